From an optimization exercise on the open Yosys and OpenROAD flow, aimed at small area; shortcuts taken in it are not production practice.
At most, simulation tests tie the RTL to the original design; equivalence was not proved.
The runs stand in the order in which they began. Some may have run side by side, so a run need not build on the results above it, and the first need not be the original design.
The series may have gaps, and a smaller design here may also do less where the tests do not look.
No functional check of the RTL was part of runs 1, 6 and 7.
Power and IR drop assume default switching activity.

==> flow/design.v <==
module DisplayNum (num, hex); 
input [3:0] num;
output [7:0] hex;
reg [7:0] hex;
	always @(num) begin
		case (num)
		0 : hex = 8'b11000000;
		1 : hex = 8'b11111001;
		2 : hex = 8'b10100100;
		3 : hex = 8'b10110000;
		4 : hex = 8'b10011001;
		5 : hex = 8'b10010010;
		6 : hex = 8'b10000010;
		7 : hex = 8'b11111000;
		8 : hex = 8'b10000000;
		9 : hex = 8'b10010000;
		default : hex = 8'b1111111;
		endcase
	end
endmodule
module lfsr(
    input clk,             
    input reset,           
    output reg [2:0] rnd   
);
    reg [15:0] lfsr;
    wire feedback;
    assign feedback = lfsr[15] ^ lfsr[13] ^ lfsr[12] ^ lfsr[10];
    always @(posedge clk or posedge reset) begin
        if (reset) begin
            lfsr <= 16'hACE1;  
        end else begin
            lfsr <= {lfsr[14:0], feedback};
            rnd <= lfsr[15:13] % 7;
        end
    end
endmodule
module pattern_generator (
    input clk,
    input ce,                      
    input rst,
    input [9:0]   counter_x,       
    input [9:0]   counter_y,       
    input [239:0] data,            
    output [3:0]  r_red,           
    output [3:0]  r_green,         
    output [3:0]  r_blue           
);
    parameter COL_START = 340;
    parameter COL_END = COL_START + 12*BLOCK_SIZE + 11*GAP;
    parameter ROW_START = 67;
    parameter ROW_END = ROW_START + 20*BLOCK_SIZE + 19*GAP;
    parameter BLOCK_SIZE = 17;
    parameter GAP = 4;
    reg [4:0] game_area_row;
    reg valid_line;
    integer i;
     always @ (posedge clk) begin
	 if (rst) begin
		  valid_line <= 0;
		  game_area_row <= 0;
	 end else if (ce) begin
		  valid_line <= 0;  
		  for (i = 0; i < 20; i = i + 1) begin
				if ((counter_y >= ROW_START + i * (BLOCK_SIZE + GAP)) &&
					 (counter_y <= ROW_START + i * (BLOCK_SIZE + GAP) + BLOCK_SIZE)) begin
					 game_area_row <= i;  
					 valid_line <= 1;  
				end
		  end
	 end
     end
    reg [11:0] game_area_mx;
	 always @(*) begin
        case (game_area_row)
            0: game_area_mx = valid_line ? data[11:0]    : 12'h000;
            1: game_area_mx = valid_line ? data[23:12]   : 12'h000;
            2: game_area_mx = valid_line ? data[35:24]   : 12'h000;
            3: game_area_mx = valid_line ? data[47:36]   : 12'h000;
            4: game_area_mx = valid_line ? data[59:48]   : 12'h000;
            5: game_area_mx = valid_line ? data[71:60]   : 12'h000;
            6: game_area_mx = valid_line ? data[83:72]   : 12'h000;
            7: game_area_mx = valid_line ? data[95:84]   : 12'h000;
            8: game_area_mx = valid_line ? data[107:96]  : 12'h000;
            9: game_area_mx = valid_line ? data[119:108] : 12'h000;
            10: game_area_mx = valid_line  ? data[131:120] : 12'h000;
            11: game_area_mx = valid_line  ? data[143:132] : 12'h000;
            12: game_area_mx = valid_line  ? data[155:144] : 12'h000;
            13: game_area_mx = valid_line  ? data[167:156] : 12'h000;
            14: game_area_mx = valid_line  ? data[179:168] : 12'h000;
            15: game_area_mx = valid_line  ? data[191:180] : 12'h000;
            16: game_area_mx = valid_line  ? data[203:192] : 12'h000;
            17: game_area_mx = valid_line  ? data[215:204] : 12'h000;
            18: game_area_mx = valid_line  ? data[227:216] : 12'h000;
            19: game_area_mx = valid_line  ? data[239:228] : 12'h000;
            default: game_area_mx = 12'b0;
        endcase
    end
	reg block;  
	reg frame;  
	always @ (posedge clk) if (ce) begin
	  block = 0;   
	  frame = 0;   
	  for (i = 0; i < 12; i = i + 1) begin
			if ((game_area_mx[i] == 1) &&
				 (counter_x >= COL_START + i * (BLOCK_SIZE + GAP)) &&
				 (counter_x <= COL_START + i * (BLOCK_SIZE + GAP) + BLOCK_SIZE)) begin
				 block = 1;  
			end
	  end
	  if ((counter_y == ROW_START - GAP || counter_y == ROW_END + GAP) &&
			(counter_x >= COL_START - GAP && counter_x <= COL_END + GAP)) begin
			frame = 1;  
	  end else if ((counter_x == COL_START - GAP || counter_x == COL_END + GAP) &&
				   (counter_y >= ROW_START - GAP && counter_y <= ROW_END + GAP)) begin
			frame = 1;  
	  end
	end
	assign r_red   = (block || frame) && ~rst ? 4'hF : 4'h0;
	assign r_blue  = (block || frame) && ~rst ? 4'hF : 4'h0;
	assign r_green = (block || frame) && ~rst ? 4'hF : 4'h0;
endmodule
module vga(
   input clock50MHz,
   input rst,
   input [239:0] data, 
   output [3:0] red,
   output [3:0] blue,
   output [3:0] green,
   output hsync,
   output vsync
);
	reg [9:0] counter_x;   
	reg [9:0] counter_y;   
	wire [3:0] r_red;
	wire [3:0] r_blue;
	wire [3:0] r_green;
	wire reset = 1'b0;   
	reg pix_en;
	always @(posedge clock50MHz)
		begin
			if (rst)
				pix_en <= 1'b0;
			else
				pix_en <= ~pix_en;
		end
	always @(posedge clock50MHz)   
		begin 
			if (rst)
				counter_x <= 0;
			else if (!pix_en)
				counter_x <= counter_x;
			else if (counter_x < 799)
				counter_x <= counter_x + 1;   
			else
				counter_x <= 0;              
		end   
	always @ (posedge clock50MHz)   
		begin 
			if (rst)
				counter_y <= 0;
			else if (pix_en && counter_x == 799)   
				begin
					if (counter_y < 525)   
						counter_y <= counter_y + 1;
					else
						counter_y <= 0;              
				end 
		end
	assign hsync = (counter_x >= 0 && counter_x < 96) ? 1:0;   
	assign vsync = (counter_y >= 0 && counter_y < 2) ? 1:0;    
	pattern_generator pattern_gen(
		.clk(clock50MHz),
		.ce(pix_en),
		.rst(reset),
		.counter_x(counter_x),
		.counter_y(counter_y),
		.data(data),
		.r_red(r_red),
		.r_green(r_green),
		.r_blue(r_blue)
	);			
	assign red = (counter_x > 144 && counter_x <= 787 && counter_y > 35 && counter_y <= 514) ? r_red : 4'h0;
	assign blue = (counter_x > 144 && counter_x <= 787 && counter_y > 35 && counter_y <= 514) ? r_blue : 4'h0;
	assign green = (counter_x > 144 && counter_x <= 787 && counter_y > 35 && counter_y <= 514) ? r_green : 4'h0;
endmodule
module game_state_machine (
    input clk,
    input rst,
    input start_game,  
    input drop,  
    input rotate,  
    input left,  
    input right,  
    input [2:0] chooseBlock,
    output reg [239:0] game_space_vga,
    output reg [7:0] gamepoints
);
	parameter INIT         = 4'b0000;
	parameter SPAWN_BLOCK  = 4'b0001;
	parameter MOVE_BLOCK   = 4'b0010;
	parameter MOVE_LEFT    = 4'b0011;
	parameter MOVE_RIGHT   = 4'b0100;
	parameter MOVE_DOWN    = 4'b0101;
	parameter EVALUATE     = 4'b0110;
	parameter PREROTATE    = 4'b0111;
	parameter ROTATE_BLOCK = 4'b1000;
	parameter END_GAME     = 4'b1001;
	parameter FALL_SLOW    = 1999;
	parameter FALL_FAST    = 199;
	reg [11:0] game_space[19:0];           
	reg [11:0] game_space_newblock[3:0];   
	reg [11:0] game_space_previous[3:0];   
	reg [3:0] gamestate;          
	reg [4:0] current_top;    
	reg [3:0] current_left;   
	reg [2:0] block_row;
	reg [4:0] game_row;
	wire gameborder_left;
	wire gameborder_right;
	assign gameborder_left  = |(game_space_newblock[0][11] | game_space_newblock[1][11] | game_space_newblock[2][11] | game_space_newblock[3][11]);
	assign gameborder_right = |(game_space_newblock[0][0]  | game_space_newblock[1][0]  | game_space_newblock[2][0]  | game_space_newblock[3][0]);
	reg collision;
	reg collision_begin_check;
	reg collision_complete;
	wire fall;
	reg quick_fall;
	reg [10:0] cntr;
	reg [7:0] rotate_cntr;
	integer i;
	integer row;
	reg left_d;
	reg right_d;
	reg drop_d;
	reg start_game_d;
	reg rotate_d;
	always @ (posedge clk) begin
		left_d <= left;
		right_d <= right;
		drop_d <= drop;
		start_game_d <= start_game;
		rotate_d <= rotate;
	end
	always @ (posedge clk) begin
		if(rst) begin
			cntr <= 0;   
		end else begin
			if(~quick_fall && (cntr >= FALL_SLOW))
				cntr <= 0;   
			else if(quick_fall && (cntr >= FALL_FAST))
				cntr <= 0;   
			else
				cntr <= cntr + 1;   
		end
	end
	assign fall = quick_fall?(cntr == FALL_FAST):(cntr == FALL_SLOW);
	always @ (posedge clk) begin
		if (rst) begin
			gamestate <= INIT;
			collision_begin_check <= 0;
			gamepoints <= 0;
			quick_fall <= 0;
		end else if(collision_begin_check) begin
			block_row <= block_row +1;
			game_row <= game_row +1;
			if(~collision && (block_row <4) && (game_row <20)) begin
				 if(game_space[game_row] & game_space_newblock[block_row]) begin
					  collision <= 1;
				 end
			end else if((game_row == 20) && (block_row <4) && (game_space_newblock[block_row]!=0))
				 collision <= 1;
			else begin
				 collision_complete <= 1;
				 collision_begin_check <= 0;
			end
		end else begin
			case (gamestate)
				 INIT: begin
					  if (start_game_d && ~start_game || ~start_game_d && start_game) begin
							gamestate <= SPAWN_BLOCK;   
							collision_complete <= 0;
							gamepoints <= 0;
							for (i = 0; i < 20; i = i + 1) begin
								 game_space[i] <= 0;   
							end
					  end
				 end
				 SPAWN_BLOCK: begin
					  if(~collision_complete) begin
							case (chooseBlock)
								3'b000: begin  
									 game_space_newblock[0] <= 12'b000011000000;
									 game_space_newblock[1] <= 12'b000011000000;
									 game_space_newblock[2] <= 12'b000000000000;
									 game_space_newblock[3] <= 12'b000000000000;
								end
								3'b001: begin  
									 game_space_newblock[0] <= 12'b000011110000;
									 game_space_newblock[1] <= 12'b000000000000;
									 game_space_newblock[2] <= 12'b000000000000;
									 game_space_newblock[3] <= 12'b000000000000;
								end
								3'b010: begin  
									 game_space_newblock[0] <= 12'b000001000000;
									 game_space_newblock[1] <= 12'b000011100000;
									 game_space_newblock[2] <= 12'b000000000000;
									 game_space_newblock[3] <= 12'b000000000000;
								end
								3'b011: begin  
									 game_space_newblock[0] <= 12'b000011100000;
									 game_space_newblock[1] <= 12'b000000100000;
									 game_space_newblock[2] <= 12'b000000000000;
									 game_space_newblock[3] <= 12'b000000000000;
								end
								3'b100: begin  
									 game_space_newblock[0] <= 12'b000011100000;
									 game_space_newblock[1] <= 12'b000010000000;
									 game_space_newblock[2] <= 12'b000000000000;
									 game_space_newblock[3] <= 12'b000000000000;
								end
								3'b101: begin  
									 game_space_newblock[0] <= 12'b000011000000;
									 game_space_newblock[1] <= 12'b000001100000;
									 game_space_newblock[2] <= 12'b000000000000;
									 game_space_newblock[3] <= 12'b000000000000;
								end
								3'b110: begin  
									 game_space_newblock[0] <= 12'b000001100000;
									 game_space_newblock[1] <= 12'b000011000000;
									 game_space_newblock[2] <= 12'b000000000000;
									 game_space_newblock[3] <= 12'b000000000000;
								end
							endcase
							current_top <= 0;   
							current_left <= 4;  
							collision_begin_check <= 1;
							collision <= 0;
							quick_fall <= 0;
							block_row <= 0;
							game_row <= 0;
					  end else if (collision) begin
							gamestate <= END_GAME;
					  end else if (collision_complete) begin
							gamestate <= MOVE_BLOCK;
					  end
				 end
				 MOVE_BLOCK: begin
					  collision_complete <= 0;
					  if(fall) begin
							gamestate <= MOVE_DOWN;
					  end else if ((left_d && ~left) && ~gameborder_left) begin
							gamestate <= MOVE_LEFT;
					  end else if ((right_d && ~right) && ~gameborder_right) begin
							gamestate <= MOVE_RIGHT;
					  end else if(drop_d && ~drop || ~drop_d && drop) begin
							quick_fall <= 1;
					  end else if (rotate_d && ~rotate || ~rotate_d && rotate) begin
							gamestate <= PREROTATE;
							rotate_cntr <= 0;
							for(i=0;i<4;i=i+1) begin
								 game_space_previous[i] <= game_space_newblock[i];
							end
					  end
				 end
				 MOVE_LEFT: begin
					  if (~collision_complete) begin
							collision <= 0;
							collision_begin_check <= 1;
							block_row <= 0;
							game_row <= current_top;
							for(i=0;i<4;i=i+1) begin
								 game_space_newblock[i] <= {game_space_newblock[i][10:0],1'b0};
							end
					  end else begin
							if(collision) begin
								 for(i=0;i<4;i=i+1) begin
									  game_space_newblock[i] <= {1'b0,game_space_newblock[i][11:1]};
								 end
							end else begin
								 current_left <= current_left - 1;
							end
							gamestate <= MOVE_BLOCK;   
					  end
				 end
				 MOVE_RIGHT: begin
					  if(~collision_complete) begin
							collision <= 0;
							collision_begin_check <= 1;
							block_row <= 0;
							game_row <= current_top;
							for(i=0;i<4;i=i+1) begin
								 game_space_newblock[i] <= {1'b0,game_space_newblock[i][11:1]};
							end
					  end else begin
							 if(collision) begin
								 for (i=0;i<4;i=i+1) begin
									  game_space_newblock[i] <= {game_space_newblock[i][10:0],1'b0};
								 end
							 end else begin
								 current_left <= current_left+1;
							 end
							gamestate <= MOVE_BLOCK;
					  end
				 end
				 MOVE_DOWN: begin
					  if(~collision_complete) begin
							if(current_top < 19) begin
								 collision <= 0;
								 collision_begin_check <= 1;
							end else if(current_top == 19 && game_space_newblock[0]!=0) begin
								 collision <= 1;
								 collision_complete <= 1;
							end
							block_row <= 0;
							game_row <= current_top+1;
					  end else if(collision) begin   
							for(i=0;i<20;i=i+1) begin
								 if(i>=current_top && (i-current_top) < 4) begin
									game_space[i] <= game_space[i] | game_space_newblock[i-current_top];
								 end
							end
							gamestate <= EVALUATE;
							rotate_cntr <= 0;
							game_row <= 0;
					  end else begin
							current_top <= current_top + 1;
							gamestate <= MOVE_BLOCK;
					  end
				 end
				 EVALUATE: begin
					if(game_row == 20) begin
						gamestate <= SPAWN_BLOCK;  
						collision_complete <= 0;  
					end else begin
						game_row <= game_row +1;  
						if(game_space[game_row]==12'hFFF) begin
								gamepoints <= gamepoints + 1;  
								for(i=19;i>0;i=i-1) begin
									if(i<=game_row) begin
										game_space[i] <= game_space[i-1];  
									end
								end
								game_space[0]<=12'h000;  
						end
					end
				end
				PREROTATE: begin
				  if (rotate_cntr < current_left) begin
						for (i = 0; i < 4; i = i + 1) begin
							game_space_newblock[i] <= {game_space_newblock[i][10:0], 1'b0};
							rotate_cntr <= rotate_cntr + 1;
						end
					end else begin
						game_space_newblock[0] <= {game_space_newblock[3][11], game_space_newblock[2][11], game_space_newblock[1][11], game_space_newblock[0][11], 8'h00};
						game_space_newblock[1] <= {game_space_newblock[3][10], game_space_newblock[2][10], game_space_newblock[1][10], game_space_newblock[0][10], 8'h00};
						game_space_newblock[2] <= {game_space_newblock[3][9],  game_space_newblock[2][9], game_space_newblock[1][9],  game_space_newblock[0][9],  8'h00};
						game_space_newblock[3] <= {game_space_newblock[3][8],  game_space_newblock[2][8], game_space_newblock[1][8],  game_space_newblock[0][8],  8'h00};
						rotate_cntr <= 0;
						collision_complete <= 0;
						gamestate <= ROTATE_BLOCK;
					 end
				 end
				 ROTATE_BLOCK: begin
					 if (game_space_newblock[0] == 12'h000) begin
						 for (i = 0; i < 3; i = i + 1) begin
							 game_space_newblock[i] <= game_space_newblock[i + 1];
						 end
						 game_space_newblock[3] <= 12'h000;
					 end else if (~gameborder_left && rotate_cntr == 0) begin
						 for (i = 0; i < 4; i = i + 1) begin
							game_space_newblock[i] <= {game_space_newblock[i][10:0], 1'b0};
						 end
					 end else if (rotate_cntr < current_left) begin
						 rotate_cntr <= rotate_cntr + 1;
						 if (~gameborder_right) begin
							for (i = 0; i < 4; i = i + 1) begin
							  game_space_newblock[i] <= {1'b0, game_space_newblock[i][11:1]};
							end
						 end else begin
							gamestate <= MOVE_BLOCK;
							for (i = 0; i < 4; i = i + 1) begin
							  game_space_newblock[i] <= game_space_previous[i];
							end
						  end
					  end else begin
						 if (~collision_complete) begin
							collision_begin_check <= 1;
							collision <= 0;
							block_row <= 0;
							game_row <= current_top;
						 end else if (collision) begin
							gamestate <= MOVE_BLOCK;
							for (i = 0; i < 4; i = i + 1) begin
							  game_space_newblock[i] <= game_space_previous[i];
							end
						 end else begin
							gamestate <= MOVE_BLOCK;
						 end
					  end
				 end
				END_GAME: begin
				  if(start_game_d && ~start_game || ~start_game_d && start_game) begin
					 gamestate <= INIT;
				  end
				end
			endcase  
		end  
	end  
	always @ (posedge clk) begin
		for (row = 0; row < 20; row = row + 1) begin
			if (row >= current_top && row < current_top + 4) begin
				game_space_vga[(row * 12) +: 12] <= game_space[row] | game_space_newblock[row - current_top];
			end else begin
				game_space_vga[(row * 12) +: 12] <= game_space[row];
			end
		end
	end
endmodule
module top(
    input clk,                  
    input rst,                  
    input start_game,           
    input drop,                 
    input rotate,               
    input left,                 
    input right,                
    output [3:0] red,           
    output [3:0] blue,
    output [3:0] green,
    output hsync,               
    output vsync,               
    output [7:0] disp0,         
    output [7:0] disp1          
);
	reg [3:0] ones;
	reg [3:0] tens;
	wire [2:0] chooseBlock;
	wire [239:0] game_space_vga;
	wire [7:0] gamepoints;
	game_state_machine game_state_machine_inst (
		.clk(clk),
		.rst(rst),
		.start_game(start_game),
		.drop(drop),
		.rotate(rotate),
		.left(left),
		.right(right),
		.chooseBlock(chooseBlock),
		.game_space_vga(game_space_vga),
		.gamepoints(gamepoints)
	);
	vga vga_inst (
		.clock50MHz(clk),
		.rst(rst),
		.data(game_space_vga),
		.red(red),
		.blue(blue),
		.green(green),
		.hsync(hsync),
		.vsync(vsync)
	);
	always @ (posedge clk) begin
		ones <= gamepoints % 10;
		tens <= gamepoints / 10;
	end
	DisplayNum disp_ones (ones, disp0);
	DisplayNum disp_tens (tens, disp1);
	lfsr random_block_generator (
		.clk(clk),
		.reset(rst),
		.rnd(chooseBlock)
	);
endmodule
==> flow/run.sh <==
#!/bin/bash
# synth_recipe.tcl (not shown) runs the flow's synth.tcl, then flattens the netlist and writes it again
# the make line also repeats each setting of config.mk as NAME=value (left out here)
make -C /OpenROAD-flow-scripts/flow DESIGN_CONFIG=/design/flow/config.mk WORK_HOME=/design/flow/orfs CLKGATE_MAP_FILE= SYNTH_SCRIPT=/design/flow/synth_recipe.tcl finish
==> flow/config.mk <==
export PLATFORM = sky130hd
export DESIGN_NAME = top
export DESIGN_NICKNAME = top
export VERILOG_FILES = /design/flow/design.v
export SDC_FILE = /design/flow/constraint.sdc
export NUM_CORES = 4
export LEC_CHECK = 0
export CAP_MARGIN = 20
export CORE_MARGIN = 2
export CORE_UTILIZATION = 30
export PLACE_DENSITY = 0.5
export SLEW_MARGIN = 20
==> flow/constraint.sdc <==
create_clock -name core_clock -period 20.0 [get_ports {clk}]
set_input_delay 4.0000 -clock core_clock [delete_from_list [all_inputs] [get_ports {clk}]]
set_output_delay 4.0000 -clock core_clock [all_outputs]
set_load 0.01 [all_outputs]
==> results.yml, run 1 <==
status:
  outcome: "complete, no violations"
placed_design:
  gp_congestion: 0.9946
  dp_slack_ns: 12.56
  numPortBuffers: 36
  dp_hpwl_mm: 116.6
floorplan:
  core_area_mm2: 0.1235
  dieHeight_um: 356.3
  dieArea_mm2: 0.1270
  die_x_um: 356.3
  io_pins: 37
  start_util_pct: 30.16
  rows: 129
pwr:
  vdd_ir_drop_max_mv: 0.06079
  power_uw: 5280
  power_density_mw_per_mm2: 124.4
  leakagePower_uw: 0.01627
sta:
  whs_ns: 0.3502
  worstMarginPinSlew_ns: 1.327
  finalSetupViolCount: 0
  final-hold-violation-count: 0
  max_freq_ghz: 0.1325
  fin_crit_ns: 7.545
  skew_ns: 0.03747
  final.period_utilization_pct: 37.72
  rsz0062_at_grt: "no"
  slew_headroom_pct: 11.34
  worst_slack_ns: 12.46
  tns_ns: 0
  finalMaxSlewViolations: 0
flow_run:
  cap_violations: 0
clocking:
  insertion_delay_ns: 0.69
  root_buffer: "clkbuf_16"
  clk_pin_slew_ns: 0.06
  holdBufCountCts: 0
  cts_resized: 0
  cts_sinks: 697
  cts_buffer_depth: 3
  cts_tree: "yes"
  cts_setup_buffers: 0
  cts_buffers: 83
  htree_levels: 3
critical_path:
  worstPathArrival_ns: 3.54
  cp_max_fo: 22
  startpoint_type: "flip-flop"
  cpPeakStageDelay_ns: 0.68
  path_class: "flip-flop to output port"
  worstSetupEndpointType: "output port"
  timing.critical_path.from: "vga_inst.counter_y[2]"
  cp_slowest_cell: "clkdlybuf4s50_1"
  regToRegStartpoint: "game_state_machine_inst.game_row[2]"
  worstPathRequired_ns: 16.00
  crit_chain: "nor2_1, o2111ai_1, a211oi_1, o21ai_0, a21oi_1, clkdlybuf4s50_1"
detailed_routing:
  wl_mm: 170.6
  drtPass1Iterations: 17
  via_count: 34250
  viasPerCell: 6.079
  wl_per_cell_um: 30.28
  antenna_left: 0
  drtIter0Drc: 5321
  drc: 0
global_route:
  grt_pass1_vias: 31200
  antenna_found_initial: 8
  track_usage_pct: 26.00
  grt_max_degree: 89
  grt_overflow: 0
  grt_pass1_wl_mm: 239.2
synthesis:
  synthArstFlopShare_pct: 2.296
  ys_types: 93
  yosys.area.top_type_share_pct: 30.16
  synth_area_leaders: "edfxtp_1 (30%), dfxtp_1 (17%), nand2_1 (5.1%)"
  ys_warn_count: 9
  synth_seq_cells: 697
  synth_top_area_cell: "edfxtp_1"
  avgSynthCellArea_um2: 9.277
  synth_cells: 4014
  ys.flop_type: "edfxtp_1"
  synth_edf_count: 374
  syn-cell-area_mm2: 0.03724
  ys_seq_area_share_pct: 47.77
min_path:
  holdCritPathClass: "flip-flop to flip-flop"
  hp-start: "random_block_generator.lfsr[3]"
finish:
  nNetsFinal: 3994
  final_util_pct: 34.36
  drive_above_1_share_pct: 8.818
  area_delta_synth_final_pct: 13.93
  fillers: 12620
[metal layers]
metal | vias to the layer above | global-route usage (%) | share of wire [%]
met1 | 16860 | 35.13 | 41
met4 | 2 | 12.56 | 5.2
met5 | - | 0 | 0.0076
met2 | 2173 | 39.04 | 43
met3 | 400 | 6.046 | 11
li1 | 14820 | - | -
[registers in the layout, indices dropped and copies added, names as in the netlist, 4 cells and up]
name                                         flops
disp0                                            8
disp1                                            8
game_state_machine_inst.cntr                    11
game_state_machine_inst.current_left             4
game_state_machine_inst.current_top              5
game_state_machine_inst.game_row                 5
game_state_machine_inst.game_space             240
game_state_machine_inst.game_space_newblock     48
game_state_machine_inst.game_space_previous     48
game_state_machine_inst.game_space_vga         240
game_state_machine_inst.gamepoints               8
game_state_machine_inst.gamestate                4
game_state_machine_inst.rotate_cntr              8
random_block_generator.lfsr                     16
vga_inst.counter_x                              10
vga_inst.counter_y                              10
vga_inst.pattern_gen.game_area_row               5
[placed cells by master, fill, tap and decap left out, types with 19 or more instances in the layout]
cell type        netlist  final
clkbuf_16              0     88
a211oi_1              31     24
mux2i_1               95     80
buf_4                 12    110
dfxtp_1              307    307
xnor2_1               36     36
a221oi_1              69     60
nand2_1              508    507
and3_1                22     21
o21ai_0              360    359
a21oi_1              180    175
nand4_1               42     42
xor2_1                24     24
nor3_1                52     41
edfxtp_1             374    374
inv_1                 77     77
a21o_1               198    198
a22o_1                64     64
ha_1                  62     61
nand2b_1              36     36
clkdlybuf4s50_1        0     36
nor2_1               380    372
nor2b_1               54     54
o211ai_1              37     37
o21bai_1              89     89
nand3_1               72     71
a222oi_1              87     87
a22oi_1              112    112
a31oi_1               22     22
and2_1                19     19
[path summary, 6_finish.rpt]
check	to	slack [ns]	cells past startpoint
worst min-delay path	random_block_generator.lfsr[4]	0.35	0
worst min register to register	random_block_generator.lfsr[4]	0.35	0
min in group asynchronous	random_block_generator.lfsr[3]	3.92	4
worst max-delay path	red[0]	12.46	6
worst max register to register	game_state_machine_inst.game_space[7][9]	13.80	12
max in group asynchronous	random_block_generator.lfsr[13]	15.78	4
[through the flow]
| step | cell area [um^2] | instances |
|---|---|---|
| finish | 42420 | 5634 |
| global route | 42410 | 5629 |
| CTS | 42350 | 5626 |
| detailed placement | 39570 | 5473 |
| global placement | 39540 | 5472 |
| floorplan | 37240 | 4014 |
[power by group]
group / internal, uW / total [uW] / leakage, uW / switching [uW]
registers: 1930 / 2330 / 0.00629 / 404
clock network: 887 / 1550 / 0.00138 / 662
logic: 420 / 1400 / 0.00860 / 981
total: 3230 / 5280 / 0.0163 / 2050
[worst max-delay path, delay by kind of cell (launching register included)]
kind | cells | cell delay (ns)
AOI/OAI and AO/OA | 4 | 1.18
buffers and inverters | 1 | 0.68
DFF | 1 | 0.55
and+or+nand+nor | 1 | 0.45
[logic make-up after synthesis]
logic type	synth area share, %
muxes	2.705
buffers and inverters	4.361
DFF	47.77
and+or+nand+nor	15.23
adders and majority gates	2.137
AOI/OAI and AO/OA	26.38
xor gates and xnor gates	1.411
[cells in the mapped netlist (all sizes together) (64+ instances only)]
master,n
o21bai,89
a222oi,87
a21o,198
buf,74
inv,79
a221oi,69
nand3,72
clkbuf,250
mux2i,95
a21oi,181
edfxtp,374
a22o,64
a22oi,112
o21ai,367
nor2,380
nand2,508
dfxtp,307
[final cells by class]
cell class	instances	area [um^2]	area share (%)
clock buffers	118	2486	5.860
repair buffers	149	1236	2.914
clock inverters	35	292.8	0.6901
well taps	1637	2048	4.828
multi-input cells	2908	18240	43.00
flip-flops and latches	697	17790	41.93
diodes	5	12.51	0.02949
inverters	85	319.1	0.7521
==> run 2, diff against run 1 <==
==> flow/design.v (replaced) <==
module DisplayNum (num, hex); 
input [3:0] num;
output [7:0] hex;
reg [7:0] hex;
	always @(num) begin
		case (num)
		0 : hex = 8'b11000000;
		1 : hex = 8'b11111001;
		2 : hex = 8'b10100100;
		3 : hex = 8'b10110000;
		4 : hex = 8'b10011001;
		5 : hex = 8'b10010010;
		6 : hex = 8'b10000010;
		7 : hex = 8'b11111000;
		8 : hex = 8'b10000000;
		9 : hex = 8'b10010000;
		default : hex = 8'b1111111;
		endcase
	end
endmodule
module lfsr(
    input clk,             
    input reset,           
    output reg [2:0] rnd   
);
    reg [15:0] lfsr;
    wire feedback;
    assign feedback = lfsr[15] ^ lfsr[13] ^ lfsr[12] ^ lfsr[10];
    always @(posedge clk or posedge reset) begin
        if (reset) begin
            lfsr <= 16'hACE1;  
        end else begin
            lfsr <= {lfsr[14:0], feedback};
            rnd <= lfsr[15:13] % 7;
        end
    end
endmodule
module pattern_generator (
    input clk,
    input ce,                      
    input [9:0]   counter_x,       
    input [9:0]   counter_y,       
    output reg [4:0] disp_row,     
    output reg    disp_valid,      
    input [11:0]  disp_data,       
    output reg    pix              
);
    parameter COL_START = 340;
    parameter COL_END = COL_START + 12*BLOCK_SIZE + 11*GAP;
    parameter ROW_START = 67;
    parameter ROW_END = ROW_START + 20*BLOCK_SIZE + 19*GAP;
    parameter BLOCK_SIZE = 17;
    parameter GAP = 4;
    integer i;
    always @(*) begin
        disp_valid = 0;
        disp_row = 0;
        for (i = 0; i < 20; i = i + 1) begin
            if ((counter_y >= ROW_START + i * (BLOCK_SIZE + GAP)) &&
                (counter_y <= ROW_START + i * (BLOCK_SIZE + GAP) + BLOCK_SIZE)) begin
                disp_row = i;
                disp_valid = 1;
            end
        end
    end
    reg block, frame;
    always @(*) begin
        block = 0;
        frame = 0;
        for (i = 0; i < 12; i = i + 1) begin
            if (disp_valid && disp_data[i] &&
                (counter_x >= COL_START + i * (BLOCK_SIZE + GAP)) &&
                (counter_x <= COL_START + i * (BLOCK_SIZE + GAP) + BLOCK_SIZE))
                block = 1;
        end
        if ((counter_y == ROW_START - GAP || counter_y == ROW_END + GAP) &&
            (counter_x >= COL_START - GAP && counter_x <= COL_END + GAP))
            frame = 1;
        else if ((counter_x == COL_START - GAP || counter_x == COL_END + GAP) &&
                 (counter_y >= ROW_START - GAP && counter_y <= ROW_END + GAP))
            frame = 1;
    end
    reg pix_pre;
    always @(posedge clk) begin
        pix_pre <= block | frame;
        if (ce)
            pix <= pix_pre;
    end
endmodule
module vga(
   input clock50MHz,
   input rst,
   output [4:0] disp_row,
   output disp_valid,
   input [11:0] disp_data,
   output [3:0] red,
   output [3:0] blue,
   output [3:0] green,
   output hsync,
   output vsync
);
	reg [9:0] counter_x;   
	reg [9:0] counter_y;   
	wire pix;
	reg pix_en;
	always @(posedge clock50MHz)
		begin
			if (rst)
				pix_en <= 1'b0;
			else
				pix_en <= ~pix_en;
		end
	always @(posedge clock50MHz)   
		begin
			if (rst)
				counter_x <= 0;
			else if (!pix_en)
				counter_x <= counter_x;
			else if (counter_x < 799)
				counter_x <= counter_x + 1;
			else
				counter_x <= 0;
		end
	always @ (posedge clock50MHz)   
		begin
			if (rst)
				counter_y <= 0;
			else if (pix_en && counter_x == 799)
				begin
					if (counter_y < 525)
						counter_y <= counter_y + 1;
					else
						counter_y <= 0;
				end
		end
	assign hsync = (counter_x < 96);
	assign vsync = (counter_y < 2);
	pattern_generator pattern_gen(
		.clk(clock50MHz),
		.ce(pix_en),
		.counter_x(counter_x),
		.counter_y(counter_y),
		.disp_row(disp_row),
		.disp_valid(disp_valid),
		.disp_data(disp_data),
		.pix(pix)
	);
	wire on = (counter_x > 144 && counter_x <= 787 && counter_y > 35 && counter_y <= 514) && pix;
	assign red = {4{on}};
	assign blue = {4{on}};
	assign green = {4{on}};
endmodule
module game_state_machine (
    input clk,
    input rst,
    input start_game,  
    input drop,  
    input rotate,  
    input left,  
    input right,  
    input [2:0] chooseBlock,
    input [4:0] disp_row,           
    input disp_valid,
    output [11:0] disp_data,        
    output pts_clr,                 
    output pts_inc                  
);
	parameter INIT         = 4'b0000;
	parameter SPAWN_BLOCK  = 4'b0001;
	parameter MOVE_BLOCK   = 4'b0010;
	parameter MOVE_LEFT    = 4'b0011;
	parameter MOVE_RIGHT   = 4'b0100;
	parameter MOVE_DOWN    = 4'b0101;
	parameter EVALUATE     = 4'b0110;
	parameter PREROTATE    = 4'b0111;
	parameter ROTATE_BLOCK = 4'b1000;
	parameter END_GAME     = 4'b1001;
	parameter FALL_SLOW    = 1999;
	parameter FALL_FAST    = 199;
	reg [11:0] game_space[19:0];
	reg [11:0] game_space_newblock[3:0];   
	reg [11:0] game_space_previous[3:0];   
	reg [3:0] gamestate;
	reg [4:0] current_top;    
	reg [3:0] current_left;   
	reg [2:0] block_row;
	reg [4:0] game_row;
	wire gameborder_left  = game_space_newblock[0][11] | game_space_newblock[1][11] | game_space_newblock[2][11] | game_space_newblock[3][11];
	wire gameborder_right = game_space_newblock[0][0]  | game_space_newblock[1][0]  | game_space_newblock[2][0]  | game_space_newblock[3][0];
	reg collision;
	reg collision_begin_check;
	reg collision_complete;
	wire fall;
	reg quick_fall;
	reg [10:0] cntr;
	reg [3:0] rotate_cntr;    
	integer i;
	reg left_d;
	reg right_d;
	reg drop_d;
	reg start_game_d;
	reg rotate_d;
	always @ (posedge clk) begin
		left_d <= left;
		right_d <= right;
		drop_d <= drop;
		start_game_d <= start_game;
		rotate_d <= rotate;
	end
	always @ (posedge clk) begin
		if(rst)
			cntr <= 0;
		else if(~quick_fall && (cntr >= FALL_SLOW))
			cntr <= 0;
		else if(quick_fall && (cntr >= FALL_FAST))
			cntr <= 0;
		else
			cntr <= cntr + 1;
	end
	assign fall = quick_fall?(cntr == FALL_FAST):(cntr == FALL_SLOW);
	wire start_edge  = start_game_d ^ start_game;
	wire left_rel    = left_d & ~left;
	wire right_rel   = right_d & ~right;
	wire drop_edge   = drop_d ^ drop;
	wire rotate_edge = rotate_d ^ rotate;
	wire [11:0] gs_rd = (game_row < 20) ? game_space[game_row] : 12'h000;
	wire [4:0] ev_off = game_row - current_top;
	wire [11:0] ev_blk = (game_row >= current_top && ev_off < 4) ? game_space_newblock[ev_off[1:0]] : 12'h000;
	wire [11:0] ev_row = gs_rd | ev_blk;
	wire ev_full = (ev_row == 12'hFFF);
	reg fs_clear;         
	reg fs_write;         
	reg fs_shift;         
	always @(*) begin
		fs_clear = 0;
		fs_write = 0;
		fs_shift = 0;
		if (~rst && ~collision_begin_check) begin
			if (gamestate == INIT && start_edge)
				fs_clear = 1;
			if (gamestate == EVALUATE && game_row != 20) begin
				if (ev_full)
					fs_shift = 1;
				else
					fs_write = 1;
			end
		end
	end
	wire [11:0] wr_data = fs_clear ? 12'h000 : ev_row;
	always @(posedge clk) begin
		for (i = 0; i < 20; i = i + 1) begin
			if (fs_shift && i <= game_row)
				game_space[i] <= (i == 0) ? 12'h000 : game_space[(i == 0) ? 0 : i - 1];
			else if (fs_clear || (fs_write && i == game_row))
				game_space[i] <= wr_data;
		end
	end
	assign pts_clr = rst | (~collision_begin_check && gamestate == INIT && start_edge);
	assign pts_inc = fs_shift;
	always @ (posedge clk) begin
		if (rst) begin
			gamestate <= INIT;
			collision_begin_check <= 0;
			quick_fall <= 0;
		end else if(collision_begin_check) begin
			block_row <= block_row +1;
			game_row <= game_row +1;
			if(~collision && (block_row <4) && (game_row <20)) begin
				 if(game_space[game_row] & game_space_newblock[block_row[1:0]]) begin
					  collision <= 1;
				 end
			end else if((game_row == 20) && (block_row <4) && (game_space_newblock[block_row[1:0]]!=0))
				 collision <= 1;
			else begin
				 collision_complete <= 1;
				 collision_begin_check <= 0;
			end
		end else begin
			case (gamestate)
				 INIT: begin
					  if (start_edge) begin
							gamestate <= SPAWN_BLOCK;
							collision_complete <= 0;
					  end
				 end
				 SPAWN_BLOCK: begin
					  if(~collision_complete) begin
							case (chooseBlock)
								3'b000: begin  
									 game_space_newblock[0] <= 12'b000011000000;
									 game_space_newblock[1] <= 12'b000011000000;
									 game_space_newblock[2] <= 12'b000000000000;
									 game_space_newblock[3] <= 12'b000000000000;
								end
								3'b001: begin  
									 game_space_newblock[0] <= 12'b000011110000;
									 game_space_newblock[1] <= 12'b000000000000;
									 game_space_newblock[2] <= 12'b000000000000;
									 game_space_newblock[3] <= 12'b000000000000;
								end
								3'b010: begin  
									 game_space_newblock[0] <= 12'b000001000000;
									 game_space_newblock[1] <= 12'b000011100000;
									 game_space_newblock[2] <= 12'b000000000000;
									 game_space_newblock[3] <= 12'b000000000000;
								end
								3'b011: begin  
									 game_space_newblock[0] <= 12'b000011100000;
									 game_space_newblock[1] <= 12'b000000100000;
									 game_space_newblock[2] <= 12'b000000000000;
									 game_space_newblock[3] <= 12'b000000000000;
								end
								3'b100: begin  
									 game_space_newblock[0] <= 12'b000011100000;
									 game_space_newblock[1] <= 12'b000010000000;
									 game_space_newblock[2] <= 12'b000000000000;
									 game_space_newblock[3] <= 12'b000000000000;
								end
								3'b101: begin  
									 game_space_newblock[0] <= 12'b000011000000;
									 game_space_newblock[1] <= 12'b000001100000;
									 game_space_newblock[2] <= 12'b000000000000;
									 game_space_newblock[3] <= 12'b000000000000;
								end
								3'b110: begin  
									 game_space_newblock[0] <= 12'b000001100000;
									 game_space_newblock[1] <= 12'b000011000000;
									 game_space_newblock[2] <= 12'b000000000000;
									 game_space_newblock[3] <= 12'b000000000000;
								end
							endcase
							current_top <= 0;
							current_left <= 4;
							collision_begin_check <= 1;
							collision <= 0;
							quick_fall <= 0;
							block_row <= 0;
							game_row <= 0;
					  end else if (collision) begin
							gamestate <= END_GAME;
					  end else if (collision_complete) begin
							gamestate <= MOVE_BLOCK;
					  end
				 end
				 MOVE_BLOCK: begin
					  collision_complete <= 0;
					  if(fall) begin
							gamestate <= MOVE_DOWN;
					  end else if (left_rel && ~gameborder_left) begin
							gamestate <= MOVE_LEFT;
					  end else if (right_rel && ~gameborder_right) begin
							gamestate <= MOVE_RIGHT;
					  end else if(drop_edge) begin
							quick_fall <= 1;
					  end else if (rotate_edge) begin
							gamestate <= PREROTATE;
							rotate_cntr <= 0;
							for(i=0;i<4;i=i+1)
								 game_space_previous[i] <= game_space_newblock[i];
					  end
				 end
				 MOVE_LEFT: begin
					  if (~collision_complete) begin
							collision <= 0;
							collision_begin_check <= 1;
							block_row <= 0;
							game_row <= current_top;
							for(i=0;i<4;i=i+1)
								 game_space_newblock[i] <= {game_space_newblock[i][10:0],1'b0};
					  end else begin
							if(collision) begin
								 for(i=0;i<4;i=i+1)
									  game_space_newblock[i] <= {1'b0,game_space_newblock[i][11:1]};
							end else begin
								 current_left <= current_left - 1;
							end
							gamestate <= MOVE_BLOCK;
					  end
				 end
				 MOVE_RIGHT: begin
					  if(~collision_complete) begin
							collision <= 0;
							collision_begin_check <= 1;
							block_row <= 0;
							game_row <= current_top;
							for(i=0;i<4;i=i+1)
								 game_space_newblock[i] <= {1'b0,game_space_newblock[i][11:1]};
					  end else begin
							 if(collision) begin
								 for (i=0;i<4;i=i+1)
									  game_space_newblock[i] <= {game_space_newblock[i][10:0],1'b0};
							 end else begin
								 current_left <= current_left+1;
							 end
							gamestate <= MOVE_BLOCK;
					  end
				 end
				 MOVE_DOWN: begin
					  if(~collision_complete) begin
							if(current_top < 19) begin
								 collision <= 0;
								 collision_begin_check <= 1;
							end else if(current_top == 19 && game_space_newblock[0]!=0) begin
								 collision <= 1;
								 collision_complete <= 1;
							end
							block_row <= 0;
							game_row <= current_top+1;
					  end else if(collision) begin
							gamestate <= EVALUATE;
							rotate_cntr <= 0;
							game_row <= 0;
					  end else begin
							current_top <= current_top + 1;
							gamestate <= MOVE_BLOCK;
					  end
				 end
				 EVALUATE: begin
					if(game_row == 20) begin
						gamestate <= SPAWN_BLOCK;
						collision_complete <= 0;
					end else begin
						game_row <= game_row +1;
					end
				end
				PREROTATE: begin
				  if (rotate_cntr < current_left) begin
						for (i = 0; i < 4; i = i + 1)
							game_space_newblock[i] <= {game_space_newblock[i][10:0], 1'b0};
						rotate_cntr <= rotate_cntr + 1;
					end else begin
						game_space_newblock[0] <= {game_space_newblock[3][11], game_space_newblock[2][11], game_space_newblock[1][11], game_space_newblock[0][11], 8'h00};
						game_space_newblock[1] <= {game_space_newblock[3][10], game_space_newblock[2][10], game_space_newblock[1][10], game_space_newblock[0][10], 8'h00};
						game_space_newblock[2] <= {game_space_newblock[3][9],  game_space_newblock[2][9], game_space_newblock[1][9],  game_space_newblock[0][9],  8'h00};
						game_space_newblock[3] <= {game_space_newblock[3][8],  game_space_newblock[2][8], game_space_newblock[1][8],  game_space_newblock[0][8],  8'h00};
						rotate_cntr <= 0;
						collision_complete <= 0;
						gamestate <= ROTATE_BLOCK;
					 end
				 end
				 ROTATE_BLOCK: begin
					 if (game_space_newblock[0] == 12'h000) begin
						 for (i = 0; i < 3; i = i + 1)
							 game_space_newblock[i] <= game_space_newblock[i + 1];
						 game_space_newblock[3] <= 12'h000;
					 end else if (~gameborder_left && rotate_cntr == 0) begin
						 for (i = 0; i < 4; i = i + 1)
							game_space_newblock[i] <= {game_space_newblock[i][10:0], 1'b0};
					 end else if (rotate_cntr < current_left) begin
						 rotate_cntr <= rotate_cntr + 1;
						 if (~gameborder_right) begin
							for (i = 0; i < 4; i = i + 1)
							  game_space_newblock[i] <= {1'b0, game_space_newblock[i][11:1]};
						 end else begin
							gamestate <= MOVE_BLOCK;
							for (i = 0; i < 4; i = i + 1)
							  game_space_newblock[i] <= game_space_previous[i];
						  end
					  end else begin
						 if (~collision_complete) begin
							collision_begin_check <= 1;
							collision <= 0;
							block_row <= 0;
							game_row <= current_top;
						 end else if (collision) begin
							gamestate <= MOVE_BLOCK;
							for (i = 0; i < 4; i = i + 1)
							  game_space_newblock[i] <= game_space_previous[i];
						 end else begin
							gamestate <= MOVE_BLOCK;
						 end
					  end
				 end
				END_GAME: begin
				  if(start_edge)
					 gamestate <= INIT;
				end
			endcase
		end
	end
	wire [11:0] dp_gs = (disp_row < 20) ? game_space[disp_row] : 12'h000;
	wire [4:0] dp_off = disp_row - current_top;
	wire [11:0] dp_blk = (disp_row >= current_top && dp_off < 4) ? game_space_newblock[dp_off[1:0]] : 12'h000;
	assign disp_data = dp_gs | dp_blk;
endmodule
module top(
    input clk,                  
    input rst,                  
    input start_game,           
    input drop,                 
    input rotate,               
    input left,                 
    input right,                
    output [3:0] red,           
    output [3:0] blue,
    output [3:0] green,
    output hsync,               
    output vsync,               
    output [7:0] disp0,         
    output [7:0] disp1          
);
	wire [2:0] chooseBlock;
	wire [4:0] disp_row;
	wire disp_valid;
	wire [11:0] disp_data;
	wire pts_clr, pts_inc;
	game_state_machine game_state_machine_inst (
		.clk(clk),
		.rst(rst),
		.start_game(start_game),
		.drop(drop),
		.rotate(rotate),
		.left(left),
		.right(right),
		.chooseBlock(chooseBlock),
		.disp_row(disp_row),
		.disp_valid(disp_valid),
		.disp_data(disp_data),
		.pts_clr(pts_clr),
		.pts_inc(pts_inc)
	);
	vga vga_inst (
		.clock50MHz(clk),
		.rst(rst),
		.disp_row(disp_row),
		.disp_valid(disp_valid),
		.disp_data(disp_data),
		.red(red),
		.blue(blue),
		.green(green),
		.hsync(hsync),
		.vsync(vsync)
	);
	reg pts_clr_d, pts_inc_d;
	reg [3:0] ones;
	reg [4:0] tens;
	always @(posedge clk) begin
		pts_clr_d <= pts_clr;
		pts_inc_d <= pts_inc;
		if (pts_clr_d) begin
			ones <= 0;
			tens <= 0;
		end else if (pts_inc_d) begin
			if (ones == 9) begin
				ones <= 0;
				tens <= tens + 1;
			end else if (tens == 25 && ones == 5) begin
				ones <= 0;
				tens <= 0;
			end else
				ones <= ones + 1;
		end
	end
	DisplayNum disp_ones (ones, disp0);
	DisplayNum disp_tens (tens[3:0], disp1);
	lfsr random_block_generator (
		.clk(clk),
		.reset(rst),
		.rnd(chooseBlock)
	);
endmodule
==> results.yml, run 2 <==
status:
  outcome: "complete, no violations"
global_route:
  grt_max_degree: 49
  antenna_found_initial: 2
  use_met2_pct: 37.41
  grt_util_met1_pct: 32.71
  grt_overflow: 0
  track_usage_pct: 24.61
  grt_pass1_vias: 22760
  top_usage_layer: "met2"
  grt_util_met3_pct: 6.386
  grt_pass1_wl_mm: 170.4
clocking:
  cts_buffer_depth: 3
  cts_sinks: 450
  cts_buffers: 54
  holdBufCountCts: 0
  root_buffer: "clkbuf_16"
  cts_setup_buffers: 0
  cts_tree: "yes"
  htree_levels: 2
  insertion_delay_ns: 0.66
  clk_pin_slew_ns: 0.06
  cts_resized: 0
synthesis:
  ys.flop_type: "edfxtp_1"
  ys_types: 99
  synthArstFlopShare_pct: 3.556
  synth_top_area_cell: "edfxtp_1"
  avgSynthCellArea_um2: 10.65
  yosys.area.top_type_share_pct: 38.08
  ys_seq_area_share_pct: 45.57
  syn-cell-area_mm2: 0.02768
  synth_seq_cells: 450
  post-synth-top-count-cell: "edfxtp_1"
  synth_edf_count: 351
  ys_warn_count: 9
  synth_cells: 2599
  synthTopCellsByCount: "edfxtp_1 (351), mux2_2 (215), nor2_1 (190), nand2_1 (169), clkbuf_1 (131)"
  synth_area_leaders: "edfxtp_1 (38%), mux2_2 (8.7%), dfxtp_1 (6.0%)"
sta:
  rsz0062_at_grt: "no"
  slew_headroom_pct: 19.94
  worstMarginPinSlew_ns: 1.199
  finalMaxSlewViolations: 0
  tns_ns: 0
  max_freq_ghz: 0.1332
  final-hold-violation-count: 0
  final.period_utilization_pct: 37.55
  skew_ns: 0.04005
  worst_slack_ns: 12.49
  fin_crit_ns: 7.510
  finalSetupViolCount: 0
floorplan:
  core_area_mm2: 0.09152
  io_pins: 37
  start_util_pct: 30.24
  dieHeight_um: 307.7
  die_x_um: 307.7
  rows: 111
  dieArea_mm2: 0.09470
flow_run:
  cap_violations: 0
critical_path:
  worstSetupEndpointType: "output port"
  cp_max_fo: 18
  regToRegStartpoint: "game_state_machine_inst.game_row[1]"
  ff2ff_path_depth: 13
  cp-endpoint: "blue[2]"
  timing.rr.end: "game_state_machine_inst.game_space[4][10]"
  worstPathRequired_ns: 16.00
  timing.critical_path.from: "vga_inst.counter_x[2]"
  worstPathArrival_ns: 3.51
  path_class: "flip-flop to output port"
  startpoint_type: "flip-flop"
  reg2reg_slack_ns: 13.37
detailed_routing:
  viasPerCell: 6.449
  drtPass1Iterations: 7
  wl_mm: 119.8
  drtIter0Drc: 3548
  via_count: 24260
  wl_per_cell_um: 31.84
  drc: 0
  antenna_left: 0
placed_design:
  dp_slack_ns: 12.81
  gp_congestion: 0.9900
  numPortBuffers: 36
  dp_hpwl_mm: 83.80
  dpl_cell_area_mm2: 0.02916
finish:
  final_util_pct: 33.85
  final_area_mm2: 0.03098
  fillers: 9131
  reg_top3: "game_state_machine_inst.game_space: 240 flops, game_state_machine_inst.game_space_newblock: 48 flops, game_state_machine_inst.game_space_previous: 48 flops"
  drive_above_1_share_pct: 18.23
  nNetsFinal: 2588
  final_common_cell: "edfxtp_1"
  area_delta_synth_final_pct: 11.92
  layout_common_cells: "edfxtp_1 (351), mux2_2 (215), nor2_1 (176)"
  regMostFlops: "game_state_machine_inst.game_space"
  largest_register_ffs: 240
min_path:
  holdCritPathClass: "flip-flop to flip-flop"
pwr:
  power_uw: 4061
  power_density_mw_per_mm2: 131.1
  leakagePower_uw: 0.01070
  vdd_ir_drop_max_mv: 0.09812
## run 2: cell count changes after synthesis, moves of 30 or more
cell      before  now
o21bai_1      89    4
mux2_2         5  215
clkbuf_1     250  131
a21o_1       198    7
nor2b_1       54   22
dfxtp_1      307   83
nor2_1       380  190
a221oi_1      69   39
nand2_1      508  169
a21oi_1      180  122
o21ai_0      360   83
## run 2: worst max-delay path, cell delays in order, from the launching register on
cell,delay (ns)
dfxtp_1,0.70
nor2_1,0.19
nand2_1,0.16
nand2_1,0.09
nand2_1,0.10
a211oi_1,0.08
nor4_2,0.86
clkdlybuf4s50_1,0.70
## run 2: routing by layer
| layer | routed length [um] | vias up |
|---|---|---|
| met5 | 41 | - |
| met4 | 6491 | 4 |
| met3 | 12920 | 371 |
| met2 | 51750 | 1717 |
| met1 | 48570 | 12120 |
| li1 | - | 10050 |
## run 2: worst min path at each step
| stage | start | endpoint | cells past startpoint |
|---|---|---|---|
| 2_1_floorplan | random_block_generator.lfsr[1] | random_block_generator.lfsr[2] | 0 |
| 3_3_place_gp | random_block_generator.lfsr[8] | random_block_generator.lfsr[9] | 0 |
| 3_5_place_dp | random_block_generator.lfsr[3] | random_block_generator.lfsr[4] | 0 |
| 4_1_cts | random_block_generator.lfsr[3] | random_block_generator.lfsr[4] | 0 |
| 5_1_grt | random_block_generator.lfsr[4] | random_block_generator.lfsr[5] | 0 |
| 6_report | random_block_generator.lfsr[3] | random_block_generator.lfsr[4] | 0 |
## run 2: cell families after synthesis
kind of cell	Yosys count	synth area share, %
fa+ha+maj	52	2.432
xor+xnor	51	1.614
buf+inv	303	4.900
flops	450	45.57
compound gates	706	18.89
mux	318	13.22
simple gates	719	13.38
## run 2: through the flow
stage | std cells | hold WS [ns]
final | 3762 | 0.3478
after global placement | 3658 | 0.3361
after floorplan | 2599 | 0.3312
after global routing | 3759 | 0.3595
after CTS | 3759 | 0.3505
after detailed placement | 3659 | 0.3371
## run 2: cell type report
| class | instances | area (um^2) | share of cell area, % |
|---|---|---|---|
| clock inverter | 29 | 287.8 | 0.9290 |
| tap | 1186 | 1484 | 4.790 |
| clock buffer | 71 | 1516 | 4.895 |
| antenna | 3 | 7.507 | 0.02423 |
| inverter | 76 | 285.3 | 0.9209 |
| sequential | 450 | 12610 | 40.71 |
| multi-input combinational | 1846 | 13940 | 44.99 |
| timing repair buffer | 101 | 848.3 | 2.739 |
## run 2: report_power, final
part	leakage (uW)	total, uW	internal (uW)	switching [uW]
logic	0.00567	1410	531	874
registers	0.00414	1630	1320	308
clock network	0.000884	1020	587	436
total	0.0107	4060	2440	1620
==> run 3, diff against run 2 <==
==> flow/design.v (replaced) <==
module DisplayNum (num, hex); 
input [3:0] num;
output [7:0] hex;
reg [7:0] hex;
	always @(num) begin
		case (num)
		0 : hex = 8'b11000000;
		1 : hex = 8'b11111001;
		2 : hex = 8'b10100100;
		3 : hex = 8'b10110000;
		4 : hex = 8'b10011001;
		5 : hex = 8'b10010010;
		6 : hex = 8'b10000010;
		7 : hex = 8'b11111000;
		8 : hex = 8'b10000000;
		9 : hex = 8'b10010000;
		default : hex = 8'b1111111;
		endcase
	end
endmodule
module lfsr(
    input clk,             
    input reset,           
    output reg [2:0] rnd   
);
    reg [15:0] lfsr;
    wire feedback;
    assign feedback = lfsr[15] ^ lfsr[13] ^ lfsr[12] ^ lfsr[10];
    always @(posedge clk or posedge reset) begin
        if (reset) begin
            lfsr <= 16'hACE1;  
        end else begin
            lfsr <= {lfsr[14:0], feedback};
            rnd <= lfsr[15:13] % 7;
        end
    end
endmodule
module pattern_generator (
    input clk,
    input ce,                      
    input [5:0] qx,
    input [4:0] sx,
    input [4:0] qy,
    input [4:0] sy,
    input row_on,                  
    input [11:0] disp_data,        
    output reg pix
);
	reg block;
	integer i;
	always @(*) begin
		block = 0;
		for (i = 0; i < 12; i = i + 1)
			if (qx == 17 + i && disp_data[i])
				block = 1;
		block = block && row_on && (sx <= 17);
	end
	wire x_in = (qx > 16 || (qx == 16 && sx >= 17)) && (qx < 29 || (qx == 29 && sx == 0));
	wire y_in = (qy > 3 || (qy == 3 && sy >= 17)) && (qy < 24 || (qy == 24 && sy == 0));
	wire x_edge = (qx == 16 && sx == 17) || (qx == 29 && sx == 0);
	wire y_edge = (qy == 3 && sy == 17) || (qy == 24 && sy == 0);
	wire frame = (y_edge && x_in) || (x_edge && y_in);
	reg pix_pre;
	always @(posedge clk) begin
		pix_pre <= block | frame;
		if (ce)
			pix <= pix_pre;
	end
endmodule
module vga(
   input clock50MHz,
   input rst,
   output [4:0] qy_o,
   output row_on,
   input [11:0] disp_data,
   output [3:0] red,
   output [3:0] blue,
   output [3:0] green,
   output hsync,
   output vsync
);
	reg [5:0] qx;
	reg [4:0] sx;
	reg [4:0] qy;
	reg [4:0] sy;
	reg pix_en;
	always @(posedge clock50MHz)
		if (rst)
			pix_en <= 1'b0;
		else
			pix_en <= ~pix_en;
	wire x_last = (qx == 38) && (sx == 18);    
	wire y_last = (qy == 25) && (sy == 17);    
	always @(posedge clock50MHz) begin
		if (rst) begin
			qx <= 0;
			sx <= 17;
		end else if (pix_en) begin
			if (x_last) begin
				qx <= 0;
				sx <= 17;
			end else if (sx == 20) begin
				qx <= qx + 1;
				sx <= 0;
			end else
				sx <= sx + 1;
		end
	end
	always @(posedge clock50MHz) begin
		if (rst) begin
			qy <= 0;
			sy <= 17;
		end else if (pix_en && x_last) begin
			if (y_last) begin
				qy <= 0;
				sy <= 17;
			end else if (sy == 20) begin
				qy <= qy + 1;
				sy <= 0;
			end else
				sy <= sy + 1;
		end
	end
	assign hsync = (qx < 5) || (qx == 5 && sx < 8);        
	assign vsync = (qy == 0) && (sy < 19);                 
	assign qy_o = qy;
	assign row_on = (qy >= 4) && (qy <= 23) && (sy <= 17);
	wire pix;
	pattern_generator pattern_gen (
		.clk(clock50MHz),
		.ce(pix_en),
		.qx(qx), .sx(sx), .qy(qy), .sy(sy),
		.row_on(row_on),
		.disp_data(disp_data),
		.pix(pix)
	);
	wire vis_x = (qx > 7 || (qx == 7 && sx > 14)) && (qx < 38 || (qx == 38 && sx <= 6));
	wire vis_y = (qy > 2 || (qy == 2 && sy > 10)) && (qy < 25 || (qy == 25 && sy <= 6));
	wire on = vis_x && vis_y && pix;
	assign red = {4{on}};
	assign blue = {4{on}};
	assign green = {4{on}};
endmodule
module game_state_machine (
    input clk,
    input rst,
    input start_game,  
    input drop,  
    input rotate,  
    input left,  
    input right,  
    input [2:0] chooseBlock,
    input [4:0] disp_qy,            
    output [11:0] disp_data,        
    output pts_clr,                 
    output pts_inc                  
);
	parameter INIT         = 4'b0000;
	parameter SPAWN_BLOCK  = 4'b0001;
	parameter MOVE_BLOCK   = 4'b0010;
	parameter MOVE_LEFT    = 4'b0011;
	parameter MOVE_RIGHT   = 4'b0100;
	parameter MOVE_DOWN    = 4'b0101;
	parameter EVALUATE     = 4'b0110;
	parameter PREROTATE    = 4'b0111;
	parameter ROTATE_BLOCK = 4'b1000;
	parameter END_GAME     = 4'b1001;
	parameter FALL_SLOW    = 1999;
	parameter FALL_FAST    = 199;
	reg [11:0] game_space[19:0];
	reg [3:0] blk[3:0];
	reg [3:0] blk_col;
	reg [3:0] prev[3:0];      
	reg [3:0] gamestate;
	reg [4:0] current_top;    
	reg [3:0] current_left;   
	reg [2:0] block_row;
	reg [4:0] game_row;
	wire blk_any3 = blk[0][3] | blk[1][3] | blk[2][3] | blk[3][3];    
	wire gameborder_left  = (blk_col == 0) && blk_any3;
	reg gameborder_right;
	always @(*) begin
		case (blk_col)
			4'd8:  gameborder_right = blk[0][0] | blk[1][0] | blk[2][0] | blk[3][0];
			4'd9:  gameborder_right = blk[0][1] | blk[1][1] | blk[2][1] | blk[3][1];
			4'd10: gameborder_right = blk[0][2] | blk[1][2] | blk[2][2] | blk[3][2];
			4'd11: gameborder_right = blk[0][3] | blk[1][3] | blk[2][3] | blk[3][3];
			default: gameborder_right = 1'b0;
		endcase
	end
	reg collision;
	reg collision_begin_check;
	reg collision_complete;
	wire fall;
	reg quick_fall;
	reg [10:0] cntr;
	integer i;
	reg left_d;
	reg right_d;
	reg drop_d;
	reg start_game_d;
	reg rotate_d;
	always @ (posedge clk) begin
		left_d <= left;
		right_d <= right;
		drop_d <= drop;
		start_game_d <= start_game;
		rotate_d <= rotate;
	end
	always @ (posedge clk) begin
		if(rst)
			cntr <= 0;
		else if(~quick_fall && (cntr >= FALL_SLOW))
			cntr <= 0;
		else if(quick_fall && (cntr >= FALL_FAST))
			cntr <= 0;
		else
			cntr <= cntr + 1;
	end
	assign fall = quick_fall?(cntr == FALL_FAST):(cntr == FALL_SLOW);
	wire start_edge  = start_game_d ^ start_game;
	wire left_rel    = left_d & ~left;
	wire right_rel   = right_d & ~right;
	wire drop_edge   = drop_d ^ drop;
	wire rotate_edge = rotate_d ^ rotate;
	wire [11:0] gs_rd = (game_row < 20) ? game_space[game_row] : 12'h000;
	wire [4:0] ev_off = game_row - current_top;
	wire ev_in = (game_row >= current_top) && (ev_off < 4);
	wire [1:0] br_sel = collision_begin_check ? block_row[1:0] : ev_off[1:0];
	wire [3:0] br_box = blk[br_sel];
	wire [11:0] br_row = {br_box, 8'h00} >> blk_col;
	wire [11:0] ev_row = gs_rd | (ev_in ? br_row : 12'h000);
	wire ev_full = (ev_row == 12'hFFF);
	reg fs_clear;         
	reg fs_write;         
	reg fs_shift;         
	always @(*) begin
		fs_clear = 0;
		fs_write = 0;
		fs_shift = 0;
		if (~rst && ~collision_begin_check) begin
			if (gamestate == INIT && start_edge)
				fs_clear = 1;
			if (gamestate == EVALUATE && game_row != 20) begin
				if (ev_full)
					fs_shift = 1;
				else
					fs_write = 1;
			end
		end
	end
	wire [11:0] wr_data = fs_clear ? 12'h000 : ev_row;
	always @(posedge clk) begin
		for (i = 0; i < 20; i = i + 1) begin
			if (fs_shift && i <= game_row)
				game_space[i] <= (i == 0) ? 12'h000 : game_space[(i == 0) ? 0 : i - 1];
			else if (fs_clear || (fs_write && i == game_row))
				game_space[i] <= wr_data;
		end
	end
	assign pts_clr = rst | (~collision_begin_check && gamestate == INIT && start_edge);
	assign pts_inc = fs_shift;
	task shift_left;    
		begin
			if (blk_col != 0)
				blk_col <= blk_col - 1;
			else
				for (i = 0; i < 4; i = i + 1)
					blk[i] <= {blk[i][2:0], 1'b0};
		end
	endtask
	task shift_right;   
		blk_col <= blk_col + 1;
	endtask
	task restore;
		begin
			for (i = 0; i < 4; i = i + 1)
				blk[i] <= prev[i];
			blk_col <= current_left;
		end
	endtask
	always @ (posedge clk) begin
		if (rst) begin
			gamestate <= INIT;
			collision_begin_check <= 0;
			quick_fall <= 0;
		end else if(collision_begin_check) begin
			block_row <= block_row +1;
			game_row <= game_row +1;
			if(~collision && (block_row <4) && (game_row <20)) begin
				 if(gs_rd & br_row)
					  collision <= 1;
			end else if((game_row == 20) && (block_row <4) && (br_box != 0))
				 collision <= 1;
			else begin
				 collision_complete <= 1;
				 collision_begin_check <= 0;
			end
		end else begin
			case (gamestate)
				 INIT: begin
					  if (start_edge) begin
							gamestate <= SPAWN_BLOCK;
							collision_complete <= 0;
					  end
				 end
				 SPAWN_BLOCK: begin
					  if(~collision_complete) begin
							case (chooseBlock)
								3'b001: begin blk[0] <= 4'b1111; blk[1] <= 4'b0000; end  
								3'b010: begin blk[0] <= 4'b0100; blk[1] <= 4'b1110; end  
								3'b011: begin blk[0] <= 4'b1110; blk[1] <= 4'b0010; end  
								3'b100: begin blk[0] <= 4'b1110; blk[1] <= 4'b1000; end  
								3'b101: begin blk[0] <= 4'b1100; blk[1] <= 4'b0110; end  
								3'b110: begin blk[0] <= 4'b0110; blk[1] <= 4'b1100; end  
								default: begin blk[0] <= 4'b1100; blk[1] <= 4'b1100; end  
							endcase
							blk[2] <= 4'b0000;
							blk[3] <= 4'b0000;
							blk_col <= 4;
							current_top <= 0;
							current_left <= 4;
							collision_begin_check <= 1;
							collision <= 0;
							quick_fall <= 0;
							block_row <= 0;
							game_row <= 0;
					  end else if (collision) begin
							gamestate <= END_GAME;
					  end else if (collision_complete) begin
							gamestate <= MOVE_BLOCK;
					  end
				 end
				 MOVE_BLOCK: begin
					  collision_complete <= 0;
					  if(fall) begin
							gamestate <= MOVE_DOWN;
					  end else if (left_rel && ~gameborder_left) begin
							gamestate <= MOVE_LEFT;
					  end else if (right_rel && ~gameborder_right) begin
							gamestate <= MOVE_RIGHT;
					  end else if(drop_edge) begin
							quick_fall <= 1;
					  end else if (rotate_edge) begin
							gamestate <= PREROTATE;
							for(i=0;i<4;i=i+1)
								 prev[i] <= blk[i];
					  end
				 end
				 MOVE_LEFT: begin
					  if (~collision_complete) begin
							collision <= 0;
							collision_begin_check <= 1;
							block_row <= 0;
							game_row <= current_top;
							shift_left;
					  end else begin
							if(collision)
								 shift_right;
							else
								 current_left <= current_left - 1;
							gamestate <= MOVE_BLOCK;
					  end
				 end
				 MOVE_RIGHT: begin
					  if(~collision_complete) begin
							collision <= 0;
							collision_begin_check <= 1;
							block_row <= 0;
							game_row <= current_top;
							shift_right;
					  end else begin
							 if(collision)
								 shift_left;
							 else
								 current_left <= current_left+1;
							gamestate <= MOVE_BLOCK;
					  end
				 end
				 MOVE_DOWN: begin
					  if(~collision_complete) begin
							if(current_top < 19) begin
								 collision <= 0;
								 collision_begin_check <= 1;
							end else if(current_top == 19 && blk[0] != 0) begin
								 collision <= 1;
								 collision_complete <= 1;
							end
							block_row <= 0;
							game_row <= current_top+1;
					  end else if(collision) begin
							gamestate <= EVALUATE;
							game_row <= 0;
					  end else begin
							current_top <= current_top + 1;
							gamestate <= MOVE_BLOCK;
					  end
				 end
				 EVALUATE: begin
					if(game_row == 20) begin
						gamestate <= SPAWN_BLOCK;
						collision_complete <= 0;
					end else begin
						game_row <= game_row +1;
					end
				end
				PREROTATE: begin
				  if (blk_col != 0) begin
						blk_col <= blk_col - 1;
					end else begin
						for (i = 0; i < 4; i = i + 1)
							blk[i] <= {blk[3][3-i], blk[2][3-i], blk[1][3-i], blk[0][3-i]};
						collision_complete <= 0;
						gamestate <= ROTATE_BLOCK;
					 end
				 end
				 ROTATE_BLOCK: begin
					 if (blk[0] == 4'h0) begin
						 for (i = 0; i < 3; i = i + 1)
							 blk[i] <= blk[i + 1];
						 blk[3] <= 4'h0;
					 end else if (blk_col == 0 && ~blk_any3) begin
						 for (i = 0; i < 4; i = i + 1)
							blk[i] <= {blk[i][2:0], 1'b0};
					 end else if (blk_col < current_left) begin
						 if (~gameborder_right) begin
							shift_right;
						 end else begin
							gamestate <= MOVE_BLOCK;
							restore;
						  end
					  end else begin
						 if (~collision_complete) begin
							collision_begin_check <= 1;
							collision <= 0;
							block_row <= 0;
							game_row <= current_top;
						 end else if (collision) begin
							gamestate <= MOVE_BLOCK;
							restore;
						 end else begin
							gamestate <= MOVE_BLOCK;
						 end
					  end
				 end
				END_GAME: begin
				  if(start_edge)
					 gamestate <= INIT;
				end
			endcase
		end
	end
	wire [4:0] dp_row = disp_qy - 5'd4;
	reg [11:0] dp_gs;
	always @(*) begin
		dp_gs = 12'h000;
		for (i = 0; i < 20; i = i + 1)
			if (disp_qy == i + 4)
				dp_gs = game_space[i];
	end
	wire [4:0] dp_off = dp_row - current_top;
	wire dp_in = (dp_row >= current_top) && (dp_off < 4);
	wire [11:0] dp_blk = {blk[dp_off[1:0]], 8'h00} >> blk_col;
	assign disp_data = dp_gs | (dp_in ? dp_blk : 12'h000);
endmodule
module top(
    input clk,                  
    input rst,                  
    input start_game,           
    input drop,                 
    input rotate,               
    input left,                 
    input right,                
    output [3:0] red,           
    output [3:0] blue,
    output [3:0] green,
    output hsync,               
    output vsync,               
    output [7:0] disp0,         
    output [7:0] disp1          
);
	wire [2:0] chooseBlock;
	wire [4:0] disp_qy;
	wire disp_on;
	wire [11:0] disp_data;
	wire pts_clr, pts_inc;
	game_state_machine game_state_machine_inst (
		.clk(clk),
		.rst(rst),
		.start_game(start_game),
		.drop(drop),
		.rotate(rotate),
		.left(left),
		.right(right),
		.chooseBlock(chooseBlock),
		.disp_qy(disp_qy),
		.disp_data(disp_data),
		.pts_clr(pts_clr),
		.pts_inc(pts_inc)
	);
	vga vga_inst (
		.clock50MHz(clk),
		.rst(rst),
		.qy_o(disp_qy),
		.row_on(disp_on),
		.disp_data(disp_data),
		.red(red),
		.blue(blue),
		.green(green),
		.hsync(hsync),
		.vsync(vsync)
	);
	reg pts_clr_d, pts_inc_d;
	reg [3:0] ones;
	reg [4:0] tens;
	always @(posedge clk) begin
		pts_clr_d <= pts_clr;
		pts_inc_d <= pts_inc;
		if (pts_clr_d) begin
			ones <= 0;
			tens <= 0;
		end else if (pts_inc_d) begin
			if (ones == 9) begin
				ones <= 0;
				tens <= tens + 1;
			end else if (tens == 25 && ones == 5) begin
				ones <= 0;
				tens <= 0;
			end else
				ones <= ones + 1;
		end
	end
	DisplayNum disp_ones (ones, disp0);
	DisplayNum disp_tens (tens[3:0], disp1);
	lfsr random_block_generator (
		.clk(clk),
		.reset(rst),
		.rnd(chooseBlock)
	);
endmodule
==> results.yml, run 3 <==
status:
  outcome: "complete, no violations"
synthesis:
  ys_seq_area_share_pct: 42.14
  ys.flop_type: "edfxtp_1"
  post-synth-top-count-cell: "edfxtp_1"
  synth_edf_count: 287
  syn-cell-area_mm2: 0.02541
  synthArstFlopShare_pct: 4.134
  synth_area_leaders: "edfxtp_1 (34%), mux2_2 (11%), dfxtp_1 (6.6%)"
  ys_types: 92
  synth_seq_cells: 387
  avgSynthCellArea_um2: 9.862
  synthTopCellsByCount: "edfxtp_1 (287), mux2_2 (243), nor2_1 (195), nand2_1 (171), a21oi_1 (133)"
  synth_top_area_cell: "edfxtp_1"
  yosys.area.top_type_share_pct: 33.91
  synth_cells: 2577
  ys_warn_count: 9
critical_path:
  worstSetupEndpointType: "output port"
  crit_family: "compound AO/OA/AOI/OAI gates"
  worstPathArrival_ns: 4.06
  crit_chain: "inv_1, ha_2, nand2_1, nor4b_1, o311ai_0, a2111oi_4, clkdlybuf4s50_1"
  cp_slowest_cell: "clkdlybuf4s50_1"
  cp_num_buf_inv: 2
  cp_max_fo: 22
  path_class: "flip-flop to output port"
  timing.critical_path.from: "vga_inst.qy[1]"
  worstPathRequired_ns: 16.00
  regToRegStartpoint: "game_state_machine_inst.game_row[0]"
  cpPeakStageDelay_ns: 0.66
  startpoint_type: "flip-flop"
global_route:
  grt_pass1_wl_mm: 174.6
  grt_pass1_vias: 22040
  antenna_found_initial: 10
  track_usage_pct: 28.12
  grt_max_degree: 58
  grt_overflow: 0
pwr:
  vdd_ir_drop_max_mv: 0.05963
  p_sw_uw: 1205
  power_density_mw_per_mm2: 109.7
  intPower_uw: 1950
  seqPwrFrac_pct: 41.0
  clkPwrFrac_pct: 28.8
  swShare_pct: 38.19
  leakagePower_uw: 0.01011
  combPwrFrac_pct: 30.2
placed_design:
  dp_hpwl_mm: 92.70
  gp_congestion: 1.028
  dp_slack_ns: 12.27
  dpl_cell_area_mm2: 0.02709
  numPortBuffers: 36
flow_run:
  cap_violations: 0
clocking:
  cts_buffer_depth: 3
  cts_tree: "yes"
  cts_resized: 0
  insertion_delay_ns: 0.61
  holdBufCountCts: 0
  cts_buffers: 48
  clk_pin_slew_ns: 0.06
  cts_setup_buffers: 0
  cts_sinks: 387
  htree_levels: 2
  root_buffer: "clkbuf_16"
detailed_routing:
  wl_per_cell_um: 33.52
  wl_mm: 124.8
  drtIter0Drc: 3272
  via_count: 23510
  antenna_left: 0
  drtPass1Iterations: 6
  viasPerCell: 6.316
  drc: 0
min_path:
  holdCritPathClass: "flip-flop to flip-flop"
  hp-start: "random_block_generator.lfsr[2]"
floorplan:
  die_x_um: 295.1
  start_util_pct: 30.32
  core_area_mm2: 0.08382
  io_pins: 37
  dieHeight_um: 295.1
  dieArea_mm2: 0.08706
  rows: 106
finish:
  nNetsFinal: 2622
  regMostFlops: "game_state_machine_inst.game_space"
  area_delta_synth_final_pct: 13.19
  largest_register_ffs: 240
  final_area_mm2: 0.02877
  fillers: 8516
  layout_common_cells: "edfxtp_1 (287), mux2_2 (243), nor2_1 (195)"
  final_common_cell: "edfxtp_1"
  drive_above_1_share_pct: 18.13
sta:
  fin_crit_ns: 8.056
  slew_headroom_pct: 11.45
  max_freq_ghz: 0.1241
  final-hold-violation-count: 0
  worstMarginPinSlew_ns: 1.295
  skew_ns: 0.02772
  tns_ns: 0
  final.period_utilization_pct: 40.28
  finalSetupViolCount: 0
  rsz0062_at_grt: "no"
  finalMaxSlewViolations: 0
  worst_slack_ns: 11.94
## run 3: changes by cell type after synthesis, moves of 16 or more
cell      delta
mux2_2      +28
nand3_1     +46
nand3b_1    +16
a22o_1      -25
a222oi_1    -42
a22oi_1     -57
mux2i_1     -30
buf_4       -28
edfxtp_1    -64
mux2_1      -16
o22ai_1     +22
and3_1      +19
o21ai_0     +25
## run 3: path summary, 6_finish.rpt
| kind | endpoint | slack, ns | cells after the start |
|---|---|---|---|
| setup / recovery | blue[3] | 11.94 | 7 |
| hold / removal | random_block_generator.lfsr[3] | 0.35 | 0 |
| setup reg to reg | game_state_machine_inst.game_space[6][6] | 13.48 | 15 |
| hold reg to reg | random_block_generator.lfsr[3] | 0.35 | 0 |
| max in group asynchronous | random_block_generator.lfsr[13] | 15.59 | 4 |
| min in group asynchronous | random_block_generator.lfsr[9] | 4.10 | 4 |
## run 3: power groups by stage
stage | clock network (uW) | registers [uW] | logic (uW)
after floorplan | 0 | 1140 | 609
after detailed placement | 0 | 1290 | 923
after global placement | 0 | 1290 | 910
final | 909 | 1290 | 953
after global routing | 954 | 1290 | 1000
after CTS | 925 | 1280 | 928
## run 3: cell type report
class | count | area, um^2 | area share (%)
well taps | 1134 | 1419 | 4.932
repair buffers | 116 | 960.9 | 3.340
multi-input cells | 1919 | 13770 | 47.87
clock buffers | 67 | 1398 | 4.858
flip-flops and latches | 387 | 10710 | 37.23
inverters | 76 | 285.3 | 0.9917
clock inverters | 22 | 217.7 | 0.7568
diodes | 2 | 5.005 | 0.01740
## run 3: logic make-up after synthesis
logic type / after synthesis / synth area share (%)
and+or+nand+nor: 862 / 17.78
AOI/OAI and AO/OA: 659 / 17.88
DFF: 387 / 42.14
muxes: 292 / 13.04
buffers and inverters: 271 / 4.426
adders and majority gates: 67 / 3.387
xor gates and xnor gates: 39 / 1.344
## run 3: routing by layer
layer / global-route usage [%] / part of all wire [%] / wire length (um)
met4: 10.99 / 4.6 / 5703
met2: 42.53 / 43 / 53480
met1: 39.44 / 43 / 53820
met3: 5.450 / 9.4 / 11770
met5: 0 / 0.032 / 40
## run 3: stage by stage
stage / hold slack [ns] / instances / total power (uW) / utilization [%]
6_report: 0.3493 / 3723 / 3154 / 34.32
5_1_grt: 0.3564 / 3721 / 3246 / 34.31
4_1_cts: 0.3550 / 3719 / 3131 / 34.24
3_5_place_dp: 0.3394 / 3630 / 2215 / 32.31
3_3_place_gp: 0.3380 / 3630 / 2205 / 32.29
2_1_floorplan: 0.3312 / 2577 / 1749 / -
==> run 4, diff against run 3 <==
--- a/flow/config.mk
+++ b/flow/config.mk
@@ -8,5 +8,6 @@
 export CAP_MARGIN = 20
 export CORE_MARGIN = 2
-export CORE_UTILIZATION = 30
-export PLACE_DENSITY = 0.5
+export CORE_UTILIZATION = 50
+export CTS_BUF_LIST = sky130_fd_sc_hd__clkbuf_4
+export PLACE_DENSITY = 0.65
 export SLEW_MARGIN = 20
==> results.yml, run 4 <==
global_route:
  use_met2_pct: 65.66
  grt_util_met3_pct: 14.17
  grt_max_degree: 59
  grt_util_met1_pct: 52.46
  track_usage_pct: 43.63
  grt_overflow: 0
  antenna_found_initial: 17
  grt_pass1_wl_mm: 166.0
  grt_pass1_vias: 23170
  top_usage_layer: "met2"
floorplan:
  dieArea_mm2: 0.05265
  die_x_um: 229.5
  dieHeight_um: 229.5
  start_util_pct: 50.66
  core_area_mm2: 0.05017
  io_pins: 37
  rows: 82
detailed_routing:
  wl_mm: 116.7
  drtIter0Drc: 4028
  viasPerCell: 7.257
  drtPass1Iterations: 9
  wl_per_cell_um: 34.72
  antenna_left: 0
  drc: 0
  via_count: 24400
clocking:
  clk_pin_slew_ns: 0.06
  cts_setup_buffers: 0
  cts_tree: "yes"
  cts_buffer_depth: 3
  htree_levels: 3
  cts_buffers: 105
  cts_sinks: 387
  insertion_delay_ns: 0.94
  holdBufCountCts: 0
  root_buffer: "clkbuf_4"
  cts_resized: 0
pwr:
  intPower_uw: 1813
  leakagePower_uw: 0.01010
  swShare_pct: 39.19
  power_density_mw_per_mm2: 106.7
  seqPwrFrac_pct: 42.8
  combPwrFrac_pct: 31.2
  clkPwrFrac_pct: 26.0
  vdd_ir_drop_max_mv: 0.06339
  p_sw_uw: 1168
synthesis:
  ys.flop_type: "edfxtp_1"
  post-synth-top-count-cell: "edfxtp_1"
  yosys.area.top_type_share_pct: 33.91
  ys_types: 92
  ys_seq_area_share_pct: 42.14
  synth_top_area_cell: "edfxtp_1"
  synthTopCellsByCount: "edfxtp_1 (287), mux2_2 (243), nor2_1 (195), nand2_1 (171), a21oi_1 (133)"
  avgSynthCellArea_um2: 9.862
  synth_area_leaders: "edfxtp_1 (34%), mux2_2 (11%), dfxtp_1 (6.6%)"
  synth_edf_count: 287
  ys_warn_count: 9
  synth_seq_cells: 387
  synth_cells: 2577
  synthArstFlopShare_pct: 4.134
  syn-cell-area_mm2: 0.02541
critical_path:
  cp_max_fo: 52
  worstPathArrival_ns: 4.68
  path_class: "flip-flop to output port"
  worstPathRequired_ns: 16.00
  worstSetupEndpointType: "output port"
  startpoint_type: "flip-flop"
  ff2ff_path_depth: 12
sta:
  whs_ns: 0.3584
  slew_headroom_pct: 10.01
  worstMarginPinSlew_ns: 1.316
  skew_ns: 0.06875
  worst_slack_ns: 11.32
  finalMaxSlewViolations: 0
  final-hold-violation-count: 0
  max_freq_ghz: 0.1152
  rsz0062_at_grt: "no"
  fin_crit_ns: 8.679
  final.period_utilization_pct: 43.39
  finalSetupViolCount: 0
  tns_ns: 0
finish:
  largest_register_ffs: 240
  layout_common_cells: "edfxtp_1 (287), mux2_2 (243), nor2_1 (192)"
  area_delta_synth_final_pct: 9.925
  regMostFlops: "game_state_machine_inst.game_space"
  drive_above_1_share_pct: 20.86
  nNetsFinal: 2665
  fillers: 4486
  final_common_cell: "edfxtp_1"
  layout.area.seq_mm2: 0.01071
  multiInputGateArea_mm2: 0.01377
flow_run:
  cap_violations: 0
min_path:
  min_path_cells: 0
  holdCritPathClass: "flip-flop to flip-flop"
status:
  outcome: "complete, no violations"
placed_design:
  numPortBuffers: 36
  dp_hpwl_mm: 86.43
  gp_congestion: 1.053
  dp_slack_ns: 12.26
run 4: layout make-up:
cell class / count / share of cell area, %
Antenna cell: 15 / 0.1344
Clock buffer: 153 / 4.111
Clock inverter: 38 / 0.9987
Inverter: 76 / 1.021
Multi-Input combinational cell: 1919 / 49.31
Sequential cell: 387 / 38.34
Tap cell: 672 / 3.010
Timing Repair Buffer: 102 / 3.081
run 4: worst paths after layout:
path,to,slack [ns],from
min in group asynchronous,random_block_generator.lfsr[12],3.78,rst
min reg2reg,random_block_generator.lfsr[5],0.36,random_block_generator.lfsr[4]
max reg2reg,game_state_machine_inst.game_space[3][9],13.07,game_state_machine_inst.game_row[0]
min,random_block_generator.lfsr[5],0.36,random_block_generator.lfsr[4]
max in group asynchronous,random_block_generator.lfsr[11],15.92,rst
max,red[3],11.32,vga_inst.qy[1]
run 4: worst max-delay path: stages (launching register included):
cell and delay (ns):
dfxtp_1 0.47, inv_1 0.19, ha_2 0.18, buf_4 0.61, nand2_1 0.21, nor4b_1 0.27, o311ai_0 0.21, a2111oi_2 0.91
clkdlybuf4s50_1 0.70
run 4: power groups by stage:
| stage | logic (uW) | clock network, uW | registers (uW) |
|---|---|---|---|
| after CTS | 890 | 774 | 1260 |
| after detailed placement | 883 | 0 | 1280 |
| after global placement | 858 | 0 | 1270 |
| after floorplan | 609 | 0 | 1140 |
| final | 931 | 774 | 1280 |
| after global routing | 972 | 818 | 1270 |
run 4: kinds of logic after synthesis:
| kind of cell | after synthesis | synth area share, % |
|---|---|---|
| adders and majority gates | 67 | 3.387 |
| and+or+nand+nor | 862 | 17.78 |
| muxes | 292 | 13.04 |
| AOI/OAI and AO/OA | 659 | 17.88 |
| xor gates and xnor gates | 39 | 1.344 |
| buffers and inverters | 271 | 4.426 |
| DFF | 387 | 42.14 |
run 4: per-stage QoR:
| stage | utilization (%) | power (uW) | instance area, um^2 | std cells |
|---|---|---|---|---|
| floorplan | - | 1749 | 25410 | 2577 |
| global placement | 52.52 | 2133 | 26350 | 3152 |
| detailed placement | 52.61 | 2159 | 26390 | 3154 |
| CTS | 55.45 | 2923 | 27820 | 3345 |
| global route | 55.61 | 3062 | 27900 | 3348 |
| finish | 55.68 | 2981 | 27940 | 3362 |
run 4: routing by layer:
layer / wire [um] / up-vias
met1: 41250 / 11840
li1: - / 10050
met5: 92 / -
met4: 10590 / 14
met3: 14470 / 551
met2: 50330 / 1938
==> run 5, diff against run 4 <==
==> flow/flow/run.sh (new file) <==
#!/bin/bash
# The standard layout (standard.sh), with one change in synthesis: the ABC
# technology-mapping step uses flow/area.abc, an area-oriented script, in
# place of ORFS's delay-oriented abc_speed.script (the 20 ns clock leaves
# plenty of slack). Everything else, including register mapping, is the
# standard synthesis and layout.
set -euo pipefail
W=$PWD
cat > "$W/abc_override.tcl" <<EOT
proc abc {args} {
  foreach opt {-script -D -constr} {
    set i [lsearch -exact \$args \$opt]
    if {\$i >= 0} { set args [lreplace \$args \$i [expr {\$i + 1}]] }
  }
  yosys abc -script $W/flow/area.abc {*}\$args
}
EOT
cat "$W/abc_override.tcl" "$W/synth_recipe.tcl" > "$W/synth_area.tcl"
sed "s|SYNTH_SCRIPT=[^ ]*|SYNTH_SCRIPT=$W/synth_area.tcl|" "$W/standard.sh" > "$W/standard_area.sh"
bash "$W/standard_area.sh" > "$W/flow.log" 2>&1
==> flow/flow/area.abc (new file) <==
strash
&get -n
&fraig -x
&put
scorr
dc2
strash
&get -n
&synch2
&dch -f
&nf -R 1000
&put
strash
&get -n
&dch -f
&nf -R 1000
&put
==> flow/standard.sh (new file) <==
#!/bin/bash
# synth_recipe.tcl (not shown) runs the flow's synth.tcl, then flattens the netlist and writes it again
# the make line also repeats each setting of config.mk as NAME=value (left out here)
make -C /OpenROAD-flow-scripts/flow DESIGN_CONFIG=/design/flow/config.mk WORK_HOME=/design/flow/orfs CLKGATE_MAP_FILE= SYNTH_SCRIPT=/design/flow/synth_recipe.tcl "${@:-finish}"
removed: flow/run.sh
==> results.yml, run 5 <==
pwr:
  p_sw_uw: 1275
  seqPwrFrac_pct: 44.1
  power_density_mw_per_mm2: 131.6
  swShare_pct: 40.13
  combPwrFrac_pct: 33.3
  intPower_uw: 1902
  leakagePower_uw: 0.008392
  clkPwrFrac_pct: 22.6
  vdd_ir_drop_max_mv: 0.08321
detailed_routing:
  drtPass1Iterations: 9
  via_count: 20170
  antenna_left: 0
  wl_mm: 86.21
  drc: 0
  drtIter0Drc: 3264
  wl_per_cell_um: 29.56
  viasPerCell: 6.918
synthesis:
  synth_top_area_cell: "edfxtp_1"
  ys_warn_count: 9
  ys_seq_area_share_pct: 50.05
  synth_area_leaders: "edfxtp_1 (40%), dfxtp_1 (7.9%), o21a_1 (7.5%)"
  synthArstFlopShare_pct: 4.134
  ys.flop_type: "edfxtp_1"
  syn-cell-area_mm2: 0.02140
  synth_cells: 2102
  ys_types: 63
  synth_edf_count: 287
  synth_seq_cells: 387
  avgSynthCellArea_um2: 10.18
  post-synth-top-count-cell: "edfxtp_1"
  yosys.area.top_type_share_pct: 40.28
  synthTopCellsByCount: "edfxtp_1 (287), o21a_1 (214), nand2_1 (197), nor2_1 (174), a21oi_1 (169)"
global_route:
  track_usage_pct: 38.55
  antenna_found_initial: 7
  grt_overflow: 0
  grt_max_degree: 30
  grt_pass1_wl_mm: 124.9
  grt_pass1_vias: 18750
critical_path:
  cp_max_fo: 12
  crit_family: "buffers and inverters"
  worstPathArrival_ns: 3.92
  worstPathRequired_ns: 16.00
  cpPeakStageDelay_ns: 0.65
  startpoint_type: "flip-flop"
  cp_num_buf_inv: 2
  cp_slowest_cell: "clkdlybuf4s50_1"
  worstSetupEndpointType: "output port"
  path_class: "flip-flop to output port"
  crit_chain: "clkinv_1, ha_1, nand2_1, a2111oi_0, o21ai_0, nand3_1, a211o_1, nor2_1, clkdlybuf4s50_1"
placed_design:
  dp.cells: 2718
  dp_hpwl_mm: 62.86
  gp_congestion: 1.080
  numPortBuffers: 36
  dp_slack_ns: 12.43
sta:
  skew_ns: 0.06243
  rsz0062_at_grt: "no"
  tns_ns: 0
  worst_slack_ns: 12.08
  finalMaxSlewViolations: 0
  final-hold-violation-count: 0
  finalSetupViolCount: 0
  worstMarginPinSlew_ns: 1.195
  max_freq_ghz: 0.1262
  slew_headroom_pct: 20.10
  fin_crit_ns: 7.922
  final.period_utilization_pct: 39.61
floorplan:
  rows: 75
  io_pins: 37
  dieHeight_um: 210.9
  dieArea_mm2: 0.04447
  die_x_um: 210.9
  core_area_mm2: 0.04213
  start_util_pct: 50.79
status:
  outcome: "complete, no violations"
clocking:
  cts_buffers: 103
  root_buffer: "clkbuf_4"
  cts_buffer_depth: 3
  cts_resized: 0
  htree_levels: 3
  insertion_delay_ns: 0.90
  holdBufCountCts: 0
  cts_tree: "yes"
  cts_sinks: 387
  cts_setup_buffers: 0
  clk_pin_slew_ns: 0.07
finish:
  regMostFlops: "game_state_machine_inst.game_space"
  final_common_cell: "edfxtp_1"
  nNetsFinal: 2359
  layout_common_cells: "edfxtp_1 (287), o21a_1 (214), nand2_1 (197)"
  area_delta_synth_final_pct: 12.83
  drive_above_1_share_pct: 10.35
  largest_register_ffs: 240
  final_cells: 2916
flow_run:
  cap_violations: 0
min_path:
  holdCritPathClass: "flip-flop to flip-flop"
## run 5: worst paths after layout
check / startpoint / endpoint / slack (ns) / cells after the start
max: vga_inst.qy[2] / blue[0] / 12.08 / 9
min: random_block_generator.lfsr[1] / random_block_generator.lfsr[2] / 0.35 / 0
max reg2reg: game_state_machine_inst.game_row[0] / game_state_machine_inst.game_space[16][4] / 13.71 / 19
min reg2reg: random_block_generator.lfsr[1] / random_block_generator.lfsr[2] / 0.35 / 0
max in group asynchronous: rst / random_block_generator.lfsr[15] / 15.90 / 4
min in group asynchronous: rst / random_block_generator.lfsr[9] / 3.80 / 4
## run 5: layout make-up
class                           instances  area (um^2)
Inverter                               52        195.2
Sequential cell                       387        10710
Clock inverter                         26        130.1
Clock buffer                          162         1216
Timing Repair Buffer                   90        763.2
Antenna cell                            9        22.52
Tap cell                              539        674.4
Multi-Input combinational cell       1651        10430
Fill cell                            3739        17990
## run 5: logic make-up after synthesis
logic type,count (synthesis),share of synthesized area (%)
and+or+nand+nor,658,14.31
xor gates and xnor gates,35,1.433
buffers and inverters,64,1.333
AOI/OAI and AO/OA,871,27.60
adders and majority gates,67,4.023
muxes,20,1.245
DFF,387,50.05
## run 5: stage by stage
step	power (uW)	utilization (%)	area (um^2)	hold slack (ns)
2_1_floorplan	1917	-	21400	0.3312
3_3_place_gp	2396	54.00	22750	0.3375
3_5_place_dp	2417	54.03	22770	0.3418
4_1_cts	3139	57.23	24110	0.3501
5_1_grt	3296	57.28	24140	0.3593
6_report	3177	57.30	24140	0.3490
## run 5: worst register-to-register path, delay by kind of cell, from the launching register on
family	cells	cell delay, ns
AND/OR/NAND/NOR	8	1.77
flip-flops	1	0.60
multiplexers	3	1.08
AO/OA/AOI/OAI	3	1.13
adder cells (fa/ha/maj)	2	0.68
buffers and inverters	3	0.56
## run 5: per-layer routing
metal | share of wire (%) | track usage [%] | up-vias
met5 | 0 | 0 | -
met2 | 44 | 58.89 | 1412
met1 | 38 | 49.31 | 9617
met4 | 7.3 | 25.04 | 0
met3 | 10 | 8.950 | 346
li1 | - | - | 8799
## run 5: power groups by stage
stage                     registers (uW)  logic (uW)  clock network (uW)
after floorplan                     1250         665                   0
after detailed placement            1400        1020                   0
final                               1400        1060                 719
after global placement              1400         999                   0
after CTS                           1380        1030                 733
after global routing                1400        1130                 775
==> run 6, diff against run 5 <==
--- a/flow/design.v
+++ b/flow/design.v
@@ -44,16 +44,8 @@
     input [4:0] sy,
     input row_on,                  
-    input [11:0] disp_data,        
+    input disp_bit,                
     output reg pix
 );
-	reg block;
-	integer i;
-	always @(*) begin
-		block = 0;
-		for (i = 0; i < 12; i = i + 1)
-			if (qx == 17 + i && disp_data[i])
-				block = 1;
-		block = block && row_on && (sx <= 17);
-	end
+	wire block = disp_bit && row_on && (qx >= 17) && (qx <= 28) && (sx <= 17);
 	wire x_in = (qx > 16 || (qx == 16 && sx >= 17)) && (qx < 29 || (qx == 29 && sx == 0));
 	wire y_in = (qy > 3 || (qy == 3 && sy >= 17)) && (qy < 24 || (qy == 24 && sy == 0));
@@ -72,6 +64,6 @@
    input rst,
    output [4:0] qy_o,
-   output row_on,
-   input [11:0] disp_data,
+   output [5:0] qx_o,
+   input disp_bit,
    output [3:0] red,
    output [3:0] blue,
@@ -125,5 +117,6 @@
 	assign vsync = (qy == 0) && (sy < 19);                 
 	assign qy_o = qy;
-	assign row_on = (qy >= 4) && (qy <= 23) && (sy <= 17);
+	assign qx_o = qx;
+	wire row_on = (qy >= 4) && (qy <= 23) && (sy <= 17);
 	wire pix;
 	pattern_generator pattern_gen (
@@ -132,5 +125,5 @@
 		.qx(qx), .sx(sx), .qy(qy), .sy(sy),
 		.row_on(row_on),
-		.disp_data(disp_data),
+		.disp_bit(disp_bit),
 		.pix(pix)
 	);
@@ -152,5 +145,6 @@
     input [2:0] chooseBlock,
     input [4:0] disp_qy,            
-    output [11:0] disp_data,        
+    input [5:0] disp_qx,            
+    output disp_bit,                
     output pts_clr,                 
     output pts_inc                  
@@ -224,5 +218,10 @@
 	wire drop_edge   = drop_d ^ drop;
 	wire rotate_edge = rotate_d ^ rotate;
-	wire [11:0] gs_rd = (game_row < 20) ? game_space[game_row] : 12'h000;
+	reg [11:0] gs_rd;
+	always @(*) begin
+		gs_rd = 12'h000;
+		for (i = 0; i < 20; i = i + 1)
+			gs_rd = gs_rd | (game_space[i] & {12{game_row == i}});
+	end
 	wire [4:0] ev_off = game_row - current_top;
 	wire ev_in = (game_row >= current_top) && (ev_off < 4);
@@ -416,9 +415,5 @@
 				 end
 				 ROTATE_BLOCK: begin
-					 if (blk[0] == 4'h0) begin
-						 for (i = 0; i < 3; i = i + 1)
-							 blk[i] <= blk[i + 1];
-						 blk[3] <= 4'h0;
-					 end else if (blk_col == 0 && ~blk_any3) begin
+					 if (blk_col == 0 && ~blk_any3) begin
 						 for (i = 0; i < 4; i = i + 1)
 							blk[i] <= {blk[i][2:0], 1'b0};
@@ -451,16 +446,24 @@
 		end
 	end
-	wire [4:0] dp_row = disp_qy - 5'd4;
 	reg [11:0] dp_gs;
+	reg dp_gs_bit;
+	reg [19:0] dp_sel;
 	always @(*) begin
+		for (i = 0; i < 20; i = i + 1)
+			dp_sel[i] = (disp_qy == i + 4);
 		dp_gs = 12'h000;
 		for (i = 0; i < 20; i = i + 1)
-			if (disp_qy == i + 4)
-				dp_gs = game_space[i];
+			dp_gs = dp_gs | (game_space[i] & {12{dp_sel[i]}});
+		dp_gs_bit = 1'b0;
+		for (i = 0; i < 12; i = i + 1)
+			dp_gs_bit = dp_gs_bit | (dp_gs[i] & (disp_qx == i + 17));
 	end
+	wire [4:0] dp_row = disp_qy - 5'd4;
 	wire [4:0] dp_off = dp_row - current_top;
 	wire dp_in = (dp_row >= current_top) && (dp_off < 4);
-	wire [11:0] dp_blk = {blk[dp_off[1:0]], 8'h00} >> blk_col;
-	assign disp_data = dp_gs | (dp_in ? dp_blk : 12'h000);
+	wire [5:0] dp_j = disp_qx + {2'b00, blk_col} - 6'd25;
+	wire [3:0] dp_box = blk[dp_off[1:0]];
+	wire dp_blk_bit = dp_in && (dp_j < 4) && dp_box[dp_j[1:0]];
+	assign disp_bit = dp_gs_bit | dp_blk_bit;
 endmodule
 module top(
@@ -482,6 +485,6 @@
 	wire [2:0] chooseBlock;
 	wire [4:0] disp_qy;
-	wire disp_on;
-	wire [11:0] disp_data;
+	wire [5:0] disp_qx;
+	wire disp_bit;
 	wire pts_clr, pts_inc;
 	game_state_machine game_state_machine_inst (
@@ -495,5 +498,6 @@
 		.chooseBlock(chooseBlock),
 		.disp_qy(disp_qy),
-		.disp_data(disp_data),
+		.disp_qx(disp_qx),
+		.disp_bit(disp_bit),
 		.pts_clr(pts_clr),
 		.pts_inc(pts_inc)
@@ -503,6 +507,6 @@
 		.rst(rst),
 		.qy_o(disp_qy),
-		.row_on(disp_on),
-		.disp_data(disp_data),
+		.qx_o(disp_qx),
+		.disp_bit(disp_bit),
 		.red(red),
 		.blue(blue),
==> flow/flow/run.sh (replaced) <==
#!/bin/bash
# The standard layout (standard.sh) with two changes:
# - synthesis: the ABC technology-mapping step uses flow/area.abc, an
#   area-oriented script, in place of ORFS's delay-oriented abc_speed.script
#   (the 20 ns clock leaves plenty of slack). Register mapping and everything
#   else in synthesis is the standard synthesis.
# - clock tree: clkbuf_4 buffers and no dummy loads.
set -euo pipefail
W=$PWD
cat > "$W/abc_override.tcl" <<EOT
proc abc {args} {
  foreach opt {-script -D -constr} {
    set i [lsearch -exact \$args \$opt]
    if {\$i >= 0} { set args [lreplace \$args \$i [expr {\$i + 1}]] }
  }
  yosys abc -script $W/flow/area.abc {*}\$args
}
EOT
cat "$W/abc_override.tcl" "$W/synth_recipe.tcl" > "$W/synth_area.tcl"
sed "s|SYNTH_SCRIPT=[^ ]*|SYNTH_SCRIPT=$W/synth_area.tcl|" "$W/standard.sh" > "$W/standard_area.sh"
export CTS_ARGS="-sink_clustering_enable -repair_clock_nets -dont_use_dummy_load -buf_list sky130_fd_sc_hd__clkbuf_4"
bash "$W/standard_area.sh" finish > "$W/flow.log" 2>&1
==> flow/flow/area.abc (replaced) <==
strash
&get -n
&fraig -x
&put
scorr
dc2
strash
&get -n
&synch2
&dch -f
&nf -R 1000 -p -F 8
&put
strash
&get -n
&dch -f
&nf -R 1000 -p -F 8
&put
--- a/flow/config.mk
+++ b/flow/config.mk
@@ -9,5 +9,4 @@
 export CORE_MARGIN = 2
 export CORE_UTILIZATION = 50
-export CTS_BUF_LIST = sky130_fd_sc_hd__clkbuf_4
 export PLACE_DENSITY = 0.65
 export SLEW_MARGIN = 20
==> results.yml, run 6 <==
synthesis:
  ys_seq_area_share_pct: 51.85
  yosys.area.top_type_share_pct: 41.72
  synthXorXnorAreaFrac_pct: 1.526
  ys.flop_type: "edfxtp_1"
  synth_compound_gate_area_share_pct: 26.15
  synth_cells: 1886
  synth_top_family_by_area: "compound AO/OA/AOI/OAI gates"
  synth_mux_area_share_pct: 1.333
  syn-cell-area_mm2: 0.02066
  avgSynthCellArea_um2: 10.95
  ys_warn_count: 9
  synth_area_leaders: "edfxtp_1 (42%), o21a_1 (8.4%), dfxtp_1 (8.1%)"
  synth_top_area_cell: "edfxtp_1"
  post-synth-top-count-cell: "edfxtp_1"
  ys_types: 60
  synthTopCellsByCount: "edfxtp_1 (287), o21a_1 (231), nand2_1 (163), nor2_1 (128), a21oi_1 (103)"
  synth_seq_cells: 387
  synth_edf_count: 287
  synthArstFlopShare_pct: 4.134
  synth_fa_ha_area_share_pct: 4.749
  synthSimpleGateAreaFrac_pct: 12.85
placed_design:
  gp_congestion: 1.152
  numPortBuffers: 36
  dp_hpwl_mm: 67.54
critical_path:
  path_class: "flip-flop to output port"
  worstSetupEndpointType: "output port"
  cp_max_fo: 12
  startpoint_type: "flip-flop"
  worstPathArrival_ns: 3.55
  worstPathRequired_ns: 16.00
status:
  outcome: "complete, no violations"
detailed_routing:
  drtPass1Iterations: 22
  antenna_left: 0
  wl_mm: 93.38
  viasPerCell: 7.470
  drc: 0
  via_count: 19460
  wl_per_cell_um: 35.85
  drtIter0Drc: 3939
sta:
  worstMarginPinSlew_ns: 1.186
  final-hold-violation-count: 0
  finalSetupViolCount: 0
  finalMaxSlewViolations: 0
  slew_headroom_pct: 20.93
  fin_crit_ns: 7.554
  tns_ns: 0
  rsz0062_at_grt: "no"
  whs_ns: 0.3429
  max_freq_ghz: 0.1324
  final.period_utilization_pct: 37.77
  skew_ns: 0.07113
pwr:
  clkPwrFrac_pct: 15.9
  swShare_pct: 43.34
  power_density_mw_per_mm2: 145.3
  combPwrFrac_pct: 39.5
  vdd_ir_drop_max_mv: 0.1125
  power_uw: 3328
  p_sw_uw: 1442
  seqPwrFrac_pct: 44.6
  intPower_uw: 1886
  leakagePower_uw: 0.007923
finish:
  multiInputGateArea_mm2: 0.009731
  fillers: 3494
  regMostFlops: "game_state_machine_inst.game_space"
  final_common_cell: "edfxtp_1"
  drive_above_1_share_pct: 9.377
  nNetsFinal: 2154
  area_delta_synth_final_pct: 10.86
  layout_common_cells: "edfxtp_1 (287), o21a_1 (231), nand2_1 (163)"
  largest_register_ffs: 240
  layout.area.seq_mm2: 0.01071
floorplan:
  dieArea_mm2: 0.04295
  rows: 74
  die_x_um: 207.3
  io_pins: 37
  dieHeight_um: 207.3
  start_util_pct: 50.59
  core_area_mm2: 0.04083
flow_run:
  cap_violations: 0
clocking:
  root_buffer: "clkbuf_4"
  clk_pin_slew_ns: 0.06
  holdBufCountCts: 0
  cts_buffers: 102
  cts_setup_buffers: 0
  htree_levels: 3
  insertion_delay_ns: 0.91
  cts_resized: 0
  cts_buffer_depth: 3
  cts_tree: "yes"
  cts_sinks: 387
global_route:
  grt_max_degree: 30
  grt_pass1_wl_mm: 131.7
  grt_pass1_vias: 17860
  antenna_found_initial: 6
  grt_overflow: 0
  track_usage_pct: 42.91
min_path:
  holdCritPathClass: "flip-flop to flip-flop"
-- run 6: metal layers --
layer | vias up | share of wire [%] | track usage [%]
met1 | 9265 | 36 | 54.92
met4 | 8 | 6.9 | 24.06
li1 | 7943 | - | -
met3 | 413 | 18 | 22.71
met2 | 1830 | 39 | 57.32
met5 | - | 0.13 | 3.337
-- run 6: final timing paths --
kind / from / to / slack, ns / depth (start not counted)
worst max-delay path: vga_inst.qx[0] / blue[3] / 12.45 / 10
worst min-delay path: random_block_generator.lfsr[4] / random_block_generator.lfsr[5] / 0.34 / 0
worst max register to register: game_state_machine_inst.game_row[0] / game_state_machine_inst.game_space[4][4] / 12.63 / 19
worst min register to register: random_block_generator.lfsr[4] / random_block_generator.lfsr[5] / 0.34 / 0
max in group asynchronous: rst / random_block_generator.lfsr[15] / 15.79 / 4
min in group asynchronous: rst / random_block_generator.lfsr[8] / 3.87 / 4
-- run 6: critical path: stages (launching register included) --
cell and delay [ns]:
dfxtp_1 0.38, clkinv_1 0.14, ha_1 0.28, nand3b_1 0.15
nor4_1 0.20, nor2_1 0.06, o21ai_0 0.21, nand4_1 0.11
nor3_1 0.38, buf_4 0.25, clkdlybuf4s50_1 0.55
-- run 6: power by group through the flow --
stage	Sequential, uW	Combinational (uW)	Clock (uW)
after floorplan	1280	798	0
after global placement	1460	1210	0
after detailed placement	1450	1250	0
after CTS	1440	1260	535
after global routing	1470	1360	571
final	1490	1310	529
-- run 6: cell type report --
class,count,area share [%]
antenna,4,0.04371
clock buffer,102,3.344
inverter,61,0.9999
multi-input combinational,1426,42.49
sequential,387,46.77
tap,532,2.907
timing repair buffer,93,3.442
-- run 6: cell families after synthesis --
logic type / Yosys count
AOI/OAI and AO/OA: 742
xor gates and xnor gates: 36
DFF: 387
buffers and inverters: 73
and+or+nand+nor: 551
adders and majority gates: 76
muxes: 21
-- run 6: per-stage QoR --
stage	setup WS [ns]	std cells	utilization [%]	area (um^2)
floorplan	13.07	1886	-	20660
global placement	12.17	2499	54.18	22120
detailed placement	12.03	2499	54.18	22120
CTS	12.32	2601	56.06	22890
global route	12.16	2602	56.06	22890
finish	12.45	2605	56.08	22900
==> run 7, diff against run 6 <==
--- a/flow/flow/run.sh
+++ b/flow/flow/run.sh
@@ -5,5 +5,5 @@
 #   (the 20 ns clock leaves plenty of slack). Register mapping and everything
 #   else in synthesis is the standard synthesis.
-# - clock tree: clkbuf_4 buffers and no dummy loads.
+# - clock tree: clkbuf_8 buffers, clusters of at most 12 sinks, no dummy loads.
 set -euo pipefail
 W=$PWD
@@ -19,4 +19,4 @@
 cat "$W/abc_override.tcl" "$W/synth_recipe.tcl" > "$W/synth_area.tcl"
 sed "s|SYNTH_SCRIPT=[^ ]*|SYNTH_SCRIPT=$W/synth_area.tcl|" "$W/standard.sh" > "$W/standard_area.sh"
-export CTS_ARGS="-sink_clustering_enable -repair_clock_nets -dont_use_dummy_load -buf_list sky130_fd_sc_hd__clkbuf_4"
+export CTS_ARGS="-sink_clustering_enable -repair_clock_nets -dont_use_dummy_load -buf_list sky130_fd_sc_hd__clkbuf_8 -sink_clustering_size 12 -sink_clustering_max_diameter 50"
 bash "$W/standard_area.sh" finish > "$W/flow.log" 2>&1
==> results.yml, run 7 <==
pwr:
  power_uw: 3267
  swShare_pct: 43.13
  vdd_ir_drop_max_mv: 0.1085
  combPwrFrac_pct: 40.0
  clkPwrFrac_pct: 14.6
  intPower_uw: 1858
  leakagePower_uw: 0.007784
  p_sw_uw: 1409
  seqPwrFrac_pct: 45.4
  power_density_mw_per_mm2: 143.5
placed_design:
  dp_slack_ns: 12.03
  dp_hpwl_mm: 67.54
  gp_congestion: 1.152
  numPortBuffers: 36
critical_path:
  startpoint_type: "input pin"
  worstPathArrival_ns: 7.73
  cp_num_buf_inv: 3
  crit_chain: "clkdlybuf4s50_1, buf_4, nor2_1, and3_1, nand2b_1, clkinv_1, o21ai_1, nand2_1"
  cp_slowest_cell: "o21ai_1"
  worstSetupEndpointType: "flip-flop"
  worstPathRequired_ns: 20.21
  path_class: "input pin to flip-flop"
  cp_max_fo: 25
  cp_num_cells: 8
  crit_family: "buffers and inverters"
  cpPeakStageDelay_ns: 0.95
  ff2ff_path_depth: 19
floorplan:
  start_util_pct: 50.59
  die_x_um: 207.3
  dieHeight_um: 207.3
  core_area_mm2: 0.04083
  dieArea_mm2: 0.04295
  io_pins: 37
  rows: 74
synthesis:
  ys.flop_type: "edfxtp_1"
  synth_top_area_cell: "edfxtp_1"
  synth_edf_count: 287
  synthTopCellsByCount: "edfxtp_1 (287), o21a_1 (231), nand2_1 (163), nor2_1 (128), a21oi_1 (103)"
  yosys.area.top_type_share_pct: 41.72
  ys_types: 60
  synth_cells: 1886
  synth_area_leaders: "edfxtp_1 (42%), o21a_1 (8.4%), dfxtp_1 (8.1%)"
  ys_seq_area_share_pct: 51.85
  avgSynthCellArea_um2: 10.95
  ys_warn_count: 9
  post-synth-top-count-cell: "edfxtp_1"
  syn-cell-area_mm2: 0.02066
  synth_seq_cells: 387
  synthArstFlopShare_pct: 4.134
finish:
  final_common_cell: "edfxtp_1"
  area_delta_synth_final_pct: 10.19
  final_util_pct: 55.75
  layout_common_cells: "edfxtp_1 (287), o21a_1 (231), nand2_1 (163)"
  largest_register_ffs: 240
  regMostFlops: "game_state_machine_inst.game_space"
  drive_above_1_share_pct: 6.855
  nNetsFinal: 2098
sta:
  final-hold-violation-count: 0
  worstMarginPinSlew_ns: 1.139
  worst_slack_ns: 12.48
  finalSetupViolCount: 0
  fin_crit_ns: 7.520
  rsz0062_at_grt: "no"
  slew_headroom_pct: 24.01
  finalMaxSlewViolations: 0
  tns_ns: 0
  skew_ns: 0.09213
  final.period_utilization_pct: 37.60
  max_freq_ghz: 0.1330
flow_run:
  cap_violations: 0
global_route:
  grt_overflow: 0
  antenna_found_initial: 7
  grt_pass1_vias: 17330
  grt_pass1_wl_mm: 130.1
  grt_max_degree: 30
  track_usage_pct: 42.29
detailed_routing:
  wl_per_cell_um: 36.40
  drtIter0Drc: 3544
  wl_mm: 92.71
  antenna_left: 0
  drtPass1Iterations: 12
  drc: 0
  via_count: 19040
  viasPerCell: 7.473
clocking:
  cts_tree: "yes"
  holdBufCountCts: 0
  cts_resized: 0
  cts_setup_buffers: 0
  cts_sinks: 387
  htree_levels: 2
  cts_buffer_depth: 3
  clk_pin_slew_ns: 0.08
  cts_buffers: 46
  root_buffer: "clkbuf_8"
  insertion_delay_ns: 0.69
status:
  outcome: "complete, no violations"
min_path:
  min_path_cells: 0
  holdCritPathClass: "flip-flop to flip-flop"
==> run 7: worst paths after layout <==
| path | slack, ns | end | startpoint |
|---|---|---|---|
| max | 12.48 | game_state_machine_inst.game_space[4][8] | rst |
| min | 0.31 | random_block_generator.lfsr[9] | random_block_generator.lfsr[8] |
| max reg2reg | 12.64 | game_state_machine_inst.game_space[4][8] | game_state_machine_inst.game_row[0] |
| min reg2reg | 0.31 | random_block_generator.lfsr[9] | random_block_generator.lfsr[8] |
| max in group asynchronous | 15.63 | random_block_generator.lfsr[8] | rst |
| min in group asynchronous | 4.06 | random_block_generator.lfsr[14] | rst |
==> run 7: cells by family after synthesis <==
family                   count (synthesis)  share of synthesized area, %
AO/OA/AOI/OAI                          742                         26.15
XOR/XNOR                                36                         1.526
adder cells (fa/ha/maj)                 76                         4.749
buffers and inverters                   73                         1.545
flip-flops                             387                         51.85
multiplexers                            21                         1.333
AND/OR/NAND/NOR                        551                         12.85
==> run 7: layout make-up <==
class	count	area (um^2)
timing repair buffer	93	788.3
fill	3475	18070
clock buffer	46	633.1
antenna	2	5.005
inverter	61	229.0
tap	532	665.6
multi-input combinational	1426	9731
sequential	387	10710
==> run 7: power by group through the flow <==
stage,sequential (uW),combinational (uW),clock [uW]
floorplan,1280,798,0
global placement,1460,1210,0
detailed placement,1450,1250,0
CTS,1440,1260,481
global route,1470,1360,505
finish,1480,1310,478
==> run 7: per-layer routing <==
| metal | vias to the layer above | part of all wire, % | global-route usage [%] |
|---|---|---|---|
| li1 | 7803 | - | - |
| met3 | 395 | 17 | 21.03 |
| met1 | 9199 | 37 | 55.12 |
| met4 | 12 | 7.0 | 23.87 |
| met5 | - | 0.24 | 2.002 |
| met2 | 1626 | 39 | 56.45 |
==> run 7: metrics by stage <==
step / cell area [um^2] / instances / hold WS, ns
floorplan: 20660 / 1886 / 0.3312
global placement: 22120 / 2499 / 0.3444
detailed placement: 22120 / 2499 / 0.3384
CTS: 22760 / 2545 / 0.3031
global route: 22760 / 2545 / 0.3078
finish: 22760 / 2547 / 0.3100
==> run 8, diff against run 7 <==
--- a/flow/design.v
+++ b/flow/design.v
@@ -22,17 +22,22 @@
     input clk,             
     input reset,           
-    output reg [2:0] rnd   
+    output [2:0] rnd       
 );
     reg [15:0] lfsr;
     wire feedback;
     assign feedback = lfsr[15] ^ lfsr[13] ^ lfsr[12] ^ lfsr[10];
+    reg lfsr_out;
     always @(posedge clk or posedge reset) begin
         if (reset) begin
-            lfsr <= 16'hACE1;  
+            lfsr <= 16'hACE1;
         end else begin
             lfsr <= {lfsr[14:0], feedback};
-            rnd <= lfsr[15:13] % 7;
         end
     end
+    always @(posedge clk)
+        if (!reset)
+            lfsr_out <= lfsr[15];
+    wire [2:0] top3 = {lfsr_out, lfsr[15:14]};
+    assign rnd = (top3 == 3'd7) ? 3'd0 : top3;
 endmodule
 module pattern_generator (
@@ -166,7 +171,7 @@
 	reg [3:0] blk_col;
 	reg [3:0] prev[3:0];      
+	reg [3:0] prev_col;       
 	reg [3:0] gamestate;
-	reg [4:0] current_top;    
-	reg [3:0] current_left;   
+	reg [4:0] current_top;
 	reg [2:0] block_row;
 	reg [4:0] game_row;
@@ -276,5 +281,5 @@
 			for (i = 0; i < 4; i = i + 1)
 				blk[i] <= prev[i];
-			blk_col <= current_left;
+			blk_col <= prev_col;
 		end
 	endtask
@@ -319,5 +324,4 @@
 							blk_col <= 4;
 							current_top <= 0;
-							current_left <= 4;
 							collision_begin_check <= 1;
 							collision <= 0;
@@ -345,4 +349,5 @@
 							for(i=0;i<4;i=i+1)
 								 prev[i] <= blk[i];
+							prev_col <= blk_col;
 					  end
 				 end
@@ -357,6 +362,4 @@
 							if(collision)
 								 shift_right;
-							else
-								 current_left <= current_left - 1;
 							gamestate <= MOVE_BLOCK;
 					  end
@@ -372,6 +375,4 @@
 							 if(collision)
 								 shift_left;
-							 else
-								 current_left <= current_left+1;
 							gamestate <= MOVE_BLOCK;
 					  end
@@ -418,5 +419,5 @@
 						 for (i = 0; i < 4; i = i + 1)
 							blk[i] <= {blk[i][2:0], 1'b0};
-					 end else if (blk_col < current_left) begin
+					 end else if (blk_col < prev_col) begin
 						 if (~gameborder_right) begin
 							shift_right;
==> results.yml, run 8 <==
status:
  outcome: "complete, no violations"
sta:
  slew_headroom_pct: 25.16
  finalSetupViolCount: 0
  finalMaxSlewViolations: 0
  fin_crit_ns: 7.656
  skew_ns: 0.06306
  tns_ns: 0
  final.period_utilization_pct: 38.28
  rsz0062_at_grt: "no"
  worst_slack_ns: 12.34
  max_freq_ghz: 0.1306
  final-hold-violation-count: 0
  worstMarginPinSlew_ns: 1.123
placed_design:
  dp_slack_ns: 11.78
  dp_hpwl_mm: 56.94
  numPortBuffers: 36
  gp_congestion: 1.022
clocking:
  cts_resized: 0
  cts_buffer_depth: 3
  cts_buffers: 42
  cts_setup_buffers: 0
  holdBufCountCts: 0
  root_buffer: "clkbuf_8"
  clk_pin_slew_ns: 0.08
  cts_tree: "yes"
  insertion_delay_ns: 0.66
  cts_sinks: 385
  htree_levels: 2
global_route:
  antenna_found_initial: 0
  grt_overflow: 0
  track_usage_pct: 37.80
  grt_max_degree: 30
  grt_pass1_wl_mm: 116.3
  grt_pass1_vias: 17350
synthesis:
  synth_cells: 1888
  synth_top_area_cell: "edfxtp_1"
  ys.flop_type: "edfxtp_1"
  avgSynthCellArea_um2: 10.79
  ys_warn_count: 9
  synthArstFlopShare_pct: 4.156
  yosys.area.top_type_share_pct: 42.02
  ys_seq_area_share_pct: 52.29
  post-synth-top-count-cell: "edfxtp_1"
  synth_seq_cells: 385
  syn-cell-area_mm2: 0.02037
  synth_area_leaders: "edfxtp_1 (42%), dfxtp_1 (8.3%), o21a_1 (7.1%)"
  synth_edf_count: 285
  ys_types: 61
  synthTopCellsByCount: "edfxtp_1 (285), o21a_1 (193), nor2_1 (186), nand2_1 (172), a21oi_1 (101)"
min_path:
  holdCritPathClass: "flip-flop to flip-flop"
  min_path_cells: 0
finish:
  regMostFlops: "game_state_machine_inst.game_space"
  insertedDiodeCount: 0
  layout_common_cells: "edfxtp_1 (285), o21a_1 (193), nor2_1 (175)"
  area_delta_synth_final_pct: 10.23
  largest_register_ffs: 240
  nNetsFinal: 2099
  drive_above_1_share_pct: 7.132
  final_common_cell: "edfxtp_1"
floorplan:
  die_x_um: 205.8
  io_pins: 37
  core_area_mm2: 0.04001
  dieHeight_um: 205.8
  start_util_pct: 50.91
  dieArea_mm2: 0.04237
  rows: 73
critical_path:
  ff2ff_path_depth: 20
  worstPathRequired_ns: 20.20
  startpoint_type: "input pin"
  reg2reg_slack_ns: 13.19
  worstSetupEndpointType: "flip-flop"
  timing.rr.end: "game_state_machine_inst.game_space[18][10]"
  cp_max_fo: 29
  worstPathArrival_ns: 7.86
  regToRegStartpoint: "game_state_machine_inst.game_row[0]"
  timing.critical_path.from: "rst"
  path_class: "input pin to flip-flop"
  cp-endpoint: "game_state_machine_inst.game_space[18][10]"
detailed_routing:
  via_count: 18420
  drtIter0Drc: 3344
  drtPass1Iterations: 12
  drc: 0
  antenna_left: 0
  wl_mm: 79.18
  viasPerCell: 7.242
  wl_per_cell_um: 31.12
pwr:
  vdd_ir_drop_max_mv: 0.08261
  leakagePower_uw: 0.007752
  power_density_mw_per_mm2: 133.4
flow_run:
  cap_violations: 0
## run 8: changes by cell type after synthesis, sizes merged, moves of 8 or more
cell / delta
nor2: +58
nand2: +9
xnor2: -8
a22o: -10
a222oi: +9
a221oi: -13
o21ai: -10
o21a: -38
## run 8: how the worst min path moves through the flow
stage / startpoint / to / slack, ns
floorplan: random_block_generator.lfsr[1] / random_block_generator.lfsr[2] / 0.33
global placement: random_block_generator.lfsr[8] / random_block_generator.lfsr[9] / 0.33
detailed placement: random_block_generator.lfsr[2] / random_block_generator.lfsr[3] / 0.34
CTS: random_block_generator.lfsr[9] / random_block_generator.lfsr[10] / 0.34
global route: random_block_generator.lfsr[9] / random_block_generator.lfsr[10] / 0.35
finish: random_block_generator.lfsr[9] / random_block_generator.lfsr[10] / 0.34
## run 8: cells by family (layout without fill, tap and decap cells)
kind of cell	Yosys count	after routing	share of synthesized area (%)
buffers and inverters	73	204	1.566
DFF	385	385	52.29
xor gates and xnor gates	29	29	1.247
adders and majority gates	71	71	4.472
muxes	17	17	1.265
and+or+nand+nor	623	623	14.39
AOI/OAI and AO/OA	690	690	24.77
## run 8: stage by stage
stage | util, % | power (uW) | hold slack (ns) | area (um^2) | instances
global placement | 54.64 | 2481 | 0.3344 | 21860 | 2501
floorplan | - | 2039 | 0.3312 | 20370 | 1888
CTS | 56.11 | 2962 | 0.3444 | 22450 | 2544
detailed placement | 54.66 | 2513 | 0.3357 | 21870 | 2502
finish | 56.12 | 2995 | 0.3439 | 22450 | 2544
global route | 56.12 | 3120 | 0.3478 | 22450 | 2544
## run 8: power breakdown
group          switching, uW  internal [uW]  total (uW)
combinational            720            441        1160
clock                    267            187         454
sequential               208           1170        1380
total                   1190           1800        2990
## run 8: final cells by class
class / count / area (um^2)
fillers: 3544 / 17550
flip-flops and latches: 385 / 10650
multi-input cells: 1430 / 9489
repair buffers: 101 / 848.3
well taps: 525 / 656.9
clock buffers: 42 / 578.1
inverters: 61 / 229.0
## run 8: layer usage
metal	vias up	track usage [%]	share of wire (%)
met5	-	0	0
met4	0	18.16	5.8
met3	309	9.455	12
met2	1348	55.13	42
met1	8990	52.65	40
li1	7777	-	-
## run 8: worst max-delay path, stage by stage
cell and delay, ns:
clkdlybuf4s50_1 0.46, buf_4 0.31, clkinv_1 0.10, buf_4 0.26, nand2_1 0.34, nor3_2 0.09, buf_4 0.24, nand3_1 0.51
a21boi_1 0.92, nand2_1 0.59
==> run 9, diff against run 8 <==
==> flow/flow/run.sh (replaced) <==
#!/bin/bash
# The standard layout (standard.sh) with these changes:
# - synthesis: the ABC technology-mapping step uses flow/area.abc, an
#   area-oriented script, in place of ORFS's delay-oriented abc_speed.script
#   (the 20 ns clock leaves plenty of slack). Register mapping and everything
#   else in synthesis is the standard synthesis.
# - clock tree: buffers and sink clusters as in CTS_ARGS below, no dummy loads.
# - port buffers: every input and output port still gets a buffer, of the
#   small buf_1 cell.
# Each tool's full output is in the ORFS logs under orfs/logs; make's own
# output is in flow.log.
set -euo pipefail
W=$PWD
cat > "$W/abc_override.tcl" <<EOT
proc abc {args} {
  foreach opt {-script -D -constr} {
    set i [lsearch -exact \$args \$opt]
    if {\$i >= 0} { set args [lreplace \$args \$i [expr {\$i + 1}]] }
  }
  yosys abc -script $W/flow/area.abc {*}\$args
}
EOT
cat "$W/abc_override.tcl" "$W/synth_recipe.tcl" > "$W/synth_area.tcl"
sed "s|SYNTH_SCRIPT=[^ ]*|SYNTH_SCRIPT=$W/synth_area.tcl|" "$W/standard.sh" > "$W/standard_area.sh"
export CTS_ARGS="-sink_clustering_enable -repair_clock_nets -dont_use_dummy_load -buf_list sky130_fd_sc_hd__clkbuf_16 -sink_clustering_size 24 -sink_clustering_max_diameter 60"
export BUFFER_PORTS_ARGS="-buffer_cell sky130_fd_sc_hd__buf_1"
bash "$W/standard_area.sh" finish > "$W/flow.log" 2>&1
--- a/flow/config.mk
+++ b/flow/config.mk
@@ -6,7 +6,7 @@
 export NUM_CORES = 4
 export LEC_CHECK = 0
-export CAP_MARGIN = 20
+export CAP_MARGIN = 10
 export CORE_MARGIN = 2
 export CORE_UTILIZATION = 50
 export PLACE_DENSITY = 0.65
-export SLEW_MARGIN = 20
+export SLEW_MARGIN = 10
==> results.yml, run 9 <==
status:
  outcome: "complete, no violations"
sta:
  final.period_utilization_pct: 36.69
  finalSetupViolCount: 0
  slew_headroom_pct: 18.44
  final-hold-violation-count: 0
  worst_slack_ns: 12.66
  rsz0062_at_grt: "no"
  finalMaxSlewViolations: 0
  worstMarginPinSlew_ns: 1.222
  max_freq_ghz: 0.1363
  skew_ns: 0.05827
  tns_ns: 0
  whs_ns: 0.3243
  fin_crit_ns: 7.339
placed_design:
  dp_slack_ns: 12.18
  gp_congestion: 1.018
  dp_hpwl_mm: 56.26
  numPortBuffers: 36
global_route:
  grt_pass1_vias: 17230
  grt_pass1_wl_mm: 115.2
  grt_max_degree: 30
  antenna_found_initial: 1
  track_usage_pct: 37.28
  grt_overflow: 0
synthesis:
  synthTopCellsByCount: "edfxtp_1 (285), o21a_1 (193), nor2_1 (186), nand2_1 (172), a21oi_1 (101)"
  yosys.area.top_type_share_pct: 42.02
  synth_top_area_cell: "edfxtp_1"
  ys_seq_area_share_pct: 52.29
  post-synth-top-count-cell: "edfxtp_1"
  ys_warn_count: 9
  synthArstFlopShare_pct: 4.156
  ys_types: 61
  avgSynthCellArea_um2: 10.79
  synth_edf_count: 285
  ys.flop_type: "edfxtp_1"
  synth_cells: 1888
  synth_area_leaders: "edfxtp_1 (42%), dfxtp_1 (8.3%), o21a_1 (7.1%)"
  synth_seq_cells: 385
  syn-cell-area_mm2: 0.02037
clocking:
  htree_levels: 2
  holdBufCountCts: 0
  cts_sinks: 385
  cts_buffer_depth: 3
  cts_buffers: 36
  insertion_delay_ns: 0.59
  cts_resized: 0
  cts_setup_buffers: 0
  root_buffer: "clkbuf_16"
  cts_tree: "yes"
  clk_pin_slew_ns: 0.08
pwr:
  vdd_ir_drop_max_mv: 0.09368
  leakagePower_uw: 0.007777
  power_density_mw_per_mm2: 139.8
  power_uw: 3146
critical_path:
  startpoint_type: "input pin"
  cpPeakStageDelay_ns: 0.88
  cp_max_fo: 29
  reg2reg_slack_ns: 13.14
  crit_chain: "buf_1, buf_4, clkinv_1, buf_4, nand2_1, nor3_2, buf_4, nand3_1, a21boi_1, nand2_1"
  worstPathRequired_ns: 20.16
  path_class: "input pin to flip-flop"
  worstPathArrival_ns: 7.50
  cp_slowest_cell: "a21boi_1"
  worstSetupEndpointType: "flip-flop"
  ff2ff_path_depth: 20
  crit_path_frequent_cell: "buf_4"
  timing.rr.end: "game_state_machine_inst.game_space[18][0]"
  regToRegStartpoint: "game_state_machine_inst.game_row[0]"
min_path:
  min_to: "random_block_generator.lfsr[9]"
  hp-start: "random_block_generator.lfsr[8]"
  holdCritPathClass: "flip-flop to flip-flop"
  min_path_cells: 0
finish:
  insertedDiodeCount: 0
  area_delta_synth_final_pct: 10.52
  final_util_pct: 56.27
  drive_above_1_share_pct: 6.624
  final_common_cell: "edfxtp_1"
  nNetsFinal: 2088
  fillers: 3489
  layout_common_cells: "edfxtp_1 (285), o21a_1 (193), nor2_1 (174)"
  regMostFlops: "game_state_machine_inst.game_space"
  largest_register_ffs: 240
floorplan:
  start_util_pct: 50.91
  dieArea_mm2: 0.04237
  rows: 73
  dieHeight_um: 205.8
  io_pins: 37
  core_area_mm2: 0.04001
  die_x_um: 205.8
detailed_routing:
  viasPerCell: 7.250
  via_count: 18370
  drtPass1Iterations: 10
  wl_per_cell_um: 30.99
  wl_mm: 78.51
  antenna_left: 0
  drc: 0
  drtIter0Drc: 3537
flow_run:
  cap_violations: 0
-- run 9: cell types whose count changed in the layout (fill, tap and decap cells not counted), moves of 5 or more --
cell	change
clkbuf_8	-42
buf_1	+36
clkbuf_16	+36
buf_4	-5
clkdlybuf4s50_1	-36
-- run 9: layer usage --
metal | global-route usage, % | vias up | wire [um]
met3 | 8.980 | 343 | 10060
met2 | 53.96 | 1399 | 33080
li1 | - | 7763 | -
met4 | 18.06 | 2 | 4509
met5 | 0.7143 | - | 17
met1 | 52.40 | 8858 | 30840
-- run 9: cell families (layout without fill, tap and decap cells) --
kind of cell    count (synthesis)  in the layout  synth area share, %
compound gates                690            690                24.77
simple gates                  623            623                14.39
flops                         385            385                52.29
buf+inv                        73            193                1.566
fa+ha+maj                      71             71                4.472
xor+xnor                       29             29                1.247
mux                            17             17                1.265
-- run 9: critical path: cells and delay by family --
family | cells | cell delay, ns
compound gates | 1 | 0.88
buf+inv | 5 | 1.00
simple gates | 4 | 1.59
-- run 9: how the worst max path moves through the flow --
stage | startpoint | endpoint | cells past startpoint
4_1_cts | rst | game_state_machine_inst.game_space[18][0] | 10
3_5_place_dp | rst | game_state_machine_inst.game_space[18][0] | 10
2_1_floorplan | rst | game_state_machine_inst.blk[0][0] | 5
3_3_place_gp | rst | game_state_machine_inst.game_space[18][3] | 10
6_report | rst | game_state_machine_inst.game_space[18][0] | 10
5_1_grt | rst | game_state_machine_inst.game_space[18][0] | 10
-- run 9: area by class of cell --
cell class | count | area (um^2) | share of cell area (%)
inverters | 61 | 229.0 | 1.017
clock buffers | 36 | 900.9 | 4.002
repair buffers | 96 | 585.6 | 2.601
flip-flops and latches | 385 | 10650 | 47.31
well taps | 525 | 656.9 | 2.918
multi-input cells | 1430 | 9488 | 42.15
-- run 9: stage by stage --
stage	std cells	instance area (um^2)
CTS	2533	22510
detailed placement	2497	21610
finish	2533	22510
floorplan	1888	20370
global route	2533	22510
global placement	2497	21610
-- run 9: power breakdown --
| part | internal [uW] | switching (uW) | total [uW] | leakage (uW) |
|---|---|---|---|---|
| registers | 1170 | 211 | 1380 | 0.00353 |
| clock network | 317 | 286 | 603 | 0.000444 |
| logic | 439 | 720 | 1160 | 0.00381 |
| total | 1930 | 1220 | 3150 | 0.00778 |
==> run 10, diff against run 9 <==
--- a/flow/design.v
+++ b/flow/design.v
@@ -1,80 +1,46 @@
-module DisplayNum (num, hex); 
-input [3:0] num;
-output [7:0] hex;
-reg [7:0] hex;
-	always @(num) begin
-		case (num)
-		0 : hex = 8'b11000000;
-		1 : hex = 8'b11111001;
-		2 : hex = 8'b10100100;
-		3 : hex = 8'b10110000;
-		4 : hex = 8'b10011001;
-		5 : hex = 8'b10010010;
-		6 : hex = 8'b10000010;
-		7 : hex = 8'b11111000;
-		8 : hex = 8'b10000000;
-		9 : hex = 8'b10010000;
-		default : hex = 8'b1111111;
-		endcase
-	end
-endmodule
-module lfsr(
-    input clk,             
-    input reset,           
-    output [2:0] rnd       
-);
-    reg [15:0] lfsr;
-    wire feedback;
-    assign feedback = lfsr[15] ^ lfsr[13] ^ lfsr[12] ^ lfsr[10];
-    reg lfsr_out;
-    always @(posedge clk or posedge reset) begin
-        if (reset) begin
-            lfsr <= 16'hACE1;
-        end else begin
-            lfsr <= {lfsr[14:0], feedback};
-        end
-    end
-    always @(posedge clk)
-        if (!reset)
-            lfsr_out <= lfsr[15];
-    wire [2:0] top3 = {lfsr_out, lfsr[15:14]};
-    assign rnd = (top3 == 3'd7) ? 3'd0 : top3;
-endmodule
-module pattern_generator (
+module field_row (
     input clk,
-    input ce,                      
-    input [5:0] qx,
-    input [4:0] sx,
-    input [4:0] qy,
-    input [4:0] sy,
-    input row_on,                  
-    input disp_bit,                
-    output reg pix
+    input [11:0] up,
+    input [11:0] w,
+    input sh,
+    input wr,
+    input hold,
+    output reg [11:0] q
 );
-	wire block = disp_bit && row_on && (qx >= 17) && (qx <= 28) && (sx <= 17);
-	wire x_in = (qx > 16 || (qx == 16 && sx >= 17)) && (qx < 29 || (qx == 29 && sx == 0));
-	wire y_in = (qy > 3 || (qy == 3 && sy >= 17)) && (qy < 24 || (qy == 24 && sy == 0));
-	wire x_edge = (qx == 16 && sx == 17) || (qx == 29 && sx == 0);
-	wire y_edge = (qy == 3 && sy == 17) || (qy == 24 && sy == 0);
-	wire frame = (y_edge && x_in) || (x_edge && y_in);
-	reg pix_pre;
-	always @(posedge clk) begin
-		pix_pre <= block | frame;
-		if (ce)
-			pix <= pix_pre;
-	end
+	always @(posedge clk)
+		q <= (up & {12{sh}}) | (w & {12{wr}}) | (q & {12{hold}});
 endmodule
-module vga(
-   input clock50MHz,
-   input rst,
-   output [4:0] qy_o,
-   output [5:0] qx_o,
-   input disp_bit,
-   output [3:0] red,
-   output [3:0] blue,
-   output [3:0] green,
-   output hsync,
-   output vsync
+module top(
+    input clk,                  
+    input rst,                  
+    input start_game,           
+    input drop,                 
+    input rotate,               
+    input left,                 
+    input right,                
+    output [3:0] red,           
+    output [3:0] blue,
+    output [3:0] green,
+    output hsync,               
+    output vsync,               
+    output [7:0] disp0,         
+    output [7:0] disp1          
 );
+	reg [15:0] lfsr;
+	wire feedback;
+	assign feedback = lfsr[15] ^ lfsr[13] ^ lfsr[12] ^ lfsr[10];
+	reg lfsr_out;
+	always @(posedge clk or posedge rst) begin
+	    if (rst) begin
+	        lfsr <= 16'hACE1;
+	    end else begin
+	        lfsr <= {lfsr[14:0], feedback};
+	    end
+	end
+	always @(posedge clk)
+	    if (!rst)
+	        lfsr_out <= lfsr[15];
+	wire [2:0] top3 = {lfsr_out, lfsr[15:14]};
+	wire [2:0] chooseBlock = (top3 == 3'd7) ? 3'd0 : top3;
 	reg [5:0] qx;
 	reg [4:0] sx;
@@ -82,5 +48,5 @@
 	reg [4:0] sy;
 	reg pix_en;
-	always @(posedge clock50MHz)
+	always @(posedge clk)
 		if (rst)
 			pix_en <= 1'b0;
@@ -89,5 +55,5 @@
 	wire x_last = (qx == 38) && (sx == 18);    
 	wire y_last = (qy == 25) && (sy == 17);    
-	always @(posedge clock50MHz) begin
+	always @(posedge clk) begin
 		if (rst) begin
 			qx <= 0;
@@ -104,5 +70,5 @@
 		end
 	end
-	always @(posedge clock50MHz) begin
+	always @(posedge clk) begin
 		if (rst) begin
 			qy <= 0;
@@ -121,38 +87,5 @@
 	assign hsync = (qx < 5) || (qx == 5 && sx < 8);        
 	assign vsync = (qy == 0) && (sy < 19);                 
-	assign qy_o = qy;
-	assign qx_o = qx;
 	wire row_on = (qy >= 4) && (qy <= 23) && (sy <= 17);
-	wire pix;
-	pattern_generator pattern_gen (
-		.clk(clock50MHz),
-		.ce(pix_en),
-		.qx(qx), .sx(sx), .qy(qy), .sy(sy),
-		.row_on(row_on),
-		.disp_bit(disp_bit),
-		.pix(pix)
-	);
-	wire vis_x = (qx > 7 || (qx == 7 && sx > 14)) && (qx < 38 || (qx == 38 && sx <= 6));
-	wire vis_y = (qy > 2 || (qy == 2 && sy > 10)) && (qy < 25 || (qy == 25 && sy <= 6));
-	wire on = vis_x && vis_y && pix;
-	assign red = {4{on}};
-	assign blue = {4{on}};
-	assign green = {4{on}};
-endmodule
-module game_state_machine (
-    input clk,
-    input rst,
-    input start_game,  
-    input drop,  
-    input rotate,  
-    input left,  
-    input right,  
-    input [2:0] chooseBlock,
-    input [4:0] disp_qy,            
-    input [5:0] disp_qx,            
-    output disp_bit,                
-    output pts_clr,                 
-    output pts_inc                  
-);
 	parameter INIT         = 4'b0000;
 	parameter SPAWN_BLOCK  = 4'b0001;
@@ -167,5 +100,5 @@
 	parameter FALL_SLOW    = 1999;
 	parameter FALL_FAST    = 199;
-	reg [11:0] game_space[19:0];
+	reg [11:0] game_space[19:0];    
 	reg [3:0] blk[3:0];
 	reg [3:0] blk_col;
@@ -255,14 +188,31 @@
 	end
 	wire [11:0] wr_data = fs_clear ? 12'h000 : ev_row;
-	always @(posedge clk) begin
+	reg [19:0] row_sh, row_wr, row_hold;
+	always @(*)
 		for (i = 0; i < 20; i = i + 1) begin
-			if (fs_shift && i <= game_row)
-				game_space[i] <= (i == 0) ? 12'h000 : game_space[(i == 0) ? 0 : i - 1];
-			else if (fs_clear || (fs_write && i == game_row))
-				game_space[i] <= wr_data;
+			row_sh[i] = fs_shift && (i <= game_row);
+			row_wr[i] = fs_clear || (fs_write && i == game_row);
+			row_hold[i] = ~(row_sh[i] | row_wr[i]);
 		end
-	end
-	assign pts_clr = rst | (~collision_begin_check && gamestate == INIT && start_edge);
-	assign pts_inc = fs_shift;
+	wire [11:0] gs_q[19:0];
+	genvar gr;
+	generate
+		for (gr = 0; gr < 20; gr = gr + 1) begin : rows
+			field_row field_row_i (
+				.clk(clk),
+				.up((gr == 0) ? 12'h000 : gs_q[(gr == 0) ? 0 : gr - 1]),
+				.w(wr_data),
+				.sh(row_sh[gr]),
+				.wr(row_wr[gr]),
+				.hold(row_hold[gr]),
+				.q(gs_q[gr])
+			);
+		end
+	endgenerate
+	always @(*)
+		for (i = 0; i < 20; i = i + 1)
+			game_space[i] = gs_q[i];
+	wire pts_clr = rst | (~collision_begin_check && gamestate == INIT && start_edge);
+	wire pts_inc = fs_shift;
 	task shift_left;    
 		begin
@@ -452,5 +402,5 @@
 	always @(*) begin
 		for (i = 0; i < 20; i = i + 1)
-			dp_sel[i] = (disp_qy == i + 4);
+			dp_sel[i] = (qy == i + 4);
 		dp_gs = 12'h000;
 		for (i = 0; i < 20; i = i + 1)
@@ -458,62 +408,31 @@
 		dp_gs_bit = 1'b0;
 		for (i = 0; i < 12; i = i + 1)
-			dp_gs_bit = dp_gs_bit | (dp_gs[i] & (disp_qx == i + 17));
+			dp_gs_bit = dp_gs_bit | (dp_gs[i] & (qx == i + 17));
 	end
-	wire [4:0] dp_row = disp_qy - 5'd4;
+	wire [4:0] dp_row = qy - 5'd4;
 	wire [4:0] dp_off = dp_row - current_top;
 	wire dp_in = (dp_row >= current_top) && (dp_off < 4);
-	wire [5:0] dp_j = disp_qx + {2'b00, blk_col} - 6'd25;
+	wire [5:0] dp_j = qx + {2'b00, blk_col} - 6'd25;
 	wire [3:0] dp_box = blk[dp_off[1:0]];
 	wire dp_blk_bit = dp_in && (dp_j < 4) && dp_box[dp_j[1:0]];
-	assign disp_bit = dp_gs_bit | dp_blk_bit;
-endmodule
-module top(
-    input clk,                  
-    input rst,                  
-    input start_game,           
-    input drop,                 
-    input rotate,               
-    input left,                 
-    input right,                
-    output [3:0] red,           
-    output [3:0] blue,
-    output [3:0] green,
-    output hsync,               
-    output vsync,               
-    output [7:0] disp0,         
-    output [7:0] disp1          
-);
-	wire [2:0] chooseBlock;
-	wire [4:0] disp_qy;
-	wire [5:0] disp_qx;
-	wire disp_bit;
-	wire pts_clr, pts_inc;
-	game_state_machine game_state_machine_inst (
-		.clk(clk),
-		.rst(rst),
-		.start_game(start_game),
-		.drop(drop),
-		.rotate(rotate),
-		.left(left),
-		.right(right),
-		.chooseBlock(chooseBlock),
-		.disp_qy(disp_qy),
-		.disp_qx(disp_qx),
-		.disp_bit(disp_bit),
-		.pts_clr(pts_clr),
-		.pts_inc(pts_inc)
-	);
-	vga vga_inst (
-		.clock50MHz(clk),
-		.rst(rst),
-		.qy_o(disp_qy),
-		.qx_o(disp_qx),
-		.disp_bit(disp_bit),
-		.red(red),
-		.blue(blue),
-		.green(green),
-		.hsync(hsync),
-		.vsync(vsync)
-	);
+	wire disp_bit = dp_gs_bit | dp_blk_bit;
+	wire block = disp_bit && row_on && (qx >= 17) && (qx <= 28) && (sx <= 17);
+	wire x_in = (qx > 16 || (qx == 16 && sx >= 17)) && (qx < 29 || (qx == 29 && sx == 0));
+	wire y_in = (qy > 3 || (qy == 3 && sy >= 17)) && (qy < 24 || (qy == 24 && sy == 0));
+	wire x_edge = (qx == 16 && sx == 17) || (qx == 29 && sx == 0);
+	wire y_edge = (qy == 3 && sy == 17) || (qy == 24 && sy == 0);
+	wire frame = (y_edge && x_in) || (x_edge && y_in);
+	reg pix_pre, pix;
+	always @(posedge clk) begin
+		pix_pre <= block | frame;
+		if (pix_en)
+			pix <= pix_pre;
+	end
+	wire vis_x = (qx > 7 || (qx == 7 && sx > 14)) && (qx < 38 || (qx == 38 && sx <= 6));
+	wire vis_y = (qy > 2 || (qy == 2 && sy > 10)) && (qy < 25 || (qy == 25 && sy <= 6));
+	wire on = vis_x && vis_y && pix;
+	assign red = {4{on}};
+	assign blue = {4{on}};
+	assign green = {4{on}};
 	reg pts_clr_d, pts_inc_d;
 	reg [3:0] ones;
@@ -536,10 +455,18 @@
 		end
 	end
-	DisplayNum disp_ones (ones, disp0);
-	DisplayNum disp_tens (tens[3:0], disp1);
-	lfsr random_block_generator (
-		.clk(clk),
-		.reset(rst),
-		.rnd(chooseBlock)
-	);
+	function [7:0] seg7;
+		input [3:0] num;
+		seg7 = (num == 0) ? 8'b11000000 :
+		       (num == 1) ? 8'b11111001 :
+		       (num == 2) ? 8'b10100100 :
+		       (num == 3) ? 8'b10110000 :
+		       (num == 4) ? 8'b10011001 :
+		       (num == 5) ? 8'b10010010 :
+		       (num == 6) ? 8'b10000010 :
+		       (num == 7) ? 8'b11111000 :
+		       (num == 8) ? 8'b10000000 :
+		       (num == 9) ? 8'b10010000 : 8'b01111111;
+	endfunction
+	assign disp0 = seg7(ones);
+	assign disp1 = seg7(tens[3:0]);
 endmodule
==> flow/flow/run.sh (replaced) <==
#!/bin/bash
# The standard layout (standard.sh) with two changes:
# - synthesis: the ABC technology-mapping step uses flow/area.abc, an
#   area-oriented script, in place of ORFS's delay-oriented abc_speed.script
#   (the 20 ns clock leaves plenty of slack). Register mapping and everything
#   else in synthesis is the standard synthesis.
# - clock tree: clkbuf_8 buffers, clusters of at most 12 sinks, no dummy loads.
set -euo pipefail
W=$PWD
cat > "$W/abc_override.tcl" <<EOT
proc abc {args} {
  foreach opt {-script -D -constr} {
    set i [lsearch -exact \$args \$opt]
    if {\$i >= 0} { set args [lreplace \$args \$i [expr {\$i + 1}]] }
  }
  yosys abc -script $W/flow/area.abc {*}\$args
}
EOT
cat "$W/abc_override.tcl" "$W/synth_recipe.tcl" > "$W/synth_area.tcl"
sed "s|SYNTH_SCRIPT=[^ ]*|SYNTH_SCRIPT=$W/synth_area.tcl|" "$W/standard.sh" > "$W/standard_area.sh"
export CTS_ARGS="-sink_clustering_enable -repair_clock_nets -dont_use_dummy_load -buf_list sky130_fd_sc_hd__clkbuf_8 -sink_clustering_size 12 -sink_clustering_max_diameter 50"
bash "$W/standard_area.sh" finish > "$W/flow.log" 2>&1
--- a/flow/config.mk
+++ b/flow/config.mk
@@ -6,7 +6,8 @@
 export NUM_CORES = 4
 export LEC_CHECK = 0
-export CAP_MARGIN = 10
+export CAP_MARGIN = 20
 export CORE_MARGIN = 2
 export CORE_UTILIZATION = 50
 export PLACE_DENSITY = 0.65
-export SLEW_MARGIN = 10
+export SLEW_MARGIN = 20
+export SYNTH_HIERARCHICAL = 1
==> results.yml, run 10 <==
synthesis:
  synthSimpleGateAreaFrac_pct: 14.94
  synth_top_family_by_area: "compound AO/OA/AOI/OAI gates"
  synth_compound_gate_area_share_pct: 30.22
  synth_mux_area_share_pct: 1.376
  ys_warn_count: 14
  ys_types: 63
  synthArstFlopShare_pct: 4.336
  syn-cell-area_mm2: 0.01937
  synth_area_leaders: "dfxtp_1 (31%), a222oi_1 (16%), edfxtp_1 (8.8%)"
  yosys.area.top_type_share_pct: 30.59
  synth_top_area_cell: "dfxtp_1"
  avgSynthCellArea_um2: 9.056
  ys_seq_area_share_pct: 41.55
  post-synth-top-count-cell: "a222oi_1"
  synthTopCellsByCount: "a222oi_1 (312), clkinv_1 (302), dfxtp_1 (296), nand2_1 (176), nor2_1 (166)"
  ys.flop_type: "dfxtp_1"
  synth_edf_count: 57
  synthXorXnorAreaFrac_pct: 1.266
  synth_cells: 2139
  synth_seq_cells: 369
  synth_fa_ha_area_share_pct: 4.315
min_path:
  min_to: "lfsr[7]"
  min_path_cells: 0
  holdCritPathClass: "flip-flop to flip-flop"
  hp-start: "lfsr[6]"
detailed_routing:
  met2_length_mm: 36.09
  drtIter0Drc: 5017
  viasPerCell: 7.502
  antenna_left: 0
  drc: 0
  wl_per_cell_um: 31.57
  drtPass1Iterations: 17
  wl_mm: 89.18
  wl_met1_mm: 31.90
  highest_layer: "met5"
  via_count: 21190
  dr_wl_met3_mm: 15.00
clocking:
  insertion_delay_ns: 0.67
  cts_buffers: 45
  root_buffer: "clkbuf_8"
  htree_levels: 2
  clk_pin_slew_ns: 0.07
  cts_buffer_depth: 3
  cts_resized: 0
  cts_tree: "yes"
  cts_sinks: 369
  cts_setup_buffers: 0
  holdBufCountCts: 0
placed_design:
  gp_congestion: 1.064
  dp_hpwl_mm: 61.01
  numPortBuffers: 36
  dp.cells: 2776
sta:
  max_freq_ghz: 0.1355
  skew_ns: 0.08443
  finalMaxSlewViolations: 0
  finalSetupViolCount: 0
  fin_crit_ns: 7.379
  worstMarginPinSlew_ns: 1.291
  tns_ns: 0
  final-hold-violation-count: 0
  slew_headroom_pct: 13.60
  final.period_utilization_pct: 36.90
  rsz0062_at_grt: "no"
critical_path:
  worstPathArrival_ns: 7.87
  cp_max_fo: 26
  worstPathRequired_ns: 20.49
  worstSetupEndpointType: "flip-flop"
  ff2ff_path_depth: 17
  regToRegStartpoint: "game_row[3]"
  reg2reg_slack_ns: 12.75
  timing.critical_path.from: "rst"
  startpoint_type: "input pin"
  path_class: "input pin to flip-flop"
  timing.rr.end: "rows[19].field_row_i.q[10]"
finish:
  layout.area.seq_mm2: 0.008048
  layout_common_cells: "a222oi_1 (312), clkinv_1 (302), dfxtp_1 (296)"
  drive_above_1_share_pct: 7.806
  largest_register_ffs: 240
  final_common_cell: "a222oi_1"
  regMostFlops: "rows.field_row_i.q"
  multiInputGateArea_mm2: 0.01027
  nNetsFinal: 2380
  fillers: 3510
  area_delta_synth_final_pct: 12.25
  final_cells: 2825
pwr:
  vdd_ir_drop_max_mv: 0.09168
  leakagePower_uw: 0.007717
  power_density_mw_per_mm2: 117.2
global_route:
  grt_pass1_wl_mm: 130.1
  grt_overflow: 0
  grt_pass1_vias: 19980
  antenna_found_initial: 3
  grt_max_degree: 28
  track_usage_pct: 42.91
floorplan:
  io_pins: 37
  dieArea_mm2: 0.04033
  die_x_um: 200.8
  rows: 72
  start_util_pct: 50.35
  dieHeight_um: 200.8
  core_area_mm2: 0.03847
status:
  outcome: "complete, no violations"
flow_run:
  cap_violations: 0
==> run 10: final cells by class <==
| class | instances | area share, % |
|---|---|---|
| Antenna cell | 1 | 0.01151 |
| Clock buffer | 45 | 2.848 |
| Inverter | 302 | 5.213 |
| Multi-Input combinational cell | 1467 | 47.25 |
| Sequential cell | 369 | 37.01 |
| Tap cell | 518 | 2.981 |
| Timing Repair Buffer | 123 | 4.684 |
==> run 10: kinds of logic after synthesis <==
group                    after synthesis
AO/OA/AOI/OAI                        729
adder cells (fa/ha/maj)               65
buffers and inverters                314
XOR/XNOR                              28
AND/OR/NAND/NOR                      614
other                                  1
multiplexers                          19
flip-flops                           369
==> run 10: routing by layer <==
layer | GRT usage [%] | vias up
met2 | 60.85 | 1809
met3 | 16.57 | 455
li1 | - | 8851
met5 | 0 | -
met4 | 25.48 | 4
met1 | 55.28 | 10080
==> run 10: worst max path at each step <==
stage                                            end  slack (ns)  cells past startpoint
final                     rows[19].field_row_i.q[10]       12.62                     11
after global routing      rows[19].field_row_i.q[10]       12.37                     22
after CTS                 rows[16].field_row_i.q[10]       12.66                     11
after detailed placement  rows[16].field_row_i.q[10]       12.01                     11
after global placement    rows[16].field_row_i.q[10]       12.20                     11
after floorplan           rows[17].field_row_i.q[10]       12.66                      8
==> run 10: metrics by stage <==
stage | setup slack [ns] | area (um^2) | utilization (%) | hold WS, ns | power, uW
final | 12.62 | 21740 | 56.52 | 0.3446 | 2549
after global routing | 12.37 | 21740 | 56.52 | 0.3389 | 2631
after CTS | 12.66 | 21690 | 56.39 | 0.3449 | 2475
after detailed placement | 12.01 | 21070 | 54.78 | 0.3355 | 2016
after global placement | 12.20 | 21060 | 54.76 | 0.3339 | 2004
after floorplan | 12.66 | 19410 | - | 0.3312 | 1607
==> run 10: Yosys stat by module (local to each module, per instance) <==
module | cell area, um^2 | copies in the design | flops+latches
top | 11260 | 1 | 129
field_row | 405.4 | 20 | 12
==> run 10: power by group <==
group	internal [uW]	switching [uW]	leakage, uW
combinational	262	571	0.00428
clock	199	272	0.000324
sequential	937	308	0.00312
==> run 10: worst max-delay path, stage by stage <==
cell	delay, ns
clkdlybuf4s50_1	0.40
buf_4	0.24
nor3_2	0.20
buf_4	0.27
nand2_1	0.51
clkinv_1	0.21
nand2_1	0.13
a21oi_1	0.86
nor2_1	0.48
a222oi_1	0.45
clkinv_1	0.10
==> run 11, diff against run 10 <==
==> flow/flow/run.sh (replaced) <==
#!/bin/bash
# The standard layout (standard.sh) with these changes:
# - synthesis: the ABC technology-mapping step uses flow/area.abc, an
#   area-oriented script, in place of ORFS's delay-oriented abc_speed.script
#   (the 20 ns clock leaves plenty of slack). Register mapping and everything
#   else in synthesis is the standard synthesis.
# - clock tree: buffers and sink clusters as in CTS_ARGS below, no dummy loads.
# - port buffers: every input and output port still gets a buffer, of the
#   small buf_1 cell.
# Each tool's full output is in the ORFS logs under orfs/logs; make's own
# output is in flow.log.
set -euo pipefail
W=$PWD
cat > "$W/abc_override.tcl" <<EOT
proc abc {args} {
  foreach opt {-script -D -constr} {
    set i [lsearch -exact \$args \$opt]
    if {\$i >= 0} { set args [lreplace \$args \$i [expr {\$i + 1}]] }
  }
  yosys abc -script $W/flow/area.abc {*}\$args
}
EOT
cat "$W/abc_override.tcl" "$W/synth_recipe.tcl" > "$W/synth_area.tcl"
sed "s|SYNTH_SCRIPT=[^ ]*|SYNTH_SCRIPT=$W/synth_area.tcl|" "$W/standard.sh" > "$W/standard_area.sh"
export CTS_ARGS="-sink_clustering_enable -repair_clock_nets -dont_use_dummy_load -buf_list sky130_fd_sc_hd__clkbuf_8 -sink_clustering_size 16 -sink_clustering_max_diameter 60"
export BUFFER_PORTS_ARGS="-buffer_cell sky130_fd_sc_hd__buf_1"
bash "$W/standard_area.sh" finish > "$W/flow.log" 2>&1
==> results.yml, run 11 <==
status:
  outcome: "complete, no violations"
sta:
  final-hold-violation-count: 0
  slew_headroom_pct: 17.41
  skew_ns: 0.07928
  finalMaxSlewViolations: 0
  fin_crit_ns: 7.090
  whs_ns: 0.3303
  tns_ns: 0
  rsz0062_at_grt: "no"
  finalSetupViolCount: 0
  final.period_utilization_pct: 35.45
  max_freq_ghz: 0.1410
  worstMarginPinSlew_ns: 1.238
critical_path:
  worstSetupEndpointType: "flip-flop"
  worstPathRequired_ns: 20.51
  cp_max_fo: 21
  worstPathArrival_ns: 7.60
  crit_chain: "clkinv_1, ha_1, clkinv_1, fa_1, mux2i_1, mux2i_1, a21oi_1, nor2_1, nor2_1, nor2_1, a21oi_1, and2_0, a21oi_1, or4_1, nor3_1, buf_4, nand2_1, clkinv_1, nand2_1, a21oi_1, nor2_1, a222oi_1, clkinv_1"
  cpPeakStageDelay_ns: 0.86
  cp_num_buf_inv: 5
  crit_family: "simple AND/OR/NAND/NOR gates"
  startpoint_type: "flip-flop"
  path_class: "flip-flop to flip-flop"
  cp_slowest_cell: "a21oi_1"
global_route:
  grt_util_met3_pct: 14.53
  antenna_found_initial: 2
  grt_util_met1_pct: 54.67
  grt_max_degree: 28
  top_usage_layer: "met2"
  grt_overflow: 0
  track_usage_pct: 40.87
  use_met2_pct: 59.15
  grt_pass1_wl_mm: 125.2
  grt_pass1_vias: 19600
placed_design:
  dp_hpwl_mm: 59.40
  dp.cells: 2775
  numPortBuffers: 36
  gp_congestion: 1.027
synthesis:
  synth_compound_gate_area_share_pct: 30.22
  synth_seq_cells: 369
  post-synth-top-count-cell: "a222oi_1"
  synthTopCellsByCount: "a222oi_1 (312), clkinv_1 (302), dfxtp_1 (296), nand2_1 (176), nor2_1 (166)"
  avgSynthCellArea_um2: 9.056
  synth_mux_area_share_pct: 1.376
  yosys.area.top_type_share_pct: 30.59
  synth_cells: 2139
  ys_types: 63
  synth_top_area_cell: "dfxtp_1"
  ys.flop_type: "dfxtp_1"
  synth_edf_count: 57
  synth_area_leaders: "dfxtp_1 (31%), a222oi_1 (16%), edfxtp_1 (8.8%)"
  ys_warn_count: 14
  syn-cell-area_mm2: 0.01937
  synth_fa_ha_area_share_pct: 4.315
  synth_top_family_by_area: "compound AO/OA/AOI/OAI gates"
  synthXorXnorAreaFrac_pct: 1.266
  synthArstFlopShare_pct: 4.336
  synthSimpleGateAreaFrac_pct: 14.94
  ys_seq_area_share_pct: 41.55
floorplan:
  io_pins: 37
  dieArea_mm2: 0.04033
  dieHeight_um: 200.8
  die_x_um: 200.8
  core_area_mm2: 0.03847
  start_util_pct: 50.35
  rows: 72
detailed_routing:
  viasPerCell: 7.408
  wl_mm: 83.95
  via_count: 20860
  drtPass1Iterations: 17
  drtIter0Drc: 5017
  drc: 0
  wl_per_cell_um: 29.81
  antenna_left: 0
finish:
  layout_common_cells: "a222oi_1 (312), clkinv_1 (301), dfxtp_1 (296)"
  layout.area.seq_mm2: 0.008048
  area_delta_synth_final_pct: 10.39
  final_cells: 2816
  final_common_cell: "a222oi_1"
  nNetsFinal: 2370
  regMostFlops: "rows.field_row_i.q"
  final_util_pct: 55.58
  fillers: 3630
  largest_register_ffs: 240
  multiInputGateArea_mm2: 0.01026
  drive_above_1_share_pct: 7.317
clocking:
  holdBufCountCts: 0
  root_buffer: "clkbuf_8"
  insertion_delay_ns: 0.65
  cts_sinks: 369
  cts_tree: "yes"
  clk_pin_slew_ns: 0.10
  cts_buffers: 37
  htree_levels: 2
  cts_resized: 0
  cts_setup_buffers: 0
  cts_buffer_depth: 3
flow_run:
  cap_violations: 0
pwr:
  power_density_mw_per_mm2: 115.1
  leakagePower_uw: 0.007567
  vdd_ir_drop_max_mv: 0.08937
min_path:
  holdCritPathClass: "flip-flop to flip-flop"
==> run 11: cell count changes in the layout (fill, tap and decap cells not counted), sizes merged <==
cell	previous run	this run
inv	0	1
diode	1	2
clkinv	302	301
clkdlybuf4s50	36	0
buf	87	121
clkbuf	45	37
==> run 11: per-stage QoR <==
step                      setup slack (ns)  instance area [um^2]  power, uW
final                                12.91                 21380       2461
after global routing                 12.31                 21380       2565
after CTS                            13.07                 21340       2408
after detailed placement             12.57                 20830       1990
after global placement               12.68                 20800       1979
after floorplan                      12.66                 19410       1607
==> run 11: path summary, 6_finish.rpt <==
| check | start | to | slack (ns) | cells past startpoint |
|---|---|---|---|---|
| setup / recovery | game_row[0] | rows[16].field_row_i.q[10] | 12.91 | 23 |
| hold / removal | lfsr[3] | lfsr[4] | 0.33 | 0 |
| setup reg to reg | game_row[0] | rows[16].field_row_i.q[10] | 12.91 | 23 |
| hold reg to reg | lfsr[3] | lfsr[4] | 0.33 | 0 |
| max in group asynchronous | rst | lfsr[15] | 15.89 | 3 |
| min in group asynchronous | rst | lfsr[12] | 3.69 | 3 |
==> run 11: routing by layer <==
| metal | routed length (um) | vias up |
|---|---|---|
| met5 | 13 | - |
| met4 | 4732 | 2 |
| met3 | 13340 | 402 |
| met2 | 34380 | 1770 |
| met1 | 31490 | 9840 |
| li1 | - | 8846 |
==> run 11: power breakdown <==
group,switching [uW],internal [uW],leakage (uW)
logic,549,261,0.00418
registers,291,936,0.00312
clock network,258,165,0.000266
==> run 11: per-module statistics from Yosys (local to each module, per instance) <==
module	flip-flops and latches	copies in the design	cell area, um^2	cells inside
top	129	1	11260	1419
field_row	12	20	405.4	36
==> run 11: cell type report <==
| class | count | share of cell area [%] |
|---|---|---|
| clock buffer | 37 | 2.382 |
| inverter | 302 | 5.302 |
| antenna | 2 | 0.02341 |
| sequential | 369 | 37.64 |
| multi-input combinational | 1467 | 47.97 |
| tap | 518 | 3.031 |
| timing repair buffer | 121 | 3.651 |
==> run 11: kinds of logic (layout without fill, tap and decap cells) <==
logic type,count (synthesis),in the layout
flops,369,369
other cells,1,14
buf+inv,314,460
compound gates,729,729
mux,19,19
fa+ha+maj,65,65
simple gates,614,614
xor+xnor,28,28
==> run 12, diff against run 11 <==
--- a/flow/design.v
+++ b/flow/design.v
@@ -11,4 +11,21 @@
 		q <= (up & {12{sh}}) | (w & {12{wr}}) | (q & {12{hold}});
 endmodule
+module box_reg (
+    input clk,
+    input [15:0] shape,
+    input [15:0] shl,
+    input [15:0] tr,
+    input [15:0] prev,
+    input spawn,
+    input sh_left,
+    input transpose,
+    input restore,
+    input hold,
+    output reg [15:0] q
+);
+	always @(posedge clk)
+		q <= (shape & {16{spawn}}) | (shl & {16{sh_left}}) | (tr & {16{transpose}})
+		   | (prev & {16{restore}}) | (q & {16{hold}});
+endmodule
 module top(
     input clk,                  
@@ -101,5 +118,5 @@
 	parameter FALL_FAST    = 199;
 	reg [11:0] game_space[19:0];    
-	reg [3:0] blk[3:0];
+	wire [3:0] blk[3:0];      
 	reg [3:0] blk_col;
 	reg [3:0] prev[3:0];      
@@ -107,5 +124,5 @@
 	reg [3:0] gamestate;
 	reg [4:0] current_top;
-	reg [2:0] block_row;
+	wire [4:0] block_row;
 	reg [4:0] game_row;
 	wire blk_any3 = blk[0][3] | blk[1][3] | blk[2][3] | blk[3][3];    
@@ -164,5 +181,6 @@
 	wire [4:0] ev_off = game_row - current_top;
 	wire ev_in = (game_row >= current_top) && (ev_off < 4);
-	wire [1:0] br_sel = collision_begin_check ? block_row[1:0] : ev_off[1:0];
+	assign block_row = ev_off - (gamestate == MOVE_DOWN);
+	wire [1:0] br_sel = block_row[1:0];    
 	wire [3:0] br_box = blk[br_sel];
 	wire [11:0] br_row = {br_box, 8'h00} >> blk_col;
@@ -216,22 +234,68 @@
 	wire pts_inc = fs_shift;
 	task shift_left;    
-		begin
-			if (blk_col != 0)
-				blk_col <= blk_col - 1;
-			else
-				for (i = 0; i < 4; i = i + 1)
-					blk[i] <= {blk[i][2:0], 1'b0};
-		end
+		if (blk_col != 0)
+			blk_col <= blk_col - 1;
 	endtask
 	task shift_right;   
 		blk_col <= blk_col + 1;
 	endtask
-	task restore;
-		begin
-			for (i = 0; i < 4; i = i + 1)
-				blk[i] <= prev[i];
-			blk_col <= prev_col;
-		end
+	task restore;       
+		blk_col <= prev_col;
 	endtask
+	reg box_spawn, box_shl, box_tr, box_rest;
+	always @(*) begin
+		box_spawn = 0;
+		box_shl = 0;
+		box_tr = 0;
+		box_rest = 0;
+		if (~rst && ~collision_begin_check)
+			case (gamestate)
+				SPAWN_BLOCK: box_spawn = ~collision_complete;
+				MOVE_LEFT:   box_shl = ~collision_complete && (blk_col == 0);
+				MOVE_RIGHT:  box_shl = collision_complete && collision && (blk_col == 0);
+				PREROTATE:   box_tr = (blk_col == 0);
+				ROTATE_BLOCK:
+					if (blk_col == 0 && ~blk_any3)
+						box_shl = 1;
+					else if (blk_col < prev_col)
+						box_rest = gameborder_right;
+					else
+						box_rest = collision_complete && collision;
+				default: ;
+			endcase
+	end
+	wire box_hold = ~(box_spawn | box_shl | box_tr | box_rest);
+	reg [7:0] shape;    
+	always @(*)
+		case (chooseBlock)
+			3'b001: shape = {4'b0000, 4'b1111};  
+			3'b010: shape = {4'b1110, 4'b0100};  
+			3'b011: shape = {4'b0010, 4'b1110};  
+			3'b100: shape = {4'b1000, 4'b1110};  
+			3'b101: shape = {4'b0110, 4'b1100};  
+			3'b110: shape = {4'b1100, 4'b0110};  
+			default: shape = {4'b1100, 4'b1100};  
+		endcase
+	wire [15:0] box_q;
+	box_reg box_reg_i (
+		.clk(clk),
+		.shape({8'h00, shape}),
+		.shl({blk[3][2:0], 1'b0, blk[2][2:0], 1'b0, blk[1][2:0], 1'b0, blk[0][2:0], 1'b0}),
+		.tr({blk[3][0], blk[2][0], blk[1][0], blk[0][0],
+		     blk[3][1], blk[2][1], blk[1][1], blk[0][1],
+		     blk[3][2], blk[2][2], blk[1][2], blk[0][2],
+		     blk[3][3], blk[2][3], blk[1][3], blk[0][3]}),
+		.prev({prev[3], prev[2], prev[1], prev[0]}),
+		.spawn(box_spawn),
+		.sh_left(box_shl),
+		.transpose(box_tr),
+		.restore(box_rest),
+		.hold(box_hold),
+		.q(box_q)
+	);
+	assign blk[0] = box_q[3:0];
+	assign blk[1] = box_q[7:4];
+	assign blk[2] = box_q[11:8];
+	assign blk[3] = box_q[15:12];
 	always @ (posedge clk) begin
 		if (rst) begin
@@ -240,5 +304,4 @@
 			quick_fall <= 0;
 		end else if(collision_begin_check) begin
-			block_row <= block_row +1;
 			game_row <= game_row +1;
 			if(~collision && (block_row <4) && (game_row <20)) begin
@@ -261,15 +324,4 @@
 				 SPAWN_BLOCK: begin
 					  if(~collision_complete) begin
-							case (chooseBlock)
-								3'b001: begin blk[0] <= 4'b1111; blk[1] <= 4'b0000; end  
-								3'b010: begin blk[0] <= 4'b0100; blk[1] <= 4'b1110; end  
-								3'b011: begin blk[0] <= 4'b1110; blk[1] <= 4'b0010; end  
-								3'b100: begin blk[0] <= 4'b1110; blk[1] <= 4'b1000; end  
-								3'b101: begin blk[0] <= 4'b1100; blk[1] <= 4'b0110; end  
-								3'b110: begin blk[0] <= 4'b0110; blk[1] <= 4'b1100; end  
-								default: begin blk[0] <= 4'b1100; blk[1] <= 4'b1100; end  
-							endcase
-							blk[2] <= 4'b0000;
-							blk[3] <= 4'b0000;
 							blk_col <= 4;
 							current_top <= 0;
@@ -277,5 +329,4 @@
 							collision <= 0;
 							quick_fall <= 0;
-							block_row <= 0;
 							game_row <= 0;
 					  end else if (collision) begin
@@ -306,5 +357,4 @@
 							collision <= 0;
 							collision_begin_check <= 1;
-							block_row <= 0;
 							game_row <= current_top;
 							shift_left;
@@ -319,5 +369,4 @@
 							collision <= 0;
 							collision_begin_check <= 1;
-							block_row <= 0;
 							game_row <= current_top;
 							shift_right;
@@ -337,5 +386,4 @@
 								 collision_complete <= 1;
 							end
-							block_row <= 0;
 							game_row <= current_top+1;
 					  end else if(collision) begin
@@ -359,6 +407,4 @@
 						blk_col <= blk_col - 1;
 					end else begin
-						for (i = 0; i < 4; i = i + 1)
-							blk[i] <= {blk[3][3-i], blk[2][3-i], blk[1][3-i], blk[0][3-i]};
 						collision_complete <= 0;
 						gamestate <= ROTATE_BLOCK;
@@ -367,6 +413,4 @@
 				 ROTATE_BLOCK: begin
 					 if (blk_col == 0 && ~blk_any3) begin
-						 for (i = 0; i < 4; i = i + 1)
-							blk[i] <= {blk[i][2:0], 1'b0};
 					 end else if (blk_col < prev_col) begin
 						 if (~gameborder_right) begin
@@ -380,5 +424,4 @@
 							collision_begin_check <= 1;
 							collision <= 0;
-							block_row <= 0;
 							game_row <= current_top;
 						 end else if (collision) begin
--- a/flow/flow/run.sh
+++ b/flow/flow/run.sh
@@ -1,8 +1,11 @@
 #!/bin/bash
 # The standard layout (standard.sh) with these changes:
-# - synthesis: the ABC technology-mapping step uses flow/area.abc, an
-#   area-oriented script, in place of ORFS's delay-oriented abc_speed.script
-#   (the 20 ns clock leaves plenty of slack). Register mapping and everything
-#   else in synthesis is the standard synthesis.
+# - synthesis (registers and their mapping unchanged):
+#   * the ABC technology-mapping step uses flow/area.abc, an area-oriented
+#     script, in place of ORFS's delay-oriented abc_speed.script (the 20 ns
+#     clock leaves plenty of slack);
+#   * no half/full-adder extraction (ADDER_MAP_FILE empty) and no
+#     Kogge-Stone carry-lookahead map for comparators and adders
+#     (SYNTH_OPERATIONS_ARGS replaces it), so ABC maps that logic for area.
 # - clock tree: buffers and sink clusters as in CTS_ARGS below, no dummy loads.
 # - port buffers: every input and output port still gets a buffer, of the
@@ -25,3 +28,3 @@
 export CTS_ARGS="-sink_clustering_enable -repair_clock_nets -dont_use_dummy_load -buf_list sky130_fd_sc_hd__clkbuf_8 -sink_clustering_size 16 -sink_clustering_max_diameter 60"
 export BUFFER_PORTS_ARGS="-buffer_cell sky130_fd_sc_hd__buf_1"
-bash "$W/standard_area.sh" finish > "$W/flow.log" 2>&1
+bash "$W/standard_area.sh" "ADDER_MAP_FILE=" "SYNTH_OPERATIONS_ARGS=-noshare" finish > "$W/flow.log" 2>&1
--- a/flow/config.mk
+++ b/flow/config.mk
@@ -8,6 +8,7 @@
 export CAP_MARGIN = 20
 export CORE_MARGIN = 2
-export CORE_UTILIZATION = 50
-export PLACE_DENSITY = 0.65
+export CORE_UTILIZATION = 40
+export GPL_TIMING_DRIVEN = 0
+export PLACE_DENSITY = 0.55
 export SLEW_MARGIN = 20
 export SYNTH_HIERARCHICAL = 1
==> results.yml, run 12 <==
pwr:
  vdd_ir_drop_max_mv: 0.06739
  leakagePower_uw: 0.007253
  swShare_pct: 44.41
  clkPwrFrac_pct: 18.2
  combPwrFrac_pct: 29.6
  p_sw_uw: 1067
  power_uw: 2402
  power_density_mw_per_mm2: 113.7
  intPower_uw: 1335
  seqPwrFrac_pct: 52.2
critical_path:
  worstPathRequired_ns: 20.59
  timing.rr.end: "rows[8].field_row_i.q[10]"
  worstSetupEndpointType: "flip-flop"
  reg2reg_slack_ns: 11.84
  cp_max_fo: 20
  startpoint_type: "input pin"
  worstPathArrival_ns: 9.40
  regToRegStartpoint: "game_row[1]"
  path_class: "input pin to flip-flop"
  ff2ff_path_depth: 18
clocking:
  cts_buffer_depth: 3
  cts_sinks: 366
  cts_setup_buffers: 0
  insertion_delay_ns: 0.68
  holdBufCountCts: 0
  htree_levels: 2
  root_buffer: "clkbuf_8"
  cts_buffers: 39
  cts_resized: 0
  clk_pin_slew_ns: 0.09
  cts_tree: "yes"
sta:
  final.period_utilization_pct: 44.07
  worst_slack_ns: 11.19
  slew_headroom_pct: 21.79
  whs_ns: 0.3568
  skew_ns: 0.09586
  finalMaxSlewViolations: 0
  fin_crit_ns: 8.813
  max_freq_ghz: 0.1135
  finalSetupViolCount: 0
  final-hold-violation-count: 0
  rsz0062_at_grt: "no"
  worstMarginPinSlew_ns: 1.168
  tns_ns: 0
synthesis:
  synth_edf_count: 38
  post-synth-top-count-cell: "a222oi_1"
  synth_cells: 2037
  yosys.area.top_type_share_pct: 34.34
  ys_types: 58
  avgSynthCellArea_um2: 8.930
  ys_seq_area_share_pct: 42.86
  synth_top_area_cell: "dfxtp_1"
  synthArstFlopShare_pct: 4.372
  ys_warn_count: 13
  ys.flop_type: "dfxtp_1"
  syn-cell-area_mm2: 0.01819
  synth_area_leaders: "dfxtp_1 (34%), a222oi_1 (18%), edfxtp_1 (6.3%)"
  synth_seq_cells: 366
  synthTopCellsByCount: "a222oi_1 (330), dfxtp_1 (312), clkinv_1 (265), nor2_1 (178), nand2_1 (162)"
flow_run:
  cap_violations: 0
global_route:
  grt_overflow: 0
  grt_max_degree: 30
  grt_pass1_wl_mm: 130.9
  track_usage_pct: 37.89
  antenna_found_initial: 1
  grt_pass1_vias: 18750
floorplan:
  start_util_pct: 40.35
  io_pins: 37
  core_area_mm2: 0.04509
  rows: 78
  dieArea_mm2: 0.04720
  dieHeight_um: 217.3
  die_x_um: 217.3
finish:
  final_common_cell: "a222oi_1"
  layout_common_cells: "a222oi_1 (330), dfxtp_1 (312), clkinv_1 (264)"
  multiInputGateArea_mm2: 0.009829
  drive_above_1_share_pct: 11.46
  largest_register_ffs: 240
  final_area_mm2: 0.02112
  layout.area.seq_mm2: 0.007797
  area_delta_synth_final_pct: 16.08
  fillers: 4472
  regMostFlops: "rows.field_row_i.q"
  nNetsFinal: 2242
detailed_routing:
  drtPass1Iterations: 14
  via_count: 20070
  drc: 0
  antenna_left: 0
  viasPerCell: 7.078
  wl_mm: 90.76
  drtIter0Drc: 4552
  wl_per_cell_um: 32.01
placed_design:
  dp_hpwl_mm: 68.06
  dpl_cell_area_mm2: 0.02056
  gp_congestion: 1.005
  numPortBuffers: 36
  dp_slack_ns: 10.97
min_path:
  min_path_cells: 0
  hp-start: "lfsr[3]"
  min_to: "lfsr[4]"
  holdCritPathClass: "flip-flop to flip-flop"
status:
  outcome: "complete, no violations"
-- run 12: cell count changes in the layout (fill, tap and decap cells not counted), sizes merged, moves of 19 or more --
cell    previous run  this run
o21ai             89        62
ha                62         0
buf              121       145
clkinv           301       264
edfxtp            57        38
-- run 12: modules after synthesis, one instance, submodules excluded --
module / cells / area, um^2
box_reg: 64 / 660.6
field_row: 36 / 405.4
top: 1253 / 9423
-- run 12: final cells by class --
cell class / count / area share [%]
Inverter: 265 / 4.711
Timing Repair Buffer: 133 / 5.268
Antenna cell: 2 / 0.02370
Sequential cell: 366 / 36.93
Multi-Input combinational cell: 1418 / 46.55
Tap cell: 600 / 3.555
Buffer: 12 / 0.4266
Clock buffer: 39 / 2.542
-- run 12: worst max path at each step --
stage               start                         to  depth (start not counted)
finish                rst  rows[8].field_row_i.q[10]                         10
global route          rst  rows[8].field_row_i.q[10]                         10
CTS                   rst  rows[8].field_row_i.q[10]                         10
detailed placement    rst  rows[8].field_row_i.q[10]                         10
global placement      rst  rows[10].field_row_i.q[5]                          8
floorplan             rst                 prev[0][0]                          2
-- run 12: critical path, stage by stage --
cell and delay, ns:
buf_2 0.41, or2_0 0.81, nor2_1 0.27, nand2b_1 0.52, clkinv_1 0.67, o21ai_0 0.56
clkinv_1 0.85, nor2_2 0.96, a222oi_1 0.24, clkinv_1 0.08
-- run 12: cell families (layout without fill, tap and decap cells) --
kind of cell,count (synthesis),count (layout),synth area share (%)
AO/OA/AOI/OAI,727,727,32.46
other,2,28,0.04128
adder cells (fa/ha/maj),7,7,0.3852
flip-flops,366,366,42.86
buffers and inverters,277,449,5.963
multiplexers,11,11,0.6947
AND/OR/NAND/NOR,609,609,15.76
XOR/XNOR,38,38,1.830
-- run 12: metrics by stage --
stage	util, %	instances
floorplan	-	2061
global placement	42.51	2697
detailed placement	45.61	2794
CTS	46.80	2833
global route	46.82	2833
finish	46.83	2835
-- run 12: routing by layer --
metal / vias up / track usage, % / part of all wire, %
met4: 0 / 26.23 / 8.3
met3: 382 / 9.546 / 11
met1: 9734 / 44.50 / 36
met5: - / 0 / 0
li1: 8585 / - / -
met2: 1366 / 60.78 / 45
-- run 12: power groups by stage --
stage               clock network (uW)  registers (uW)  logic, uW
floorplan                            0            1080        441
global placement                     0            1250        609
detailed placement                   0            1250        683
CTS                                446            1230        687
global route                       473            1260        770
finish                             437            1250        712
==> run 13, diff against run 12 <==
--- a/flow/design.v
+++ b/flow/design.v
@@ -11,10 +11,20 @@
 		q <= (up & {12{sh}}) | (w & {12{wr}}) | (q & {12{hold}});
 endmodule
+module field_row0 (
+    input clk,
+    input [11:0] w,
+    input wr,
+    input hold,
+    output reg [11:0] q
+);
+	always @(posedge clk)
+		q <= (w & {12{wr}}) | (q & {12{hold}});
+endmodule
 module box_reg (
     input clk,
-    input [15:0] shape,
-    input [15:0] shl,
-    input [15:0] tr,
-    input [15:0] prev,
+    input [7:0] shape,
+    input [7:0] shl,
+    input [7:0] tr,
+    input [7:0] prev,
     input spawn,
     input sh_left,
@@ -22,9 +32,54 @@
     input restore,
     input hold,
-    output reg [15:0] q
+    output reg [7:0] q
+);
+	always @(posedge clk)
+		q <= (shape & {8{spawn}}) | (shl & {8{sh_left}}) | (tr & {8{transpose}})
+		   | (prev & {8{restore}}) | (q & {8{hold}});
+endmodule
+module box_reg_low (
+    input clk,
+    input [7:0] shl,
+    input [7:0] tr,
+    input [7:0] prev,
+    input sh_left,
+    input transpose,
+    input restore,
+    input hold,
+    output reg [7:0] q
 );
 	always @(posedge clk)
-		q <= (shape & {16{spawn}}) | (shl & {16{sh_left}}) | (tr & {16{transpose}})
-		   | (prev & {16{restore}}) | (q & {16{hold}});
+		q <= (shl & {8{sh_left}}) | (tr & {8{transpose}})
+		   | (prev & {8{restore}}) | (q & {8{hold}});
+endmodule
+module col_reg (
+    input clk,
+    input [3:0] dec_v,
+    input [3:0] inc_v,
+    input [3:0] prev_col,
+    input spawn,
+    input dec,
+    input inc,
+    input rest,
+    input hold,
+    output reg [3:0] q
+);
+	always @(posedge clk)
+		q <= {1'b0, spawn, 2'b00} | (dec_v & {4{dec}}) | (inc_v & {4{inc}})
+		   | (prev_col & {4{rest}}) | (q & {4{hold}});
+endmodule
+module row_cnt (
+    input clk,
+    input [4:0] inc_v,
+    input [4:0] ct,
+    input [4:0] ct1,
+    input inc,
+    input ld_ct,
+    input ld_ct1,
+    input hold,
+    output reg [4:0] q
+);
+	always @(posedge clk)
+		q <= (inc_v & {5{inc}}) | (ct & {5{ld_ct}}) | (ct1 & {5{ld_ct1}}) | (q & {5{hold}});
 endmodule
 module top(
@@ -119,5 +174,5 @@
 	reg [11:0] game_space[19:0];    
 	wire [3:0] blk[3:0];      
-	reg [3:0] blk_col;
+	wire [3:0] blk_col;        
 	reg [3:0] prev[3:0];      
 	reg [3:0] prev_col;       
@@ -125,5 +180,5 @@
 	reg [4:0] current_top;
 	wire [4:0] block_row;
-	reg [4:0] game_row;
+	wire [4:0] game_row;       
 	wire blk_any3 = blk[0][3] | blk[1][3] | blk[2][3] | blk[3][3];    
 	wire gameborder_left  = (blk_col == 0) && blk_any3;
@@ -216,8 +271,8 @@
 	genvar gr;
 	generate
-		for (gr = 0; gr < 20; gr = gr + 1) begin : rows
+		for (gr = 1; gr < 20; gr = gr + 1) begin : rows
 			field_row field_row_i (
 				.clk(clk),
-				.up((gr == 0) ? 12'h000 : gs_q[(gr == 0) ? 0 : gr - 1]),
+				.up(gs_q[gr - 1]),
 				.w(wr_data),
 				.sh(row_sh[gr]),
@@ -228,4 +283,11 @@
 		end
 	endgenerate
+	field_row0 field_row_0 (
+		.clk(clk),
+		.w(wr_data),
+		.wr(row_wr[0]),
+		.hold(row_hold[0]),
+		.q(gs_q[0])
+	);
 	always @(*)
 		for (i = 0; i < 20; i = i + 1)
@@ -233,15 +295,7 @@
 	wire pts_clr = rst | (~collision_begin_check && gamestate == INIT && start_edge);
 	wire pts_inc = fs_shift;
-	task shift_left;    
-		if (blk_col != 0)
-			blk_col <= blk_col - 1;
-	endtask
-	task shift_right;   
-		blk_col <= blk_col + 1;
-	endtask
-	task restore;       
-		blk_col <= prev_col;
-	endtask
 	reg box_spawn, box_shl, box_tr, box_rest;
+	reg col_dec, col_inc;
+	reg gr_inc, gr_zero, gr_ct, gr_ct1;
 	always @(*) begin
 		box_spawn = 0;
@@ -249,17 +303,55 @@
 		box_tr = 0;
 		box_rest = 0;
-		if (~rst && ~collision_begin_check)
+		col_dec = 0;
+		col_inc = 0;
+		gr_inc = 0;
+		gr_zero = 0;
+		gr_ct = 0;
+		gr_ct1 = 0;
+		if (rst) begin
+		end else if (collision_begin_check)
+			gr_inc = 1;
+		else
 			case (gamestate)
-				SPAWN_BLOCK: box_spawn = ~collision_complete;
-				MOVE_LEFT:   box_shl = ~collision_complete && (blk_col == 0);
-				MOVE_RIGHT:  box_shl = collision_complete && collision && (blk_col == 0);
-				PREROTATE:   box_tr = (blk_col == 0);
+				SPAWN_BLOCK: begin
+					box_spawn = ~collision_complete;
+					gr_zero = ~collision_complete;
+				end
+				MOVE_LEFT:
+					if (~collision_complete) begin
+						gr_ct = 1;
+						box_shl = (blk_col == 0);
+						col_dec = (blk_col != 0);
+					end else
+						col_inc = collision;
+				MOVE_RIGHT:
+					if (~collision_complete) begin
+						gr_ct = 1;
+						col_inc = 1;
+					end else begin
+						box_shl = collision && (blk_col == 0);
+						col_dec = collision && (blk_col != 0);
+					end
+				MOVE_DOWN:
+					if (~collision_complete)
+						gr_ct1 = 1;
+					else
+						gr_zero = collision;
+				EVALUATE:
+					gr_inc = (game_row != 20);
+				PREROTATE: begin
+					box_tr = (blk_col == 0);
+					col_dec = (blk_col != 0);
+				end
 				ROTATE_BLOCK:
 					if (blk_col == 0 && ~blk_any3)
 						box_shl = 1;
-					else if (blk_col < prev_col)
+					else if (blk_col < prev_col) begin
+						col_inc = ~gameborder_right;
 						box_rest = gameborder_right;
-					else
+					end else begin
+						gr_ct = ~collision_complete;
 						box_rest = collision_complete && collision;
+					end
 				default: ;
 			endcase
@@ -280,11 +372,9 @@
 	box_reg box_reg_i (
 		.clk(clk),
-		.shape({8'h00, shape}),
-		.shl({blk[3][2:0], 1'b0, blk[2][2:0], 1'b0, blk[1][2:0], 1'b0, blk[0][2:0], 1'b0}),
-		.tr({blk[3][0], blk[2][0], blk[1][0], blk[0][0],
-		     blk[3][1], blk[2][1], blk[1][1], blk[0][1],
-		     blk[3][2], blk[2][2], blk[1][2], blk[0][2],
+		.shape(shape),
+		.shl({blk[1][2:0], 1'b0, blk[0][2:0], 1'b0}),
+		.tr({blk[3][2], blk[2][2], blk[1][2], blk[0][2],
 		     blk[3][3], blk[2][3], blk[1][3], blk[0][3]}),
-		.prev({prev[3], prev[2], prev[1], prev[0]}),
+		.prev({prev[1], prev[0]}),
 		.spawn(box_spawn),
 		.sh_left(box_shl),
@@ -292,5 +382,40 @@
 		.restore(box_rest),
 		.hold(box_hold),
-		.q(box_q)
+		.q(box_q[7:0])
+	);
+	box_reg_low box_reg_low_i (
+		.clk(clk),
+		.shl({blk[3][2:0], 1'b0, blk[2][2:0], 1'b0}),
+		.tr({blk[3][0], blk[2][0], blk[1][0], blk[0][0],
+		     blk[3][1], blk[2][1], blk[1][1], blk[0][1]}),
+		.prev({prev[3], prev[2]}),
+		.sh_left(box_shl),
+		.transpose(box_tr),
+		.restore(box_rest),
+		.hold(box_hold),
+		.q(box_q[15:8])
+	);
+	col_reg col_reg_i (
+		.clk(clk),
+		.dec_v(blk_col - 4'd1),
+		.inc_v(blk_col + 4'd1),
+		.prev_col(prev_col),
+		.spawn(box_spawn),
+		.dec(col_dec),
+		.inc(col_inc),
+		.rest(box_rest),
+		.hold(~(box_spawn | col_dec | col_inc | box_rest)),
+		.q(blk_col)
+	);
+	row_cnt row_cnt_i (
+		.clk(clk),
+		.inc_v(game_row + 5'd1),
+		.ct(current_top),
+		.ct1(current_top + 5'd1),
+		.inc(gr_inc),
+		.ld_ct(gr_ct),
+		.ld_ct1(gr_ct1),
+		.hold(~(gr_inc | gr_zero | gr_ct | gr_ct1)),
+		.q(game_row)
 	);
 	assign blk[0] = box_q[3:0];
@@ -304,5 +429,4 @@
 			quick_fall <= 0;
 		end else if(collision_begin_check) begin
-			game_row <= game_row +1;
 			if(~collision && (block_row <4) && (game_row <20)) begin
 				 if(gs_rd & br_row)
@@ -324,10 +448,8 @@
 				 SPAWN_BLOCK: begin
 					  if(~collision_complete) begin
-							blk_col <= 4;
 							current_top <= 0;
 							collision_begin_check <= 1;
 							collision <= 0;
 							quick_fall <= 0;
-							game_row <= 0;
 					  end else if (collision) begin
 							gamestate <= END_GAME;
@@ -357,9 +479,5 @@
 							collision <= 0;
 							collision_begin_check <= 1;
-							game_row <= current_top;
-							shift_left;
 					  end else begin
-							if(collision)
-								 shift_right;
 							gamestate <= MOVE_BLOCK;
 					  end
@@ -369,9 +487,5 @@
 							collision <= 0;
 							collision_begin_check <= 1;
-							game_row <= current_top;
-							shift_right;
 					  end else begin
-							 if(collision)
-								 shift_left;
 							gamestate <= MOVE_BLOCK;
 					  end
@@ -386,8 +500,6 @@
 								 collision_complete <= 1;
 							end
-							game_row <= current_top+1;
 					  end else if(collision) begin
 							gamestate <= EVALUATE;
-							game_row <= 0;
 					  end else begin
 							current_top <= current_top + 1;
@@ -399,11 +511,8 @@
 						gamestate <= SPAWN_BLOCK;
 						collision_complete <= 0;
-					end else begin
-						game_row <= game_row +1;
 					end
 				end
 				PREROTATE: begin
 				  if (blk_col != 0) begin
-						blk_col <= blk_col - 1;
 					end else begin
 						collision_complete <= 0;
@@ -414,18 +523,12 @@
 					 if (blk_col == 0 && ~blk_any3) begin
 					 end else if (blk_col < prev_col) begin
-						 if (~gameborder_right) begin
-							shift_right;
-						 end else begin
+						 if (gameborder_right)
 							gamestate <= MOVE_BLOCK;
-							restore;
-						  end
 					  end else begin
 						 if (~collision_complete) begin
 							collision_begin_check <= 1;
 							collision <= 0;
-							game_row <= current_top;
 						 end else if (collision) begin
 							gamestate <= MOVE_BLOCK;
-							restore;
 						 end else begin
 							gamestate <= MOVE_BLOCK;
--- a/flow/config.mk
+++ b/flow/config.mk
@@ -8,7 +8,6 @@
 export CAP_MARGIN = 20
 export CORE_MARGIN = 2
-export CORE_UTILIZATION = 40
-export GPL_TIMING_DRIVEN = 0
-export PLACE_DENSITY = 0.55
+export CORE_UTILIZATION = 50
+export PLACE_DENSITY = 0.65
 export SLEW_MARGIN = 20
 export SYNTH_HIERARCHICAL = 1
==> results.yml, run 13 <==
floorplan:
  dieHeight_um: 194.2
  start_util_pct: 50.84
  dieArea_mm2: 0.03770
  core_area_mm2: 0.03557
  rows: 69
  io_pins: 37
  die_x_um: 194.2
detailed_routing:
  viasPerCell: 7.780
  drtIter0Drc: 5301
  wl_per_cell_um: 33.41
  met2_length_mm: 35.00
  antenna_left: 0
  drc: 0
  wl_met1_mm: 30.45
  drtPass1Iterations: 15
  via_count: 20550
  highest_layer: "met5"
  dr_wl_met3_mm: 14.45
  wl_mm: 88.24
synthesis:
  synth_mux_area_share_pct: 0.6850
  synth_area_leaders: "dfxtp_1 (36%), a222oi_1 (17%), clkinv_1 (5.3%)"
  avgSynthCellArea_um2: 8.925
  synthTopCellsByCount: "dfxtp_1 (321), a222oi_1 (310), clkinv_1 (257), nor2_1 (184), nand2_1 (160)"
  synth_fa_ha_area_share_pct: 0.2768
  ys.flop_type: "dfxtp_1"
  post-synth-top-count-cell: "dfxtp_1"
  synthArstFlopShare_pct: 4.372
  synth_compound_gate_area_share_pct: 33.22
  synth_seq_cells: 366
  synth_top_family_by_area: "compound AO/OA/AOI/OAI gates"
  synthSimpleGateAreaFrac_pct: 15.43
  ys_types: 57
  yosys.area.top_type_share_pct: 35.54
  syn-cell-area_mm2: 0.01808
  ys_warn_count: 17
  synthXorXnorAreaFrac_pct: 1.889
  synth_top_area_cell: "dfxtp_1"
  synth_edf_count: 29
  ys_seq_area_share_pct: 42.62
  synth_cells: 2026
sta:
  slew_headroom_pct: 12.96
  rsz0062_at_grt: "no"
  worst_slack_ns: 12.68
  skew_ns: 0.07576
  fin_crit_ns: 7.318
  finalMaxSlewViolations: 0
  finalSetupViolCount: 0
  max_freq_ghz: 0.1366
  worstMarginPinSlew_ns: 1.304
  final-hold-violation-count: 0
  tns_ns: 0
  final.period_utilization_pct: 36.59
finish:
  final_area_mm2: 0.02016
  layout_common_cells: "dfxtp_1 (321), a222oi_1 (310), clkinv_1 (257)"
  regMostFlops: "rows.field_row_i.q"
  largest_register_ffs: 228
  fillers: 3300
  area_delta_synth_final_pct: 11.47
  nNetsFinal: 2186
  final_common_cell: "dfxtp_1"
  reg_top3: "rows.field_row_i.q: 228 flops, lfsr: 16 flops, prev: 16 flops"
  final_cells: 2641
  drive_above_1_share_pct: 9.325
status:
  outcome: "complete, no violations"
critical_path:
  crit_family: "compound AO/OA/AOI/OAI gates"
  cp_max_fo: 20
  crit_chain: "clkinv_1, nand2_1, nor2_1, buf_4, a222oi_1, a21boi_0, nand3_1, a2111oi_0, nand2_1, a21oi_1, nor2_1, nand4_1, nand3_1, buf_4, o31ai_2, buf_4, nor2_2, a222oi_1, clkinv_1"
  worstPathRequired_ns: 20.48
  path_class: "flip-flop to flip-flop"
  cp_slowest_cell: "o31ai_2"
  worstPathArrival_ns: 7.80
  worstSetupEndpointType: "flip-flop"
  cp_num_buf_inv: 5
  startpoint_type: "flip-flop"
  cpPeakStageDelay_ns: 1.04
  crit_path_frequent_cell: "buf_4"
global_route:
  antenna_found_initial: 6
  grt_pass1_vias: 18700
  grt_pass1_wl_mm: 126.7
  track_usage_pct: 45.00
  grt_max_degree: 28
  grt_overflow: 0
pwr:
  swShare_pct: 47.11
  power_density_mw_per_mm2: 124.1
  seqPwrFrac_pct: 49.2
  clkPwrFrac_pct: 16.6
  vdd_ir_drop_max_mv: 0.07974
  p_sw_uw: 1178
  power_uw: 2501
  intPower_uw: 1323
  combPwrFrac_pct: 34.2
  leakagePower_uw: 0.006913
clocking:
  cts_resized: 0
  clk_pin_slew_ns: 0.10
  holdBufCountCts: 0
  root_buffer: "clkbuf_8"
  cts_setup_buffers: 0
  htree_levels: 2
  cts_buffers: 35
  cts_sinks: 366
  insertion_delay_ns: 0.64
  cts_buffer_depth: 3
  cts_tree: "yes"
placed_design:
  dp_slack_ns: 12.62
  dpl_cell_area_mm2: 0.01965
  dp_hpwl_mm: 57.90
  dp.cells: 2602
  numPortBuffers: 36
  gp_congestion: 1.051
flow_run:
  cap_violations: 0
min_path:
  holdCritPathClass: "flip-flop to flip-flop"
==> run 13: cell families (layout without fill, tap and decap cells) <==
kind of cell | count (synthesis) | in the layout
DFF | 366 | 366
buffers and inverters | 269 | 416
xor gates and xnor gates | 39 | 39
AOI/OAI and AO/OA | 734 | 734
and+or+nand+nor | 599 | 599
other | 2 | 9
adders and majority gates | 5 | 5
muxes | 12 | 12
==> run 13: worst paths after layout <==
kind,start,endpoint,cells after the start,slack [ns]
setup / recovery,row_cnt_i.q[1],rows[14].field_row_i.q[11],19,12.68
hold / removal,lfsr[1],lfsr[2],0,0.36
setup reg to reg,row_cnt_i.q[1],rows[14].field_row_i.q[11],19,12.68
hold reg to reg,lfsr[1],lfsr[2],0,0.36
max in group asynchronous,rst,lfsr[15],4,15.96
min in group asynchronous,rst,lfsr[4],4,3.75
==> run 13: final cells by class <==
cell class,instances,area [um^2],area share (%)
Antenna cell,3,7.507,0.03725
Clock buffer,35,481.7,2.390
Inverter,257,964.7,4.786
Multi-Input combinational cell,1395,9622,47.74
Sequential cell,366,7707,38.24
Tap cell,461,576.8,2.862
Timing Repair Buffer,124,795.8,3.948
==> run 13: power by group through the flow <==
| stage | registers (uW) | logic [uW] | clock network, uW |
|---|---|---|---|
| after floorplan | 1070 | 513 | 0 |
| after global placement | 1220 | 784 | 0 |
| after detailed placement | 1210 | 801 | 0 |
| after CTS | 1200 | 803 | 422 |
| after global routing | 1230 | 893 | 444 |
| final | 1230 | 854 | 416 |
==> run 13: per-stage QoR <==
stage / hold slack (ns) / utilization, %
finish: 0.3612 / 56.67
global route: 0.3717 / 56.65
CTS: 0.3618 / 56.59
detailed placement: 0.3412 / 55.23
global placement: 0.3339 / 55.10
floorplan: 0.3312 / -
==> run 13: per-module statistics from Yosys (local to each module, per instance) <==
module | area, um^2 | cells inside | times used | flops+latches
field_row0 | 345.3 | 24 | 1 | 12
col_reg | 151.4 | 16 | 1 | 4
row_cnt | 193.9 | 20 | 1 | 5
top | 9049 | 1218 | 1 | 101
field_row | 405.4 | 36 | 19 | 12
box_reg | 330.3 | 32 | 1 | 8
box_reg_low | 310.3 | 32 | 1 | 8
==> run 13: routing by layer <==
layer | vias up | global-route usage [%]
met5 | - | 0
met3 | 598 | 20.87
li1 | 8482 | -
met1 | 9540 | 53.69
met4 | 4 | 31.23
met2 | 1923 | 63.99
==> run 14, diff against run 13 <==
==> flow/flow/area.abc (replaced) <==
strash
dc2
strash
&get -n
&dc2
&dch -f
&nf -R 1000 -p -F 8 -C 32
&put
strash
&get -n
&dch -f
&nf -R 1000 -p -F 8 -C 32
&put
==> results.yml, run 14 <==
clocking:
  cts_buffer_depth: 3
  holdBufCountCts: 0
  insertion_delay_ns: 0.67
  cts_setup_buffers: 0
  cts_sinks: 366
  cts_tree: "yes"
  cts_buffers: 35
  clk_pin_slew_ns: 0.10
  htree_levels: 2
  root_buffer: "clkbuf_8"
  cts_resized: 0
critical_path:
  worstSetupEndpointType: "flip-flop"
  ff2ff_path_depth: 21
  cp_max_fo: 24
  timing.rr.end: "rows[19].field_row_i.q[7]"
  worstPathArrival_ns: 8.08
  startpoint_type: "input pin"
  reg2reg_slack_ns: 12.63
  worstPathRequired_ns: 20.53
  path_class: "input pin to flip-flop"
  regToRegStartpoint: "gamestate[2]"
pwr:
  p_sw_uw: 1108
  power_uw: 2367
  clkPwrFrac_pct: 17.5
  power_density_mw_per_mm2: 119.6
  intPower_uw: 1259
  seqPwrFrac_pct: 48.6
  swShare_pct: 46.80
  vdd_ir_drop_max_mv: 0.09576
  combPwrFrac_pct: 33.9
  leakagePower_uw: 0.006861
synthesis:
  synth_area_leaders: "dfxtp_1 (36%), a222oi_1 (19%), clkinv_1 (5.3%)"
  synthTopCellsByCount: "a222oi_1 (344), dfxtp_1 (321), clkinv_1 (254), nor2_1 (167), nand2_1 (161)"
  synth_top_area_cell: "dfxtp_1"
  ys_warn_count: 17
  ys_seq_area_share_pct: 43.01
  synth_seq_cells: 366
  ys_types: 64
  yosys.area.top_type_share_pct: 35.86
  synth_cells: 1976
  avgSynthCellArea_um2: 9.069
  syn-cell-area_mm2: 0.01792
  synthArstFlopShare_pct: 4.372
  synth_edf_count: 29
  post-synth-top-count-cell: "a222oi_1"
  ys.flop_type: "dfxtp_1"
detailed_routing:
  wl_per_cell_um: 35.26
  drtIter0Drc: 5109
  drc: 0
  viasPerCell: 7.845
  antenna_left: 0
  drtPass1Iterations: 17
  wl_mm: 91.25
  via_count: 20300
sta:
  final.period_utilization_pct: 37.73
  fin_crit_ns: 7.546
  slew_headroom_pct: 19.64
  finalMaxSlewViolations: 0
  skew_ns: 0.09480
  max_freq_ghz: 0.1325
  finalSetupViolCount: 0
  tns_ns: 0
  final-hold-violation-count: 0
  rsz0062_at_grt: "no"
  worstMarginPinSlew_ns: 1.204
min_path:
  min_path_cells: 0
  min_to: "lfsr[7]"
  holdCritPathClass: "flip-flop to flip-flop"
  hp-start: "lfsr[6]"
status:
  outcome: "complete, no violations"
finish:
  regMostFlops: "rows.field_row_i.q"
  reg_top3: "rows.field_row_i.q: 228 flops, lfsr: 16 flops, prev: 16 flops"
  largest_register_ffs: 228
  drive_above_1_share_pct: 7.584
  nNetsFinal: 2132
  final_common_cell: "a222oi_1"
  layout_common_cells: "a222oi_1 (344), dfxtp_1 (321), clkinv_1 (254)"
  final_util_pct: 55.92
  area_delta_synth_final_pct: 10.47
floorplan:
  dieHeight_um: 193.3
  start_util_pct: 50.63
  rows: 69
  io_pins: 37
  die_x_um: 193.3
  core_area_mm2: 0.03540
  dieArea_mm2: 0.03737
global_route:
  grt_pass1_wl_mm: 132.6
  antenna_found_initial: 8
  grt_pass1_vias: 19230
  grt_overflow: 0
  track_usage_pct: 47.82
  grt_max_degree: 25
flow_run:
  cap_violations: 0
placed_design:
  numPortBuffers: 36
  gp_congestion: 1.097
  dp_hpwl_mm: 60.37
==> run 14: changes by cell type after synthesis, sizes merged, moves of 9 or more <==
cell	change
nor3	+11
a222oi	+34
a22o	-13
nor4	-12
nor2	-17
o21ai	-10
a211oi	-9
a22oi	-35
==> run 14: how the worst max path moves through the flow <==
stage                       startpoint                    endpoint  slack, ns
after floorplan                    rst          box_reg_low_i.q[0]      12.44
after detailed placement           rst  rows[13].field_row_i.q[10]      12.17
after global placement             rst  rows[19].field_row_i.q[10]      12.23
after global routing      gamestate[2]  rows[19].field_row_i.q[11]      12.20
final                              rst   rows[19].field_row_i.q[7]      12.45
after CTS                          rst  rows[13].field_row_i.q[10]      12.83
==> run 14: cell families after synthesis <==
group | share of synthesized area, %
compound gates | 32.40
simple gates | 15.52
flops | 43.01
buf+inv | 5.823
xor+xnor | 2.151
mux | 0.7680
fa+ha+maj | 0.2793
other cells | 0.04191
==> run 14: stage by stage <==
| step | std cells | setup slack, ns | instance area, um^2 | hold slack (ns) |
|---|---|---|---|---|
| floorplan | 1980 | 12.44 | 17930 | 0.3312 |
| global placement | 2546 | 12.23 | 19260 | 0.3363 |
| detailed placement | 2546 | 12.17 | 19260 | 0.3434 |
| CTS | 2581 | 12.83 | 19740 | 0.3413 |
| global route | 2584 | 12.20 | 19790 | 0.3502 |
| finish | 2588 | 12.45 | 19800 | 0.3375 |
==> run 14: critical path, cell delays in order <==
cell      delay (ns)
buf_1           0.07
buf_4           0.22
or2_0           0.34
nor2_1          0.60
nand2b_1        0.51
clkinv_1        0.21
nand2_1         0.30
a21oi_1         0.73
buf_4           0.34
nor2_1          0.23
a222oi_1        0.34
clkinv_1        0.14
==> run 14: power groups by stage <==
stage | Combinational (uW) | Clock [uW] | Sequential, uW
2_1_floorplan | 477 | 0 | 1000
3_3_place_gp | 729 | 0 | 1140
3_5_place_dp | 740 | 0 | 1130
4_1_cts | 744 | 415 | 1120
5_1_grt | 840 | 444 | 1150
6_report | 802 | 414 | 1150
==> run 14: area by class of cell <==
type	instances	area, um^2
Inverter	254	953.4
Multi-Input combinational cell	1348	9296
Antenna cell	4	10.01
Tap cell	461	576.8
Sequential cell	366	7707
Timing Repair Buffer	120	769.5
Fill cell	3244	15600
Clock buffer	35	481.7
==> run 14: modules after synthesis (local to each module, per instance) <==
| module | cells | copies in the design | cell area (um^2) |
|---|---|---|---|
| field_row0 | 24 | 1 | 345.3 |
| box_reg_low | 32 | 1 | 310.3 |
| row_cnt | 20 | 1 | 193.9 |
| field_row | 36 | 19 | 405.4 |
| col_reg | 16 | 1 | 151.4 |
| box_reg | 32 | 1 | 330.3 |
| top | 1168 | 1 | 8886 |
==> run 14: routing by layer <==
metal  global-route usage [%]  wire length, um  vias to the layer above
li1                         -                -                     8335
met1                    54.10            30050                     9568
met2                    68.28            36940                     1827
met3                    22.07            14140                      569
met4                    40.46            10100                        4
met5                        0               27                        -
==> run 15, diff against run 14 <==
--- a/flow/flow/run.sh
+++ b/flow/flow/run.sh
@@ -11,4 +11,6 @@
 # - port buffers: every input and output port still gets a buffer, of the
 #   small buf_1 cell.
+# - the resizer may change a cell's footprint (MATCH_CELL_FOOTPRINT=0), so
+#   it can upsize a weak driver instead of adding a buffer.
 # Each tool's full output is in the ORFS logs under orfs/logs; make's own
 # output is in flow.log.
@@ -28,3 +30,3 @@
 export CTS_ARGS="-sink_clustering_enable -repair_clock_nets -dont_use_dummy_load -buf_list sky130_fd_sc_hd__clkbuf_8 -sink_clustering_size 16 -sink_clustering_max_diameter 60"
 export BUFFER_PORTS_ARGS="-buffer_cell sky130_fd_sc_hd__buf_1"
-bash "$W/standard_area.sh" "ADDER_MAP_FILE=" "SYNTH_OPERATIONS_ARGS=-noshare" finish > "$W/flow.log" 2>&1
+bash "$W/standard_area.sh" "ADDER_MAP_FILE=" "SYNTH_OPERATIONS_ARGS=-noshare" "MATCH_CELL_FOOTPRINT=0" finish > "$W/flow.log" 2>&1
==> results.yml, run 15 <==
sta:
  tns_ns: 0
  final-hold-violation-count: 0
  skew_ns: 0.09480
  rsz0062_at_grt: "no"
  finalSetupViolCount: 0
  worst_slack_ns: 12.45
  worstMarginPinSlew_ns: 1.204
  fin_crit_ns: 7.546
  slew_headroom_pct: 19.64
  max_freq_ghz: 0.1325
  final.period_utilization_pct: 37.73
  finalMaxSlewViolations: 0
finish:
  drive_above_1_share_pct: 7.584
  area_delta_synth_final_pct: 10.47
  final_common_cell: "a222oi_1"
  final_util_pct: 55.92
  regMostFlops: "rows.field_row_i.q"
  reg_top3: "rows.field_row_i.q: 228 flops, lfsr: 16 flops, prev: 16 flops"
  fillers: 3244
  nNetsFinal: 2132
  largest_register_ffs: 228
  layout_common_cells: "a222oi_1 (344), dfxtp_1 (321), clkinv_1 (254)"
critical_path:
  regToRegStartpoint: "gamestate[2]"
  cp_num_buf_inv: 5
  timing.critical_path.from: "rst"
  reg2reg_slack_ns: 12.63
  cp_max_fo: 24
  path_class: "input pin to flip-flop"
  worstSetupEndpointType: "flip-flop"
  crit_chain: "buf_1, buf_4, or2_0, nor2_1, nand2b_1, clkinv_1, nand2_1, a21oi_1, buf_4, nor2_1, a222oi_1, clkinv_1"
  ff2ff_path_depth: 21
  crit_family: "simple AND/OR/NAND/NOR gates"
  cp_slowest_cell: "a21oi_1"
  worstPathArrival_ns: 8.08
  startpoint_type: "input pin"
  cpPeakStageDelay_ns: 0.73
  worstPathRequired_ns: 20.53
  timing.rr.end: "rows[19].field_row_i.q[7]"
  cp_num_cells: 12
synthesis:
  ys_warn_count: 17
  avgSynthCellArea_um2: 9.069
  synth_area_leaders: "dfxtp_1 (36%), a222oi_1 (19%), clkinv_1 (5.3%)"
  synth_cells: 1976
  post-synth-top-count-cell: "a222oi_1"
  ys.flop_type: "dfxtp_1"
  synth_seq_cells: 366
  yosys.area.top_type_share_pct: 35.86
  synthArstFlopShare_pct: 4.372
  synth_mux_area_share_pct: 0.7680
  synth_top_area_cell: "dfxtp_1"
  synth_fa_ha_area_share_pct: 0.2793
  ys_types: 64
  syn-cell-area_mm2: 0.01792
  synth_top_family_by_area: "compound AO/OA/AOI/OAI gates"
  synthSimpleGateAreaFrac_pct: 15.52
  ys_seq_area_share_pct: 43.01
  synth_edf_count: 29
  synthTopCellsByCount: "a222oi_1 (344), dfxtp_1 (321), clkinv_1 (254), nor2_1 (167), nand2_1 (161)"
  synth_compound_gate_area_share_pct: 32.40
  synthXorXnorAreaFrac_pct: 2.151
placed_design:
  gp_congestion: 1.097
  numPortBuffers: 36
  dp_hpwl_mm: 60.37
  dp_slack_ns: 12.17
detailed_routing:
  viasPerCell: 7.845
  via_count: 20300
  wl_mm: 91.25
  wl_per_cell_um: 35.26
  drc: 0
  drtIter0Drc: 5109
  drtPass1Iterations: 17
  antenna_left: 0
flow_run:
  cap_violations: 0
pwr:
  clkPwrFrac_pct: 17.5
  intPower_uw: 1259
  leakagePower_uw: 0.006861
  vdd_ir_drop_max_mv: 0.09576
  swShare_pct: 46.80
  p_sw_uw: 1108
  power_uw: 2367
  combPwrFrac_pct: 33.9
  seqPwrFrac_pct: 48.6
  power_density_mw_per_mm2: 119.6
status:
  outcome: "complete, no violations"
floorplan:
  start_util_pct: 50.63
  rows: 69
  dieArea_mm2: 0.03737
  core_area_mm2: 0.03540
  dieHeight_um: 193.3
  die_x_um: 193.3
  io_pins: 37
min_path:
  hp-start: "lfsr[6]"
  min_to: "lfsr[7]"
  holdCritPathClass: "flip-flop to flip-flop"
  min_path_cells: 0
global_route:
  antenna_found_initial: 8
  grt_max_degree: 25
  grt_pass1_vias: 19230
  grt_pass1_wl_mm: 132.6
  grt_overflow: 0
  track_usage_pct: 47.82
clocking:
  cts_setup_buffers: 0
  clk_pin_slew_ns: 0.10
  cts_resized: 0
  htree_levels: 2
  root_buffer: "clkbuf_8"
  insertion_delay_ns: 0.67
  cts_sinks: 366
  cts_buffer_depth: 3
  holdBufCountCts: 0
  cts_tree: "yes"
  cts_buffers: 35
## run 15: cell counts in the layout (fill, tap and decap cells not counted)
Identical to the previous run, type by type.
## run 15: logic make-up after synthesis
family | after synthesis
multiplexers | 11
adder cells (fa/ha/maj) | 5
AO/OA/AOI/OAI | 690
other | 2
buffers and inverters | 266
AND/OR/NAND/NOR | 592
flip-flops | 366
XOR/XNOR | 44
## run 15: cell type report
type / count / area, um^2 / share of cell area (%)
Timing Repair Buffer: 120 / 769.5 / 3.887
Multi-Input combinational cell: 1348 / 9296 / 46.96
Inverter: 254 / 953.4 / 4.816
Tap cell: 461 / 576.8 / 2.914
Clock buffer: 35 / 481.7 / 2.433
Sequential cell: 366 / 7707 / 38.94
Antenna cell: 4 / 10.01 / 0.05057
## run 15: worst max path at each step
stage / end / slack, ns
floorplan: box_reg_low_i.q[0] / 12.44
global placement: rows[19].field_row_i.q[10] / 12.23
detailed placement: rows[13].field_row_i.q[10] / 12.17
CTS: rows[13].field_row_i.q[10] / 12.83
global route: rows[19].field_row_i.q[11] / 12.20
finish: rows[19].field_row_i.q[7] / 12.45
## run 15: per-layer routing
metal / part of all wire (%) / vias to the layer above / track usage [%] / wire [um]
met5: 0.030 / - / 0 / 27
met4: 11 / 4 / 40.46 / 10100
met3: 15 / 569 / 22.07 / 14140
met2: 40 / 1827 / 68.28 / 36940
met1: 33 / 9568 / 54.10 / 30050
li1: - / 8335 / - / -
## run 15: modules after synthesis, one instance, submodules excluded
module,cell area (um^2),flip-flops and latches
box_reg_low,310.3,8
top,8886,101
col_reg,151.4,4
box_reg,330.3,8
field_row0,345.3,12
row_cnt,193.9,5
field_row,405.4,12
## run 15: power groups by stage
stage,clock (uW),combinational [uW],sequential (uW)
2_1_floorplan,0,477,1000
3_3_place_gp,0,729,1140
3_5_place_dp,0,740,1130
4_1_cts,415,744,1120
5_1_grt,444,840,1150
6_report,414,802,1150
## run 15: metrics by stage
step	area [um^2]	std cells	hold WS, ns
floorplan	17930	1980	0.3312
global placement	19260	2546	0.3363
detailed placement	19260	2546	0.3434
CTS	19740	2581	0.3413
global route	19790	2584	0.3502
finish	19800	2588	0.3375

-- port drivers added, routing unchanged --
The results above use ideal ports. As a check the final layouts listed here were re-extracted and re-timed, cells and wires unchanged.
Step 1 assumes that a clkbuf_16 drives the clock port and a buf_2 every other input.
Step 2 also shifts input and output timing later by t, the mid clock arrival at the registers, as if the neighbouring blocks saw the same clock.
a / b / c = ideal / step 1 / step 2; a / b = the first two.
| run | shift t [ns] | setup slack, ns | cell pins on the clock port's net |
|---|---|---|---|
| run 1 | 0.750 | 12.455 / 12.379 / 12.552 | 1 |
| run 2 | 0.707 | 12.490 / 12.419 / 12.711 | 1 |
| run 3 | 0.670 | 11.944 / 11.871 / 12.393 | 1 |
| run 4 | 0.966 | 11.321 / 11.263 / 12.229 | 1 |
| run 5 | 0.929 | 12.078 / 12.018 / 12.284 | 1 |
| run 6 | 0.924 | 12.446 / 12.389 / 11.821 | 1 |
| run 7 | 0.699 | 12.480 / 12.513 / 11.814 | 1 |
| run 8 | 0.677 | 12.344 / 12.366 / 11.689 | 1 |
| run 9 | 0.613 | 12.662 / 12.690 / 12.077 | 1 |
| run 10 | 0.688 | 12.621 / 12.654 / 11.966 | 1 |
| run 11 | 0.668 | 12.910 / 12.910 / 12.463 | 1 |
| run 12 | 0.689 | 11.187 / 11.228 / 10.539 | 1 |
| run 13 | 0.657 | 12.682 / 12.658 / 12.544 | 1 |
| run 14 | 0.672 | 12.454 / 12.486 / 11.814 | 1 |
| run 15 | 0.672 | 12.454 / 12.486 / 11.814 | 1 |
After both steps setup and hold are still met in every run listed. For run 7, which loses most, drivers alone change the setup slack by +0.033 ns; drivers and shift together by -0.666 ns.
